This design comes from an exercise in tuning for small area on the open sky130 flow, not from production work. At most, simulation tests tie the RTL to the original design; equivalence was not proved. Order is by start time. A run may have started before the one above it ended, and the first run may already hold edits. The series may have gaps, and a smaller design here may also do less where the tests do not look. For run 4, only the layout was checked, not whether the RTL still works. In runs 12 to 19 the design's own scripts or RTL, not TritonCTS, make the clock network. The clock input has no modelled driver; a real chip could not lean on it and would need a root buffer or a full tree. Power is estimated from default activity; no workload was simulated.

$ cat design.v
module EF_PSRAM_CTRL_V2 (
    input   wire            clk,
    input   wire            rst,
    input   wire [23:0]     addr,
    input   wire [31: 0]    data_i,
    output  wire [31: 0]    data_o,
    input   wire [2:0]      size,
    input   wire            start,
    output  wire            done,
    input   wire  [3:0]     wait_states,
    input   wire  [7:0]     cmd,
    input   wire            rd_wr,
    input   wire            qspi,
    input   wire            qpi,
    input   wire            short_cmd,
    output  reg             sck,
    output  reg             ce_n,
    input   wire [3:0]      din,
    output  wire [3:0]      dout,
    output  wire [3:0]      douten
);
    localparam  IDLE = 1'b0, 
                BUSY = 1'b1;
    reg         state, nstate;
    reg [7:0]   counter;
    reg [23:0]  saddr;
    reg [7:0]   data [3:0]; 
    always @*
        case (state)
            IDLE: if(start) nstate = BUSY; else nstate = IDLE;
            BUSY: if(done) nstate = IDLE; else nstate = BUSY;
        endcase 
    always @ (posedge clk or posedge rst)
        if(rst) state <= IDLE;
        else state <= nstate;
    always @ (posedge clk or posedge rst)
        if(rst) 
            sck <= 1'b0;
        else if(done) 
            sck <= 1'b0;
        else if(~ce_n) 
            sck <= ~ sck;
    always @ (posedge clk or posedge rst)
        if(rst) 
            ce_n <= 1'b1;
        else if(done)
            ce_n <= 1'b1;
        else if (state == BUSY) 
            ce_n <= 1'b0;
        else 
            ce_n <= 1'b1;
    wire [7:0]  wait_start  = (~qpi ? 8 : 2)                     
                            + ((qpi | qspi) ? 6 : 24);           
    wire [7:0]  data_start  = wait_start + (rd_wr ? wait_states : 0);
    wire [7:0]  data_count  = ((qpi | qspi) ? 2 : 8) * size;    
    wire [7:0]  final_count = short_cmd ? 8 : data_start + data_count;
    assign done     = (counter == final_count);
    always @ (posedge clk or posedge rst)
        if(rst) 
            counter <= 8'b0;
        else if(sck & ~done) 
            counter <= counter + 1'b1;
        else if(state == IDLE) 
            counter <= 8'b0;
    wire [3:0]      dout_spi;
    wire [3:0]      dout_qspi;
    wire [3:0]      dout_qpi;
    wire [7:0]      spi_bit_index = (counter < 40)  ?   39 - (counter)  :
                                    (counter < 48)  ?   55 - (counter)  :
                                    (counter < 56)  ?   71 - (counter)  :
                                    (counter < 64)  ?   87 - (counter)  :
                                    0;
    assign dout_spi =   (counter < 8)   ?   cmd[7 - counter]            :
                        (counter < 32)  ?   addr[31 - counter]          : 
                        data_i[spi_bit_index];
    assign dout_qspi=   (counter < 8)   ?   cmd[7 - counter]            :
                        (counter == 8)  ?   addr[23:20]                 : 
                        (counter == 9)  ?   addr[19:16]                 :
                        (counter == 10) ?   addr[15:12]                 :
                        (counter == 11) ?   addr[11:8]                  :
                        (counter == 12) ?   addr[7:4]                   :
                        (counter == 13) ?   addr[3:0]                   :
                        (counter == 14) ?   data_i[7:4]                 :
                        (counter == 15) ?   data_i[3:0]                 :
                        (counter == 16) ?   data_i[15:12]               :
                        (counter == 17) ?   data_i[11:8]                :
                        (counter == 18) ?   data_i[23:20]               :
                        (counter == 19) ?   data_i[19:16]               :
                        (counter == 20) ?   data_i[31:28]               :                   
                        (counter == 21) ?   data_i[27:24]                 :
                        4'b0000;
    assign dout_qpi =   (counter == 0)  ?   cmd[7:4]                    :
                        (counter == 1)  ?   cmd[3:0]                    :
                        (counter == 2)  ?   addr[23:20]                 : 
                        (counter == 3)  ?   addr[19:16]                 :
                        (counter == 4)  ?   addr[15:12]                 :
                        (counter == 5)  ?   addr[11:8]                  :
                        (counter == 6)  ?   addr[7:4]                   :
                        (counter == 7)  ?   addr[3:0]                   :
                        (counter == 8)  ?   data_i[7:4]                 :
                        (counter == 9)  ?   data_i[3:0]                 :
                        (counter == 10) ?   data_i[15:12]               :
                        (counter == 11) ?   data_i[11:8]                :
                        (counter == 12) ?   data_i[23:20]               :
                        (counter == 13) ?   data_i[19:16]               :
                        (counter == 14) ?   data_i[31:28]               :                   
                        (counter == 15) ?   data_i[27:24]                 :
                        4'b0000;
    assign  dout    =   qpi     ?   dout_qpi    :
                        qspi    ?   dout_qspi   :
                        dout_spi;
    wire [7:0]  byte_index = (counter - data_start) >> ((qpi | qspi) ? 1 : 3);
    always @ (posedge clk)
        if(counter >= data_start && counter <= final_count)
            if(sck) 
                if(qpi | qspi) 
                    data[byte_index] <= {data[byte_index][3:0], din}; 
                else
                    data[byte_index] <= {data[byte_index][6:0], din[1]};  
    assign data_o = {data[3], data[2], data[1], data[0]};
    wire [3:0]  douten_qpi;
    wire [3:0]  douten_qspi;
    wire [3:0]  douten_spi;
    wire        has_wait_states = (wait_states != 0) & rd_wr;
    assign douten_spi   =   4'b0001;
    assign douten_qspi  =   (counter < 8)                               ?   4'b0001 :
                            (counter < 14)                              ?   4'b1111 :
                            ((counter < data_start) & has_wait_states)  ?   4'b0000 :
                            (rd_wr)                                     ?   4'b0000 :
                            4'b1111;
    assign douten_qpi   =   (counter < 2)                               ?   4'b1111 :
                            (counter < 8)                               ?   4'b1111 :
                            ((counter < data_start) & has_wait_states)  ?   4'b0000 :
                            (rd_wr)                                     ?   4'b0000 :
                            4'b1111;
    assign  douten      =   qpi     ?   douten_qpi    :
                            qspi    ?   douten_qspi   :
                            douten_spi;
endmodule
$ cat run.sh
#!/bin/bash
# synth_recipe.tcl (not shown) runs the flow's synth.tcl, then flattens the netlist and writes it again
# the make line also repeats each setting of config.mk as NAME=value (left out here)
make -C /OpenROAD-flow-scripts/flow DESIGN_CONFIG=/design/flow/config.mk WORK_HOME=/design/flow/orfs CLKGATE_MAP_FILE= SYNTH_SCRIPT=/design/flow/synth_recipe.tcl finish
$ cat config.mk
export PLATFORM = sky130hd
export DESIGN_NAME = EF_PSRAM_CTRL_V2
export DESIGN_NICKNAME = EF_PSRAM_CTRL_V2
export VERILOG_FILES = /design/flow/design.v
export SDC_FILE = /design/flow/constraint.sdc
export NUM_CORES = 4
export LEC_CHECK = 0
export CAP_MARGIN = 20
export CORE_MARGIN = 2
export CORE_UTILIZATION = 40
export SLEW_MARGIN = 20
$ cat constraint.sdc
create_clock -name core_clock -period 6.5 [get_ports {clk}]
set_input_delay 1.3000 -clock core_clock [delete_from_list [all_inputs] [get_ports {clk}]]
set_output_delay 1.3000 -clock core_clock [all_outputs]
set_load 0.01 [all_outputs]
==> run summary, run 1 <==
Slew HR 0.4129; class of the worst hold path flop to flop; largest net degree at the start of global routing 38; Initial Util 0.4097; first-pass GRT wire length ~32 mm; DR iter-0 viols between 400 and 500; HP Start state; layout cells sized above 1 0.1154; reg2reg setup slack between 2 and 3 ns; Rows slightly above 40; core area 12620 sq um; Area after DPL around 6700 sq um; Worst Hold Depth 1; Mapped Area between 5000 and 6000 sq um; Hold Path Sink ce_n; antenna violations before repair 0; Chip Width between 100 and 150 um; Worst setup SP type input pin; vias in the first global route between 5000 and 6000; FF-to-FF End data[2][7]; Post-synth EDFFs 32; Max Clk Rate between 0.15 and 0.2 GHz; Final Max Tran Viols 0; Yosys top cell area share 0.1859; HPWL Detailed 15.82 mm; die height 117.7 um; Worst VDD drop around 0.22 mV; nets@finish 864; Final period util 0.9728; Area Growth Syn to Fin 33.42%; Top FF cell, synth edfxtp_1; synthesized instance count 620; pre-CTS setup slack -0.5810 ns; worst-case reg-to-reg path depth 11; Syn Nets 740; Ys Warns 1; Slew @ Worst Pin about 0.9 ns; I/O Buffers 124; WL per Instance ~22 um; GR Overflow Total 0; drt pass-1 iters 5; worst setup margin ~0.18 ns; Via density around 6; max cap viols 0; die area 13850 sq um; status finished clean; synth unique cells just over 80; via count roughly 5700; H-tree Lvls 2; CP required 5.20 ns; final core occ 0.5466; Seq cells post-synth between 40 and 50; clock latency (worst-skew pair) about 0.28 ns; RSZ-0062 raised after global routing false; hold_ws between 0.5 and 0.6 ns; Root Driver clkbuf_16; I/O pin cnt ~130; crit path capture type output port; CTS Buf Count 5; largest cells by area after synthesis edfxtp_1 (19%), ha_1 (8.0%), mux2i_1 (5.8%); hold buffer count at cts 0; Yosys top cell by area edfxtp_1; clk_skew about 0.0028 ns; DRC 0; Max FO, Critical Path 2; CTS tree yes; ANT nets after route 0; Post-Route WL 20.54 mm; clock buffer depth 2; Final Setup Violations 0; Crit Path Category input pin to output port; sum of negative setup slack 0 ns; Arrival @ worst endpoint around 5 ns; sequential share of the synthesized area 0.2394; routability cong. 0.9812; Clock Pin Slew Worst Setup and Hold Paths ~0.06 ns; Leak roughly 0.0028 uW; global-route usage over all layers 0.2911; post-route minimum period 6.323 ns; clock tree sinks 43; FFs w/ async S/R, synth 0.2558; FF-to-FF Start counter[0]; ANT cells 0; mean post-synth cell area about 8.3 sq um; final instance area roughly 7000 sq um; Filler cells between 1000 and 1500; Hold Fails Final Rpt 0; PD cells ~330 nW/um^2
## sequential cells by signal, indices dropped and copies added, names as in the netlist
| register | count |
|---|---|
| data | 32 |
| counter | 8 |
| ce_n | 1 |
| sck | 1 |
| state | 1 |
## cell families (layout without fill, tap and decap cells)
kind of cell               Yosys count  after routing  share of synthesized area
other                                1              1                  0.0007253
adders and majority gates           38             38                    0.09923
muxes                               47             47                     0.1133
AOI/OAI and AO/OA                  175            175                     0.2338
xor gates and xnor gates            12             12                    0.02033
buffers and inverters               77            202                    0.06413
and+or+nand+nor                    227            227                     0.2292
DFF                                 43             43                     0.2394
## cells in the mapped netlist (6+ instances only)
cell type,n
nand2_1,54
nor2_1,44
o21ai_0,43
inv_1,36
ha_1,33
edfxtp_1,32
nand3_1,32
mux2i_1,30
a21oi_1,28
clkbuf_1,18
a211oi_1,14
nor3_1,14
o211ai_1,14
buf_2,13
and3_1,12
nor2b_1,11
dfrtp_1,10
a221oi_1,9
nand4_1,9
a21o_1,8
and2_1,8
mux2_2,8
mux4_2,8
nand2b_1,8
xor2_1,7
a221o_1,6
nor4_1,6
o22ai_1,6
## metal layers
metal | GRT usage | vias up | wire [um]
met2 | 0.4942 | 284 | 9878
met5 | 0 | - | 0
met4 | 0.1325 | 0 | 781
met1 | 0.3661 | 2729 | 8414
met3 | 0.04070 | 56 | 1465
li1 | - | 2597 | -
## how the worst max path moves through the flow
stage / start / end / slack (ns) / cells past startpoint
2_1_floorplan: qspi / done / 0.12 / 15
3_3_place_gp: qspi / done / -0.44 / 17
3_5_place_dp: qspi / done / -0.58 / 17
4_1_cts: wait_states[3] / done / 0.01 / 16
5_1_grt: wait_states[1] / done / 0.03 / 18
6_report: wait_states[1] / done / 0.18 / 18
## final cells by class
| cell class | instances | area [sq um] | area share |
|---|---|---|---|
| Multi-Input combinational cell | 500 | 3676 | 0.5329 |
| Timing Repair Buffer | 156 | 1485 | 0.2153 |
| Sequential cell | 43 | 1237 | 0.1794 |
| Tap cell | 172 | 215.2 | 0.03120 |
| Inverter | 38 | 142.6 | 0.02068 |
| Clock buffer | 6 | 128.9 | 0.01868 |
| Clock inverter | 2 | 12.51 | 0.001814 |
## report_power, final
group          internal, uW  switching [uW]
clock network           142            99.7
logic                   663             927
registers               361            50.1
total                  1170            1080
## worst max-delay path, cell delays in order
cell             delay, ns
clkdlybuf4s50_1       0.39
and2_1                0.17
fa_2                  0.33
ha_1                  0.20
inv_2                 0.06
fa_2                  0.45
inv_2                 0.08
ha_4                  0.19
ha_1                  0.28
a21o_1                0.19
a21oi_2               0.14
nor2b_1               0.07
or3_4                 0.38
ha_4                  0.27
and4_4                0.23
nand3_2               0.08
inv_1                 0.07
buf_2                 0.13
## cells in the final DEF, fill, tap and decap left out, types with 8 or more instances in the layout
master	count
clkdlybuf4s50_1	120
nand2_1	54
nor2_1	44
o21ai_0	43
inv_1	33
edfxtp_1	32
nand3_1	31
ha_1	31
buf_4	31
mux2i_1	30
a21oi_1	26
o211ai_1	14
nor3_1	14
a211oi_1	14
and3_1	12
nor2b_1	11
dfrtp_1	10
nand4_1	9
a221oi_1	9
and2_1	8
a21o_1	8
nand2b_1	8
mux2_2	8
mux4_2	8
## per-stage QoR
step | instances | total power (uW)
floorplan | 620 | 1429
global placement | 907 | 1934
detailed placement | 907 | 1940
CTS | 917 | 2209
global route | 917 | 2388
finish | 917 | 2242
## repair_timing
action	4_1_cts	5_1_grt
setup buffers	2	0
gates resized for setup	13	9
setup endpoints to repair	1	1
pin swaps	5	4
==> inputs of run 2 (changes only) <==
==> design.v (replaced) <==
module EF_PSRAM_CTRL_V2 (
    input   wire            clk,
    input   wire            rst,
    input   wire [23:0]     addr,
    input   wire [31: 0]    data_i,
    output  wire [31: 0]    data_o,
    input   wire [2:0]      size,
    input   wire            start,
    output  wire            done,
    input   wire  [3:0]     wait_states,
    input   wire  [7:0]     cmd,
    input   wire            rd_wr,
    input   wire            qspi,
    input   wire            qpi,
    input   wire            short_cmd,
    output  reg             sck,
    output  reg             ce_n,
    input   wire [3:0]      din,
    output  wire [3:0]      dout,
    output  wire [3:0]      douten
);
    reg         busy;
    reg [6:0]   counter;
    wire        quad = qpi | qspi;
    wire [6:0]  base        = qpi ? 7'd8 : (qspi ? 7'd14 : 7'd32);
    wire [6:0]  data_count  = quad ? {3'd0, size, 1'b0} : {1'b0, size, 3'd0};
    wire [6:0]  final_count = short_cmd ? 7'd8 :
                              base + (rd_wr ? {3'd0, wait_states} : 7'd0) + data_count;
    assign done = (counter == final_count);
    always @(posedge clk or posedge rst)
        if (rst)
            busy <= 1'b0;
        else if (busy)
            busy <= ~done;
        else
            busy <= start;
    always @(posedge clk or posedge rst)
        if (rst)
            ce_n <= 1'b1;
        else
            ce_n <= done | ~busy;
    always @(posedge clk or posedge rst)
        if (rst) begin
            counter <= 7'd0;
            sck     <= 1'b0;
        end else if (ce_n) begin
            counter <= 7'd0;
            sck     <= 1'b0;
        end else if (~done)
            {counter, sck} <= {counter, sck} + 8'd1;
    wire [63:0] stream;
    genvar gi;
    generate
        for (gi = 0; gi < 8; gi = gi + 1) begin : g_cmd
            assign stream[gi] = cmd[7 - gi];
        end
        for (gi = 0; gi < 24; gi = gi + 1) begin : g_addr
            assign stream[8 + gi] = addr[23 - gi];
        end
        for (gi = 0; gi < 32; gi = gi + 1) begin : g_data
            assign stream[32 + gi] = data_i[8 * (gi / 8) + 7 - (gi % 8)];
        end
    endgenerate
    wire        serial = ~qpi & (~qspi | (counter < 7'd8));
    wire [4:0]  nib    = qpi ? counter[4:0] : (counter[4:0] - 5'd6);
    wire [3:0]  m      = serial ? counter[5:2] : nib[3:0];
    wire        zero   = ~serial & nib[4];
    wire [3:0]  q;
    generate
        for (gi = 0; gi < 4; gi = gi + 1) begin : g_q
            wire [15:0] lane;
            genvar gk;
            for (gk = 0; gk < 16; gk = gk + 1) begin : g_l
                assign lane[gk] = stream[4 * gk + gi];
            end
            assign q[gi] = lane[m];
        end
    endgenerate
    wire [1:0]  bsel = serial ? counter[1:0] : 2'b11;
    assign dout[0] = (serial & counter[6]) ? data_i[0] : (~zero & q[bsel]);
    assign dout[1] = ~zero & q[2];
    assign dout[2] = ~zero & q[1];
    assign dout[3] = ~zero & q[0];
    wire        lt8  = (counter < 7'd8);
    wire        lt14 = (counter < 7'd14);
    assign douten[0]   = ~quad | ~rd_wr | lt8 | (~qpi & lt14);
    assign douten[3:1] = {3{qpi ? (lt8 | ~rd_wr) : (qspi & ~lt8 & (lt14 | ~rd_wr))}};
    reg  [31:0] data;
    wire [1:0]  phase = counter[1:0] - wait_states[1:0];
    wire [3:0]  lane_en;
    wire [3:0]  src;
    wire [3:0]  entry = {1'b1, size == 3'd3, size == 3'd2, size == 3'd1};
    generate
        for (gi = 0; gi < 4; gi = gi + 1) begin : g_lane
            assign lane_en[gi] = sck & (quad | (phase == 2'd3 - gi));
            assign src[gi]     = quad ? din[gi] : din[1];
        end
    endgenerate
    genvar gb, gj;
    generate
        for (gb = 0; gb < 4; gb = gb + 1) begin : g_byte
            for (gj = 0; gj < 4; gj = gj + 1) begin : g_bit
                wire chain_in;
                if (gb == 3) begin : g_top
                    assign chain_in = src[gj];
                end else begin : g_mid
                    assign chain_in = entry[gb] ? src[gj] : data[8 * gb + 12 + gj];
                end
                always @(posedge clk)
                    if (lane_en[gj]) begin
                        data[8 * gb + 4 + gj] <= data[8 * gb + gj];
                        data[8 * gb + gj]     <= chain_in;
                    end
            end
        end
    endgenerate
    assign data_o = data;
endmodule
--- a/config.mk
+++ b/config.mk
@@ -5,6 +5,7 @@
 export SDC_FILE = /design/flow/constraint.sdc
 export NUM_CORES = 4
 export LEC_CHECK = 0
+export ABC_AREA = 1
 export CAP_MARGIN = 20
 export CORE_MARGIN = 2
 export CORE_UTILIZATION = 40
==> run 2 against run 1 <==
  * Non-clock buffer count is 29 lower
  * Via count is 44% lower
  * Wire length is 55% lower
  * Maximum frequency is 3.0% higher
  * Critical path depth is 1 lower
  * Clock power is 13% lower
  * Clock skew is 0.0062 ns higher
  * Highest routed layer unchanged
  * Global-route usage is 7.8 points lower
  * Sequential share of layout area is 8.7 points higher
  * Still clean on timing, DRC and antenna
  * Final area is 34% lower
  * Critical endpoint unchanged
==> run summary, run 2 <==
routability cong. 0.8753 (-11%); Cells after DPL 619 (-32%); CTS Buf Count 5 (unchanged); FFs w/ async S/R, synth 0.2381 (-0.01772); sw power 521.4 uW (-52%); Post-Route WL 9.252 mm (-55%); synthesized instance count 403 (-35%); largest cells by area after synthesis edfxtp_1 (31%), nand2_1 (15%), nand3_1 (13%); Mapped Area 3151 sq um (-39%); post-route minimum period 6.138 ns (-0.1845 ns); Leak 0.001931 uW (-31%); Via density 5.026 (-19%); CTS tree yes; post-route insts no fill 627 (-32%); clock tree sinks 42 (-2.3%); mux share of post-synthesis cell area 0 (-0.1133); CP required 5.20 ns (about the same); Max Clk Rate 0.1629 GHz (+3.0%); critical-path cell list clkdlybuf4s50_1, buf_4, inv_4, nand2_2, inv_2, fa_1, ha_1, fa_1, a21oi_1, o21ai_0, xor2_1, a21oi_1, nand2_1, nor2_1, nand2_2, inv_1, clkdlybuf4s50_1; Filler cells 687 (-44%); Syn Nets 495 (-33%); clock latency (worst-skew pair) 0.29 ns (about the same); FF-to-FF End data[25]; Final Max Tran Viols 0 (unchanged); mean post-synth cell area 7.818 sq um (-6.2%); largest net degree at the start of global routing 32 (-16%); Yosys top cell by area edfxtp_1; nets@finish 616 (-29%); Slew HR 0.3577 (-0.05526); worst path bufs/invs 6 (+1); sequential share of the synthesized area 0.3848 (+0.1455); Storage cell area 1212 sq um (-2.0%); core area 7687 sq um (-39%); HP Start busy; max cap viols 0 (unchanged); Top Registers data: 32 flops, counter: 7 flops; Tot Pwr 1362 uW (-39%); most frequent cells in the layout nand2_1 (130), clkdlybuf4s50_1 (124), nand3_1 (80), edfxtp_1 (32), inv_1 (29); area occupied by multi-input gates 1699 sq um (-54%); commonest non-fill, non-tap cell in the layout nand2_1; Top FF cell, synth edfxtp_1; first-pass GRT wire length 14.59 mm (-55%); Logic pwr share 0.492 (-0.217); die height 92.75 um (-21%); Hold Path Sink ce_n; vias in the first global route 2921 (-49%); HPWL Detailed 6.998 mm (-56%); Yosys top cell area share 0.3050 (+0.1191); XOR/XNOR share of the synthesized area 0.03058 (+0.01025); Rows 32 (-22%); Final Setup Violations 0 (unchanged); Post-CTS Setup Inserts 0 (-2); class of the worst hold path flop to flop; die area 8603 sq um (-38%); hold_ws 0.4142 ns (-0.09833 ns); GR Overflow Total 0 (unchanged); I/O Buffers 124 (unchanged); DRC 0 (unchanged); final core occ 0.5916 (+0.04504); Post-Synth Simple-Gate Area 0.4035 (+0.1743); largest register by flop count data; H-tree Lvls 2 (unchanged); antenna violations before repair 0 (unchanged); Initial Util 0.4098 (about the same); Slew @ Worst Pin 0.9561 ns (+0.07734 ns); Clock power frac 0.154 (+0.046); Max FO, Critical Path 10 (+8); clk_skew 0.008966 ns (+0.006181 ns); most frequent cells after synthesis nand2_1 (130), nand3_1 (80), edfxtp_1 (32); switching portion of total power 0.3829 (-0.09739); Worst setup SP type input pin; Hold Fails Final Rpt 0 (unchanged); sum of negative setup slack 0 ns (unchanged); I/O pin cnt 125 (unchanged); worst-case reg-to-reg path depth 7 (-4); Clock Pin Slew Worst Setup and Hold Paths 0.09 ns (+0.03 ns); synth unique cells 34 (-59%); most frequent cell after synthesis nand2_1; Flop pwr share 0.354 (+0.171); ANT nets after route 0 (unchanged); Largest stage delay, worst path 0.53 ns (+0.08 ns); Largest register FFs 32 (unchanged); main combinational cell family by area after synthesis simple AND/OR/NAND/NOR gates; post-synthesis compound-gate area fraction 0.05520 (-0.1786); status finished clean; Chip Width 92.75 um (-21%); clock buffer depth 2 (unchanged); via count 3151 (-44%); Worst VDD drop 0.1824 mV (-16%); Final period util 0.9444 (-0.02839); Ys Warns 1 (unchanged); crit path capture type output port; Cell Int Power 840.3 uW (-28%); Crit Path Category input pin to output port; Root Driver clkbuf_8; Arrival @ worst endpoint 4.84 ns (-0.18 ns); WL per Instance 14.76 um (-34%); Largest delay share family, worst path buffers and inverters; drt pass-1 iters 5 (unchanged); PD cells 299.4 nW/um^2 (-7.9%); DR iter-0 viols 143 (-67%); Post-synth EDFFs 32 (unchanged); Worst Hold Depth 1 (unchanged); Area Growth Syn to Fin 44.36%; FF-to-FF Start counter[0]; Seq cells post-synth 42 (-2.3%); Post-Synth Adder-Cell Area 0.04925 (-0.04998); reg2reg setup slack 3.94 ns (+1.08 ns); RSZ-0062 raised after global routing false; ANT cells 0 (unchanged); global-route usage over all layers 0.2129 (-0.07826); layout cells sized above 1 0.06857 (-0.04686); Crit-path slowest cell clkdlybuf4s50_1
-- run 2: cell count changes after synthesis, sizes merged, moves of 17 or more --
cell | previous run | this run
clkbuf | 18 | 0
nor2 | 45 | 28
o21ai | 45 | 13
nand2 | 55 | 139
a21oi | 29 | 9
nand3 | 32 | 84
mux2i | 30 | 0
ha | 33 | 6
-- run 2: worst max-delay path by stage --
stage               depth (start not counted)  slack, ns  from  endpoint
detailed placement                         17       0.36   qpi      done
finish                                     17       0.36   qpi      done
floorplan                                  14       1.56  qspi      done
CTS                                        17       0.35   qpi      done
global placement                           17       0.41   qpi      done
global route                               17      0.004   qpi      done
-- run 2: power groups by stage --
stage	Combinational [uW]	Clock [uW]	Sequential, uW
after CTS	675	215	483
after floorplan	349	0	512
after global placement	673	0	484
final	670	210	482
after detailed placement	672	0	488
after global routing	739	225	494
-- run 2: timing repair --
| item | 4_1_cts | 5_1_grt |
|---|---|---|
| setup endpoints to repair | 0 | 1 |
| gates resized for setup | 0 | 1 |
| hold buffers | 0 | 0 |
-- run 2: through the flow --
stage	setup slack [ns]	instance area, sq um
after floorplan	1.561	3151
after global placement	0.4071	4433
after detailed placement	0.3626	4433
after CTS	0.3485	4546
after global routing	0.003947	4548
final	0.3615	4548
-- run 2: metal layers --
| layer | track usage | share of wire | vias up | wire (um) |
|---|---|---|---|---|
| li1 | - | - | 1590 | - |
| met2 | 0.3327 | 0.44 | 129 | 4088 |
| met3 | 0.03743 | 0.072 | 7 | 665 |
| met5 | 0 | 0 | - | 0 |
| met4 | 0.05270 | 0.0050 | 0 | 46 |
| met1 | 0.3070 | 0.48 | 1425 | 4452 |
-- run 2: worst register-to-register path, stage by stage (launching register included) --
cell	delay, ns
dfrtp_1	0.55
inv_1	0.26
ha_1	0.25
xor2_1	0.14
xor2_1	0.17
inv_1	0.09
nand2_1	0.05
a21oi_1	0.68
-- run 2: final cells by class --
type	count	area share
sequential	42	0.2666
clock buffer	5	0.01513
inverter	34	0.02916
timing repair buffer	127	0.2779
clock inverter	3	0.009629
multi-input combinational	314	0.3736
tap	102	0.02806
-- run 2: cell families after synthesis --
logic type | count (synthesis)
AOI/OAI and AO/OA | 29
xor gates and xnor gates | 11
adders and majority gates | 10
buffers and inverters | 47
DFF | 42
and+or+nand+nor | 264
==> inputs of run 3 (changes only) <==
==> flow/run.sh (new file) <==
#!/bin/bash
# Standard layout, with the smallest buffer on each input and output port.
set -euo pipefail
export BUFFER_PORTS_ARGS="-buffer_cell sky130_fd_sc_hd__buf_1"
bash standard.sh > standard.log 2>&1
==> standard.sh (new file) <==
#!/bin/bash
# synth_recipe.tcl (not shown) runs the flow's synth.tcl, then flattens the netlist and writes it again
# the make line also repeats each setting of config.mk as NAME=value (left out here)
make -C /OpenROAD-flow-scripts/flow DESIGN_CONFIG=/design/flow/config.mk WORK_HOME=/design/flow/orfs CLKGATE_MAP_FILE= SYNTH_SCRIPT=/design/flow/synth_recipe.tcl "${@:-finish}"
removed: run.sh
==> run 3 against run 2 <==
  * Critical endpoint unchanged
  * Register-to-register slack gained 0.05 ns
  * Combinational power shrank 22%
  * Clock-buffer cell count up 1
  * Clock power fell by about 20%
==> run summary, run 3 <==
status finished clean; ANT cells 0 (unchanged); ANT nets after route 0 (unchanged); Post-Route WL 8.561 mm (-7.5%); Largest register FFs 32 (unchanged); FFs w/ async S/R, synth 0.2381 (unchanged); clock latency (worst-skew pair) 0.29 ns (about the same); I/O pin cnt 125 (unchanged); Max FO, Critical Path 11 (+1); Worst VDD drop 0.1563 mV (-14%); Worst setup SP type input pin; Logic pwr share 0.447 (-0.045); gr busiest metal met2; met3 Use GR 0.02034 (-0.01709); first-pass GRT wire length 13.72 mm (-6.0%); Arrival @ worst endpoint 4.51 ns (-0.33 ns); post-route minimum period 5.808 ns (-0.3300 ns); drt pass-1 iters 7 (+2); most frequent cell after synthesis nand2_1; vias in the first global route 2818 (-3.5%); synth unique cells 34 (unchanged); Top FF cell, synth edfxtp_1; RSZ-0062 raised after global routing false; core area 7687 sq um (unchanged); PD cells 315.0 nW/um^2 (+5.2%); final instance area 3721 sq um (-18%); Seq cells post-synth 42 (unchanged); clock tree sinks 42 (unchanged); antenna violations before repair 0 (unchanged); Ys Warns 1 (unchanged); Hold Fails Final Rpt 0 (unchanged); Initial Util 0.4098 (unchanged); HPWL Detailed 6.701 mm (-4.3%); Max Clk Rate 0.1722 GHz (+5.7%); Syn Nets 495 (unchanged); synthesized instance count 403 (unchanged); most frequent cells in the layout nand2_1 (130), buf_1 (124), nand3_1 (80), edfxtp_1 (32), inv_1 (29); Yosys top cell area share 0.3050 (unchanged); Chip Width 92.75 um (unchanged); Area after DPL 3635 sq um (-18%); max cap viols 0 (unchanged); commonest non-fill, non-tap cell in the layout nand2_1; die area 8603 sq um (unchanged); Rows 32 (unchanged); CTS tree yes; Flop pwr share 0.409 (+0.055); I/O Buffers 124 (unchanged); sum of negative setup slack 0 ns (unchanged); CP required 5.20 ns (about the same); most frequent cells after synthesis nand2_1 (130), nand3_1 (80), edfxtp_1 (32); class of the worst hold path flop to flop; Final Setup Violations 0 (unchanged); pre-CTS setup slack 0.7171 ns (+0.3545 ns); Root Driver clkbuf_8; Final Max Tran Viols 0 (unchanged); switching portion of total power 0.4343 (+0.05145); worst setup margin 0.6915 ns (+0.3300 ns); Final period util 0.8936 (-0.05077); Slew HR 0.3575 (about the same); sw power 509.1 uW (-2.4%); largest register by flop count data; layout cells sized above 1 0.05939 (-0.009184); GR Overflow Total 0 (unchanged); mean post-synth cell area 7.818 sq um (unchanged); Via density 4.889 (-2.7%); Slew @ Worst Pin 0.9565 ns (+0.0003233 ns); Area Growth Syn to Fin 18.11%; CTS Buf Count 5 (unchanged); clk_skew 0.009350 ns (+0.0003839 ns); Yosys top cell by area edfxtp_1; nets@finish 613 (-0.49%); Cell Int Power 663.0 uW (-21%); Global Route met2 Usage 0.3273 (-0.005474); H-tree Lvls 2 (unchanged); via count 3051 (-3.2%); crit path capture type output port; Top Registers data: 32 flops, counter: 7 flops; Mapped Area 3151 sq um (unchanged); global-route usage over all layers 0.1980 (-0.01487); Post-CTS Resized 0 (unchanged); Leak 0.001565 uW (-19%); DR iter-0 viols 130 (-9.1%); largest net degree at the start of global routing 32 (unchanged); Post-CTS Setup Inserts 0 (unchanged); clock buffer depth 2 (unchanged); hold buffer count at cts 0 (unchanged); WL per Instance 13.72 um (-7.0%); Clock power frac 0.143 (-0.011); Clock Pin Slew Worst Setup and Hold Paths 0.08 ns (about the same); Post-synth EDFFs 32 (unchanged); DRC 0 (unchanged); sequential share of the synthesized area 0.3848 (unchanged); Crit Path Category input pin to output port; die height 92.75 um (unchanged); routability cong. 0.8803 (+0.57%); largest cells by area after synthesis edfxtp_1 (31%), nand2_1 (15%), nand3_1 (13%); GRT met1 Usage 0.2823 (-0.02468)
-- run 3: metrics by stage --
step	hold WS, ns	cells	util	power (uW)
6_report	0.4120	624	0.4840	1172
3_5_place_dp	0.4043	616	0.4728	1017
5_1_grt	0.4254	624	0.4840	1272
3_3_place_gp	0.4007	616	0.4728	1008
2_1_floorplan	0.3823	403	-	861.0
4_1_cts	0.4178	624	0.4840	1185
-- run 3: worst paths after layout --
kind,from,to,slack (ns),cells after the start
worst max register to register,counter[0],data[18],3.99,6
max in group asynchronous,rst,ce_n,5.25,2
worst max-delay path,qspi,done,0.69,15
min in group asynchronous,rst,counter[1],0.94,2
worst min-delay path,busy,ce_n,0.41,1
worst min register to register,busy,ce_n,0.41,1
-- run 3: layout make-up --
cell class,count,area [sq um]
repair buffers,124,465.4
clock buffers,6,72.57
multi-input cells,314,1697
well taps,102,127.6
inverters,34,132.6
flip-flops and latches,42,1212
fillers,862,3966
clock inverters,2,13.76
-- run 3: per-layer routing --
metal  vias to the layer above  routed length, um  part of all wire
li1                       1590                  -                 -
met1                      1332               4057              0.47
met2                       122               3804              0.44
met3                         7                606             0.071
met4                         0                 93             0.011
met5                         -                  0                 0
-- run 3: cells by family after synthesis --
kind of cell    after synthesis  share of synthesized area
fa+ha+maj                    10                    0.04925
simple gates                264                     0.4035
flops                        42                     0.3848
xor+xnor                     11                    0.03058
compound gates               29                    0.05520
buf+inv                      47                    0.07664
-- run 3: power by group through the flow --
stage          clock [uW]  sequential [uW]  combinational [uW]
6_report              168              480                 524
4_1_cts               171              482                 531
2_1_floorplan           0              512                 349
3_3_place_gp            0              485                 523
5_1_grt               181              493                 598
3_5_place_dp            0              488                 529
-- run 3: critical path, stage by stage --
cell,delay [ns]
buf_1,0.17
nor2_1,0.67
o21ai_0,0.21
fa_1,0.52
inv_1,0.07
fa_1,0.45
a21oi_1,0.15
o21ai_0,0.11
xor2_1,0.16
a21oi_1,0.12
nand2_1,0.06
nor2_1,0.11
nand2_2,0.16
inv_1,0.09
buf_1,0.15
==> inputs of run 4 (changes only) <==
--- a/design.v
+++ b/design.v
@@ -65,6 +65,12 @@
     wire [4:0]  nib    = qpi ? counter[4:0] : (counter[4:0] - 5'd6);
     wire [3:0]  m      = serial ? counter[5:2] : nib[3:0];
     wire        zero   = ~serial & nib[4];
+    wire [15:0] sel;
+    generate
+        for (gi = 0; gi < 16; gi = gi + 1) begin : g_sel
+            assign sel[gi] = (m == gi);
+        end
+    endgenerate
     wire [3:0]  q;
     generate
         for (gi = 0; gi < 4; gi = gi + 1) begin : g_q
@@ -73,7 +79,7 @@
             for (gk = 0; gk < 16; gk = gk + 1) begin : g_l
                 assign lane[gk] = stream[4 * gk + gi];
             end
-            assign q[gi] = lane[m];
+            assign q[gi] = |(lane & sel);
         end
     endgenerate
     wire [1:0]  bsel = serial ? counter[1:0] : 2'b11;
==> flow/run.sh (replaced) <==
#!/bin/bash
# Standard layout, with two changes: an area-oriented ABC script for the
# technology mapping, and the smallest buffer on each input and output port.
set -euo pipefail
here=$(pwd)
export BUFFER_PORTS_ARGS="-buffer_cell sky130_fd_sc_hd__buf_1"
export AREA_ABC_SCRIPT=$here/flow/area.abc
cat flow/abc_override.tcl synth_recipe.tcl > area_synth.tcl
bash standard.sh SYNTH_SCRIPT=$here/area_synth.tcl finish > standard.log 2>&1
==> flow/abc_override.tcl (new file) <==
# Map with an area-oriented ABC script in place of ORFS's.
proc abc {args} {
  set i [lsearch -exact $args -script]
  if { $i >= 0 } { lset args [expr { $i + 1 }] $::env(AREA_ABC_SCRIPT) }
  yosys abc {*}$args
}
==> flow/area.abc (new file) <==
strash
dc2
dch -f
amap
--- a/config.mk
+++ b/config.mk
@@ -9,4 +9,5 @@
 export CAP_MARGIN = 20
 export CORE_MARGIN = 2
 export CORE_UTILIZATION = 40
+export GPL_TIMING_DRIVEN = 0
 export SLEW_MARGIN = 20
==> run 4 against run 3 <==
  * Non-clock buffer count up 8
  * Worst hold slack better by 0.0013 ns
  * Still clean on timing, DRC and antenna
  * Sequential cell count unchanged
  * Power up 7.5%
  * Final cell count down 21%
  * Largest power group unchanged
  * Setup slack worse by 0.50 ns
==> run summary, run 4 <==
largest cells by area after synthesis edfxtp_1 (37%), dfrtp_1 (8.8%), nor2_1 (7.5%); die area 7072 sq um (-18%); critical-path cell list buf_1, clkinv_1, a21oi_2, clkinv_1, a222oi_1, buf_4, clkinv_1, nor4_2, a222oi_1, nand4_1, nand3b_1, nor3_1, a31oi_1, nor2_1, o41ai_1, buf_1; Critical Path Source qpi; Logic pwr share 0.477 (+0.030); drt pass-1 iters 7 (unchanged); Post-Route WL 7.866 mm (-8.1%); Final period util 0.9705 (+0.07691); commonest non-fill, non-tap cell in the layout buf_1; mean post-synth cell area 9.332 sq um (+19%); nets@finish 504 (-18%); RSZ-0062 raised after global routing true; synthesized instance count 275 (-32%); sw power 557.9 uW (+9.6%); post-route minimum period 6.308 ns (+0.4999 ns); PD cells 365.1 nW/um^2 (+16%); most frequent cells in the layout buf_1 (124), nor2_1 (50), edfxtp_1 (32), clkinv_1 (31), a21oi_1 (20); DRC 0 (unchanged); Final Setup Violations 0 (unchanged); CTS tree yes; Area Growth Syn to Fin 34.47%; Largest register FFs 32 (unchanged); H-tree Lvls 2 (unchanged); Syn Nets 367 (-26%); sequential share of the synthesized area 0.4725 (+0.08762); Worst setup SP type input pin; switching portion of total power 0.4428 (+0.008441); HP Start busy; first-pass GRT wire length 11.94 mm (-13%); routability cong. 0.9488 (+7.8%); Largest stage delay, worst path 0.60 ns (-0.07 ns); Initial Util 0.4088 (-0.001021); WL per Instance 16.05 um (+17%); I/O Buffers 124 (unchanged); Flop pwr share 0.384 (-0.025); Cell Int Power 702.1 uW (+5.9%); status finished clean; DR iter-0 viols 229 (+76%); antenna violations before repair 0 (unchanged); final instance area 3451 sq um (-7.3%); clk_skew 0.01226 ns (+0.002907 ns); crit path capture type output port; core area 6277 sq um (-18%); post-route insts no fill 490 (-21%); FF-to-FF Start counter[1]; layout cells sized above 1 0.09443 (+0.03504); FFs w/ async S/R, synth 0.2381 (unchanged); Rows 29 (-9.4%); I/O pin cnt 125 (unchanged); Tot Pwr 1260 uW (+7.5%); HPWL Detailed 6.008 mm (-10%); Leak 0.001120 uW (-28%); pre-CTS setup slack -0.5424 ns (-1.259 ns); Root Driver clkbuf_8; clock tree sinks 42 (unchanged); Area after DPL 3128 sq um (-14%); Yosys top cell by area edfxtp_1; max cap viols 0 (unchanged); clock latency (worst-skew pair) 0.31 ns (+0.02 ns); largest register by flop count data; global-route usage over all layers 0.2108 (+0.01283); Mapped Area 2566 sq um (-19%); worst setup margin 0.1916 ns (-0.4999 ns); Worst VDD drop 0.1983 mV (+27%); Via density 5.765 (+18%); Top Registers data: 32 flops, counter: 7 flops; Max FO, Critical Path 8 (-3); Ys Warns 1 (unchanged); most frequent cells after synthesis nor2_1 (51), clkinv_1 (35), edfxtp_1 (32); CP dominant cell by count clkinv_1; ANT cells 0 (unchanged); Top FF cell, synth edfxtp_1; largest net degree at the start of global routing 16 (-50%); synth unique cells 29 (-15%); Chip Width 84.10 um (-9.3%); Post-synth EDFFs 32 (unchanged); Arrival @ worst endpoint 5.01 ns (+0.50 ns); Cells after DPL 476 (-23%); via count 2825 (-7.4%); CP required 5.20 ns (about the same); GR Overflow Total 0 (unchanged); Yosys top cell area share 0.3745 (+0.06945); Slew @ Worst Pin 0.8863 ns (-0.07017 ns); clock buffer depth 2 (unchanged); Hold Fails Final Rpt 0 (unchanged); class of the worst hold path flop to flop; Final Max Tran Viols 0 (unchanged); die height 84.10 um (-9.3%); Slew HR 0.4037 (+0.04624); Seq cells post-synth 42 (unchanged); most frequent cell after synthesis nor2_1; ANT nets after route 0 (unchanged); vias in the first global route 2522 (-11%); hold buffer count at cts 0 (unchanged); Clock power frac 0.139 (-0.004); Crit-path slowest cell nor4_2; Clock Pin Slew Worst Setup and Hold Paths 0.08 ns (about the same); CTS Buf Count 5 (unchanged); Max Clk Rate 0.1585 GHz (-7.9%); Crit Path Category input pin to output port; final core occ 0.5497 (+0.06568)
## run 4: critical path: cells and delay by family
family / cells / cell delay, ns
AO/OA/AOI/OAI: 5 / 1.28
buffers and inverters: 6 / 1.41
AND/OR/NAND/NOR: 5 / 1.01
## run 4: stage by stage
| step | hold slack, ns | setup TNS, ns |
|---|---|---|
| final | 0.4133 | 0 |
| after global routing | 0.4227 | -0.2749 |
| after CTS | 0.4167 | -0.04594 |
| after detailed placement | 0.4032 | -0.8398 |
| after global placement | 0.3915 | -0.8107 |
| after floorplan | 0.3788 | 0 |
## run 4: kinds of logic after synthesis
family                   synth area share
adder cells (fa/ha/maj)           0.06046
flip-flops                         0.4725
AO/OA/AOI/OAI                      0.2160
AND/OR/NAND/NOR                    0.1941
buffers and inverters             0.05705
## run 4: layout make-up
class                      instances  area [sq um]
clock buffer                       5         68.82
fill                             573          2826
timing repair buffer             130         510.5
sequential                        42          1212
buffer                             2         15.01
inverter                          35         140.1
multi-input combinational        196          1383
tap                               77         96.34
clock inverter                     3         25.02
## run 4: path summary, 6_finish.rpt
| path | endpoint | slack [ns] | cells past startpoint |
|---|---|---|---|
| worst max-delay path | dout[0] | 0.19 | 16 |
| worst min-delay path | ce_n | 0.41 | 1 |
| worst max register to register | counter[6] | 3.75 | 12 |
| worst min register to register | ce_n | 0.41 | 1 |
| max in group asynchronous | ce_n | 5.34 | 2 |
| min in group asynchronous | counter[4] | 0.89 | 2 |
## run 4: layer usage
metal	up-vias	track usage	share of wire
met5	-	0	0
met2	158	0.3449	0.48
met3	14	0.04748	0.093
met1	1309	0.2806	0.41
met4	0	0.06012	0.015
li1	1344	-	-
## run 4: power groups by stage
stage                     Combinational [uW]  Clock, uW  Sequential, uW
after floorplan                          307          0             511
after global placement                   509          0             485
after detailed placement                 510          0             489
after CTS                                533        181             483
after global routing                     660        193             497
final                                    602        175             484
## run 4: what timing repair did
action / CTS / global route
setup endpoints to repair: 4 / 5
endpoints found under the hold margin: 0 / 0
setup buffers: 5 / 1
resized for setup: 3 / 27
pin swaps: 3 / 1
==> inputs of run 5 (changes only) <==
--- a/design.v
+++ b/design.v
@@ -22,11 +22,11 @@
     reg         busy;
     reg [6:0]   counter;
     wire        quad = qpi | qspi;
-    wire [6:0]  base        = qpi ? 7'd8 : (qspi ? 7'd14 : 7'd32);
-    wire [6:0]  data_count  = quad ? {3'd0, size, 1'b0} : {1'b0, size, 3'd0};
-    wire [6:0]  final_count = short_cmd ? 7'd8 :
-                              base + (rd_wr ? {3'd0, wait_states} : 7'd0) + data_count;
-    assign done = (counter == final_count);
+    wire [6:0]  cq = (qspi & ~qpi) ? counter - 7'd6 : counter;
+    wire [6:0]  k  = quad ? {2'b00, size[2], ~size[2], size[1:0], 1'b0}
+                          : {size[2], ~size[2], size[1:0], 3'b000};
+    wire [6:0]  w  = rd_wr ? {3'd0, wait_states} : 7'd0;
+    assign done = short_cmd ? (counter == 7'd8) : (cq == k + w);
     always @(posedge clk or posedge rst)
         if (rst)
             busy <= 1'b0;
@@ -62,15 +62,7 @@
         end
     endgenerate
     wire        serial = ~qpi & (~qspi | (counter < 7'd8));
-    wire [4:0]  nib    = qpi ? counter[4:0] : (counter[4:0] - 5'd6);
-    wire [3:0]  m      = serial ? counter[5:2] : nib[3:0];
-    wire        zero   = ~serial & nib[4];
-    wire [15:0] sel;
-    generate
-        for (gi = 0; gi < 16; gi = gi + 1) begin : g_sel
-            assign sel[gi] = (m == gi);
-        end
-    endgenerate
+    wire [4:0]  m      = serial ? counter[6:2] : cq[4:0];
     wire [3:0]  q;
     generate
         for (gi = 0; gi < 4; gi = gi + 1) begin : g_q
@@ -79,14 +71,14 @@
             for (gk = 0; gk < 16; gk = gk + 1) begin : g_l
                 assign lane[gk] = stream[4 * gk + gi];
             end
-            assign q[gi] = |(lane & sel);
+            assign q[gi] = lane[m[3:0]] & ~m[4];
         end
     endgenerate
     wire [1:0]  bsel = serial ? counter[1:0] : 2'b11;
-    assign dout[0] = (serial & counter[6]) ? data_i[0] : (~zero & q[bsel]);
-    assign dout[1] = ~zero & q[2];
-    assign dout[2] = ~zero & q[1];
-    assign dout[3] = ~zero & q[0];
+    assign dout[0] = q[bsel] | (serial & counter[6] & data_i[0]);
+    assign dout[1] = q[2];
+    assign dout[2] = q[1];
+    assign dout[3] = q[0];
     wire        lt8  = (counter < 7'd8);
     wire        lt14 = (counter < 7'd14);
     assign douten[0]   = ~quad | ~rd_wr | lt8 | (~qpi & lt14);
==> flow/run.sh (replaced) <==
#!/bin/bash
# Standard layout, with three changes: an area-oriented ABC script for the
# technology mapping, the smallest buffer on each input and output port, and
# a clock tree of small buffers without dummy loads.
set -euo pipefail
here=$(pwd)
export BUFFER_PORTS_ARGS="-buffer_cell sky130_fd_sc_hd__buf_1"
export AREA_ABC_SCRIPT=$here/flow/area.abc
export CTS_ARGS="-sink_clustering_enable -repair_clock_nets -dont_use_dummy_load"
cat flow/abc_override.tcl synth_recipe.tcl > area_synth.tcl
bash standard.sh SYNTH_SCRIPT=$here/area_synth.tcl finish > standard.log 2>&1
--- a/config.mk
+++ b/config.mk
@@ -9,5 +9,4 @@
 export CAP_MARGIN = 20
 export CORE_MARGIN = 2
 export CORE_UTILIZATION = 40
-export GPL_TIMING_DRIVEN = 0
 export SLEW_MARGIN = 20
==> run 5 against run 4 <==
  * Still clean on timing, DRC and antenna
  * Critical path type unchanged
  * Combinational power is 5.1% higher
  * Synthesized cell count grew 4.0%
  * Non-clock buffer count decreased by 3
  * Register-to-register slack worse by 0.37 ns
  * Critical endpoint unchanged
  * Area after synthesis up 0.20%
  * Setup slack gained 0.39 ns
  * Sequential cell count is the same
==> run summary, run 5 <==
HPWL Detailed 5.959 mm (-0.80%); sum of negative setup slack 0 ns (unchanged); commonest non-fill, non-tap cell in the layout buf_1; Rows 29 (unchanged); WL per Instance 15.06 um (-6.2%); nets@finish 509 (+0.99%); Post-CTS Resized 0 (-3); most frequent cells in the layout buf_1 (124), nor2_1 (52), clkinv_1 (35), edfxtp_1 (32), o22ai_1 (31); max cap viols 0 (unchanged); Largest stage delay, worst path 0.55 ns (-0.05 ns); most frequent cell after synthesis nor2_1; Yosys top cell area share 0.3737 (-0.0007289); die area 7085 sq um (+0.19%); Slew @ Worst Pin 0.9540 ns (+0.06775 ns); drt pass-1 iters 4 (-3); vias in the first global route 2567 (+1.8%); I/O Buffers 124 (unchanged); layout cells sized above 1 0.02871 (-0.06572); Largest register FFs 32 (unchanged); Via density 5.440 (-5.6%); PD cells 397.9 nW/um^2 (+9.0%); Seq cells post-synth 42 (unchanged); class of the worst hold path flop to flop; worst path bufs/invs 5 (-1); largest cells by area after synthesis edfxtp_1 (37%), dfrtp_1 (8.8%), o22ai_1 (7.8%); Hold Fails Final Rpt 0 (unchanged); RSZ-0062 raised after global routing false; Ys Warns 1 (unchanged); Initial Util 0.4096 (+0.0007973); FFs w/ async S/R, synth 0.2381 (unchanged); largest register by flop count data; hold buffer count at cts 0 (unchanged); Final period util 0.9101 (-0.06046); most frequent cells after synthesis nor2_1 (52), clkinv_1 (35), edfxtp_1 (32), o22ai_1 (32), a21oi_1 (27); ANT nets after route 0 (unchanged); CTS Buf Count 5 (unchanged); DRC 0 (unchanged); crit path capture type output port; Max Clk Rate 0.1690 GHz (+6.6%); Top FF cell, synth edfxtp_1; Final Max Tran Viols 0 (unchanged); post-route minimum period 5.915 ns (-0.3930 ns); die height 84.18 um (about the same); Worst setup SP type input pin; via count 2693 (-4.7%); clock buffer depth 2 (unchanged); Post-Route WL 7.453 mm (-5.3%); routability cong. 0.8373 (-12%); sequential share of the synthesized area 0.4715 (-0.0009196); reg2reg setup slack 3.38 ns (-0.37 ns); synthesized instance count 286 (+4.0%); Yosys top cell by area edfxtp_1; Post-CTS Setup Inserts 0 (-5); Chip Width 84.18 um (about the same); H-tree Lvls 2 (unchanged); Worst VDD drop 0.2025 mV (+2.1%); Root Driver clkbuf_8; core area 6277 sq um (unchanged); Crit-path slowest cell clkinv_1; global-route usage over all layers 0.2094 (-0.001468); CP required 5.20 ns (about the same); Area Growth Syn to Fin 25.64%; critical-path cell list buf_1, nor2_1, buf_4, a21oi_1, clkinv_1, o22ai_2, clkinv_1, o22ai_1, o32ai_1, nor2_1, a31oi_1, o22ai_1, nor3_1, nor3_1, o32ai_1, buf_1; Mapped Area 2571 sq um (+0.20%); first-pass GRT wire length 11.98 mm (+0.29%); Post-synth EDFFs 32 (unchanged); synth unique cells 31 (+6.9%); clock latency (worst-skew pair) 0.30 ns (about the same); ANT cells 0 (unchanged); GR Overflow Total 0 (unchanged); Max FO, Critical Path 25 (+17); Syn Nets 375 (+2.2%); Largest delay share family, worst path compound AO/OA/AOI/OAI gates; antenna violations before repair 0 (unchanged); Tot Pwr 1286 uW (+2.0%); status finished clean; Top Registers data: 32 flops, counter: 7 flops; Arrival @ worst endpoint 4.62 ns (-0.39 ns); clk_skew 0.01914 ns (+0.006886 ns); clock tree sinks 42 (unchanged); mean post-synth cell area 8.990 sq um (-3.7%); Crit Path Category input pin to output port; CTS tree yes; Clock Pin Slew Worst Setup and Hold Paths 0.07 ns (about the same); Final Setup Violations 0 (unchanged); Slew HR 0.3591 (-0.04461); I/O pin cnt 125 (unchanged); largest net degree at the start of global routing 33 (+17); DR iter-0 viols 116 (-49%); Leak 0.001088 uW (-2.9%)
run 5: worst paths after layout:
path | from | end | depth (start not counted)
worst max register to register | counter[1] | counter[6] | 13
min in group asynchronous | rst | counter[0] | 2
worst min register to register | busy | ce_n | 1
worst max-delay path | qpi | dout[0] | 16
max in group asynchronous | rst | ce_n | 2
worst min-delay path | busy | ce_n | 1
run 5: cell type report:
cell class / instances / area (sq um)
well taps: 77 / 96.34
multi-input cells: 207 / 1219
repair buffers: 129 / 503.0
fillers: 646 / 3047
flip-flops and latches: 42 / 1212
clock buffers: 5 / 68.82
inverters: 35 / 131.4
run 5: cell families (layout without fill, tap and decap cells):
family	Yosys count	in the layout	share of synthesized area
buf+inv	37	169	0.05693
simple gates	87	87	0.1377
flops	42	42	0.4715
xor+xnor	1	1	0.003407
fa+ha+maj	7	7	0.03698
compound gates	112	112	0.2934
run 5: layer usage:
layer / global-route usage / part of all wire / up-vias
met5: 0 / 0 / -
met2: 0.3571 / 0.49 / 64
met1: 0.2832 / 0.46 / 1237
met4: 0.04106 / 0.0091 / 0
li1: - / - / 1385
met3: 0.03540 / 0.038 / 7
run 5: power breakdown:
group	total, uW	internal [uW]	switching [uW]
Clock	151	69.3	81.9
Combinational	633	219	414
Sequential	502	432	70.0
run 5: through the flow:
stage / hold WS [ns] / cell area, sq um / util / setup WS, ns / cells
after floorplan: 0.3788 / 2577 / - / 0.4401 / 286
after global placement: 0.3922 / 3162 / 0.5037 / 0.7542 / 490
after detailed placement: 0.4028 / 3162 / 0.5037 / 0.5972 / 490
after CTS: 0.4140 / 3231 / 0.5147 / 0.5816 / 495
after global routing: 0.4453 / 3231 / 0.5147 / 0.08012 / 495
final: 0.4089 / 3231 / 0.5147 / 0.5846 / 495
run 5: worst register-to-register path: stages, from the launching register on:
cell	delay [ns]
dfrtp_1	0.39
clkinv_1	0.25
o21ai_0	0.37
nor2_1	0.07
a221oi_1	0.22
o221ai_1	0.15
a2111o_1	0.36
a2111oi_0	0.43
nor2_1	0.22
clkinv_1	0.15
nor3_1	0.09
nand3_1	0.10
nor2_1	0.05
a211oi_1	0.18
==> inputs of run 6 (changes only) <==
--- a/flow/run.sh
+++ b/flow/run.sh
@@ -6,6 +6,6 @@
 here=$(pwd)
 export BUFFER_PORTS_ARGS="-buffer_cell sky130_fd_sc_hd__buf_1"
 export AREA_ABC_SCRIPT=$here/flow/area.abc
-export CTS_ARGS="-sink_clustering_enable -repair_clock_nets -dont_use_dummy_load"
+export CTS_ARGS="-repair_clock_nets -buf_list sky130_fd_sc_hd__clkbuf_16 -dont_use_dummy_load"
 cat flow/abc_override.tcl synth_recipe.tcl > area_synth.tcl
 bash standard.sh SYNTH_SCRIPT=$here/area_synth.tcl finish > standard.log 2>&1
==> run 6 against run 5 <==
  * Synthesized cell count did not move
  * Clock skew decreased by 0.0083 ns
  * Die area unchanged
  * Combinational power barely moved
  * Sequential power is essentially flat
  * Final area up 1.7%
  * Power up 5.9%
  * Setup slack got worse by 0.020 ns
  * Area after synthesis did not move
==> run summary, run 6 <==
status finished clean; I/O pin cnt 125 (unchanged); via count 2700 (+0.26%); synthesized instance count 286 (unchanged); Post-CTS Setup Inserts 0 (unchanged); Seq cells post-synth 42 (unchanged); drt pass-1 iters 4 (unchanged); Initial Util 0.4096 (unchanged); mux share of post-synthesis cell area 0 (unchanged); Post-Synth Simple-Gate Area 0.1377 (unchanged); Clock Pin Slew Worst Setup and Hold Paths 0.05 ns (-0.02 ns); Slew @ Worst Pin 0.9814 ns (+0.02739 ns); Tot Pwr 1361 uW (+5.9%); Leak 0.001114 uW (+2.4%); Crit Path Category input pin to output port; XOR/XNOR share of the synthesized area 0.003406 (unchanged); Slew HR 0.3407 (-0.01840); synth unique cells 31 (unchanged); worst setup margin 0.5650 ns (-0.01959 ns); Syn Nets 375 (unchanged); largest net degree at the start of global routing 33 (unchanged); Chip Width 84.18 um (unchanged); Mapped Area 2571 sq um (unchanged); clock tree sinks 42 (unchanged); DRC 0 (unchanged); die area 7085 sq um (unchanged); Post-Route WL 7.473 mm (+0.27%); CTS tree yes; Area Growth Syn to Fin 27.83%; Yosys top cell by area edfxtp_1; layout cells sized above 1 0.02871 (unchanged); hold buffer count at cts 0 (unchanged); CTS Buf Count 5 (unchanged); post-synthesis compound-gate area fraction 0.2934 (unchanged); ANT nets after route 0 (unchanged); Hold Fails Final Rpt 0 (unchanged); Final Setup Violations 0 (unchanged); Worst VDD drop 0.2093 mV (+3.4%); Rows 29 (unchanged); main combinational cell family by area after synthesis compound AO/OA/AOI/OAI gates; clk_skew 0.01089 ns (-0.008255 ns); Post-Synth Adder-Cell Area 0.03698 (unchanged); commonest non-fill, non-tap cell in the layout buf_1; clock latency (worst-skew pair) 0.28 ns (-0.02 ns); die height 84.18 um (unchanged); largest cells by area after synthesis edfxtp_1 (37%), dfrtp_1 (8.8%), o22ai_1 (7.8%); max cap viols 0 (unchanged); Top FF cell, synth edfxtp_1; vias in the first global route 2559 (-0.31%); Worst setup SP type input pin; Final period util 0.9131 (+0.003014); Top Registers data: 32 flops, counter: 7 flops; largest register by flop count data; Filler cells 638 (-1.2%); GR Overflow Total 0 (unchanged); HPWL Detailed 5.959 mm (unchanged); PD cells 414.0 nW/um^2 (+4.0%); Max Clk Rate 0.1685 GHz (-0.33%); mean post-synth cell area 8.990 sq um (unchanged); sum of negative setup slack 0 ns (unchanged); sequential share of the synthesized area 0.4715 (unchanged); RSZ-0062 raised after global routing false; pre-CTS setup slack 0.5972 ns (unchanged); ANT cells 0 (unchanged); Ys Warns 1 (unchanged); clock buffer depth 2 (unchanged); crit path capture type output port; CP required 5.20 ns (about the same); WL per Instance 15.10 um (+0.27%); global-route usage over all layers 0.2129 (+0.003534); DR iter-0 viols 144 (+24%); routability cong. 0.8373 (unchanged); Largest register FFs 32 (unchanged); core area 6277 sq um (unchanged); I/O Buffers 124 (unchanged); nets@finish 509 (unchanged); class of the worst hold path flop to flop; H-tree Lvls 2 (unchanged); Max FO, Critical Path 25 (unchanged); FFs w/ async S/R, synth 0.2381 (unchanged); Yosys top cell area share 0.3737 (unchanged); Arrival @ worst endpoint 4.64 ns (+0.02 ns); Via density 5.455 (+0.26%); antenna violations before repair 0 (unchanged); Root Driver clkbuf_16; most frequent cell after synthesis nor2_1; Post-CTS Resized 0 (unchanged); first-pass GRT wire length 12.03 mm (+0.46%); Final Max Tran Viols 0 (unchanged); most frequent cells in the layout buf_1 (124), nor2_1 (52), clkinv_1 (35), edfxtp_1 (32), o22ai_1 (31); post-route minimum period 5.935 ns (+0.01959 ns); most frequent cells after synthesis nor2_1 (52), clkinv_1 (35), edfxtp_1 (32), o22ai_1 (32), a21oi_1 (27); Post-synth EDFFs 32 (unchanged)
[run 6: metal layers]
metal / global-route usage / wire length, um
met5: 0 / 0
met4: 0.05865 / 92
met3: 0.03835 / 343
met2: 0.3557 / 3629
met1: 0.2857 / 3407
[run 6: cell families after synthesis]
family	Yosys count
AO/OA/AOI/OAI	112
AND/OR/NAND/NOR	87
flip-flops	42
buffers and inverters	37
adder cells (fa/ha/maj)	7
XOR/XNOR	1
[run 6: worst max-delay path: stages]
cell and delay [ns]:
buf_1 0.10, nor2_1 0.06, buf_4 0.17, a21oi_1 0.43, clkinv_1 0.30, o22ai_2 0.23
clkinv_1 0.56, o22ai_1 0.42, o32ai_1 0.12, nor2_1 0.10, a31oi_1 0.06, o22ai_1 0.26
nor3_1 0.07, nor3_1 0.20, o32ai_1 0.10, buf_1 0.15
[run 6: layout make-up]
class	instances	area, sq um	area share
Tap cell	77	96.34	0.02931
Sequential cell	42	1212	0.3689
Timing Repair Buffer	129	503.0	0.1530
Inverter	35	131.4	0.03997
Multi-Input combinational cell	207	1219	0.3708
Clock buffer	5	125.1	0.03807
[run 6: final timing paths]
check / startpoint / slack (ns) / endpoint / depth (start not counted)
worst max-delay path: qspi / 0.56 / dout[0] / 16
worst min-delay path: busy / 0.41 / ce_n / 1
worst max register to register: counter[1] / 3.38 / counter[6] / 13
worst min register to register: busy / 0.41 / ce_n / 1
max in group asynchronous: rst / 5.32 / ce_n / 2
min in group asynchronous: rst / 0.91 / counter[0] / 2
[run 6: where the power goes]
part | internal (uW) | leakage, uW | switching (uW) | total, uW
combinational | 219 | 0.000620 | 415 | 634
sequential | 432 | 0.000431 | 70.5 | 503
clock | 136 | 0.0000616 | 89.0 | 225
[run 6: metrics by stage]
stage	hold WS, ns	std cells	util	cell area [sq um]
after floorplan	0.3788	286	-	2577
after global placement	0.3922	490	0.5037	3162
after detailed placement	0.4028	490	0.5037	3162
after CTS	0.4112	495	0.5236	3287
after global routing	0.4420	495	0.5236	3287
final	0.4064	495	0.5236	3287
==> inputs of run 7 (changes only) <==
--- a/flow/run.sh
+++ b/flow/run.sh
@@ -6,6 +6,7 @@
 here=$(pwd)
 export BUFFER_PORTS_ARGS="-buffer_cell sky130_fd_sc_hd__buf_1"
 export AREA_ABC_SCRIPT=$here/flow/area.abc
-export CTS_ARGS="-repair_clock_nets -buf_list sky130_fd_sc_hd__clkbuf_16 -dont_use_dummy_load"
+export GPL_KEEP_OVERFLOW=0
+export CTS_ARGS="-sink_clustering_enable -repair_clock_nets -dont_use_dummy_load"
 cat flow/abc_override.tcl synth_recipe.tcl > area_synth.tcl
 bash standard.sh SYNTH_SCRIPT=$here/area_synth.tcl finish > standard.log 2>&1
==> run 7 against run 6 <==
  * Still clean on timing, DRC and antenna
  * Global-route usage grew 0.43 points
  * Die area is the same
  * Final cell count shrank 0.81%
  * Sequential cell count is the same
  * Critical path type unchanged
  * Critical endpoint unchanged
  * Largest cell class unchanged
  * Highest routed layer unchanged
==> run summary, run 7 <==
nets@finish 505 (-0.79%); largest net degree at the start of global routing 33 (unchanged); Final Max Tran Viols 0 (unchanged); Post-synth EDFFs 32 (unchanged); Leak 0.001074 uW (-3.6%); Chip Width 84.18 um (unchanged); Filler cells 630 (-1.3%); Worst setup SP type input pin; antenna violations before repair 0 (unchanged); via count 2822 (+4.5%); hold buffer count at cts 0 (unchanged); PD cells 402.6 nW/um^2 (-2.8%); Ys Warns 1 (unchanged); Top Registers data: 32 flops, counter: 7 flops; Area after DPL 3138 sq um (-0.75%); WL per Instance 15.76 um (+4.4%); Root Driver clkbuf_8; DR iter-0 viols 185 (+28%); max cap viols 0 (unchanged); largest cells by area after synthesis edfxtp_1 (37%), dfrtp_1 (8.8%), o22ai_1 (7.8%); Slew @ Worst Pin 0.9527 ns (-0.02877 ns); Post-CTS Setup Inserts 0 (unchanged); Final Setup Violations 0 (unchanged); post-route minimum period 6.191 ns (+0.2559 ns); die area 7085 sq um (unchanged); largest register by flop count data; Largest register FFs 32 (unchanged); most frequent cells in the layout buf_1 (124), nor2_1 (51), clkinv_1 (34), edfxtp_1 (32), o22ai_1 (30); ANT cells 0 (unchanged); status finished clean; CTS tree yes; die height 84.18 um (unchanged); Tot Pwr 1303 uW (-4.3%); Max FO, Critical Path 17 (-32%); CTS Buf Count 5 (unchanged); Crit Path Category input pin to output port; H-tree Lvls 2 (unchanged); most frequent cells after synthesis nor2_1 (52), clkinv_1 (35), edfxtp_1 (32), o22ai_1 (32), a21oi_1 (27); final instance area 3236 sq um (-1.6%); clock buffer depth 2 (unchanged); synth unique cells 31 (unchanged); Mapped Area 2571 sq um (unchanged); Slew HR 0.3600 (+0.01933); Largest stage delay, worst path 0.54 ns (-0.02 ns); global-route usage over all layers 0.2172 (+0.004293); synthesized instance count 286 (unchanged); RSZ-0062 raised after global routing false; crit path capture type output port; clock tree sinks 42 (unchanged); Via density 5.747 (+5.4%); first-pass GRT wire length 12.66 mm (+5.2%); I/O Buffers 124 (unchanged); Area Growth Syn to Fin 25.84%; I/O pin cnt 125 (unchanged); GR Overflow Total 0 (unchanged); drt pass-1 iters 4 (unchanged); Yosys top cell area share 0.3737 (unchanged); DRC 0 (unchanged); critical-path cell list buf_1, clkinv_1, a21oi_2, clkinv_1, o22ai_4, clkinv_1, a221oi_1, o32ai_1, o221a_1, o32ai_1, buf_1; CP dominant cell by count clkinv_1; clk_skew 0.01675 ns (+0.005859 ns); class of the worst hold path flop to flop; HPWL Detailed 5.974 mm (+0.25%); Rows 29 (unchanged); core area 6277 sq um (unchanged); Top FF cell, synth edfxtp_1; Worst VDD drop 0.2083 mV (-0.48%); ANT nets after route 0 (unchanged); commonest non-fill, non-tap cell in the layout buf_1; clock latency (worst-skew pair) 0.29 ns (about the same); Crit-path slowest cell clkinv_1; Hold Fails Final Rpt 0 (unchanged); Yosys top cell by area edfxtp_1; routability cong. 0.8873 (+6.0%); CP required 5.20 ns (about the same); Clock Pin Slew Worst Setup and Hold Paths 0.06 ns (about the same); vias in the first global route 2659 (+3.9%); most frequent cell after synthesis nor2_1; Max Clk Rate 0.1615 GHz (-4.1%); FFs w/ async S/R, synth 0.2381 (unchanged); Syn Nets 375 (unchanged); Initial Util 0.4096 (unchanged); mean post-synth cell area 8.990 sq um (unchanged); Arrival @ worst endpoint 4.89 ns (+0.25 ns); layout cells sized above 1 0.02899 (+0.0002774); Seq cells post-synth 42 (unchanged); sequential share of the synthesized area 0.4715 (unchanged); Post-Route WL 7.738 mm (+3.5%); Final period util 0.9524 (+0.03936)
==> run 7: changes by cell type in the layout (fill, tap and decap cells not counted), moves of 2 or more <==
cell and delta:
buf_4 -5, clkbuf_16 -5, clkbuf_8 +5, o22ai_4 +2
==> run 7: layer usage <==
layer | GRT usage | vias up | wire, um
met5 | 0 | - | 0
met4 | 0.04106 | 0 | 96
met3 | 0.04228 | 13 | 484
met2 | 0.3615 | 102 | 3765
met1 | 0.2989 | 1329 | 3391
li1 | - | 1378 | -
==> run 7: worst max-delay path: cells and delay by family <==
kind	cells	cell delay, ns
compound gates	6	2.15
buf+inv	5	1.44
==> run 7: path summary, 6_finish.rpt <==
path	from	slack [ns]	cells after the start	to
worst max-delay path	qpi	0.31	11	dout[0]
worst min-delay path	busy	0.41	1	ce_n
worst max register to register	counter[2]	3.37	13	counter[6]
worst min register to register	busy	0.41	1	ce_n
max in group asynchronous	rst	5.32	2	ce_n
min in group asynchronous	rst	0.91	2	busy
==> run 7: report_power, final <==
group | switching [uW] | internal [uW] | leakage (uW) | total (uW)
registers | 78.0 | 432 | 0.000431 | 510
logic | 427 | 218 | 0.000607 | 645
clock network | 78.3 | 69.2 | 0.0000359 | 147
total | 584 | 719 | 0.00107 | 1300
==> run 7: area by class of cell <==
type,count,area [sq um],area share
flip-flops and latches,42,1212,0.3747
repair buffers,124,465.4,0.1439
inverters,35,133.9,0.04138
clock buffers,5,68.82,0.02127
well taps,77,96.34,0.02978
multi-input cells,208,1259,0.3890
==> run 7: logic make-up (layout without fill, tap and decap cells) <==
group,count (synthesis),count (layout),share of synthesized area
DFF,42,42,0.4715
buffers and inverters,37,164,0.05693
xor gates and xnor gates,1,1,0.003407
and+or+nand+nor,87,87,0.1377
AOI/OAI and AO/OA,112,113,0.2934
adders and majority gates,7,7,0.03698
==> run 7: metrics by stage <==
stage            util  instances  setup TNS (ns)  setup slack [ns]  hold slack, ns
2_1_floorplan       -        286               0            0.4401          0.3788
3_3_place_gp   0.4977        485          -1.782           -0.6854          0.4145
3_5_place_dp   0.4999        485          -1.023           -0.5053          0.4097
4_1_cts        0.5137        491               0            0.2191          0.4210
5_1_grt        0.5154        491               0           0.05420          0.4468
6_report       0.5154        491               0            0.3091          0.4121
==> run 7: repair_timing <==
item	in CTS	in global routing
gates cloned	1	0
resized for setup	2	3
hold endpoints to repair	0	0
setup endpoints to repair	4	2
pin swaps	1	0
==> inputs of run 8 (changes only) <==
==> flow/run.sh (replaced) <==
#!/bin/bash
# Standard layout, with these changes: an area-oriented ABC script for the
# technology mapping, the smallest buffer on each input and output port, and
# a clock tree without dummy loads whose root buffer is removed after CTS (the
# clock port drives the tree's few leaf buffers directly).
set -euo pipefail
here=$(pwd)
export BUFFER_PORTS_ARGS="-buffer_cell sky130_fd_sc_hd__buf_1"
export AREA_ABC_SCRIPT=$here/flow/area.abc
export CTS_ARGS="-sink_clustering_enable -repair_clock_nets -dont_use_dummy_load"
cat flow/abc_override.tcl synth_recipe.tcl > area_synth.tcl
bash standard.sh SYNTH_SCRIPT=$here/area_synth.tcl cts > standard_cts.log 2>&1
CTS_ODB=$here/orfs/results/$FLOW_PLATFORM/EF_PSRAM_CTRL_V2/base/4_cts.odb \
  openroad -no_init -no_splash -exit $here/flow/clock_tree.tcl > clock_tree.log 2>&1
bash standard.sh SYNTH_SCRIPT=$here/area_synth.tcl finish > standard.log 2>&1
==> flow/clock_tree.tcl (new file) <==
read_db $::env(CTS_ODB)
set block [ord::get_db_block]
set clk_net [$block findNet clk]
set root ""
foreach it [$clk_net getITerms] {
  if { [string match sky130_fd_sc_hd__clkbuf_* [[[$it getInst] getMaster] getName]] } {
    set root [$it getInst]
  }
}
if { $root == "" || [llength [$clk_net getITerms]] != 1 } { error "unexpected clock root" }
set root_out [[$root findITerm X] getNet]
set loads {}
foreach it [$root_out getITerms] {
  if { [$it getInst] != $root } { lappend loads $it }
}
set ok [expr { [llength $loads] <= 4 }]
foreach it $loads {
  if { ![string match sky130_fd_sc_hd__clkbuf_* [[[$it getInst] getMaster] getName]] } { set ok 0 }
}
if { $ok } {
  foreach it $loads {
    $it disconnect
    $it connect $clk_net
  }
  [$root findITerm A] disconnect
  [$root findITerm X] disconnect
  odb::dbInst_destroy $root
  odb::dbNet_destroy $root_out
  puts "clock tree: removed root buffer; the clock port drives [llength $loads] buffers"
} else {
  puts "clock tree: kept as built"
}
write_db $::env(CTS_ODB)
--- a/config.mk
+++ b/config.mk
@@ -8,5 +8,5 @@
 export ABC_AREA = 1
 export CAP_MARGIN = 20
 export CORE_MARGIN = 2
-export CORE_UTILIZATION = 40
+export CORE_UTILIZATION = 75
 export SLEW_MARGIN = 20
==> run 8 against run 7 <==
  * The run now fails in global placement
  * Synthesized cell count unchanged
  * Area after synthesis unchanged
==> run summary, run 8 <==
Rows 21 (-28%); FFs w/ async S/R, synth 0.2381 (unchanged); Post-Synth Adder-Cell Area 0.03698 (unchanged); mux share of post-synthesis cell area 0 (unchanged); Post-synth EDFFs 32 (unchanged); Yosys top cell area share 0.3737 (unchanged); mean post-synth cell area 8.990 sq um (unchanged); most frequent cell after synthesis nor2_1; largest cells by area after synthesis edfxtp_1 (37%), dfrtp_1 (8.8%), o22ai_1 (7.8%); XOR/XNOR share of the synthesized area 0.003406 (unchanged); synthesized instance count 286 (unchanged); sequential share of the synthesized area 0.4715 (unchanged); Initial Util 0.7766 (+0.3670); Post-Synth Simple-Gate Area 0.1377 (unchanged); Yosys top cell by area edfxtp_1; Syn Nets 375 (unchanged); Fail Step global placement; Seq cells post-synth 42 (unchanged); die height 62.55 um (-26%); Mapped Area 2571 sq um (unchanged); Top FF cell, synth edfxtp_1; Ys Warns 1 (unchanged); I/O pin cnt 125 (unchanged); status aborted with a tool error; Chip Width 62.55 um (-26%); first error [ERROR GPL-0301] Utilization 103.618 % exceeds 100%.; post-synthesis compound-gate area fraction 0.2934 (unchanged); synth unique cells 31 (unchanged); most frequent cells after synthesis nor2_1 (52), clkinv_1 (35), edfxtp_1 (32), o22ai_1 (32), a21oi_1 (27); I/O Buffers 124 (unchanged); main combinational cell family by area after synthesis compound AO/OA/AOI/OAI gates
## run 8: cell counts after synthesis
Identical to the previous run, type by type.
## run 8: cell families after synthesis
kind of cell,Yosys count
compound gates,112
simple gates,87
flops,42
buf+inv,37
fa+ha+maj,7
xor+xnor,1
==> inputs of run 9 (changes only) <==
--- a/config.mk
+++ b/config.mk
@@ -8,5 +8,5 @@
 export ABC_AREA = 1
 export CAP_MARGIN = 20
 export CORE_MARGIN = 2
-export CORE_UTILIZATION = 75
+export CORE_UTILIZATION = 60
 export SLEW_MARGIN = 20
==> run 9 against run 8 <==
  * The run now finishes clean
  * Synthesized cell count is the same
  * Area after synthesis is the same
==> run summary, run 9 <==
Syn Nets 375 (unchanged); Post-synth EDFFs 32 (unchanged); layout cells sized above 1 0.02871; first-pass GRT wire length between 10 and 15 mm; Yosys top cell by area edfxtp_1; switching portion of total power 0.4435; Top Registers data: 32 flops, counter: 7 flops; critical-path cell list buf_1, nor2_1, clkinv_1, a22oi_1, ha_1, clkinv_1, nor2_1, o21ai_0, nor2_1, a21oi_1, xor2_1, a2111o_1, a2111oi_0, nor2_1, clkinv_1, buf_1; CP required roughly 5.2 ns; DRC 0; nets@finish 509; FF-to-FF End counter[5]; Slew @ Worst Pin 1.006 ns; sequential share of the synthesized area 0.4715 (unchanged); routability cong. 0.8925; Post-Route WL 7.600 mm; Clock power frac 0.098; RSZ-0062 raised after global routing false; post-route insts no fill 468; Final period util 0.9329; most frequent cells in the layout buf_1 (124), nor2_1 (52), clkinv_1 (35), edfxtp_1 (32), o22ai_1 (31); Critical Path Source qspi; Cells after DPL 464; ANT cells 0; Worst Hold Depth 1; Largest register FFs 32; sw power around 570 uW; reg2reg setup slack between 3 and 4 ns; synth unique cells 31 (unchanged); crit path capture type output port; Worst VDD drop ~0.26 mV; Initial Util 0.6337 (-0.1430); Hold Path Sink ce_n; largest net degree at the start of global routing 33; status finished clean; commonest non-fill, non-tap cell in the layout buf_1; final instance area approximately 3200 sq um; Chip Width 69.46 um (+11%); most frequent cells after synthesis nor2_1 (52), clkinv_1 (35), edfxtp_1 (32), o22ai_1 (32), a21oi_1 (27); drt pass-1 iters 5; core area between 4000 and 5000 sq um; Worst setup SP type input pin; WL per Instance ~16 um; Crit Path Category input pin to output port; Post-CTS Setup Inserts 0; Mapped Area 2571 sq um (unchanged); Max FO, Critical Path 12; Area Growth Syn to Fin 24.09%; Yosys top cell area share 0.3737 (unchanged); Logic pwr share 0.506; via count 2911; clock tree sinks 42; I/O pin cnt 125 (unchanged); GR Overflow Total 0; sum of negative setup slack 0 ns; most frequent cell after synthesis nor2_1; synthesized instance count 286 (unchanged); Post-CTS Resized 0; worst-case reg-to-reg path depth 12; FF-to-FF Start counter[1]; Flop pwr share 0.397; worst setup margin 0.4361 ns; ANT nets after route 0; Arrival @ worst endpoint 4.76 ns; FFs w/ async S/R, synth 0.2381 (unchanged); max cap viols 0; final core occ 0.7863; CP dominant cell by count nor2_1; clk_skew approximately 0.018 ns; post-route minimum period 6.064 ns; Hold Fails Final Rpt 0; pre-CTS setup slack roughly 0.49 ns; Final Setup Violations 0; Area after DPL around 3100 sq um; Top FF cell, synth edfxtp_1; I/O Buffers 124 (unchanged); Slew HR 0.3244; Ys Warns 1 (unchanged); Largest stage delay, worst path between 0.5 and 0.6 ns; Cell Int Power between 700 and 800 uW; Crit-path slowest cell nor2_1; mean post-synth cell area 8.990 sq um (unchanged); die area a little under 5000 sq um; HP Start busy; die height 69.46 um (+11%); vias in the first global route between 2000 and 3000; largest cells by area after synthesis edfxtp_1 (37%), dfrtp_1 (8.8%), o22ai_1 (7.8%); Clock Pin Slew Worst Setup and Hold Paths roughly 0.07 ns; largest register by flop count data; Rows 23 (+9.5%); Leak about 0.0011 uW; global-route usage over all layers 0.3179; hold buffer count at cts 0; Via density 6.220; Max Clk Rate ~0.16 GHz; class of the worst hold path flop to flop; DR iter-0 viols 343; Seq cells post-synth 42 (unchanged); PD cells around 400 nW/um^2; HPWL Detailed a little under 6 mm; Filler cells between 200 and 300; clock latency (worst-skew pair) ~0.15 ns; Final Max Tran Viols 0; antenna violations before repair 0
==> run 9: cell families after synthesis <==
group / synth area share
AOI/OAI and AO/OA: 0.2934
xor gates and xnor gates: 0.003407
adders and majority gates: 0.03698
buffers and inverters: 0.05693
DFF: 0.4715
and+or+nand+nor: 0.1377
==> run 9: final cells by class <==
class / count / area [sq um] / area share
Sequential cell: 42 / 1212 / 0.3800
Timing Repair Buffer: 130 / 510.5 / 0.1600
Inverter: 35 / 131.4 / 0.04118
Multi-Input combinational cell: 207 / 1219 / 0.3820
Tap cell: 50 / 62.56 / 0.01961
Clock buffer: 4 / 55.05 / 0.01725
==> run 9: how the worst max path moves through the flow <==
stage | cells after the start | end | slack, ns
floorplan | 13 | dout[0] | 0.44
global placement | 16 | done | 0.66
detailed placement | 13 | dout[0] | 0.49
CTS | 13 | dout[0] | 0.48
global route | 13 | dout[0] | 0.08
finish | 16 | done | 0.44
==> run 9: metal layers <==
layer  routed length (um)  share of wire  GRT usage  vias up
met1                 3008           0.40     0.4052     1318
met5                    0              0          0        -
met2                 3661           0.48     0.5395      199
li1                     -              -          -     1376
met3                  694          0.091    0.04942       18
met4                  236          0.031     0.1329        0
==> run 9: power by group through the flow <==
stage	Clock [uW]	Sequential, uW	Combinational [uW]
global placement	0	503	617
global route	135	519	713
floorplan	0	533	390
detailed placement	0	511	639
CTS	155	505	643
finish	125	508	648
==> run 9: through the flow <==
| stage | hold slack (ns) | total power (uW) |
|---|---|---|
| 6_report | 0.4177 | 1281 |
| 5_1_grt | 0.4575 | 1366 |
| 4_1_cts | 0.4230 | 1303 |
| 3_5_place_dp | 0.4118 | 1149 |
| 3_3_place_gp | 0.3953 | 1119 |
| 2_1_floorplan | 0.3788 | 923.2 |
==> run 9: critical path, delay by kind of cell <==
family / cells / cell delay [ns]
AO/OA/AOI/OAI: 5 / 1.47
XOR/XNOR: 1 / 0.10
adder cells (fa/ha/maj): 1 / 0.26
buffers and inverters: 5 / 0.66
AND/OR/NAND/NOR: 4 / 0.95
==> inputs of run 10 (changes only) <==
--- a/config.mk
+++ b/config.mk
@@ -8,5 +8,5 @@
 export ABC_AREA = 1
 export CAP_MARGIN = 20
 export CORE_MARGIN = 2
-export CORE_UTILIZATION = 60
+export CORE_UTILIZATION = 40
 export SLEW_MARGIN = 20
==> run 10 against run 9 <==
  * Critical path type unchanged
  * Still clean
  * Critical path depth is the same
  * Area after synthesis is the same
  * Sequential share of layout area decreased by 0.31 points
  * Power down 2.0%
  * Via count down 7.0%
  * Sequential power decreased by 1%
==> run summary, run 10 <==
commonest non-fill, non-tap cell in the layout buf_1; DRC 0 (unchanged); Max Clk Rate 0.1689 GHz (+2.4%); Logic pwr share 0.503 (-0.003); Worst setup SP type input pin; Filler cells 646 (+120%); switching portion of total power 0.4375 (-0.005988); die height 84.18 um (+21%); most frequent cells after synthesis nor2_1 (52), clkinv_1 (35), edfxtp_1 (32), o22ai_1 (32), a21oi_1 (27); clock latency (worst-skew pair) 0.15 ns (about the same); clock tree sinks 42 (unchanged); Crit Path Category input pin to output port; core area 6277 sq um (+55%); Seq cells post-synth 42 (unchanged); I/O Buffers 124 (unchanged); ANT nets after route 0 (unchanged); Cell Int Power 706.3 uW (-0.90%); synth unique cells 31 (unchanged); Storage cell area 1212 sq um (unchanged); post-route insts no fill 494 (+5.6%); sequential share of the synthesized area 0.4715 (unchanged); Clock Pin Slew Worst Setup and Hold Paths 0.07 ns (about the same); Via density 5.478 (-12%); area occupied by multi-input gates 1219 sq um (unchanged); GR Overflow Total 0 (unchanged); Mapped Area 2571 sq um (unchanged); I/O pin cnt 125 (unchanged); mean post-synth cell area 8.990 sq um (unchanged); class of the worst hold path flop to flop; Yosys top cell by area edfxtp_1; largest register by flop count data; RSZ-0062 raised after global routing false; Post-Route WL 7.421 mm (-2.4%); Leak 0.001081 uW (-0.42%); Cells after DPL 490 (+5.6%); Top FF cell, synth edfxtp_1; largest net degree at the start of global routing 33 (unchanged); hold buffer count at cts 0 (unchanged); Slew HR 0.3435 (+0.01910); Largest stage delay, worst path 0.55 ns (-0.04 ns); global-route usage over all layers 0.2081 (-0.1098); worst setup margin 0.5778 ns (+0.1417 ns); Final period util 0.9111 (-0.02181); first-pass GRT wire length 11.96 mm (-3.6%); antenna violations before repair 0 (unchanged); Ys Warns 1 (unchanged); Post-CTS Resized 0 (unchanged); CP required 5.20 ns (about the same); Top Registers data: 32 flops, counter: 7 flops; status finished clean; vias in the first global route 2554 (-3.2%); Post-synth EDFFs 32 (unchanged); Worst Hold Depth 1 (unchanged); Final Setup Violations 0 (unchanged); Chip Width 84.18 um (+21%); hold_ws 0.4086 ns (-0.009164 ns); most frequent cell after synthesis nor2_1; WL per Instance 15.02 um (-7.5%); Max FO, Critical Path 25 (+13); sw power 549.4 uW (-3.3%); pre-CTS setup slack 0.5972 ns (+0.1052 ns); Syn Nets 375 (unchanged); nets@finish 508 (-0.20%); crit path capture type output port; max cap viols 0 (unchanged); clk_skew 0.01924 ns (+0.0009583 ns); Yosys top cell area share 0.3737 (unchanged); Worst VDD drop 0.2031 mV (-22%); Arrival @ worst endpoint 4.62 ns (-0.14 ns); Crit-path slowest cell clkinv_1; via count 2706 (-7.0%); largest cells by area after synthesis edfxtp_1 (37%), dfrtp_1 (8.8%), o22ai_1 (7.8%); drt pass-1 iters 4 (-1); Rows 29 (+26%); die area 7085 sq um (+47%); synthesized instance count 286 (unchanged); Hold Fails Final Rpt 0 (unchanged); Area Growth Syn to Fin 25.11%; DR iter-0 viols 146 (-57%); routability cong. 0.8373 (-6.2%); HPWL Detailed 5.959 mm (+1.9%); Slew @ Worst Pin 0.9773 ns (-0.02843 ns); post-route minimum period 5.922 ns (-0.1417 ns); FFs w/ async S/R, synth 0.2381 (unchanged); Largest register FFs 32 (unchanged); Clock power frac 0.098 (about the same); critical-path cell list buf_1, nor2_1, buf_4, a21oi_1, clkinv_1, o22ai_2, clkinv_1, o22ai_1, o32ai_1, nor2_1, a31oi_1, o22ai_1, nor3_1, nor3_1, o32ai_1, buf_1; PD cells 390.4 nW/um^2 (-2.8%); worst-case reg-to-reg path depth 13 (+1); Initial Util 0.4096 (-0.2241); sum of negative setup slack 0 ns (unchanged); Final Max Tran Viols 0 (unchanged); layout cells sized above 1 0.02638 (-0.002329); Flop pwr share 0.399 (+0.002); Post-CTS Setup Inserts 0 (unchanged); most frequent cells in the layout buf_1 (124), nor2_1 (52), clkinv_1 (35), edfxtp_1 (32), o22ai_1 (31); ANT cells 0 (unchanged)
-- run 10: changes by cell type in the layout (fill, tap and decap cells not counted), sizes merged --
cell	before	now
buf	130	129
-- run 10: worst paths after layout --
check                           startpoint         end  slack [ns]
worst max-delay path                  qspi     dout[0]        0.58
worst min register to register        busy        ce_n        0.41
worst max register to register  counter[1]  counter[6]        3.38
worst min-delay path                  busy        ce_n        0.41
min in group asynchronous              rst  counter[0]        1.05
max in group asynchronous              rst        ce_n        5.18
-- run 10: area by class of cell --
| type | count | share of cell area |
|---|---|---|
| sequential | 42 | 0.3769 |
| clock buffer | 4 | 0.01711 |
| multi-input combinational | 207 | 0.3788 |
| inverter | 35 | 0.04084 |
| timing repair buffer | 129 | 0.1564 |
| tap | 77 | 0.02995 |
-- run 10: per-layer routing --
metal  track usage  wire length [um]
met2        0.3571              3649
met4       0.03666                63
met3       0.03245               353
met5             0                 0
met1        0.2832              3354
-- run 10: worst max-delay path, delay by kind of cell --
| kind | cells | cell delay, ns |
|---|---|---|
| buf+inv | 5 | 1.27 |
| simple gates | 4 | 0.43 |
| compound gates | 7 | 1.62 |
-- run 10: cells by family (layout without fill, tap and decap cells) --
logic type	count (synthesis)	in the layout	synth area share
XOR/XNOR	1	1	0.003407
buffers and inverters	37	168	0.05693
AO/OA/AOI/OAI	112	112	0.2934
adder cells (fa/ha/maj)	7	7	0.03698
AND/OR/NAND/NOR	87	87	0.1377
flip-flops	42	42	0.4715
-- run 10: per-stage QoR --
stage                     area, sq um  utilization  power (uW)
after global placement           3162       0.5037        1126
after floorplan                  2577            -       923.2
after detailed placement         3162       0.5037        1141
after global routing             3217       0.5125        1359
after CTS                        3231       0.5147        1294
final                            3217       0.5125        1256
-- run 10: power by group through the flow --
stage / clock, uW / sequential [uW] / combinational (uW)
floorplan: 0 / 533 / 390
global placement: 0 / 505 / 621
detailed placement: 0 / 510 / 631
CTS: 156 / 504 / 634
global route: 139 / 517 / 703
finish: 123 / 502 / 631
==> inputs of run 11 (changes only) <==
--- a/config.mk
+++ b/config.mk
@@ -6,7 +6,7 @@
 export NUM_CORES = 4
 export LEC_CHECK = 0
 export ABC_AREA = 1
-export CAP_MARGIN = 20
+export CAP_MARGIN = 0
 export CORE_MARGIN = 2
 export CORE_UTILIZATION = 40
-export SLEW_MARGIN = 20
+export SLEW_MARGIN = 0
==> run 11 against run 10 <==
  * Final cell count did not move
  * Area after synthesis unchanged
  * Clock skew is the same
  * Non-clock buffer count stayed put
  * Worst hold slack is the same
  * Register-to-register slack hardly changed
  * Power stayed put
  * Critical path depth is the same
  * Critical endpoint unchanged
==> run summary, run 11 <==
GR Overflow Total 0 (unchanged); Area after DPL 3162 sq um (unchanged); Mapped Area 2571 sq um (unchanged); most frequent cells after synthesis nor2_1 (52), clkinv_1 (35), edfxtp_1 (32), o22ai_1 (32), a21oi_1 (27); synthesized instance count 286 (unchanged); Chip Width 84.18 um (unchanged); clock latency (worst-skew pair) 0.15 ns (about the same); I/O Buffers 124 (unchanged); Worst VDD drop 0.2031 mV (unchanged); post-route minimum period 5.922 ns (unchanged); Final Max Tran Viols 0 (unchanged); mean post-synth cell area 8.990 sq um (unchanged); Largest delay share family, worst path compound AO/OA/AOI/OAI gates; Syn Nets 375 (unchanged); status finished clean; Hold Fails Final Rpt 0 (unchanged); Seq cells post-synth 42 (unchanged); most frequent cell after synthesis nor2_1; sequential share of the synthesized area 0.4715 (unchanged); Yosys top cell area share 0.3737 (unchanged); hold buffer count at cts 0 (unchanged); Leak 0.001081 uW (unchanged); Slew @ Worst Pin 0.9773 ns (unchanged); max cap viols 0 (unchanged); critical-path cell list buf_1, nor2_1, buf_4, a21oi_1, clkinv_1, o22ai_2, clkinv_1, o22ai_1, o32ai_1, nor2_1, a31oi_1, o22ai_1, nor3_1, nor3_1, o32ai_1, buf_1; Clock Pin Slew Worst Setup and Hold Paths 0.07 ns (about the same); core area 6277 sq um (unchanged); Global Route met2 Usage 0.3571 (unchanged); class of the worst hold path flop to flop; Max FO, Critical Path 25 (unchanged); die area 7085 sq um (unchanged); Crit-path slowest cell clkinv_1; Final period util 0.9111 (unchanged); Via density 5.478 (unchanged); Post-CTS Resized 0 (unchanged); gr busiest metal met2; Worst setup SP type input pin; commonest non-fill, non-tap cell in the layout buf_1; Arrival @ worst endpoint 4.62 ns (about the same); layout cells sized above 1 0.02638 (unchanged); antenna violations before repair 0 (unchanged); drt pass-1 iters 4 (unchanged); Final Setup Violations 0 (unchanged); largest cells by area after synthesis edfxtp_1 (37%), dfrtp_1 (8.8%), o22ai_1 (7.8%); met3 Use GR 0.03245 (unchanged); sum of negative setup slack 0 ns (unchanged); Top FF cell, synth edfxtp_1; Post-synth EDFFs 32 (unchanged); CP required 5.20 ns (about the same); nets@finish 508 (unchanged); worst path bufs/invs 5 (unchanged); vias in the first global route 2554 (unchanged); via count 2706 (unchanged); largest register by flop count data; GRT met1 Usage 0.2832 (unchanged); Post-Route WL 7.421 mm (unchanged); Area Growth Syn to Fin 25.11% (unchanged); synth unique cells 31 (unchanged); first-pass GRT wire length 11.96 mm (unchanged); PD cells 390.4 nW/um^2 (unchanged); ANT cells 0 (unchanged); Slew HR 0.3435 (unchanged); most frequent cells in the layout buf_1 (124), nor2_1 (52), clkinv_1 (35), edfxtp_1 (32), o22ai_1 (31); routability cong. 0.8373 (unchanged); I/O pin cnt 125 (unchanged); Rows 29 (unchanged); RSZ-0062 raised after global routing false; Yosys top cell by area edfxtp_1; final instance area 3217 sq um (unchanged); Max Clk Rate 0.1689 GHz (unchanged); WL per Instance 15.02 um (unchanged); Ys Warns 1 (unchanged); HPWL Detailed 5.959 mm (unchanged); crit path capture type output port; Crit Path Category input pin to output port; ANT nets after route 0 (unchanged); clock tree sinks 42 (unchanged); Tot Pwr 1256 uW (unchanged); die height 84.18 um (unchanged); global-route usage over all layers 0.2081 (unchanged); Largest register FFs 32 (unchanged); DR iter-0 viols 146 (unchanged); largest net degree at the start of global routing 33 (unchanged); Post-CTS Setup Inserts 0 (unchanged); Top Registers data: 32 flops, counter: 7 flops; Initial Util 0.4096 (unchanged); Largest stage delay, worst path 0.55 ns (about the same); FFs w/ async S/R, synth 0.2381 (unchanged); DRC 0 (unchanged); clk_skew 0.01924 ns (unchanged)
run 11: metal layers:
layer / part of all wire / routed length [um]
met1: 0.45 / 3354
met2: 0.49 / 3649
met3: 0.048 / 353
met4: 0.0085 / 63
met5: 0 / 0
run 11: cell families (layout without fill, tap and decap cells):
kind of cell / after synthesis / in the layout / synth area share
flops: 42 / 42 / 0.4715
fa+ha+maj: 7 / 7 / 0.03698
xor+xnor: 1 / 1 / 0.003407
compound gates: 112 / 112 / 0.2934
buf+inv: 37 / 168 / 0.05693
simple gates: 87 / 87 / 0.1377
run 11: report_power, final:
| part | internal (uW) | switching, uW | leakage, uW |
|---|---|---|---|
| clock network | 56.2 | 66.7 | 0.0000288 |
| logic | 219 | 413 | 0.000620 |
| registers | 432 | 70.1 | 0.000431 |
run 11: metrics by stage:
step	hold WS, ns	setup slack, ns	utilization	instances
6_report	0.4086	0.5778	0.5125	494
5_1_grt	0.4452	0.08012	0.5125	494
4_1_cts	0.4140	0.5816	0.5147	495
3_5_place_dp	0.4028	0.5972	0.5037	490
3_3_place_gp	0.3922	0.7542	0.5037	490
2_1_floorplan	0.3788	0.4401	-	286
run 11: cell type report:
| type | count | area, sq um |
|---|---|---|
| Multi-Input combinational cell | 207 | 1219 |
| Clock buffer | 4 | 55.05 |
| Tap cell | 77 | 96.34 |
| Timing Repair Buffer | 129 | 503.0 |
| Inverter | 35 | 131.4 |
| Sequential cell | 42 | 1212 |
| Fill cell | 646 | 3060 |
run 11: path summary, 6_finish.rpt:
kind / start / endpoint / slack (ns) / cells after the start
max: qspi / dout[0] / 0.58 / 16
min: busy / ce_n / 0.41 / 1
max reg2reg: counter[1] / counter[6] / 3.38 / 13
min reg2reg: busy / ce_n / 0.41 / 1
max in group asynchronous: rst / ce_n / 5.18 / 2
min in group asynchronous: rst / counter[0] / 1.05 / 2
==> inputs of run 12 (changes only) <==
==> flow/run.sh (replaced) <==
#!/bin/bash
# Standard layout, with these changes: an area-oriented ABC script for the
# technology mapping, the smallest buffer on each input and output port, and
# a clock tree of small buffers: after CTS the tree is rebuilt as one root
# buffer driving a few leaf buffers, each driving a group of nearby registers
# (flow/clock_tree.tcl).
set -euo pipefail
here=$(pwd)
export BUFFER_PORTS_ARGS="-buffer_cell sky130_fd_sc_hd__buf_1"
export AREA_ABC_SCRIPT=$here/flow/area.abc
export CTS_ARGS="-sink_clustering_enable -repair_clock_nets -dont_use_dummy_load"
cat flow/abc_override.tcl synth_recipe.tcl > area_synth.tcl
bash standard.sh SYNTH_SCRIPT=$here/area_synth.tcl cts > standard_cts.log 2>&1
CTS_ODB=$here/orfs/results/$FLOW_PLATFORM/EF_PSRAM_CTRL_V2/base/4_cts.odb \
CLK_GROUPS=5 CLK_BUF=sky130_fd_sc_hd__clkbuf_4 CLK_ROOT=sky130_fd_sc_hd__clkbuf_2 \
  openroad -no_init -no_splash -exit $here/flow/clock_tree.tcl > clock_tree.log 2>&1
bash standard.sh SYNTH_SCRIPT=$here/area_synth.tcl finish > standard.log 2>&1
==> flow/clock_tree.tcl (replaced) <==
# Rebuild the clock tree that CTS built as two levels of buffers: the
# registers are split into CLK_GROUPS groups of nearby registers (by
# position), each driven by one CLK_BUF placed at the middle of its group, and
# one CLK_ROOT buffer, which the clock port drives, drives the CLK_BUFs. Every
# register sees the same buffer types and depth.
read_db $::env(CTS_ODB)
set block [ord::get_db_block]
set db [ord::get_db]
set clk_net [$block findNet clk]
set ngroups $::env(CLK_GROUPS)
set root_master [$db findMaster $::env(CLK_ROOT)]
set master [$db findMaster $::env(CLK_BUF)]

# the clock buffers of the tree and the register clock pins below them
set bufs {}
set todo [list $clk_net]
set sinks {}
while { [llength $todo] } {
  set net [lindex $todo 0]
  set todo [lrange $todo 1 end]
  foreach it [$net getITerms] {
    if { ![$it isInputSignal] } { continue }
    set inst [$it getInst]
    if { [string match sky130_fd_sc_hd__clkbuf_* [[$inst getMaster] getName]] } {
      lappend bufs $inst
      lappend todo [[$inst findITerm X] getNet]
    } else {
      lappend sinks $it
    }
  }
}
puts "clock tree: [llength $bufs] buffers, [llength $sinks] sinks"

# remove the tree
foreach inst $bufs {
  set out [[$inst findITerm X] getNet]
  foreach it [$out getITerms] { $it disconnect }
  [$inst findITerm A] disconnect
  odb::dbInst_destroy $inst
  odb::dbNet_destroy $out
}

# group the sinks by recursive bisection: split a group in two halves by x
# (or by y, alternating), until there are CLK_GROUPS groups
proc split_groups { pts ngroups axis } {
  if { $ngroups <= 1 } { return [list $pts] }
  set pts [lsort -integer -index $axis $pts]
  set n [llength $pts]
  set left [expr { $ngroups / 2 }]
  set cut [expr { ($n * $left) / $ngroups }]
  set next [expr { 1 - $axis }]
  return [concat \
    [split_groups [lrange $pts 0 [expr { $cut - 1 }]] $left $next] \
    [split_groups [lrange $pts $cut end] [expr { $ngroups - $left }] $next]]
}
set pts {}
foreach it $sinks {
  set xy [$it getAvgXY]
  lappend pts [list [lindex $xy 1] [lindex $xy 2] $it]
}
set groups [split_groups $pts $ngroups 0]

set site_w [[[lindex [$block getRows] 0] getSite] getWidth]
proc place_at { inst x y } {
  global site_w
  $inst setLocation [expr { ($x / $site_w) * $site_w }] $y
  $inst setPlacementStatus PLACED
}

# the root buffer, at the middle of all registers
set sx 0
set sy 0
foreach p $pts {
  incr sx [lindex $p 0]
  incr sy [lindex $p 1]
}
set root [odb::dbInst_create $block $root_master "clkbuf_root"]
set root_net [odb::dbNet_create $block "clknet_root"]
$root_net setSigType CLOCK
[$root findITerm A] connect $clk_net
[$root findITerm X] connect $root_net
place_at $root [expr { $sx / [llength $pts] }] [expr { $sy / [llength $pts] }]

set g 0
foreach grp $groups {
  set sx 0
  set sy 0
  foreach p $grp {
    incr sx [lindex $p 0]
    incr sy [lindex $p 1]
  }
  set cx [expr { $sx / [llength $grp] }]
  set cy [expr { $sy / [llength $grp] }]
  set inst [odb::dbInst_create $block $master "clkbuf_leaf_$g"]
  set net [odb::dbNet_create $block "clknet_leaf_$g"]
  $net setSigType CLOCK
  [$inst findITerm A] connect $root_net
  [$inst findITerm X] connect $net
  foreach p $grp { [lindex $p 2] connect $net }
  place_at $inst $cx $cy
  puts "clock tree: clkbuf_leaf_$g drives [llength $grp] registers"
  incr g
}
detailed_placement
check_placement
write_db $::env(CTS_ODB)
--- a/config.mk
+++ b/config.mk
@@ -6,7 +6,7 @@
 export NUM_CORES = 4
 export LEC_CHECK = 0
 export ABC_AREA = 1
-export CAP_MARGIN = 0
+export CAP_MARGIN = 20
 export CORE_MARGIN = 2
 export CORE_UTILIZATION = 40
-export SLEW_MARGIN = 0
+export SLEW_MARGIN = 20
==> run 12 against run 11 <==
  * Final cell count increased by 0.40%
  * Combinational power about the same
  * Power decreased by 0.19%
  * Critical path type unchanged
  * Maximum frequency increased by 0.12%
  * Clock power about the same
  * Die area unchanged
  * Critical endpoint unchanged
  * Global-route usage decreased by 0.10 points
  * Still clean
  * First-iteration DRC count decreased by 25%
==> run summary, run 12 <==
status finished clean; Yosys top cell by area edfxtp_1; Via density 5.399 (-1.4%); largest register by flop count data; Clock Pin Slew Worst Setup and Hold Paths 0.09 ns (+0.02 ns); XOR/XNOR share of the synthesized area 0.003406 (unchanged); most frequent cells after synthesis nor2_1 (52), clkinv_1 (35), edfxtp_1 (32), o22ai_1 (32), a21oi_1 (27); clk_skew 0.01559 ns (-0.003653 ns); Area Growth Syn to Fin 24.62%; ANT cells 0 (unchanged); Syn Nets 375 (unchanged); max cap viols 0 (unchanged); Ys Warns 1 (unchanged); first-pass GRT wire length 12.04 mm (+0.64%); Slew HR 0.3535 (+0.01005); Yosys top cell area share 0.3737 (unchanged); die area 7085 sq um (unchanged); post-route minimum period 5.915 ns (-0.007136 ns); Crit-path slowest cell clkinv_1; Crit Path Category input pin to output port; Post-Route WL 7.453 mm (+0.43%); hold buffer count at cts 0 (unchanged); Post-Synth Adder-Cell Area 0.03698 (unchanged); Post-CTS Setup Inserts 0 (unchanged); Slew @ Worst Pin 0.9623 ns (-0.01496 ns); Worst setup SP type input pin; Final period util 0.9100 (-0.001098); hold_ws 0.4212 ns (+0.01262 ns); Final Setup Violations 0 (unchanged); Cell Int Power 689.2 uW (-2.4%); Flop pwr share 0.400 (about the same); Rows 29 (unchanged); Max Clk Rate 0.1691 GHz (+0.12%); GR Overflow Total 0 (unchanged); RSZ-0062 raised after global routing false; Largest stage delay, worst path 0.55 ns (about the same); CP required 5.20 ns (about the same); nets@finish 510 (+0.39%); sequential share of the synthesized area 0.4715 (unchanged); I/O pin cnt 125 (unchanged); routability cong. 0.8373 (unchanged); Final Max Tran Viols 0 (unchanged); Clock power frac 0.096 (-0.002); HPWL Detailed 5.959 mm (unchanged); I/O Buffers 124 (unchanged); Chip Width 84.18 um (unchanged); most frequent cell after synthesis nor2_1; Post-CTS Resized 0 (unchanged); Top Registers data: 32 flops, counter: 7 flops; Area after DPL 3162 sq um (unchanged); switching portion of total power 0.4501 (+0.01261); Initial Util 0.4096 (unchanged); layout cells sized above 1 0.03103 (+0.004647); ANT nets after route 0 (unchanged); WL per Instance 15.03 um (about the same); DR iter-0 viols 110 (-25%); Arrival @ worst endpoint 4.62 ns (about the same); Post-synth EDFFs 32 (unchanged); PD cells 391.2 nW/um^2 (+0.20%); Seq cells post-synth 42 (unchanged); antenna violations before repair 1 (+1); worst setup margin 0.5850 ns (+0.007136 ns); pre-CTS setup slack 0.5972 ns (unchanged); Post-Synth Simple-Gate Area 0.1377 (unchanged); synthesized instance count 286 (unchanged); commonest non-fill, non-tap cell in the layout buf_1; via count 2678 (-1.0%); critical-path cell list buf_1, nor2_1, buf_4, a21oi_1, clkinv_1, o22ai_2, clkinv_1, o22ai_1, o32ai_1, nor2_1, a31oi_1, o22ai_1, nor3_1, nor3_1, o32ai_1, buf_1; mean post-synth cell area 8.990 sq um (unchanged); drt pass-1 iters 4 (unchanged); DRC 0 (unchanged); most frequent cells in the layout buf_1 (124), nor2_1 (52), clkinv_1 (35), edfxtp_1 (32), o22ai_1 (31); crit path capture type output port; Largest delay share family, worst path compound AO/OA/AOI/OAI gates; die height 84.18 um (unchanged); Worst VDD drop 0.2079 mV (+2.4%); final instance area 3204 sq um (-0.39%); worst path bufs/invs 5 (unchanged); post-route insts no fill 496 (+0.40%); Logic pwr share 0.504 (about the same); mux share of post-synthesis cell area 0 (unchanged); clock tree sinks 42 (unchanged); Cells after DPL 490 (unchanged); class of the worst hold path flop to flop; Mapped Area 2571 sq um (unchanged); Leak 0.001079 uW (-0.15%); main combinational cell family by area after synthesis compound AO/OA/AOI/OAI gates; Max FO, Critical Path 25 (unchanged); FFs w/ async S/R, synth 0.2381 (unchanged); Largest register FFs 32 (unchanged); Hold Fails Final Rpt 0 (unchanged); global-route usage over all layers 0.2071 (-0.001040); largest net degree at the start of global routing 33 (unchanged); Top FF cell, synth edfxtp_1; synth unique cells 31 (unchanged); vias in the first global route 2570 (+0.63%); largest cells by area after synthesis edfxtp_1 (37%), dfrtp_1 (8.8%), o22ai_1 (7.8%); sw power 564.2 uW (+2.7%); post-synthesis compound-gate area fraction 0.2934 (unchanged); clock latency (worst-skew pair) 0.42 ns (+0.27 ns); core area 6277 sq um (unchanged); sum of negative setup slack 0 ns (unchanged)
==> run 12: final timing paths <==
check,cells after the start,slack (ns),startpoint,to
max,16,0.58,qpi,dout[0]
min,1,0.42,busy,ce_n
max reg2reg,13,3.38,counter[1],counter[6]
min reg2reg,1,0.42,busy,ce_n
max in group asynchronous,2,5.46,rst,ce_n
min in group asynchronous,2,0.77,rst,counter[5]
==> run 12: routing by layer <==
metal,wire length [um],share of wire,GRT usage,up-vias
li1,-,-,-,1388
met1,3336,0.45,0.2769,1213
met2,3654,0.49,0.3593,69
met3,393,0.053,0.03736,8
met4,69,0.0093,0.03226,0
met5,0,0,0,-
==> run 12: cells by family (layout without fill, tap and decap cells) <==
group / count (synthesis) / count (layout)
buffers and inverters: 37 / 170
adders and majority gates: 7 / 7
and+or+nand+nor: 87 / 87
xor gates and xnor gates: 1 / 1
AOI/OAI and AO/OA: 112 / 112
DFF: 42 / 42
==> run 12: worst reg2reg max path: stages (launching register included) <==
cell and delay [ns]:
dfrtp_1 0.40, clkinv_1 0.26, o21ai_0 0.37, nor2_1 0.07
a221oi_1 0.22, o221ai_1 0.15, a2111o_1 0.36, a2111oi_0 0.43
nor2_1 0.21, clkinv_1 0.14, nor3_1 0.09, nand3_1 0.10
nor2_1 0.05, a211oi_1 0.18
==> run 12: power by group through the flow <==
stage | Sequential [uW] | Clock, uW | Combinational, uW
after global placement | 505 | 0 | 621
after floorplan | 533 | 0 | 390
after CTS | 504 | 156 | 634
final | 502 | 120 | 632
after detailed placement | 510 | 0 | 631
after global routing | 517 | 137 | 704
==> run 12: per-stage QoR <==
| step | total power, uW | utilization |
|---|---|---|
| CTS | 1294 | 0.5147 |
| floorplan | 923.2 | - |
| detailed placement | 1141 | 0.5037 |
| finish | 1253 | 0.5105 |
| global placement | 1126 | 0.5037 |
| global route | 1357 | 0.5105 |
==> run 12: final cells by class <==
cell class / instances / area, sq um
fill: 646 / 3073
timing repair buffer: 129 / 503.0
inverter: 35 / 131.4
sequential: 42 / 1212
buffer: 6 / 42.54
tap: 77 / 96.34
multi-input combinational: 207 / 1219
==> inputs of run 13 (changes only) <==
==> flow/run.sh (replaced) <==
#!/bin/bash
# Standard layout, with these changes: an area-oriented ABC script for the
# technology mapping, which also maps the adders (no ADDER_MAP_FILE), the smallest buffer on each input and output port, and
# a clock tree of small buffers: after CTS the tree is rebuilt as one root
# buffer driving a few leaf buffers, each driving a group of nearby registers
# (flow/clock_tree.tcl).
set -euo pipefail
here=$(pwd)
export BUFFER_PORTS_ARGS="-buffer_cell sky130_fd_sc_hd__buf_1"
export AREA_ABC_SCRIPT=$here/flow/area.abc
export CTS_ARGS="-sink_clustering_enable -repair_clock_nets -dont_use_dummy_load"
cat flow/abc_override.tcl synth_recipe.tcl > area_synth.tcl
bash standard.sh SYNTH_SCRIPT=$here/area_synth.tcl ADDER_MAP_FILE= cts > standard_cts.log 2>&1
CTS_ODB=$here/orfs/results/$FLOW_PLATFORM/EF_PSRAM_CTRL_V2/base/4_cts.odb \
CLK_GROUPS=5 CLK_BUF=sky130_fd_sc_hd__clkbuf_4 CLK_ROOT=sky130_fd_sc_hd__clkbuf_2 \
  openroad -no_init -no_splash -exit $here/flow/clock_tree.tcl > clock_tree.log 2>&1
bash standard.sh SYNTH_SCRIPT=$here/area_synth.tcl ADDER_MAP_FILE= finish > standard.log 2>&1
==> run 13 against run 12 <==
  * Final cell count is 1.6% lower
  * Critical path type is now flop to output port
  * Sequential share of layout area is 1.2 points higher
  * Register-to-register slack worse by 0.55 ns
  * Area after synthesis is 3.7% lower
  * Core utilization is 1.1 points higher
==> run summary, run 13 <==
status finished clean; Chip Width 82.66 um (-1.8%); final instance area 3107 sq um (-3.0%); Final period util 0.9287 (+0.01869); die area 6833 sq um (-3.6%); HPWL Detailed 5.544 mm (-7.0%); Rows 28 (-3.4%); sum of negative setup slack 0 ns (unchanged); Via density 5.525 (+2.3%); GR Overflow Total 0 (unchanged); Largest register FFs 32 (unchanged); Area after DPL 3064 sq um (-3.1%); CP required 5.20 ns (about the same); routability cong. 0.8343 (-0.36%); most frequent cells after synthesis nor2_1 (53), clkinv_1 (34), o22ai_1 (34); Post-synth EDFFs 32 (unchanged); synthesized instance count 280 (-2.1%); class of the worst hold path flop to flop; Storage cell area 1212 sq um (unchanged); ANT cells 0 (unchanged); clock latency (worst-skew pair) 0.41 ns (about the same); Global Route met2 Usage 0.3508 (-0.008501); commonest non-fill, non-tap cell in the layout buf_1; FF-to-FF Start counter[1]; largest cells by area after synthesis edfxtp_1 (39%), dfrtp_1 (9.1%), o22ai_1 (8.6%); Crit Path Category flop to output port; Post-Route WL 7.063 mm (-5.2%); Cells after DPL 482 (-1.6%); Post-CTS Setup Inserts 0 (unchanged); Top FF cell, synth edfxtp_1; max cap viols 0 (unchanged); clock tree sinks 42 (unchanged); Hold Fails Final Rpt 0 (unchanged); die height 82.66 um (-1.8%); nets@finish 497 (-2.5%); post-route insts no fill 488 (-1.6%); sequential share of the synthesized area 0.4899 (+0.01836); Slew HR 0.3238 (-0.02968); PD cells 379.1 nW/um^2 (-3.1%); DRC 0 (unchanged); first-pass GRT wire length 11.07 mm (-8.1%); Filler cells 609 (-5.7%); core area 5956 sq um (-5.1%); area occupied by multi-input gates 1126 sq um (-7.6%); Leak 0.001015 uW (-6.0%); GRT met1 Usage 0.2698 (-0.007078); met3 Use GR 0.03804 (+0.0006787); Clock Pin Slew Worst Setup and Hold Paths 0.10 ns (about the same); Final Max Tran Viols 0 (unchanged); Initial Util 0.4155 (+0.005939); via count 2696 (+0.67%); FFs w/ async S/R, synth 0.2381 (unchanged); Post-CTS Resized 0 (unchanged); Worst VDD drop 0.1939 mV (-6.8%); synth unique cells 27 (-13%); hold_ws 0.4199 ns (-0.001247 ns); Mapped Area 2475 sq um (-3.7%); most frequent cells in the layout buf_1 (124), nor2_1 (53), clkinv_1 (33), o22ai_1 (33), edfxtp_1 (32); Seq cells post-synth 42 (unchanged); DR iter-0 viols 109 (-0.91%); Max Clk Rate 0.1657 GHz (-2.0%); post-route minimum period 6.037 ns (+0.1215 ns); Critical Path Source counter[4]; hold buffer count at cts 0 (unchanged); vias in the first global route 2465 (-4.1%); Yosys top cell area share 0.3883 (+0.01455); clk_skew 0.01303 ns (-0.002561 ns); most frequent cell after synthesis nor2_1; Area Growth Syn to Fin 25.53%; mean post-synth cell area 8.839 sq um (-1.7%); crit path capture type output port; largest net degree at the start of global routing 33 (unchanged); largest register by flop count data; I/O Buffers 124 (unchanged); I/O pin cnt 125 (unchanged); Ys Warns 1 (unchanged); WL per Instance 14.47 um (-3.7%); RSZ-0062 raised after global routing false; Yosys top cell by area edfxtp_1; gr busiest metal met2; layout cells sized above 1 0.03390 (+0.002872); Worst setup SP type flop; Slew @ Worst Pin 1.007 ns (+0.04417 ns); drt pass-1 iters 5 (+1); HP Start busy; ANT nets after route 0 (unchanged); Arrival @ worst endpoint 4.74 ns (+0.12 ns); Max FO, Critical Path 17 (-32%); Top Registers data: 32 flops, counter: 7 flops; Syn Nets 362 (-3.5%); Final Setup Violations 0 (unchanged); antenna violations before repair 0 (-1); global-route usage over all layers 0.2061 (-0.0009899)
==> run 13: changes by cell type after synthesis, sizes merged, moves of 2 or more <==
cell,previous run,this run
o22ai,32,34
o221ai,5,3
a31oi,2,0
a221o,0,3
nor3,11,6
nand3,5,2
nand2b,0,2
a221oi,16,14
a21oi,27,24
ha,6,0
o21ai,8,19
==> run 13: final cells by class <==
| cell class | instances | share of cell area |
|---|---|---|
| Tap cell | 75 | 0.03021 |
| Timing Repair Buffer | 129 | 0.1619 |
| Inverter | 34 | 0.04148 |
| Sequential cell | 42 | 0.3903 |
| Multi-Input combinational cell | 202 | 0.3625 |
| Buffer | 6 | 0.01369 |
==> run 13: critical path, stage by stage, from the launching register on <==
cell and delay [ns]:
dfrtp_1 0.43, or3_1 0.44, nor2_1 0.20, clkinv_1 0.11
o21ai_0 0.61, clkinv_1 0.32, o22ai_1 0.22, buf_4 0.24
clkinv_1 0.38, a221oi_1 0.38, o32ai_1 0.18, o221a_1 0.28
o32ai_1 0.33, buf_1 0.19
==> run 13: logic make-up (layout without fill, tap and decap cells) <==
family	after synthesis	count (layout)	share of synthesized area
and+or+nand+nor	84	84	0.1375
AOI/OAI and AO/OA	118	118	0.3150
DFF	42	42	0.4899
buffers and inverters	36	169	0.05763
==> run 13: through the flow <==
| step | setup slack, ns | util | power (uW) |
|---|---|---|---|
| global route | 0.08316 | 0.5216 | 1284 |
| CTS | 0.6445 | 0.5261 | 1212 |
| detailed placement | 0.6617 | 0.5145 | 1063 |
| finish | 0.4635 | 0.5216 | 1178 |
| floorplan | 0.1654 | - | 865.5 |
| global placement | 0.8056 | 0.5145 | 1052 |
==> run 13: worst paths after layout <==
path | slack (ns) | to | cells past startpoint
max reg2reg | 2.83 | counter[6] | 21
max in group asynchronous | 5.45 | ce_n | 2
min | 0.42 | ce_n | 1
min in group asynchronous | 0.77 | counter[1] | 2
max | 0.46 | dout[0] | 13
min reg2reg | 0.42 | ce_n | 1
==> run 13: power breakdown <==
group          switching, uW  leakage, uW  internal (uW)
Clock                   78.9    0.0000272           39.5
Sequential              59.1     0.000431            426
Combinational            378     0.000557            197
==> run 13: routing by layer <==
metal / share of wire / wire, um / up-vias
li1: - / - / 1352
met3: 0.072 / 509 / 15
met5: 0 / 0 / -
met4: 0.019 / 131 / 0
met1: 0.45 / 3151 / 1239
met2: 0.46 / 3271 / 90
==> inputs of run 14 (changes only) <==
--- a/design.v
+++ b/design.v
@@ -47,7 +47,7 @@
             counter <= 7'd0;
             sck     <= 1'b0;
         end else if (~done)
-            {counter, sck} <= {counter, sck} + 8'd1;
+            {counter, sck} <= {counter, sck} ^ {&{counter[5:0], sck}, &{counter[4:0], sck}, &{counter[3:0], sck}, &{counter[2:0], sck}, &{counter[1:0], sck}, &{counter[0], sck}, sck, 1'b1};
     wire [63:0] stream;
     genvar gi;
     generate
--- a/flow/run.sh
+++ b/flow/run.sh
@@ -1,9 +1,11 @@
 #!/bin/bash
-# Standard layout, with these changes: an area-oriented ABC script for the
-# technology mapping, which also maps the adders (no ADDER_MAP_FILE), the smallest buffer on each input and output port, and
-# a clock tree of small buffers: after CTS the tree is rebuilt as one root
-# buffer driving a few leaf buffers, each driving a group of nearby registers
-# (flow/clock_tree.tcl).
+# Standard layout, with these changes:
+# - an area-oriented ABC script for the technology mapping, which also maps
+#   the adders (ADDER_MAP_FILE empty, so no separate adder cells);
+# - the smallest buffer (buf_1) on each input and output port;
+# - a clock tree of small buffers: after CTS the tree is rebuilt as one root
+#   buffer driving a few leaf buffers, each driving a group of nearby
+#   registers (flow/clock_tree.tcl).
 set -euo pipefail
 here=$(pwd)
 export BUFFER_PORTS_ARGS="-buffer_cell sky130_fd_sc_hd__buf_1"
==> run 14 against run 13 <==
  * Setup slack gained 0.24 ns
  * Core utilization shrank 0.38 points
  * Area after synthesis shrank 0.25%
  * Largest cell class unchanged
==> run summary, run 14 <==
Worst setup SP type input pin; synth unique cells 28 (+3.7%); Max FO, Critical Path 32 (+15); GR Overflow Total 0 (unchanged); most frequent cells after synthesis nor2_1 (50), clkinv_1 (32), edfxtp_1 (32); Crit Path Category input pin to output port; most frequent cell after synthesis nor2_1; Area Growth Syn to Fin 24.94%; core area 5956 sq um (unchanged); Syn Nets 359 (-0.83%); hold buffer count at cts 0 (unchanged); Filler cells 614 (+0.82%); sw power 529.7 uW (+2.7%); switching portion of total power 0.4411 (+0.003220); Top Registers data: 32 flops, counter: 7 flops; WL per Instance 14.16 um (-2.2%); Post-CTS Setup Inserts 0 (unchanged); Yosys top cell by area edfxtp_1; Arrival @ worst endpoint 4.50 ns (-0.24 ns); Post-Route WL 6.838 mm (-3.2%); ANT nets after route 0 (unchanged); Ys Warns 1 (unchanged); Tot Pwr 1201 uW (+2.0%); die height 82.56 um (-0.12%); via count 2603 (-3.4%); Logic pwr share 0.498 (+0.010); nets@finish 492 (-1.0%); area occupied by multi-input gates 1127 sq um (+0.11%); Final Setup Violations 0 (unchanged); Worst VDD drop 0.1734 mV (-11%); clock tree sinks 42 (unchanged); synthesized instance count 277 (-1.1%); FFs w/ async S/R, synth 0.2381 (unchanged); sum of negative setup slack 0 ns (unchanged); routability cong. 0.8984 (+7.7%); RSZ-0062 raised after global routing false; largest register by flop count data; Slew @ Worst Pin 1.029 ns (+0.02269 ns); Slew HR 0.3086 (-0.01524); Initial Util 0.4145 (-0.001050); Cells after DPL 477 (-1.0%); commonest non-fill, non-tap cell in the layout buf_1; Leak 0.001012 uW (-0.30%); mean post-synth cell area 8.912 sq um (+0.83%); clk_skew 0.009939 ns (-0.003092 ns); status finished clean; worst setup margin 0.7047 ns (+0.2412 ns); Post-synth EDFFs 32 (unchanged); max cap viols 0 (unchanged); post-route insts no fill 483 (-1.0%); DR iter-0 viols 130 (+19%); Yosys top cell area share 0.3893 (+0.0009840); most frequent cells in the layout buf_1 (124), nor2_1 (50), clkinv_1 (32), edfxtp_1 (32), o22ai_1 (28); Top FF cell, synth edfxtp_1; pre-CTS setup slack 0.7482 ns (+0.08646 ns); Rows 28 (unchanged); Flop pwr share 0.406 (-0.006); Final period util 0.8916 (-0.03711); Seq cells post-synth 42 (unchanged); I/O pin cnt 125 (unchanged); Storage cell area 1212 sq um (unchanged); sequential share of the synthesized area 0.4911 (+0.001241); Clock Pin Slew Worst Setup and Hold Paths 0.09 ns (about the same); CP required 5.20 ns (about the same); global-route usage over all layers 0.1995 (-0.006586); crit path capture type output port; I/O Buffers 124 (unchanged); largest net degree at the start of global routing 33 (unchanged); Hold Fails Final Rpt 0 (unchanged); Via density 5.389 (-2.5%); class of the worst hold path flop to flop; first-pass GRT wire length 10.81 mm (-2.4%); antenna violations before repair 0 (unchanged); Cell Int Power 671.2 uW (+1.4%); Final Max Tran Viols 0 (unchanged); DRC 0 (unchanged); die area 6816 sq um (-0.24%); drt pass-1 iters 4 (-1); Chip Width 82.56 um (-0.12%); largest cells by area after synthesis edfxtp_1 (39%), dfrtp_1 (9.1%), nor2_1 (7.6%); clock latency (worst-skew pair) 0.39 ns (-0.02 ns); final core occ 0.5179 (-0.003782); Post-CTS Resized 0 (unchanged); post-route minimum period 5.795 ns (-0.2412 ns); Max Clk Rate 0.1726 GHz (+4.2%); HPWL Detailed 5.414 mm (-2.3%); Mapped Area 2469 sq um (-0.25%); ANT cells 0 (unchanged); vias in the first global route 2400 (-2.6%); Largest register FFs 32 (unchanged); Clock power frac 0.096 (-0.005); layout cells sized above 1 0.02696 (-0.006938); PD cells 389.4 nW/um^2 (+2.7%)
[run 14: changes by cell type in the layout (fill, tap and decap cells not counted), sizes merged, moves of 3 or more]
cell,delta
o22ai,-5
nand2,+3
nor2,-3
a221oi,+3
a21oi,-4
a221o,-3
[run 14: power by group through the flow]
stage	clock [uW]	combinational, uW	sequential [uW]
detailed placement	0	597	495
global route	135	674	502
global placement	0	588	489
floorplan	0	370	520
CTS	153	598	489
finish	116	598	487
[run 14: area by class of cell]
type,count,share of cell area
plain buffers,6,0.01379
inverters,32,0.03895
multi-input cells,201,0.3655
flip-flops and latches,42,0.3931
well taps,75,0.03043
repair buffers,127,0.1582
[run 14: critical path, cell delays in order]
cell and delay [ns]:
buf_1 0.08, clkinv_1 0.05, nor2_1 0.04, nor2_1 0.44
clkinv_1 0.27, o22ai_2 0.16, clkinv_1 0.68, o22ai_1 0.38
a221oi_1 0.13, o32ai_1 0.45, o221a_1 0.26, o32ai_1 0.08
buf_1 0.16
[run 14: path summary, 6_finish.rpt]
kind                             from         end  slack [ns]  depth (start not counted)
hold / removal                   busy        ce_n        0.41                          1
hold reg to reg                  busy        ce_n        0.41                          1
setup / recovery                 qspi     dout[0]        0.70                         13
min in group asynchronous         rst         sck        0.79                          2
max in group asynchronous         rst        ce_n        5.45                          2
setup reg to reg           counter[1]  counter[6]        2.94                         19
[run 14: logic make-up after synthesis]
kind of cell,Yosys count,share of synthesized area
AO/OA/AOI/OAI,118,0.3193
flip-flops,42,0.4911
buffers and inverters,34,0.05474
AND/OR/NAND/NOR,83,0.1348
[run 14: stage by stage]
stage,instance area (sq um),hold WS (ns)
floorplan,2475,0.3867
global placement,3042,0.4026
detailed placement,3042,0.4092
CTS,3110,0.4204
global route,3084,0.4437
finish,3084,0.4122
[run 14: per-layer routing]
layer | global-route usage | vias up | part of all wire | routed length, um
li1 | - | 1339 | - | -
met1 | 0.2746 | 1181 | 0.47 | 3209
met2 | 0.3339 | 74 | 0.46 | 3131
met3 | 0.03261 | 9 | 0.060 | 409
met4 | 0.03934 | 0 | 0.013 | 88
met5 | 0 | - | 0 | 0
==> inputs of run 15 (changes only) <==
--- a/flow/run.sh
+++ b/flow/run.sh
@@ -14,6 +14,6 @@
 cat flow/abc_override.tcl synth_recipe.tcl > area_synth.tcl
 bash standard.sh SYNTH_SCRIPT=$here/area_synth.tcl ADDER_MAP_FILE= cts > standard_cts.log 2>&1
 CTS_ODB=$here/orfs/results/$FLOW_PLATFORM/EF_PSRAM_CTRL_V2/base/4_cts.odb \
-CLK_GROUPS=5 CLK_BUF=sky130_fd_sc_hd__clkbuf_4 CLK_ROOT=sky130_fd_sc_hd__clkbuf_2 \
+CLK_GROUPS=5 CLK_BUF=sky130_fd_sc_hd__clkbuf_4 CLK_ROOT=sky130_fd_sc_hd__clkbuf_2 UNBUFFER=1 \
   openroad -no_init -no_splash -exit $here/flow/clock_tree.tcl > clock_tree.log 2>&1
 bash standard.sh SYNTH_SCRIPT=$here/area_synth.tcl ADDER_MAP_FILE= finish > standard.log 2>&1
--- a/flow/clock_tree.tcl
+++ b/flow/clock_tree.tcl
@@ -101,6 +101,30 @@
   puts "clock tree: clkbuf_leaf_$g drives [llength $grp] registers"
   incr g
 }
+# remove the buffers that timing-driven placement inserted on signal nets
+# (not the port buffers); the repairs after global routing add back what
+# timing and slew need
+if { [info exists ::env(UNBUFFER)] && $::env(UNBUFFER) } {
+  foreach inst [$block getInsts] {
+    set name [$inst getName]
+    if { [string match input* $name] || [string match output* $name] } { continue }
+    set mname [[$inst getMaster] getName]
+    if { ![string match sky130_fd_sc_hd__buf_* $mname] } { continue }
+    set in [[$inst findITerm A] getNet]
+    set out [[$inst findITerm X] getNet]
+    if { [llength [$out getBTerms]] || [llength [$in getBTerms]] } { continue }
+    foreach it [$out getITerms] {
+      if { [$it getInst] == $inst } { continue }
+      $it disconnect
+      $it connect $in
+    }
+    [$inst findITerm A] disconnect
+    [$inst findITerm X] disconnect
+    odb::dbInst_destroy $inst
+    odb::dbNet_destroy $out
+    puts "removed buffer $name ($mname)"
+  }
+}
 detailed_placement
 check_placement
 write_db $::env(CTS_ODB)
==> run 15 against run 14 <==
  * Sequential share of layout area fell by 0.35 points
  * Power rose by 1.8%
  * Register-to-register slack got worse by 0.02 ns
  * Setup slack got worse by 0.26 ns
  * First-iteration DRC count rose by 1.5%
  * Global-route usage rose by 0.069 points
  * Via count rose by 1.6%
  * Maximum frequency fell by 4.3%
  * Sequential cell count did not move
  * Die area did not move
  * Area after synthesis did not move
  * Worst hold slack improved by 0.0024 ns
  * Largest power group unchanged
==> run summary, run 15 <==
die height 82.56 um (unchanged); Yosys top cell area share 0.3893 (unchanged); antenna violations before repair 0 (unchanged); CP dominant cell by count clkinv_1; hold buffer count at cts 0 (unchanged); Final period util 0.9317 (+0.04010); Final Max Tran Viols 0 (unchanged); Crit-path slowest cell o22ai_4; mean post-synth cell area 8.912 sq um (unchanged); commonest non-fill, non-tap cell in the layout buf_1; die area 6816 sq um (unchanged); Final Setup Violations 0 (unchanged); Largest register FFs 32 (unchanged); synthesized instance count 277 (unchanged); FFs w/ async S/R, synth 0.2381 (unchanged); largest register by flop count data; Mapped Area 2469 sq um (unchanged); most frequent cell after synthesis nor2_1; Largest stage delay, worst path 0.54 ns (-0.14 ns); Clock Pin Slew Worst Setup and Hold Paths 0.08 ns (about the same); Via density 5.485 (+1.8%); largest cells by area after synthesis edfxtp_1 (39%), dfrtp_1 (9.1%), nor2_1 (7.6%); Hold Fails Final Rpt 0 (unchanged); RSZ-0062 raised after global routing false; Rows 28 (unchanged); synth unique cells 28 (unchanged); GR Overflow Total 0 (unchanged); final core occ 0.5225 (+0.004622); I/O Buffers 124 (unchanged); sum of negative setup slack 0 ns (unchanged); status finished clean; Slew HR 0.3095 (+0.0009010); worst setup margin 0.4440 ns (-0.2606 ns); Worst setup SP type input pin; class of the worst hold path flop to flop; Area Growth Syn to Fin 26.05%; drt pass-1 iters 4 (unchanged); Post-Route WL 7.158 mm (+4.7%); Arrival @ worst endpoint 4.76 ns (+0.26 ns); Crit Path Category input pin to output port; CP required 5.20 ns (about the same); pre-CTS setup slack 0.7482 ns (unchanged); crit path capture type output port; ANT nets after route 0 (unchanged); clock latency (worst-skew pair) 0.39 ns (about the same); Slew @ Worst Pin 1.028 ns (-0.001342 ns); worst path bufs/invs 5 (unchanged); Largest delay share family, worst path compound AO/OA/AOI/OAI gates; core area 5956 sq um (unchanged); first-pass GRT wire length 10.83 mm (+0.19%); post-route insts no fill 482 (-0.21%); most frequent cells after synthesis nor2_1 (50), clkinv_1 (32), edfxtp_1 (32); most frequent cells in the layout buf_1 (124), nor2_1 (48), edfxtp_1 (32), clkinv_1 (31), o22ai_1 (27); PD cells 392.9 nW/um^2 (+0.92%); Top FF cell, synth edfxtp_1; clock tree sinks 42 (unchanged); Storage cell area 1212 sq um (unchanged); final instance area 3112 sq um (+0.89%); Yosys top cell by area edfxtp_1; nets@finish 491 (-0.20%); largest net degree at the start of global routing 34 (+3.0%); ANT cells 0 (unchanged); max cap viols 0 (unchanged); Post-synth EDFFs 32 (unchanged); post-route minimum period 6.056 ns (+0.2606 ns); via count 2644 (+1.6%); layout cells sized above 1 0.03440 (+0.007437); Syn Nets 359 (unchanged); Initial Util 0.4145 (unchanged); HPWL Detailed 5.414 mm (unchanged); routability cong. 0.8984 (unchanged); Chip Width 82.56 um (unchanged); global-route usage over all layers 0.2002 (+0.0006919); Worst VDD drop 0.1796 mV (+3.6%); Max Clk Rate 0.1651 GHz (-4.3%); Leak 0.001002 uW (-0.92%); Max FO, Critical Path 19 (-41%); critical-path cell list buf_1, clkinv_1, nor2_1, nor2_2, clkinv_1, o22ai_4, clkinv_1, a221oi_1, o32ai_1, o221a_1, o32ai_1, buf_1; clk_skew 0.01164 ns (+0.001704 ns); Cells after DPL 477 (unchanged); Ys Warns 1 (unchanged); I/O pin cnt 125 (unchanged); area occupied by multi-input gates 1166 sq um (+3.4%); Top Registers data: 32 flops, counter: 7 flops; DRC 0 (unchanged); sequential share of the synthesized area 0.4911 (unchanged); Area after DPL 3042 sq um (unchanged); Filler cells 617 (+0.49%); WL per Instance 14.85 um (+4.9%); DR iter-0 viols 132 (+1.5%); vias in the first global route 2396 (-0.17%); Seq cells post-synth 42 (unchanged)
run 15: cell counts after synthesis:
Identical to the previous run, type by type.
run 15: worst register-to-register path: stages, from the launching register on:
cell and delay (ns):
dfrtp_1 0.42, clkinv_1 0.20, nor2_1 0.19, clkinv_1 0.09, o21ai_0 0.14, clkinv_1 0.13
a2111oi_0 0.39, o21ai_0 0.14, a21oi_1 0.12, o21ai_0 0.09, a2111oi_0 0.36, a31o_1 0.29
nor2_1 0.10, nand2_1 0.12, nor3_1 0.09, nand2_1 0.10, nor2_1 0.06, nand2_1 0.09
clkinv_1 0.08, a221oi_1 0.28
run 15: kinds of logic (layout without fill, tap and decap cells):
logic type             after synthesis  in the layout  synth area share
AND/OR/NAND/NOR                     83             83            0.1348
buffers and inverters               34            163           0.05474
flip-flops                          42             42            0.4911
AO/OA/AOI/OAI                      118            119            0.3193
run 15: area by class of cell:
type,count,share of cell area
timing repair buffer,124,0.1496
tap,75,0.03016
multi-input combinational,202,0.3747
sequential,42,0.3896
inverter,32,0.03981
timing repair inverter,1,0.002413
buffer,6,0.01367
run 15: where the power goes:
group	internal (uW)	leakage [uW]	switching, uW	total, uW
Combinational	208	0.000545	408	616
Clock	39.6	0.0000272	76.3	116
Sequential	426	0.000431	64.4	491
run 15: layer usage:
layer,GRT usage,vias up,share of wire
met1,0.2780,1201,0.46
li1,-,1340,-
met2,0.3323,92,0.46
met4,0.03934,0,0.013
met3,0.03261,11,0.067
met5,0,-,0
run 15: stage by stage:
step | hold WS (ns) | power (uW)
floorplan | 0.3867 | 890.1
global placement | 0.4026 | 1077
detailed placement | 0.4092 | 1092
CTS | 0.4204 | 1241
global route | 0.4431 | 1332
finish | 0.4146 | 1223
run 15: what timing repair did:
action                     4_1_cts  5_1_grt
setup endpoints to repair        0        4
buffers inserted                 0        0
resized for setup                0        5
run 15: final timing paths:
check / startpoint / slack [ns] / cells past startpoint / to
max: qspi / 0.44 / 12 / dout[0]
min: busy / 0.41 / 1 / ce_n
max reg2reg: counter[1] / 2.92 / 19 / counter[6]
min reg2reg: busy / 0.41 / 1 / ce_n
max in group asynchronous: rst / 5.45 / 2 / ce_n
min in group asynchronous: rst / 0.79 / 2 / sck
==> inputs of run 16 (changes only) <==
--- a/flow/run.sh
+++ b/flow/run.sh
@@ -14,6 +14,6 @@
 cat flow/abc_override.tcl synth_recipe.tcl > area_synth.tcl
 bash standard.sh SYNTH_SCRIPT=$here/area_synth.tcl ADDER_MAP_FILE= cts > standard_cts.log 2>&1
 CTS_ODB=$here/orfs/results/$FLOW_PLATFORM/EF_PSRAM_CTRL_V2/base/4_cts.odb \
-CLK_GROUPS=5 CLK_BUF=sky130_fd_sc_hd__clkbuf_4 CLK_ROOT=sky130_fd_sc_hd__clkbuf_2 UNBUFFER=1 \
+CLK_GROUPS=5 CLK_BUF=sky130_fd_sc_hd__clkbuf_4 CLK_ROOT=sky130_fd_sc_hd__clkbuf_2 \
   openroad -no_init -no_splash -exit $here/flow/clock_tree.tcl > clock_tree.log 2>&1
 bash standard.sh SYNTH_SCRIPT=$here/area_synth.tcl ADDER_MAP_FILE= finish > standard.log 2>&1
--- a/flow/clock_tree.tcl
+++ b/flow/clock_tree.tcl
@@ -101,30 +101,6 @@
   puts "clock tree: clkbuf_leaf_$g drives [llength $grp] registers"
   incr g
 }
-# remove the buffers that timing-driven placement inserted on signal nets
-# (not the port buffers); the repairs after global routing add back what
-# timing and slew need
-if { [info exists ::env(UNBUFFER)] && $::env(UNBUFFER) } {
-  foreach inst [$block getInsts] {
-    set name [$inst getName]
-    if { [string match input* $name] || [string match output* $name] } { continue }
-    set mname [[$inst getMaster] getName]
-    if { ![string match sky130_fd_sc_hd__buf_* $mname] } { continue }
-    set in [[$inst findITerm A] getNet]
-    set out [[$inst findITerm X] getNet]
-    if { [llength [$out getBTerms]] || [llength [$in getBTerms]] } { continue }
-    foreach it [$out getITerms] {
-      if { [$it getInst] == $inst } { continue }
-      $it disconnect
-      $it connect $in
-    }
-    [$inst findITerm A] disconnect
-    [$inst findITerm X] disconnect
-    odb::dbInst_destroy $inst
-    odb::dbNet_destroy $out
-    puts "removed buffer $name ($mname)"
-  }
-}
 detailed_placement
 check_placement
 write_db $::env(CTS_ODB)
--- a/config.mk
+++ b/config.mk
@@ -9,4 +9,5 @@
 export CAP_MARGIN = 20
 export CORE_MARGIN = 2
 export CORE_UTILIZATION = 40
+export PLACE_DENSITY = 0.75
 export SLEW_MARGIN = 20
==> run 16 against run 15 <==
  * Global-route usage decreased by 0.24 points
  * Setup slack better by 0.22 ns
  * Power down 1.4%
  * Maximum frequency up 3.7%
  * Critical path type unchanged
  * Largest power group unchanged
==> run summary, run 16 <==
Post-Route WL 6.918 mm (-3.4%); commonest non-fill, non-tap cell in the layout buf_1; Final Max Tran Viols 0 (unchanged); Post-CTS Setup Inserts 0 (unchanged); most frequent cells in the layout buf_1 (124), nor2_1 (50), clkinv_1 (32), edfxtp_1 (32), o22ai_1 (28); Worst setup SP type input pin; Initial Util 0.4145 (unchanged); class of the worst hold path flop to flop; Via density 5.529 (+0.79%); I/O pin cnt 125 (unchanged); Post-synth EDFFs 32 (unchanged); PD cells 389.9 nW/um^2 (-0.77%); layout cells sized above 1 0.02934 (-0.005058); Yosys top cell area share 0.3893 (unchanged); Clock Pin Slew Worst Setup and Hold Paths 0.08 ns (about the same); largest net degree at the start of global routing 33 (-2.9%); Largest register FFs 32 (unchanged); HPWL Detailed 5.454 mm (+0.73%); Seq cells post-synth 42 (unchanged); Filler cells 590 (-4.4%); Worst VDD drop 0.2008 mV (+12%); ANT nets after route 0 (unchanged); WL per Instance 14.29 um (-3.8%); post-route insts no fill 484 (+0.41%); Leak 0.001017 uW (+1.4%); Chip Width 82.56 um (unchanged); switching portion of total power 0.4407 (-0.008442); Final Setup Violations 0 (unchanged); Crit-path slowest cell clkinv_1; Yosys top cell by area edfxtp_1; Slew HR 0.3836 (+0.07410); nets@finish 493 (+0.41%); largest cells by area after synthesis edfxtp_1 (39%), dfrtp_1 (9.1%), nor2_1 (7.6%); DR iter-0 viols 205 (+55%); max cap viols 0 (unchanged); synthesized instance count 277 (unchanged); Largest delay share family, worst path compound AO/OA/AOI/OAI gates; first-pass GRT wire length 10.72 mm (-1.0%); status finished clean; global-route usage over all layers 0.1978 (-0.002392); die area 6816 sq um (unchanged); die height 82.56 um (unchanged); post-route minimum period 5.838 ns (-0.2178 ns); core area 5956 sq um (unchanged); FFs w/ async S/R, synth 0.2381 (unchanged); most frequent cells after synthesis nor2_1 (50), clkinv_1 (32), edfxtp_1 (32); clock tree sinks 42 (unchanged); Cell Int Power 674.2 uW (+0.10%); Max FO, Critical Path 32 (+13); Area Growth Syn to Fin 25.24%; I/O Buffers 124 (unchanged); final core occ 0.5191 (-0.003361); sum of negative setup slack 0 ns (unchanged); Hold Fails Final Rpt 0 (unchanged); Cells after DPL 478 (+0.21%); Final period util 0.8982 (-0.03351); synth unique cells 28 (unchanged); Top Registers data: 32 flops, counter: 7 flops; Max Clk Rate 0.1713 GHz (+3.7%); via count 2676 (+1.2%); hold_ws 0.4238 ns (+0.009187 ns); Logic pwr share 0.498 (-0.006); Ys Warns 1 (unchanged); hold buffer count at cts 0 (unchanged); sw power 531.3 uW (-3.3%); RSZ-0062 raised after global routing false; Post-CTS Resized 0 (unchanged); critical-path cell list buf_1, clkinv_1, nor2_1, nor2_1, clkinv_1, o22ai_2, clkinv_1, o22ai_1, a221oi_1, o32ai_1, o221a_1, o32ai_1, buf_1; Clock power frac 0.097 (+0.002); sequential share of the synthesized area 0.4911 (unchanged); routability cong. 0.8465 (-5.8%); drt pass-1 iters 4 (unchanged); Arrival @ worst endpoint 4.54 ns (-0.22 ns); most frequent cell after synthesis nor2_1; GR Overflow Total 0 (unchanged); Tot Pwr 1206 uW (-1.4%); Rows 28 (unchanged); largest register by flop count data; clk_skew 0.01309 ns (+0.001441 ns); vias in the first global route 2405 (+0.38%); ANT cells 0 (unchanged); CP dominant cell by count clkinv_1; DRC 0 (unchanged); Slew @ Worst Pin 0.9175 ns (-0.1103 ns); antenna violations before repair 0 (unchanged); Syn Nets 359 (unchanged); Mapped Area 2469 sq um (unchanged); Flop pwr share 0.405 (+0.004); crit path capture type output port; clock latency (worst-skew pair) 0.40 ns (about the same); CP required 5.20 ns (about the same); worst path bufs/invs 5 (unchanged); Crit Path Category input pin to output port; Top FF cell, synth edfxtp_1; mean post-synth cell area 8.912 sq um (unchanged); Largest stage delay, worst path 0.65 ns (+0.11 ns)
==> run 16: power by group through the flow <==
stage / logic [uW] / registers (uW) / clock network (uW)
3_3_place_gp: 581 / 487 / 0
3_5_place_dp: 595 / 495 / 0
6_report: 600 / 488 / 117
5_1_grt: 673 / 502 / 133
4_1_cts: 598 / 489 / 151
2_1_floorplan: 370 / 520 / 0
==> run 16: cell families (layout without fill, tap and decap cells) <==
family                 after synthesis  in the layout  share of synthesized area
AND/OR/NAND/NOR                     83             83                     0.1348
buffers and inverters               34            166                    0.05474
flip-flops                          42             42                     0.4911
AO/OA/AOI/OAI                      118            118                     0.3193
==> run 16: final cells by class <==
class,instances,area (sq um),area share
Buffer,6,42.54,0.01376
Inverter,32,120.1,0.03885
Multi-Input combinational cell,201,1127,0.3646
Sequential cell,42,1212,0.3921
Tap cell,75,93.84,0.03035
Timing Repair Buffer,128,495.5,0.1603
==> run 16: routing by layer <==
| layer | track usage | part of all wire |
|---|---|---|
| met1 | 0.2620 | 0.44 |
| met2 | 0.3403 | 0.49 |
| met3 | 0.03587 | 0.057 |
| met4 | 0.03770 | 0.013 |
| met5 | 0 | 0 |
==> run 16: per-stage QoR <==
| stage | setup slack [ns] | cell area (sq um) |
|---|---|---|
| 2_1_floorplan | 0.5860 | 2475 |
| 3_3_place_gp | 0.9459 | 3049 |
| 3_5_place_dp | 0.7828 | 3049 |
| 4_1_cts | 0.7630 | 3118 |
| 5_1_grt | 0.3994 | 3092 |
| 6_report | 0.6619 | 3092 |
==> run 16: path summary, 6_finish.rpt <==
| path | startpoint | endpoint | slack (ns) | cells after the start |
|---|---|---|---|---|
| max | qspi | dout[0] | 0.66 | 13 |
| min | busy | ce_n | 0.42 | 1 |
| max reg2reg | counter[1] | counter[6] | 2.96 | 19 |
| min reg2reg | busy | ce_n | 0.42 | 1 |
| max in group asynchronous | rst | ce_n | 5.45 | 2 |
| min in group asynchronous | rst | counter[3] | 0.79 | 2 |
==> inputs of run 17 (changes only) <==
--- a/flow/run.sh
+++ b/flow/run.sh
@@ -14,6 +14,6 @@
 cat flow/abc_override.tcl synth_recipe.tcl > area_synth.tcl
 bash standard.sh SYNTH_SCRIPT=$here/area_synth.tcl ADDER_MAP_FILE= cts > standard_cts.log 2>&1
 CTS_ODB=$here/orfs/results/$FLOW_PLATFORM/EF_PSRAM_CTRL_V2/base/4_cts.odb \
-CLK_GROUPS=5 CLK_BUF=sky130_fd_sc_hd__clkbuf_4 CLK_ROOT=sky130_fd_sc_hd__clkbuf_2 \
+CLK_GROUPS=5 CLK_BUF=sky130_fd_sc_hd__clkbuf_4 CLK_ROOT=sky130_fd_sc_hd__clkbuf_1 \
   openroad -no_init -no_splash -exit $here/flow/clock_tree.tcl > clock_tree.log 2>&1
 bash standard.sh SYNTH_SCRIPT=$here/area_synth.tcl ADDER_MAP_FILE= finish > standard.log 2>&1
--- a/config.mk
+++ b/config.mk
@@ -9,5 +9,4 @@
 export CAP_MARGIN = 20
 export CORE_MARGIN = 2
 export CORE_UTILIZATION = 40
-export PLACE_DENSITY = 0.75
 export SLEW_MARGIN = 20
==> run 17 against run 16 <==
  * Critical path depth is 1 higher
  * Sequential power hardly changed
  * Setup slack better by 0.035 ns
  * Combinational power hardly changed
  * Via count is 2.9% lower
  * Synthesized cell count stayed put
  * Largest cell class unchanged
  * Highest routed layer unchanged
==> run summary, run 17 <==
status finished clean; vias in the first global route 2400 (-0.21%); Worst setup SP type flop; Leak 0.001009 uW (-0.79%); Worst VDD drop 0.1734 mV (-14%); global-route usage over all layers 0.1995 (+0.001701); Mapped Area 2469 sq um (unchanged); Chip Width 82.56 um (unchanged); WL met2 3.134 mm (-6.7%); PD cells 388.9 nW/um^2 (-0.26%); largest cells by area after synthesis edfxtp_1 (39%), dfrtp_1 (9.1%), nor2_1 (7.6%); WL per Instance 14.17 um (-0.86%); FFs w/ async S/R, synth 0.2381 (unchanged); Area Growth Syn to Fin 24.89%; Final period util 0.8928 (-0.005382); Post-CTS Resized 0 (unchanged); via count 2599 (-2.9%); RSZ-0062 raised after global routing false; Final Setup Violations 0 (unchanged); Syn Nets 359 (unchanged); antenna violations before repair 0 (unchanged); ANT nets after route 0 (unchanged); Hold Fails Final Rpt 0 (unchanged); Max Clk Rate 0.1723 GHz (+0.60%); pre-CTS setup slack 0.7482 ns (-0.03459 ns); mean post-synth cell area 8.912 sq um (unchanged); routability cong. 0.8984 (+6.1%); HP Start busy; clock latency (worst-skew pair) 0.56 ns (+0.16 ns); Largest register FFs 32 (unchanged); Ys Warns 1 (unchanged); Final Max Tran Viols 0 (unchanged); Post-Route WL 6.844 mm (-1.1%); hold buffer count at cts 0 (unchanged); Crit Path Category flop to output port; drt pass-1 iters 4 (unchanged); Post-synth EDFFs 32 (unchanged); clk_skew 0.01007 ns (-0.003018 ns); Critical Path Source counter[4]; largest net degree at the start of global routing 33 (unchanged); Yosys top cell by area edfxtp_1; FF-to-FF Start counter[1]; Initial Util 0.4145 (unchanged); layout cells sized above 1 0.02451 (-0.004830); worst setup margin 0.6969 ns (+0.03498 ns); GR Overflow Total 0 (unchanged); Rows 28 (unchanged); post-route minimum period 5.803 ns (-0.03498 ns); Met1 Wirelength 3.187 mm (+3.9%); commonest non-fill, non-tap cell in the layout buf_1; ANT cells 0 (unchanged); crit path capture type output port; I/O Buffers 124 (unchanged); Max FO, Critical Path 32 (unchanged); Seq cells post-synth 42 (unchanged); first-pass GRT wire length 10.81 mm (+0.84%); Arrival @ worst endpoint 4.50 ns (-0.04 ns); most frequent cells after synthesis nor2_1 (50), clkinv_1 (32), edfxtp_1 (32); die height 82.56 um (unchanged); Filler cells 614 (+4.1%); Post-CTS Setup Inserts 0 (unchanged); Slew HR 0.3087 (-0.07486); clock tree sinks 42 (unchanged); DR iter-0 viols 125 (-39%); core area 5956 sq um (unchanged); DRC 0 (unchanged); nets@finish 492 (-0.20%); synthesized instance count 277 (unchanged); Top FF cell, synth edfxtp_1; Slew @ Worst Pin 1.029 ns (+0.1114 ns); Yosys top cell area share 0.3893 (unchanged); HPWL Detailed 5.414 mm (-0.72%); Top Registers data: 32 flops, counter: 7 flops; die area 6816 sq um (unchanged); I/O pin cnt 125 (unchanged); CP required 5.20 ns (about the same); Highest Signal Layer met4; synth unique cells 28 (unchanged); Via density 5.381 (-2.7%); Tot Pwr 1199 uW (-0.54%); largest register by flop count data; most frequent cells in the layout buf_1 (124), nor2_1 (50), clkinv_1 (32), edfxtp_1 (32), o22ai_1 (28); sequential share of the synthesized area 0.4911 (unchanged); Clock Pin Slew Worst Setup and Hold Paths 0.09 ns (about the same); most frequent cell after synthesis nor2_1; class of the worst hold path flop to flop; max cap viols 0 (unchanged); met3 WL 434 um (+9.6%); sum of negative setup slack 0 ns (unchanged)
[run 17: changes by cell type in the layout (fill, tap and decap cells not counted), sizes merged]
cell	delta
buf	-1
[run 17: area by class of cell]
class                      instances  area (sq um)  share of cell area
tap                               75         93.84             0.03044
buffer                             6         41.29             0.01339
inverter                          32         120.1             0.03896
timing repair buffer             127         488.0              0.1583
sequential                        42          1212              0.3933
multi-input combinational        201          1127              0.3657
[run 17: report_power, final]
| group | switching (uW) | internal, uW | total (uW) |
|---|---|---|---|
| registers | 61.0 | 426 | 487 |
| clock network | 76.1 | 37.5 | 114 |
| logic | 393 | 205 | 598 |
| total | 530 | 669 | 1200 |
[run 17: path summary, 6_finish.rpt]
kind	endpoint	slack [ns]	cells after the start
setup reg to reg	counter[6]	2.94	19
max in group asynchronous	ce_n	5.62	2
hold / removal	ce_n	0.41	1
hold reg to reg	ce_n	0.41	1
min in group asynchronous	sck	0.62	2
setup / recovery	dout[0]	0.70	14
[run 17: logic make-up (layout without fill, tap and decap cells)]
group,count (synthesis),in the layout,share of synthesized area
AND/OR/NAND/NOR,83,83,0.1348
AO/OA/AOI/OAI,118,118,0.3193
buffers and inverters,34,165,0.05474
flip-flops,42,42,0.4911
[run 17: critical path, cell delays in order (launching register included)]
cell and delay (ns):
dfrtp_1 0.42, clkinv_1 0.11, nand3_1 0.13, nor2_1 0.21, nor2_1 0.06, nor2_1 0.44
clkinv_1 0.27, o22ai_2 0.16, clkinv_1 0.68, o22ai_1 0.38, a221oi_1 0.13, o32ai_1 0.45
o221a_1 0.26, o32ai_1 0.08, buf_1 0.16
[run 17: routing by layer]
metal,vias to the layer above,global-route usage
li1,1340,-
met1,1174,0.2746
met2,76,0.3339
met3,9,0.03261
met4,0,0.03934
met5,-,0
[run 17: through the flow]
| stage | util | cell area [sq um] | instances | hold WS (ns) |
|---|---|---|---|---|
| finish | 0.5176 | 3083 | 483 | 0.4126 |
| floorplan | - | 2475 | 277 | 0.3867 |
| global placement | 0.5107 | 3042 | 477 | 0.4026 |
| detailed placement | 0.5107 | 3042 | 477 | 0.4092 |
| CTS | 0.5223 | 3110 | 482 | 0.4204 |
| global route | 0.5176 | 3083 | 483 | 0.4444 |
==> inputs of run 18 (changes only) <==
--- a/design.v
+++ b/design.v
@@ -63,15 +63,17 @@
     endgenerate
     wire        serial = ~qpi & (~qspi | (counter < 7'd8));
     wire [4:0]  m      = serial ? counter[6:2] : cq[4:0];
+    wire [3:0]  m_lo = 4'b0001 << m[1:0];
     wire [3:0]  q;
     generate
         for (gi = 0; gi < 4; gi = gi + 1) begin : g_q
-            wire [15:0] lane;
+            wire [3:0] grp;
             genvar gk;
-            for (gk = 0; gk < 16; gk = gk + 1) begin : g_l
-                assign lane[gk] = stream[4 * gk + gi];
+            for (gk = 0; gk < 4; gk = gk + 1) begin : g_g
+                assign grp[gk] = |(m_lo & {stream[16 * gk + 12 + gi], stream[16 * gk + 8 + gi],
+                                           stream[16 * gk + 4 + gi], stream[16 * gk + gi]});
             end
-            assign q[gi] = lane[m[3:0]] & ~m[4];
+            assign q[gi] = grp[m[3:2]] & ~m[4];
         end
     endgenerate
     wire [1:0]  bsel = serial ? counter[1:0] : 2'b11;
==> run 18 against run 17 <==
  * Sequential share of layout area increased by 0.70 points
  * Maximum frequency decreased by 0.49%
  * Combinational power decreased by 7.2%
  * Final cell count decreased by 1.4%
  * Clock power increased by 4%
  * Setup slack got worse by 0.029 ns
  * Critical path type is now input pin to output port
  * Largest power group unchanged
==> run summary, run 18 <==
core area 5851 sq um (-1.8%); first-pass GRT wire length 11.09 mm (+2.6%); Area Growth Syn to Fin 25.90%; FF-to-FF End counter[6]; mean post-synth cell area 8.978 sq um (+0.74%); Hold Path Sink ce_n; Seq cells post-synth 42 (unchanged); Ys Warns 1 (unchanged); layout cells sized above 1 0.02743 (+0.002922); antenna violations before repair 0 (unchanged); global-route usage over all layers 0.2096 (+0.01015); post-route insts no fill 476 (-1.4%); HPWL Detailed 5.455 mm (+0.76%); status finished clean; max cap viols 0 (unchanged); PD cells 382.1 nW/um^2 (-1.7%); Crit Path Category input pin to output port; Max Clk Rate 0.1715 GHz (-0.49%); sum of negative setup slack 0 ns (unchanged); Worst setup SP type input pin; HP Start busy; most frequent cells after synthesis nor2_1 (52), edfxtp_1 (32), nand2_1 (30); Max FO, Critical Path 16 (-50%); Arrival @ worst endpoint 4.53 ns (+0.03 ns); Yosys top cell by area edfxtp_1; CP required 5.20 ns (about the same); clock tree sinks 42 (unchanged); WL per Instance 14.39 um (+1.6%); Final period util 0.8972 (+0.004429); Post-CTS Setup Inserts 0 (unchanged); clk_skew 0.01327 ns (+0.003203 ns); ANT nets after route 0 (unchanged); commonest non-fill, non-tap cell in the layout buf_1; Syn Nets 350 (-2.5%); die area 6651 sq um (-2.4%); routability cong. 0.8408 (-6.4%); Final Max Tran Viols 0 (unchanged); worst-case reg-to-reg path depth 18 (-1); Mapped Area 2406 sq um (-2.5%); class of the worst hold path flop to flop; Final Setup Violations 0 (unchanged); vias in the first global route 2471 (+3.0%); Post-CTS Resized 0 (unchanged); Via density 5.485 (+1.9%); Yosys top cell area share 0.3994 (+0.01012); largest cells by area after synthesis edfxtp_1 (40%), dfrtp_1 (9.4%), nor2_1 (8.1%); die height 81.56 um (-1.2%); Leak 0.001019 uW (+1.0%); largest net degree at the start of global routing 17 (-48%); FFs w/ async S/R, synth 0.2381 (unchanged); final core occ 0.5178 (about the same); Chip Width 81.56 um (-1.2%); nets@finish 485 (-1.4%); DRC 0 (unchanged); Worst Hold Depth 1 (unchanged); Worst VDD drop 0.1683 mV (-3.0%); Slew @ Worst Pin 1.023 ns (-0.006139 ns); Clock Pin Slew Worst Setup and Hold Paths 0.09 ns (about the same); Top Registers data: 32 flops, counter: 7 flops; largest register by flop count data; I/O Buffers 124 (unchanged); Hold Fails Final Rpt 0 (unchanged); RSZ-0062 raised after global routing false; Top FF cell, synth edfxtp_1; Post-Route WL 6.851 mm (+0.10%); Post-synth EDFFs 32 (unchanged); drt pass-1 iters 7 (+3); reg2reg setup slack 3.13 ns (+0.19 ns); most frequent cells in the layout buf_1 (124), nor2_1 (52), edfxtp_1 (32), nand2_1 (30); Tot Pwr 1158 uW (-3.5%); Slew HR 0.3156 (+0.006851); post-route minimum period 5.832 ns (+0.02879 ns); sequential share of the synthesized area 0.5039 (+0.01277); GR Overflow Total 0 (unchanged); DR iter-0 viols 158 (+26%); Cells after DPL 470 (-1.5%); via count 2611 (+0.46%); clock latency (worst-skew pair) 0.57 ns (about the same); I/O pin cnt 125 (unchanged); synth unique cells 29 (+3.6%); crit path capture type output port; FF-to-FF Start counter[0]; most frequent cell after synthesis nor2_1; ANT cells 0 (unchanged); hold buffer count at cts 0 (unchanged); Rows 28 (unchanged); Initial Util 0.4112 (-0.003247); synthesized instance count 268 (-3.2%); Largest register FFs 32 (unchanged)
==> run 18: changes by cell type in the layout (fill, tap and decap cells not counted), sizes merged, moves of 5 or more <==
cell,before,now
o22ai,29,7
a222oi,0,16
a221oi,17,4
nand2,20,30
a21oi,20,26
clkinv,32,26
nand3,2,7
==> run 18: cells by family after synthesis <==
kind of cell           Yosys count  share of synthesized area
AOI/OAI and AO/OA               96                     0.2746
DFF                             42                     0.5039
and+or+nand+nor                102                     0.1747
buffers and inverters           28                    0.04680
==> run 18: through the flow <==
step	instance area, sq um	hold WS (ns)	worst slack (ns)
3_5_place_dp	2988	0.4079	0.7058
3_3_place_gp	2988	0.3988	0.8335
2_1_floorplan	2406	0.3867	0.9544
6_report	3029	0.4248	0.6681
5_1_grt	3029	0.4402	0.3589
4_1_cts	3057	0.4200	0.7075
==> run 18: per-layer routing <==
metal,vias up,part of all wire,track usage
met3,14,0.075,0.03846
met5,-,0,0
met1,1193,0.43,0.2713
li1,1299,-,-
met2,105,0.47,0.3615
met4,0,0.020,0.05254
==> run 18: report_power, final <==
| group | switching, uW | internal, uW | leakage, uW |
|---|---|---|---|
| Combinational | 359 | 196 | 0.000564 |
| Clock | 81.1 | 37.5 | 0.0000242 |
| Sequential | 58.3 | 425 | 0.000431 |
==> run 18: area by class of cell <==
| cell class | count | area, sq um |
|---|---|---|
| buffer | 6 | 41.29 |
| sequential | 42 | 1212 |
| tap | 75 | 93.84 |
| inverter | 26 | 97.59 |
| multi-input combinational | 198 | 1081 |
| timing repair buffer | 129 | 503.0 |
| fill | 577 | 2821 |
==> run 18: critical path, cell delays in order <==
cell      delay (ns)
buf_1           0.11
clkinv_1        0.12
nand2_1         0.18
clkinv_1        0.12
o22ai_1         0.24
o22ai_1         0.19
nor2_1          0.82
a222oi_1        0.22
a221oi_1        0.34
a31oi_1         0.11
o221a_1         0.29
o32ai_1         0.31
buf_1           0.19
==> run 18: worst max-delay path by stage <==
stage	cells past startpoint	endpoint	slack [ns]	startpoint
2_1_floorplan	9	dout[0]	0.95	qspi
3_3_place_gp	13	dout[0]	0.83	qpi
3_5_place_dp	13	dout[0]	0.71	qpi
4_1_cts	13	dout[0]	0.71	qpi
5_1_grt	13	dout[0]	0.36	qpi
6_report	13	dout[0]	0.67	qpi
==> inputs of run 19 (changes only) <==
--- a/config.mk
+++ b/config.mk
@@ -9,4 +9,5 @@
 export CAP_MARGIN = 20
 export CORE_MARGIN = 2
 export CORE_UTILIZATION = 40
+export GPL_TIMING_DRIVEN = 0
 export SLEW_MARGIN = 20
==> run 19 against run 18 <==
  * Still clean
  * Sequential power barely moved
  * Power fell by 0.54%
  * Maximum frequency fell by 3.9%
  * Combinational power fell by 1%
  * Sequential cell count did not move
  * Global-route usage fell by 0.42 points
  * Clock skew fell by 0.0078 ns
  * Wire length fell by 2.7%
  * Critical path depth did not move
  * Critical path type unchanged
  * Critical endpoint unchanged
==> run summary, run 19 <==
status finished clean; Post-CTS Setup Inserts 0 (unchanged); RSZ-0062 raised after global routing false; hold_ws 0.4234 ns (-0.001395 ns); global-route usage over all layers 0.2054 (-0.004247); most frequent cells after synthesis nor2_1 (52), edfxtp_1 (32), nand2_1 (30); I/O Buffers 124 (unchanged); ANT cells 0 (unchanged); largest register by flop count data; die area 6651 sq um (unchanged); FFs w/ async S/R, synth 0.2381 (unchanged); Syn Nets 350 (unchanged); Final period util 0.9336 (+0.03638); mean post-synth cell area 8.978 sq um (unchanged); Final Max Tran Viols 0 (unchanged); Arrival @ worst endpoint 4.77 ns (+0.24 ns); synthesized instance count 268 (unchanged); Storage cell area 1212 sq um (unchanged); largest net degree at the start of global routing 17 (unchanged); area occupied by multi-input gates 1091 sq um (+0.93%); routability cong. 0.8116 (-3.5%); clock latency (worst-skew pair) 0.58 ns (about the same); Initial Util 0.4112 (unchanged); Top Registers data: 32 flops, counter: 7 flops; CP dominant cell by count clkinv_1; WL per Instance 14.09 um (-2.1%); CP required 5.20 ns (about the same); Largest delay share family, worst path compound AO/OA/AOI/OAI gates; I/O pin cnt 125 (unchanged); drt pass-1 iters 8 (+1); Yosys top cell area share 0.3994 (unchanged); Hold Fails Final Rpt 0 (unchanged); GR Overflow Total 0 (unchanged); worst path bufs/invs 5 (+1); Area Growth Syn to Fin 25.38%; via count 2596 (-0.57%); Seq cells post-synth 42 (unchanged); Rows 28 (unchanged); Max FO, Critical Path 16 (unchanged); post-route minimum period 6.068 ns (+0.2365 ns); DRC 0 (unchanged); Slew HR 0.2966 (-0.01898); Yosys top cell by area edfxtp_1; Worst VDD drop 0.1602 mV (-4.9%); critical-path cell list buf_1, clkinv_1, a21oi_1, clkinv_1, o22ai_1, clkinv_1, nor2b_2, a222oi_1, a221oi_1, a31oi_1, o221a_1, o32ai_1, buf_1; nets@finish 482 (-0.62%); hold buffer count at cts 0 (unchanged); sequential share of the synthesized area 0.5039 (unchanged); Largest stage delay, worst path 0.55 ns (-0.27 ns); core area 5851 sq um (unchanged); Leak 0.001004 uW (-1.5%); worst setup margin 0.4316 ns (-0.2365 ns); clock tree sinks 42 (unchanged); die height 81.56 um (unchanged); Max Clk Rate 0.1648 GHz (-3.9%); final core occ 0.5156 (-0.002138); Top FF cell, synth edfxtp_1; PD cells 381.6 nW/um^2 (-0.13%); synth unique cells 29 (unchanged); largest cells by area after synthesis edfxtp_1 (40%), dfrtp_1 (9.4%), nor2_1 (8.1%); ANT nets after route 0 (unchanged); vias in the first global route 2425 (-1.9%); Crit-path slowest cell nor2b_2; antenna violations before repair 0 (unchanged); Slew @ Worst Pin 1.051 ns (+0.02836 ns); pre-CTS setup slack -0.1450 ns (-0.8508 ns); first-pass GRT wire length 10.85 mm (-2.1%); sum of negative setup slack 0 ns (unchanged); Ys Warns 1 (unchanged); Post-Route WL 6.665 mm (-2.7%); commonest non-fill, non-tap cell in the layout buf_1; HPWL Detailed 5.243 mm (-3.9%); Chip Width 81.56 um (unchanged); Filler cells 607 (+5.2%); Mapped Area 2406 sq um (unchanged); class of the worst hold path flop to flop; Largest register FFs 32 (unchanged); crit path capture type output port; clk_skew 0.005447 ns (-0.007822 ns); layout cells sized above 1 0.03015 (+0.002719); Final Setup Violations 0 (unchanged); Worst setup SP type input pin; most frequent cell after synthesis nor2_1; DR iter-0 viols 176 (+11%); max cap viols 0 (unchanged); Via density 5.488 (about the same); Clock Pin Slew Worst Setup and Hold Paths 0.09 ns (about the same); Crit Path Category input pin to output port; Post-synth EDFFs 32 (unchanged); most frequent cells in the layout buf_1 (124), nor2_1 (50), edfxtp_1 (32), nand2_1 (30)
## run 19: cell counts after synthesis
Identical to the previous run, type by type.
## run 19: final timing paths
| kind | startpoint | endpoint | slack, ns | cells past startpoint |
|---|---|---|---|---|
| max | qpi | dout[0] | 0.43 | 13 |
| max reg2reg | counter[1] | counter[6] | 3.11 | 18 |
| min reg2reg | busy | ce_n | 0.42 | 1 |
| min | busy | ce_n | 0.42 | 1 |
| min in group asynchronous | rst | counter[2] | 0.59 | 2 |
| max in group asynchronous | rst | ce_n | 5.64 | 2 |
## run 19: cells by family after synthesis
family                 after synthesis  synth area share
AO/OA/AOI/OAI                       96            0.2746
buffers and inverters               28           0.04680
flip-flops                          42            0.5039
AND/OR/NAND/NOR                    102            0.1747
## run 19: area by class of cell
type / count / area share
sequential: 42 / 0.4019
multi-input combinational: 198 / 0.3617
timing repair buffer: 124 / 0.1543
inverter: 26 / 0.03235
tap: 75 / 0.03111
buffer: 8 / 0.01866
## run 19: power breakdown
group / total [uW] / internal, uW / switching (uW) / leakage, uW
Clock: 119 / 37.5 / 81.9 / 0.0000242
Sequential: 485 / 426 / 59.1 / 0.000431
Combinational: 547 / 189 / 358 / 0.000549
Total: 1150 / 653 / 499 / 0.00100
## run 19: worst register-to-register path: cells and delay by family (launching register included)
kind                   cells  cell delay [ns]
and+or+nand+nor           11             1.66
DFF                        1             0.45
buffers and inverters      1             0.19
AOI/OAI and AO/OA          6             1.02
## run 19: metal layers
metal	part of all wire	vias to the layer above	routed length [um]	GRT usage
li1	-	1289	-	-
met3	0.076	9	507	0.03846
met1	0.44	1200	2933	0.2653
met5	0	-	0	0
met4	0.013	0	88	0.04576
met2	0.47	98	3135	0.3574
## run 19: metrics by stage
step                instances  area (sq um)  power, uW
floorplan                 268          2406      850.8
global placement          467          2965       1025
detailed placement        467          2965       1033
CTS                       472          3039       1186
global route              473          3017       1254
finish                    473          3017       1151
## run 19: what timing repair did
item	in CTS	in global routing
gates resized for setup	2	2
endpoints found under the setup margin	1	1
pin swaps	0	0

==> what the ideal ports hide <==
Ports are ideal in the flow. The routed layouts listed here were re-timed in OpenROAD. Step 1, drivers: a clkbuf_16 drives clk and a buf_2 each remaining input, both assumed. Step 2 adds t to the input delays and takes it off the output delays; t is the mean of the earliest and latest rising clock arrival at the registers after step 1. Input paths then give back, and output paths get back, about the clock's delay inside the block. Slacks: ideal / step 1 / step 2; pairs: ideal / step 1.
run | shift t [ns] | setup slack, ns | latest minus earliest clock arrival (ns) | worst register clock-pin slew, ns | worst slew at a driven data input, ns
run 1 | 0.319 | 0.177 / 0.154 / 0.069 | 0.002 / 0.003 | 0.06 / 0.06 | 0.05
run 2 | 0.311 | 0.362 / 0.335 / 0.335 | 0.013 / 0.013 | 0.09 / 0.09 | 0.05
run 3 | 0.314 | 0.692 / 0.668 / 0.668 | 0.011 / 0.010 | 0.09 / 0.09 | 0.05
run 4 | 0.328 | 0.192 / 0.168 / 0.168 | 0.014 / 0.015 | 0.09 / 0.09 | 0.06
run 5 | 0.318 | 0.585 / 0.552 / 0.552 | 0.020 / 0.019 | 0.09 / 0.09 | 0.05
run 6 | 0.311 | 0.565 / 0.538 / 0.538 | 0.012 / 0.012 | 0.06 / 0.06 | 0.05
run 7 | 0.307 | 0.309 / 0.285 / 0.285 | 0.017 / 0.017 | 0.08 / 0.08 | 0.05
run 9 | 0.189 | 0.436 / 0.399 / 0.399 | 0.023 / 0.022 | 0.09 / 0.09 | 0.04
run 10 | 0.192 | 0.578 / 0.546 / 0.546 | 0.020 / 0.020 | 0.09 / 0.09 | 0.05
run 11 | 0.192 | 0.578 / 0.546 / 0.546 | 0.020 / 0.020 | 0.09 / 0.09 | 0.05
run 12 | 0.434 | 0.585 / 0.553 / 0.553 | 0.016 / 0.015 | 0.10 / 0.10 | 0.05
run 13 | 0.432 | 0.463 / 0.439 / 0.599 | 0.013 / 0.013 | 0.10 / 0.10 | 0.06
run 14 | 0.409 | 0.705 / 0.684 / 0.684 | 0.010 / 0.010 | 0.09 / 0.09 | 0.05
run 15 | 0.410 | 0.444 / 0.423 / 0.423 | 0.012 / 0.012 | 0.09 / 0.09 | 0.05
run 16 | 0.421 | 0.662 / 0.641 / 0.641 | 0.013 / 0.013 | 0.10 / 0.10 | 0.05
run 17 | 0.573 | 0.697 / 0.674 / 0.683 | 0.010 / 0.011 | 0.10 / 0.10 | 0.05
run 18 | 0.589 | 0.668 / 0.643 / 0.643 | 0.013 / 0.014 | 0.10 / 0.10 | 0.04
run 19 | 0.607 | 0.432 / 0.409 / 0.409 | 0.005 / 0.005 | 0.10 / 0.10 | 0.04
After both steps setup and hold are still met in every run listed. For run 1, which loses most, drivers alone change the setup slack by -0.023 ns; drivers and shift together by -0.108 ns.
